Source: an optimization exercise on an open RTL-to-GDS flow (aim: small area and a short achievable clock period). Production flows keep margins and buffers that such runs may drop. Where RTL was checked, it was by simulation tests only, not by an equivalence proof against the original. Order is by start time. A run may have started before the one above it ended, and the first run may already hold edits. Some runs may be left out. An edit can pass the tests and still lose a function that they never use. The RTL of run 19 was laid out without a check of its function. Power is estimated from default activity; no workload was simulated.

**config.mk**
```make
export PLATFORM = sky130hd
export DESIGN_NAME = dwt_haar2d
export DESIGN_NICKNAME = dwt_haar2d
export VERILOG_FILES = /design/flow/design.v
export SDC_FILE = /design/flow/constraint.sdc
export NUM_CORES = 4
export LEC_CHECK = 0
export CAP_MARGIN = 20
export CORE_MARGIN = 2
export CORE_UTILIZATION = 40
export SLEW_MARGIN = 20
```
**constraint.sdc**
```tcl
create_clock -name core_clock -period 7.0 [get_ports {HCLK}]
set_input_delay 1.4000 -clock core_clock [delete_from_list [all_inputs] [get_ports {HCLK}]]
set_output_delay 1.4000 -clock core_clock [all_outputs]
set_load 0.01 [all_outputs]
```
**design.v**
```verilog
module dwt_haar2d
#(parameter WIDTH = 128                      
)
(
    input                     HCLK,          
    input                     HRESETn,       
    input                     in_valid,      
    input       [7:0]         in_r0,         
    input       [7:0]         in_g0,
    input       [7:0]         in_b0,
    input       [7:0]         in_r1,         
    input       [7:0]         in_g1,
    input       [7:0]         in_b1,
    output reg                out_valid,
    output reg  signed [9:0]  out_r_ca,
    output reg  signed [9:0]  out_g_ca,
    output reg  signed [9:0]  out_b_ca,
    output reg  signed [9:0]  out_r_ch,
    output reg  signed [9:0]  out_g_ch,
    output reg  signed [9:0]  out_b_ch,
    output reg  signed [9:0]  out_r_cv,
    output reg  signed [9:0]  out_g_cv,
    output reg  signed [9:0]  out_b_cv,
    output reg  signed [9:0]  out_r_cd,
    output reg  signed [9:0]  out_g_cd,
    output reg  signed [9:0]  out_b_cd
);
localparam PAIRS = WIDTH/2;
reg [7:0] col;                               
reg       row_odd;                           
reg signed [8:0] org_R_L [0 : PAIRS-1];
reg signed [8:0] org_G_L [0 : PAIRS-1];
reg signed [8:0] org_B_L [0 : PAIRS-1];
reg signed [8:0] org_R_H [0 : PAIRS-1];
reg signed [8:0] org_G_H [0 : PAIRS-1];
reg signed [8:0] org_B_H [0 : PAIRS-1];
wire [9:0] sum_r  = {2'b00, in_r0} + {2'b00, in_r1};
wire [9:0] sum_g  = {2'b00, in_g0} + {2'b00, in_g1};
wire [9:0] sum_b  = {2'b00, in_b0} + {2'b00, in_b1};
wire [9:0] diff_r = {2'b00, in_r0} - {2'b00, in_r1};
wire [9:0] diff_g = {2'b00, in_g0} - {2'b00, in_g1};
wire [9:0] diff_b = {2'b00, in_b0} - {2'b00, in_b1};
wire signed [8:0] DATA_R_L = sum_r[9:1];
wire signed [8:0] DATA_G_L = sum_g[9:1];
wire signed [8:0] DATA_B_L = sum_b[9:1];
wire signed [8:0] DATA_R_H = diff_r[9:1];
wire signed [8:0] DATA_G_H = diff_g[9:1];
wire signed [8:0] DATA_B_H = diff_b[9:1];
always @(posedge HCLK, negedge HRESETn) begin
    if (!HRESETn) begin
        col     <= 0;
        row_odd <= 1'b0;
    end else if (in_valid) begin
        if (col == PAIRS-1) begin
            col     <= 0;
            row_odd <= ~row_odd;
        end else begin
            col     <= col + 1;
        end
    end
end
always @(posedge HCLK) begin
    if (in_valid && !row_odd) begin
        org_R_L[col] <= DATA_R_L;
        org_G_L[col] <= DATA_G_L;
        org_B_L[col] <= DATA_B_L;
        org_R_H[col] <= DATA_R_H;
        org_G_H[col] <= DATA_G_H;
        org_B_H[col] <= DATA_B_H;
    end
end
always @(posedge HCLK, negedge HRESETn) begin
    if (!HRESETn)
        out_valid <= 1'b0;
    else
        out_valid <= in_valid && row_odd;
end
always @(posedge HCLK) begin
    if (in_valid && row_odd) begin
        out_r_ca <= org_R_L[col] + DATA_R_L;
        out_g_ca <= org_G_L[col] + DATA_G_L;
        out_b_ca <= org_B_L[col] + DATA_B_L;
        out_r_ch <= org_R_L[col] - DATA_R_L;
        out_g_ch <= org_G_L[col] - DATA_G_L;
        out_b_ch <= org_B_L[col] - DATA_B_L;
        out_r_cv <= org_R_H[col] + DATA_R_H;
        out_g_cv <= org_G_H[col] + DATA_G_H;
        out_b_cv <= org_B_H[col] + DATA_B_H;
        out_r_cd <= org_R_H[col] - DATA_R_H;
        out_g_cd <= org_G_H[col] - DATA_G_H;
        out_b_cd <= org_B_H[col] - DATA_B_H;
    end
end
endmodule
```
**run.sh**
```bash
#!/bin/bash
# synth_recipe.tcl (not shown) runs the flow's synth.tcl, then flattens the netlist and writes it again
# the make line also repeats each setting of config.mk as NAME=value (left out here)
make -C /OpenROAD-flow-scripts/flow DESIGN_CONFIG=/design/flow/config.mk WORK_HOME=/design/flow/orfs CLKGATE_MAP_FILE= SYNTH_SCRIPT=/design/flow/synth_recipe.tcl finish
```
==> results of run 1 <==
==> sequential cells by signal (all words and copies together), names as in the netlist <==
signal and flops:
col 8, org_B_H 512, org_B_L 512, org_G_H 512, org_G_L 512, org_R_H 512
org_R_L 512, out_b_ca 9, out_b_cd 10, out_b_ch 9, out_b_cv 9, out_g_ca 8
out_g_cd 10, out_g_ch 10, out_g_cv 9, out_r_ca 8, out_r_cd 9, out_r_ch 10
out_r_cv 10, out_valid 1, row_odd 1
==> final timing paths <==
check                        start     endpoint  slack (ps)  depth (start not counted)
min in group asynchronous  HRESETn       col[5]        1120                          1
hold reg to reg             col[7]       col[7]         520                          1
hold / removal              col[7]       col[7]         520                          1
max in group asynchronous  HRESETn       col[1]        5030                          1
setup / recovery            col[2]  out_g_ch[7]         810                         16
setup reg to reg            col[2]  out_g_ch[7]         810                         16
==> cell usage after synthesis (20+ instances only) <==
library cell / number
nand3_1: 34
a21oi_1: 185
nand4_1: 40
a31oi_1: 84
buf_2: 160
inv_1: 143
nor2_1: 275
a41oi_1: 20
edfxtp_1: 3183
o21bai_1: 46
nor3_1: 63
xnor2_1: 84
o22ai_1: 440
nor4_1: 62
nor2b_1: 26
nand2_1: 93
a22oi_1: 428
o22a_1: 40
a221oi_1: 167
a222oi_1: 25
xor2_1: 33
o221ai_1: 95
nand2b_1: 24
a22o_1: 107
buf_4: 36
buf_1: 74
mux4_2: 32
mux2i_1: 137
ha_1: 140
or2_2: 20
mux2_2: 139
o21ai_0: 99
clkbuf_1: 146
==> worst reg2reg max path: stages (launching register included) <==
cell and delay (ps):
dfrtp_4 640, buf_12 290, and2_1 550, a221oi_1 510, a21oi_1 90, a221oi_1 240
o22ai_1 190, nor4_1 960, o21ai_0 730, ha_1 620, inv_1 80, a21oi_1 240
o21bai_1 110, a21oi_1 240, o21bai_1 100, a21oi_1 220, xor2_1 100
==> layer usage <==
layer  vias to the layer above  share of wire (%)  routed length (um)
li1                      29659                  -                   -
met1                     39869                 36              166000
met2                      6643                 44              202000
met3                      1242                 14               66400
met4                         0                6.3               29200
met5                         -                  0                   0
==> cell families (layout without fill, tap and decap cells) <==
family | count (synthesis) | after routing | synth area share [%]
mux | 308 | 308 | 2.99
other cells | 1 | 19 | 0.00306
xor+xnor | 117 | 117 | 0.837
fa+ha+maj | 158 | 158 | 1.72
buf+inv | 575 | 1285 | 2.12
compound gates | 1909 | 1909 | 11.3
simple gates | 700 | 700 | 2.81
flops | 3193 | 3193 | 78.3
==> area by class of cell <==
type                            count  area, sq um
Tap cell                         4100         5130
Timing Repair Buffer              562         5400
Sequential cell                  3193        95800
Antenna cell                       16         40.0
Clock inverter                    188         1750
Multi-Input combinational cell   3195        25000
Fill cell                       25751       163000
Clock buffer                      390         8570
Inverter                          145          547
==> power by group <==
group	internal, W	switching [W]
Clock	0.00984	0.00736
Combinational	0.00541	0.0123
Sequential	0.0229	0.000257
Total	0.0382	0.0199
==> per-stage QoR <==
stage               hold WS, ps  total power [W]
global placement            475           0.0406
global route                519           0.0594
finish                      517           0.0581
CTS                         506           0.0576
floorplan                   459           0.0330
detailed placement          496           0.0407
==> reports/metrics.cfg, run 1 <==
[run_status]
status=timing/DRC/antenna clean

[finish]
syn_to_final_growth_pct=16.2
layout_commonest_cell=edfxtp_1
fin_cells=11789
layout-drive-gt1-share_pct=15.7
stdcell_area_sq_um=142000
num-nets-final=7631
utilization_pct=46.6
layout_common_cells=edfxtp_1, o22ai_1, a22oi_1

[clocking]
cts_resized=0
cts_setup_buffers=0
cts_tree=done
cts_hold_buf=0
clock-sinks=3193
clkTransAtPathRegs_ps=60
ctsLongestPathBuffers=4
numCtsBuffers=325
clock_latency_ps=910
cts_root_buffer=clkbuf_16
h-tree-depth=5

[placed_design]
dpl_worst_slack_ps=1190
place_area_sq_um=132000
hpwl_um=257000
gp_congestion=0.910
portBuffers=168
place_inst=11195

[min_path]
min_path_type=flip-flop to flip-flop

[synthesis]
ys_types=91
avgSynthCellArea_sq_um=17.6
synth_cells=6961
synthArstFlopShare_pct=0.313
yosysTopAreaCellShare_pct=78.1
yosysWarnings=1
synth_ff_type=edfxtp_1
ys_seq_area_share_pct=78.3
synthesis.area_sq_um=122000
synth_area_leader_cell=edfxtp_1
synth_edf_count=3183
netlist_top_cells_area=edfxtp_1, a22oi_1, o22ai_1, ha_1, mux2_2
ys_seq_elements=3193

[global_routing]
grt_pass1_vias=71675
overflow=0
gr-usage-met3_pct=7.84
grt_start_max_net_pins=103
grtUsageMet2_pct=43.0
grt_usage_pct=29.0
grt_most_used_layer=met2
grt_pass1_wl_um=617000
met1_usage_pct=38.9
antenna_found_initial=27

[worst_setup_path]
crit_fanout=49
path_delay_family=compound AO/OA/AOI/OAI gates
criticalPathCategory=flip-flop to flip-flop
path_common_cell=a21oi_1
required_ps=7610
cp-start-kind=flip-flop
end_kind=flip-flop
worst_path_max_delay_cell=nor4_1
path_cells=buf_12 > and2_1 > a221oi_1 > a21oi_1 > a221oi_1 > o22ai_1 > nor4_1 > o21ai_0 > ha_1 > inv_1 > a21oi_1 > o21bai_1 > a21oi_1 > o21bai_1 > a21oi_1 > xor2_1
worst-path-buf-inv=2
worst_ep_arrival_time_ps=6800
critPathMaxStageDelay_ps=950

[timing]
slew_headroom_pct=15.1
fmax_ghz=0.162
worst_slew_pin_slew_ps=1260
fin_crit_ps=6190
finalMaxSlewViolations=0
fin_crit_sh_pct=88.4
setup_tns_ps=0
final_hold_viol_count=0
setup_slack_ps=811
skew_ps=58.0
setup_viol=0
rsz0062_at_grt=false

[floorplanning]
rows=203
io_pins=172
core_area_sq_um=305000
dieHeight_um=557
die_x_um=557
die_area_sq_um=311000
start_util_pct=40.1

[power]
peakVddDrop_v=0.000210
powerDensity_nw_per_um2=408
p_leak_nw=45.1

[routing]
routedWlPerCell_um=39.3
via_count=77413
drt_iter0_drc=14941
drt-pass1-iter-count=8
drc=0
ant_nets=0
via_per_inst=6.57
wirelength_um=463000

[run]
cap_violations=0

==> inputs of run 2 (changes only) <==
==> design.v (replaced) <==
module dwt_haar2d
#(parameter WIDTH = 128                      
)
(
    input                     HCLK,          
    input                     HRESETn,       
    input                     in_valid,      
    input       [7:0]         in_r0,         
    input       [7:0]         in_g0,
    input       [7:0]         in_b0,
    input       [7:0]         in_r1,         
    input       [7:0]         in_g1,
    input       [7:0]         in_b1,
    output reg                out_valid,
    output reg  signed [9:0]  out_r_ca,
    output reg  signed [9:0]  out_g_ca,
    output reg  signed [9:0]  out_b_ca,
    output reg  signed [9:0]  out_r_ch,
    output reg  signed [9:0]  out_g_ch,
    output reg  signed [9:0]  out_b_ch,
    output reg  signed [9:0]  out_r_cv,
    output reg  signed [9:0]  out_g_cv,
    output reg  signed [9:0]  out_b_cv,
    output reg  signed [9:0]  out_r_cd,
    output reg  signed [9:0]  out_g_cd,
    output reg  signed [9:0]  out_b_cd
);
localparam PAIRS = WIDTH/2;
reg        v1;                               
reg [47:0] pix;                              
always @(posedge HCLK, negedge HRESETn) begin
    if (!HRESETn)
        v1 <= 1'b0;
    else
        v1 <= in_valid;
end
always @(posedge HCLK)
    pix <= {in_r0, in_g0, in_b0, in_r1, in_g1, in_b1};
wire [7:0] r0 = pix[47:40], g0 = pix[39:32], b0 = pix[31:24];
wire [7:0] r1 = pix[23:16], g1 = pix[15:8],  b1 = pix[7:0];
reg [5:0] col;                               
reg       row_odd;                           
always @(posedge HCLK, negedge HRESETn) begin
    if (!HRESETn) begin
        col     <= 6'd0;
        row_odd <= 1'b0;
    end else if (v1) begin
        col <= col + 6'd1;
        if (col == PAIRS-1)
            row_odd <= ~row_odd;
    end
end
wire [8:0] sum_r  = {1'b0, r0} + {1'b0, r1};
wire [8:0] sum_g  = {1'b0, g0} + {1'b0, g1};
wire [8:0] sum_b  = {1'b0, b0} + {1'b0, b1};
wire [8:0] diff_r = {1'b0, r0} - {1'b0, r1};
wire [8:0] diff_g = {1'b0, g0} - {1'b0, g1};
wire [8:0] diff_b = {1'b0, b0} - {1'b0, b1};
wire [7:0] L_r = sum_r[8:1],  L_g = sum_g[8:1],  L_b = sum_b[8:1];     
wire [7:0] H_r = diff_r[8:1], H_g = diff_g[8:1], H_b = diff_b[8:1];    
wire [47:0] lh = {L_r, L_g, L_b, H_r, H_g, H_b};
reg [47:0] sr [0:PAIRS-1];
integer i;
always @(posedge HCLK) begin
    if (v1) begin
        sr[0] <= lh;
        for (i = 1; i < PAIRS; i = i + 1)
            sr[i] <= sr[i-1];
    end
end
wire [47:0] top = sr[PAIRS-1];
wire [7:0] tL_r = top[47:40], tL_g = top[39:32], tL_b = top[31:24];
wire [7:0] tH_r = top[23:16], tH_g = top[15:8],  tH_b = top[7:0];
always @(posedge HCLK, negedge HRESETn) begin
    if (!HRESETn)
        out_valid <= 1'b0;
    else
        out_valid <= v1 && row_odd;
end
always @(posedge HCLK) begin
    out_r_ca <= {2'b00, tL_r} + {2'b00, L_r};
    out_g_ca <= {2'b00, tL_g} + {2'b00, L_g};
    out_b_ca <= {2'b00, tL_b} + {2'b00, L_b};
    out_r_ch <= {2'b00, tL_r} - {2'b00, L_r};
    out_g_ch <= {2'b00, tL_g} - {2'b00, L_g};
    out_b_ch <= {2'b00, tL_b} - {2'b00, L_b};
    out_r_cv <= {{2{tH_r[7]}}, tH_r} + {{2{H_r[7]}}, H_r};
    out_g_cv <= {{2{tH_g[7]}}, tH_g} + {{2{H_g[7]}}, H_g};
    out_b_cv <= {{2{tH_b[7]}}, tH_b} + {{2{H_b[7]}}, H_b};
    out_r_cd <= {{2{tH_r[7]}}, tH_r} - {{2{H_r[7]}}, H_r};
    out_g_cd <= {{2{tH_g[7]}}, tH_g} - {{2{H_g[7]}}, H_g};
    out_b_cd <= {{2{tH_b[7]}}, tH_b} - {{2{H_b[7]}}, H_b};
end
endmodule
==> reports/metrics.cfg, run 2 <==
[synthesis]
yosysTopAreaCellShare_pct=90.5  ; was 78.1%
ys_types=70  ; was 91
ys_seq_elements=3231  ; was 3193
synth_compound_area_share_pct=1.50  ; was 11.3%
synth_ff_type=edfxtp_1  ; unchanged
synth_fa_ha_area_share_pct=2.13  ; was 1.72%
synth-simple-area-share_pct=0.823  ; was 2.81%
ys_top_cells_by_count=edfxtp_1, dfxtp_1, ha_1  ; was edfxtp_1, o22ai_1, a22oi_1
synthesis.area_sq_um=102000  ; was 122000 sq um
synthArstFlopShare_pct=0.279  ; was 0.313%
netlist_top_cells_area=edfxtp_1, dfxtp_1, ha_1, xnor2_1, inv_1  ; was edfxtp_1, a22oi_1, o22ai_1, ha_1, mux2_2
yosysWarnings=2  ; was 1
synth_area_leader_cell=edfxtp_1  ; unchanged
synth_mux_area_share_pct=0.0503  ; was 2.99%
synth_edf_count=3072  ; was 3183
synth_xor_area_share_pct=1.01  ; was 0.837%
ys_seq_area_share_pct=93.7  ; was 78.3%
synth_most_common_cell=edfxtp_1  ; unchanged
synth_top_family_by_area=adder cells  ; was compound AO/OA/AOI/OAI gates
synth_cells=4042  ; was 6961
avgSynthCellArea_sq_um=25.2  ; was 17.6 sq um

[global_routing]
antenna_found_initial=13  ; was 27
grt_start_max_net_pins=232  ; was 103
grt_pass1_wl_um=209000  ; was 617000 um
overflow=0  ; unchanged
grt_usage_pct=10.3  ; was 29.0%
grt_pass1_vias=35931  ; was 71.7k

[floorplanning]
start_util_pct=40.2  ; was 40.1%
rows=185  ; was 203
dieHeight_um=509  ; was 557 um
die_area_sq_um=259000  ; was 311000 sq um
io_pins=172  ; unchanged
core_area_sq_um=254000  ; was 305000 sq um
die_x_um=509  ; was 557 um

[routing]
wirelength_um=136000  ; was 463000 um
drt_iter0_drc=3434  ; was 14.9k
ant_nets=0  ; unchanged
routedWlPerCell_um=16.8  ; was 39.3 um
drc=0  ; unchanged
via_per_inst=4.50  ; was 6.57
via_count=36661  ; was 77.4k
drt-pass1-iter-count=5  ; was 8

[worst_setup_path]
required_ps=5600  ; was 7610 ps
critPathMaxStageDelay_ps=630  ; was 950 ps
rr_startpoint=pix[10]  ; was col[2]
crit_fanout=1  ; was 49
worst_ep_arrival_time_ps=2100  ; was 6800 ps
regToRegSetupSlack_ps=3750  ; was 810 ps
end_kind=output pin  ; was flip-flop
ff2ff_path_depth=13  ; was 16
r2r-end=out_g_cd[7]  ; was out_g_ch[7]
worst_path_max_delay_cell=clkdlybuf4s50_1  ; was nor4_1
path_cells=clkdlybuf4s50_1  ; was buf_12 > and2_1 > a221oi_1 > a21oi_1 > a221oi_1 > o22ai_1 > nor4_1 > o21ai_0 > ha_1 > inv_1 > a21oi_1 > o21bai_1 > a21oi_1 > o21bai_1 > a21oi_1 > xor2_1
worst-path-buf-inv=1  ; was 2
path_delay_family=buffers and inverters  ; was compound AO/OA/AOI/OAI gates
cp-start-kind=flip-flop  ; unchanged
criticalPathCategory=flip-flop to output pin  ; was flip-flop to flip-flop

[finish]
layout_commonest_cell=edfxtp_1  ; unchanged
utilization_pct=46.7  ; was 46.6%
stdcell_area_sq_um=119000  ; was 142000 sq um
syn_to_final_growth_pct=16.3  ; was 16.2%
layout_common_cells=edfxtp_1, clkbuf_16, clkdlybuf4s50_1  ; was edfxtp_1, o22ai_1, a22oi_1
num-nets-final=4745  ; was 7631
regMostFlops=sr
largest_register_ffs=3072
reg.largest.list=sr: 3072 flops, pix: 48 flops
layout-drive-gt1-share_pct=11.5  ; was 15.7%

[clocking]
clock_latency_ps=930  ; was 910 ps
clock-sinks=3231  ; was 3193
cts_hold_buf=0  ; unchanged
numCtsBuffers=332  ; was 325
ctsLongestPathBuffers=4  ; unchanged
cts_root_buffer=clkbuf_16  ; unchanged
cts_setup_buffers=0  ; unchanged
clkTransAtPathRegs_ps=60  ; about the same
h-tree-depth=5  ; unchanged
cts_resized=0  ; unchanged
cts_tree=done  ; unchanged

[timing]
fin_crit_ps=3500  ; was 6190 ps
fin_crit_sh_pct=50.1  ; was 88.4%
slew_headroom_pct=29.8  ; was 15.1%
finalMaxSlewViolations=0  ; unchanged
setup_tns_ps=0  ; unchanged
skew_ps=92.9  ; was 58.0 ps
fmax_ghz=0.285  ; was 0.162 GHz
worst_slew_pin_slew_ps=1050  ; was 1260 ps
rsz0062_at_grt=false  ; unchanged
setup_viol=0  ; unchanged
final_hold_viol_count=0  ; unchanged

[power]
p_switching_w=0.00863  ; was 0.0199 W
power_frac_seq_pct=54.7  ; was 39.9%
peakVddDrop_v=0.000259  ; was 0.000210 V
swShare_pct=20.3  ; was 34.3%
pwr-share-clk_pct=40.1  ; was 29.6%
powerDensity_nw_per_um2=359  ; was 408 nW/um^2
p_leak_nw=40.6  ; was 45.1 nW
power_frac_comb_pct=5.2  ; was 30.5%
intPower_w=0.0339  ; was 0.0382 W

[placed_design]
gp_congestion=0.786  ; was 0.910
portBuffers=168  ; unchanged
place_area_sq_um=108000  ; was 132000 sq um
hpwl_um=67600  ; was 257000 um

[run_status]
status=timing/DRC/antenna clean  ; unchanged

[run]
cap_violations=0  ; unchanged

[min_path]
min_to=sr[3][25]  ; was col[7]
min_path_type=flip-flop to flip-flop  ; unchanged
hold_path_depth=0  ; was 1
min-delay-start=sr[2][25]  ; was col[7]

## run 2: kinds of logic (layout without fill, tap and decap cells)
group,after synthesis,after routing
AO/OA/AOI/OAI,191,191
XOR/XNOR,117,117
adder cells (fa/ha/maj),163,163
buffers and inverters,174,904
flip-flops,3231,3231
multiplexers,5,5
other,1,4
AND/OR/NAND/NOR,160,160
## run 2: metrics by stage
step / std cells / power (W) / hold WS [ps] / worst slack [ps]
global route: 8141 / 0.0443 / 350 / 3400
global placement: 7562 / 0.0259 / 401 / 3820
detailed placement: 7562 / 0.0259 / 405 / 3760
floorplan: 4044 / 0.0253 / 400 / -15820
finish: 8141 / 0.0425 / 346 / 3500
CTS: 8139 / 0.0433 / 344 / 3400
## run 2: cell type report
cell class | instances | area (sq um)
diodes | 1 | 2.50
clock inverters | 172 | 1850
flip-flops and latches | 3231 | 95500
clock buffers | 405 | 8770
inverters | 123 | 462
repair buffers | 204 | 2120
fillers | 20580 | 135000
multi-input cells | 639 | 5630
well taps | 3366 | 4210
## run 2: worst max-delay path by stage
| stage | slack (ps) | startpoint | end | cells after the start |
|---|---|---|---|---|
| 2_1_floorplan | -15820 | v1 | col[1] | 1 |
| 3_3_place_gp | 3820 | pix[10] | out_g_cd[7] | 13 |
| 3_5_place_dp | 3760 | pix[10] | out_g_cd[7] | 13 |
| 4_1_cts | 3400 | out_g_cd[8] | out_g_cd[9] | 1 |
| 5_1_grt | 3400 | out_g_cd[8] | out_g_cd[8] | 1 |
| 6_report | 3500 | out_g_cv[7] | out_g_cv[7] | 1 |
## run 2: power by group through the flow
stage	logic [W]	clock network (W)	registers [W]
after CTS	0.00224	0.0177	0.0233
after detailed placement	0.00224	0	0.0237
after global routing	0.00242	0.0185	0.0234
after global placement	0.00220	0	0.0237
final	0.00220	0.0171	0.0233
after floorplan	0.000926	0	0.0244
## run 2: metal layers
metal | up-vias | part of all wire (%) | track usage, %
met2 | 659 | 41 | 13.5
met5 | - | 0 | 0
met3 | 317 | 4.2 | 2.40
li1 | 16810 | - | -
met4 | 0 | 3.1 | 3.98
met1 | 18875 | 52 | 16.3
==> inputs of run 3 (changes only) <==
--- a/design.v
+++ b/design.v
@@ -28,5 +28,6 @@
 localparam PAIRS = WIDTH/2;
 reg        v1;                               
-reg [47:0] pix;                              
+reg [5:0]  col;                              
+reg        row_odd;                          
 always @(posedge HCLK, negedge HRESETn) begin
     if (!HRESETn)
@@ -35,10 +36,4 @@
         v1 <= in_valid;
 end
-always @(posedge HCLK)
-    pix <= {in_r0, in_g0, in_b0, in_r1, in_g1, in_b1};
-wire [7:0] r0 = pix[47:40], g0 = pix[39:32], b0 = pix[31:24];
-wire [7:0] r1 = pix[23:16], g1 = pix[15:8],  b1 = pix[7:0];
-reg [5:0] col;                               
-reg       row_odd;                           
 always @(posedge HCLK, negedge HRESETn) begin
     if (!HRESETn) begin
@@ -51,13 +46,15 @@
     end
 end
-wire [8:0] sum_r  = {1'b0, r0} + {1'b0, r1};
-wire [8:0] sum_g  = {1'b0, g0} + {1'b0, g1};
-wire [8:0] sum_b  = {1'b0, b0} + {1'b0, b1};
-wire [8:0] diff_r = {1'b0, r0} - {1'b0, r1};
-wire [8:0] diff_g = {1'b0, g0} - {1'b0, g1};
-wire [8:0] diff_b = {1'b0, b0} - {1'b0, b1};
-wire [7:0] L_r = sum_r[8:1],  L_g = sum_g[8:1],  L_b = sum_b[8:1];     
-wire [7:0] H_r = diff_r[8:1], H_g = diff_g[8:1], H_b = diff_b[8:1];    
-wire [47:0] lh = {L_r, L_g, L_b, H_r, H_g, H_b};
+wire [8:0] sum_r  = {1'b0, in_r0} + {1'b0, in_r1};
+wire [8:0] sum_g  = {1'b0, in_g0} + {1'b0, in_g1};
+wire [8:0] sum_b  = {1'b0, in_b0} + {1'b0, in_b1};
+wire [8:0] diff_r = {1'b0, in_r0} - {1'b0, in_r1};
+wire [8:0] diff_g = {1'b0, in_g0} - {1'b0, in_g1};
+wire [8:0] diff_b = {1'b0, in_b0} - {1'b0, in_b1};
+reg [47:0] lh;                               
+always @(posedge HCLK)
+    lh <= {sum_r[8:1], sum_g[8:1], sum_b[8:1], diff_r[8:1], diff_g[8:1], diff_b[8:1]};
+wire [7:0] L_r = lh[47:40], L_g = lh[39:32], L_b = lh[31:24];     
+wire [7:0] H_r = lh[23:16], H_g = lh[15:8],  H_b = lh[7:0];       
 reg [47:0] sr [0:PAIRS-1];
 integer i;
==> reports/metrics.cfg, run 3 <==
[routing]
drc=0  ; unchanged
drt-pass1-iter-count=5  ; unchanged
via_count=36788  ; was 36.7k
via_per_inst=4.50  ; about the same
ant_nets=0  ; unchanged
dr_wl_met2_um=54300  ; was 55400 um
topRoutingLayerUsed=met4  ; unchanged
routedWlPerCell_um=16.2  ; was 16.8 um
wl_met3_um=6520  ; was 5770 um
wirelength_um=132000  ; was 136000 um
drt_iter0_drc=3511  ; was 3434
wl_met1_um=67100  ; was 70900 um

[worst_setup_path]
required_ps=5600  ; about the same
end_kind=output pin  ; unchanged
criticalPathCategory=flip-flop to output pin  ; unchanged
worst-path-buf-inv=1  ; unchanged
path_delay_family=buffers and inverters  ; unchanged
cp-start-kind=flip-flop  ; unchanged
path_cells=clkdlybuf4s50_1  ; unchanged
r2r-end=sr[11][24]  ; was out_g_cd[7]
ff2ff_path_depth=2  ; was 13
worst_path_max_delay_cell=clkdlybuf4s50_1  ; unchanged
rr_startpoint=v1  ; was pix[10]
worst_ep_arrival_time_ps=1970  ; was 2100 ps
crit_fanout=1  ; unchanged
regToRegSetupSlack_ps=4150  ; was 3750 ps
critPathMaxStageDelay_ps=600  ; was 630 ps

[synthesis]
ys_seq_elements=3231  ; unchanged
synth_most_common_cell=edfxtp_1  ; unchanged
ys_top_cells_by_count=edfxtp_1, dfxtp_1, ha_1, inv_1, xnor2_1  ; was edfxtp_1, dfxtp_1, ha_1
ys_seq_area_share_pct=94.0  ; was 93.7%
synth_fa_ha_area_share_pct=2.07  ; was 2.13%
synth_mux_area_share_pct=0.0111  ; was 0.0503%
netlist_top_cells_area=edfxtp_1, dfxtp_1, ha_1, xnor2_1, inv_1  ; unchanged
avgSynthCellArea_sq_um=25.0  ; was 25.2 sq um
synth_xor_area_share_pct=0.880  ; was 1.01%
synthArstFlopShare_pct=0.279  ; unchanged
synthesis.area_sq_um=102000  ; about the same
synth_top_family_by_area=adder cells  ; unchanged
synth_cells=4061  ; was 4042
synth-simple-area-share_pct=0.908  ; was 0.823%
yosysTopAreaCellShare_pct=90.8  ; was 90.5%
synth_compound_area_share_pct=1.32  ; was 1.50%
synth_edf_count=3072  ; unchanged
yosysWarnings=2  ; unchanged
synth_ff_type=edfxtp_1  ; unchanged
synth_area_leader_cell=edfxtp_1  ; unchanged
ys_types=59  ; was 70

[floorplanning]
dieHeight_um=508  ; was 509 um
rows=184  ; was 185
die_area_sq_um=258000  ; was 259000 sq um
core_area_sq_um=252000  ; was 254000 sq um
start_util_pct=40.3  ; was 40.2%
io_pins=172  ; unchanged
die_x_um=508  ; was 509 um

[timing]
final_hold_viol_count=0  ; unchanged
fin_crit_ps=3370  ; was 3500 ps
worst_slew_pin_slew_ps=980  ; was 1050 ps
fin_crit_sh_pct=48.1  ; was 50.1%
fin_hold_ws_ps=375  ; was 346 ps
setup_slack_ps=3630  ; was 3500 ps
skew_ps=57.4  ; was 92.9 ps
setup_viol=0  ; unchanged
slew_headroom_pct=33.8  ; was 29.8%
setup_tns_ps=0  ; unchanged
finalMaxSlewViolations=0  ; unchanged
fmax_ghz=0.297  ; was 0.285 GHz
rsz0062_at_grt=false  ; unchanged

[global_routing]
grt_start_max_net_pins=177  ; was 232
grt_pass1_vias=35992  ; was 35.9k
overflow=0  ; unchanged
antenna_found_initial=23  ; was 13
grt_usage_pct=9.93  ; was 10.3%
grt_pass1_wl_um=204000  ; was 209000 um

[power]
p_leak_nw=40.4  ; was 40.6 nW
peakVddDrop_v=0.000266  ; was 0.000259 V
powerDensity_nw_per_um2=358  ; was 359 nW/um^2

[clocking]
numCtsBuffers=338  ; was 332
clock-sinks=3231  ; unchanged
cts_root_buffer=clkbuf_16  ; unchanged
cts_resized=0  ; unchanged
clkTransAtPathRegs_ps=70  ; was 60 ps
ctsLongestPathBuffers=4  ; unchanged
cts_setup_buffers=0  ; unchanged
clock_latency_ps=930  ; about the same
cts_hold_buf=0  ; unchanged
cts_tree=done  ; unchanged
h-tree-depth=5  ; unchanged

[finish]
num-nets-final=4784  ; was 4745
layout_common_cells=edfxtp_1, clkbuf_16, clkdlybuf4s50_1  ; unchanged
stdcell_area_sq_um=118000  ; was 119000 sq um
syn_to_final_growth_pct=16.3  ; about the same
layout-drive-gt1-share_pct=10.6  ; was 11.5%
regMostFlops=sr  ; unchanged
utilization_pct=46.9  ; was 46.7%
largest_register_ffs=3072  ; unchanged
reg.largest.list=sr: 3072 flops, lh: 48 flops  ; was sr: 3072 flops, pix: 48 flops
layout_commonest_cell=edfxtp_1  ; unchanged

[placed_design]
gp_congestion=0.774  ; was 0.786
portBuffers=168  ; unchanged
hpwl_um=65100  ; was 67600 um
dpl_worst_slack_ps=3440  ; was 3760 ps
place_area_sq_um=108000  ; about the same

[min_path]
min_path_type=flip-flop to flip-flop  ; unchanged
hold_path_depth=0  ; unchanged
min-delay-start=sr[0][45]  ; was sr[2][25]
min_to=sr[1][45]  ; was sr[3][25]

[run_status]
status=timing/DRC/antenna clean  ; unchanged

[run]
cap_violations=0  ; unchanged

[run 3: how the worst max path moves through the flow]
stage / slack (ps) / endpoint / startpoint / depth (start not counted)
final: 3630 / out_b_ch[7] / out_b_ch[7] / 1
after global routing: 3510 / out_b_ch[7] / out_b_ch[7] / 1
after CTS: 3480 / out_b_ch[7] / out_b_ch[7] / 1
after detailed placement: 3440 / lh[46] / in_r1[2] / 8
after global placement: 3460 / lh[46] / in_r1[2] / 8
after floorplan: -15820 / col[1] / v1 / 1
[run 3: where the power goes]
| group | leakage, nW | switching [W] | internal (W) |
|---|---|---|---|
| clock network | 5.07 | 0.00686 | 0.00988 |
| registers | 31.4 | 0.000542 | 0.0228 |
| logic | 3.92 | 0.00124 | 0.000979 |
| total | 40.4 | 0.00865 | 0.0336 |
[run 3: cells by family after synthesis]
family / Yosys count
mux: 1
other cells: 1
buf+inv: 187
compound gates: 187
xor+xnor: 102
simple gates: 195
flops: 3231
fa+ha+maj: 157
[run 3: layer usage]
metal / track usage [%] / vias up
met1: 15.3 / 18819
met3: 2.47 / 331
li1: - / 16897
met5: 0 / -
met4: 4.31 / 0
met2: 13.3 / 741
[run 3: area by class of cell]
cell class / count / area [sq um]
Inverter: 139 / 522
Fill cell: 20310 / 134000
Multi-Input combinational cell: 645 / 5280
Clock buffer: 411 / 8880
Tap cell: 3348 / 4190
Sequential cell: 3231 / 95500
Clock inverter: 177 / 1510
Timing Repair Buffer: 221 / 2250
Antenna cell: 2 / 5.00
[run 3: stage by stage]
stage               total power, W  cells
floorplan                   0.0253   4063
global placement            0.0259   7584
detailed placement          0.0260   7584
CTS                         0.0430   8172
global route                0.0440   8173
finish                      0.0423   8174
[run 3: worst reg2reg max path, stage by stage, from the launching register on]
cell	delay, ps
dfrtp_4	980
buf_12	800
buf_12	670
==> inputs of run 4 (changes only) <==
--- a/config.mk
+++ b/config.mk
@@ -9,3 +9,6 @@
 export CORE_MARGIN = 2
 export CORE_UTILIZATION = 40
+export CTS_BUF_LIST = sky130_fd_sc_hd__clkbuf_8
+export CTS_CLUSTER_SIZE = 30
+export SETUP_SLACK_MARGIN = 5
 export SLEW_MARGIN = 20
==> reports/metrics.cfg, run 4 <==
[timing]
rsz0062_at_grt=true  ; was false
finalMaxSlewViolations=0  ; unchanged
worst_slew_pin_slew_ps=778  ; was 980 ps
skew_ps=93.8  ; was 57.4 ps
fmax_ghz=0.339  ; was 0.297 GHz
setup_tns_ps=0  ; unchanged
fin_crit_ps=2950  ; was 3370 ps
fin_crit_sh_pct=42.1  ; was 48.1%
slew_headroom_pct=48.2  ; was 33.8%
fin_hold_ws_ps=359  ; was 375 ps
final_hold_viol_count=0  ; unchanged
setup_viol=0  ; unchanged

[worst_setup_path]
worst_ep_arrival_time_ps=1550  ; was 1970 ps
worst_path_max_delay_cell=dfxtp_4  ; was clkdlybuf4s50_1
criticalPathCategory=flip-flop to output pin  ; unchanged
required_ps=5600  ; about the same
end_kind=output pin  ; unchanged
crit_fanout=1  ; unchanged
cp-start-kind=flip-flop  ; unchanged
path_cells=buf_6  ; was clkdlybuf4s50_1
critPathMaxStageDelay_ps=400  ; was 600 ps
path_delay_family=flip-flops  ; was buffers and inverters
worst-path-buf-inv=1  ; unchanged

[finish]
regMostFlops=sr  ; unchanged
utilization_pct=47.3  ; was 46.9%
reg.largest.list=sr: 3072 flops, lh: 48 flops  ; unchanged
layout-drive-gt1-share_pct=21.4  ; was 10.6%
layout_commonest_cell=edfxtp_1  ; unchanged
layout_common_cells=edfxtp_1, clkbuf_8, inv_1  ; was edfxtp_1, clkbuf_16, clkdlybuf4s50_1
syn_to_final_growth_pct=17.2  ; was 16.3%
num-nets-final=5046  ; was 4784
largest_register_ffs=3072  ; unchanged
fin_cells=8553  ; was 8174
stdcell_area_sq_um=119000  ; was 118000 sq um

[clocking]
cts_root_buffer=clkbuf_8  ; was clkbuf_16
ctsLongestPathBuffers=4  ; unchanged
clock_latency_ps=1070  ; was 930 ps
numCtsBuffers=531  ; was 338
clkTransAtPathRegs_ps=70  ; about the same
h-tree-depth=6  ; was 5
clock-sinks=3231  ; unchanged
cts_tree=done  ; unchanged

[placed_design]
place_area_sq_um=108000  ; unchanged
hpwl_um=65100  ; unchanged
portBuffers=168  ; unchanged
place_inst=7584  ; unchanged
gp_congestion=0.774  ; unchanged

[routing]
drc=0  ; unchanged
wirelength_um=141000  ; was 132000 um
ant_nets=0  ; unchanged
drt-pass1-iter-count=5  ; unchanged
drt_iter0_drc=3135  ; was 3511
via_count=38474  ; was 36.8k
routedWlPerCell_um=16.5  ; was 16.2 um
via_per_inst=4.50  ; about the same

[power]
powerDensity_nw_per_um2=340  ; was 358 nW/um^2
peakVddDrop_v=0.000244  ; was 0.000266 V
p_leak_nw=41.6  ; was 40.4 nW

[synthesis]
ys_types=59  ; unchanged
yosysTopAreaCellShare_pct=90.8  ; unchanged
synth_mux_area_share_pct=0.0111  ; unchanged
yosysWarnings=2  ; unchanged
ys_seq_elements=3231  ; unchanged
synth-simple-area-share_pct=0.908  ; unchanged
synth_ff_type=edfxtp_1  ; unchanged
synth_edf_count=3072  ; unchanged
ys_seq_area_share_pct=94.0  ; unchanged
synth_xor_area_share_pct=0.880  ; unchanged
synth_cells=4061  ; unchanged
avgSynthCellArea_sq_um=25.0  ; unchanged
netlist_top_cells_area=edfxtp_1, dfxtp_1, ha_1, xnor2_1, inv_1  ; unchanged
synth_top_family_by_area=adder cells  ; unchanged
ys_top_cells_by_count=edfxtp_1, dfxtp_1, ha_1, inv_1, xnor2_1  ; unchanged
synth_most_common_cell=edfxtp_1  ; unchanged
synth_compound_area_share_pct=1.32  ; unchanged
synth_fa_ha_area_share_pct=2.07  ; unchanged
synth_area_leader_cell=edfxtp_1  ; unchanged
synthesis.area_sq_um=102000  ; unchanged
synthArstFlopShare_pct=0.279  ; unchanged

[global_routing]
grt_pass1_vias=38488  ; was 36.0k
grt_usage_pct=10.6  ; was 9.93%
grt_pass1_wl_um=216000  ; was 204000 um
grt_start_max_net_pins=151  ; was 177
antenna_found_initial=27  ; was 23
overflow=0  ; unchanged

[floorplanning]
core_area_sq_um=252000  ; unchanged
dieHeight_um=508  ; unchanged
rows=184  ; unchanged
io_pins=172  ; unchanged
start_util_pct=40.3  ; unchanged
die_x_um=508  ; unchanged
die_area_sq_um=258000  ; unchanged

[run]
cap_violations=0  ; unchanged

[min_path]
min_path_type=flip-flop to flip-flop  ; unchanged

[run_status]
status=timing/DRC/antenna clean  ; unchanged

run 4: kinds of logic after synthesis:
family | after synthesis
buf+inv | 187
xor+xnor | 102
fa+ha+maj | 157
compound gates | 187
flops | 3231
mux | 1
simple gates | 195
other cells | 1
run 4: per-stage QoR:
stage	power [W]	setup slack, ps
4_1_cts	0.0410	3880
2_1_floorplan	0.0253	-15820
3_3_place_gp	0.0259	3460
6_report	0.0404	4050
3_5_place_dp	0.0260	3440
5_1_grt	0.0424	3930
run 4: path summary, 6_finish.rpt:
path | startpoint | to | slack, ps | depth (start not counted)
min in group asynchronous | HRESETn | row_odd | 690 | 1
max in group asynchronous | HRESETn | v1 | 5940 | 1
setup reg to reg | sr[63][8] | out_g_cv[8] | 4940 | 6
hold reg to reg | sr[43][10] | sr[44][10] | 360 | 0
setup / recovery | out_b_ch[7] | out_b_ch[7] | 4050 | 1
hold / removal | sr[43][10] | sr[44][10] | 360 | 0
run 4: report_power, final:
group	switching [W]	total (W)	internal, W
Clock	0.00698	0.0146	0.00758
Combinational	0.00136	0.00250	0.00114
Sequential	0.000591	0.0234	0.0228
Total	0.00892	0.0404	0.0315
run 4: final cells by class:
| class | count | area (sq um) |
|---|---|---|
| antenna | 4 | 10.0 |
| tap | 3348 | 4190 |
| fill | 20325 | 133000 |
| timing repair buffer | 290 | 3290 |
| sequential | 3231 | 95600 |
| clock buffer | 543 | 7470 |
| clock inverter | 353 | 1820 |
| inverter | 139 | 524 |
| multi-input combinational | 645 | 6080 |
run 4: repair_timing:
| action | 4_1_cts | 5_1_grt |
|---|---|---|
| setup endpoints to repair | 2960 | 891 |
| pin swaps | 41 | 62 |
| buffers inserted | 26 | 31 |
| hold buffers | 0 | 0 |
| resized for setup | 769 | 178 |
| cloned | 11 | 1 |
run 4: metal layers:
layer | GRT usage (%) | wire length [um]
met3 | 3.23 | 8330
met2 | 14.2 | 59500
met4 | 4.84 | 4010
met1 | 15.8 | 69400
met5 | 0 | 0
==> inputs of run 5 (changes only) <==
--- a/config.mk
+++ b/config.mk
@@ -8,7 +8,9 @@
 export CAP_MARGIN = 20
 export CORE_MARGIN = 2
-export CORE_UTILIZATION = 40
-export CTS_BUF_LIST = sky130_fd_sc_hd__clkbuf_8
+export CORE_UTILIZATION = 70
+export CTS_BUF_LIST = sky130_fd_sc_hd__clkbuf_16
+export CTS_CLUSTER_DIAMETER = 100
 export CTS_CLUSTER_SIZE = 30
+export PLACE_DENSITY = 0.75
 export SETUP_SLACK_MARGIN = 5
 export SLEW_MARGIN = 20
==> reports/metrics.cfg, run 5 <==
[run]
cap_violations=0  ; unchanged

[routing]
wl_met1_um=66400  ; was 69400 um
wl_met3_um=6670  ; was 8330 um
topRoutingLayerUsed=met5  ; was met4
dr_wl_met2_um=69000  ; was 59500 um
drc=0  ; unchanged
wirelength_um=145000  ; was 141000 um
via_per_inst=5.63  ; was 4.50
routedWlPerCell_um=22.6  ; was 16.5 um
ant_nets=0  ; unchanged
via_count=36106  ; was 38.5k
drt_iter0_drc=3467  ; was 3135
drt-pass1-iter-count=5  ; unchanged

[finish]
largest_register_ffs=3072  ; unchanged
num-nets-final=4630  ; was 5046
regMostFlops=sr  ; unchanged
fillerInstances=6954  ; was 20.3k
reg.largest.list=sr: 3072 flops, lh: 48 flops  ; unchanged
layout-drive-gt1-share_pct=14.6  ; was 21.4%
stdcell_area_sq_um=111000  ; was 119000 sq um
layout_commonest_cell=edfxtp_1  ; unchanged
layout_common_cells=edfxtp_1, inv_1, clkbuf_16  ; was edfxtp_1, clkbuf_8, inv_1
syn_to_final_growth_pct=9.55  ; was 17.2%

[worst_setup_path]
path_cells=buf_2  ; was buf_6
critPathMaxStageDelay_ps=370  ; was 400 ps
end_kind=output pin  ; unchanged
worst-path-buf-inv=1  ; unchanged
criticalPathCategory=flip-flop to output pin  ; unchanged
cp-start-kind=flip-flop  ; unchanged
worst_ep_arrival_time_ps=1250  ; was 1550 ps
crit_fanout=1  ; unchanged
path_delay_family=flip-flops  ; unchanged
worst_path_max_delay_cell=dfrtp_1  ; was dfxtp_4
required_ps=5600  ; about the same

[global_routing]
antenna_found_initial=4  ; was 27
grt_pass1_vias=34816  ; was 38.5k
grt_usage_pct=18.8  ; was 10.6%
overflow=0  ; unchanged
grt_pass1_wl_um=209000  ; was 216000 um
grt_start_max_net_pins=141  ; was 151

[placed_design]
hpwl_um=64600  ; was 65100 um
portBuffers=168  ; unchanged
dpl_worst_slack_ps=3450  ; was 3440 ps
place_area_sq_um=106000  ; was 108000 sq um
gp_congestion=0.827  ; was 0.774

[floorplanning]
start_util_pct=70.6  ; was 40.3%
dieHeight_um=385  ; was 508 um
io_pins=172  ; unchanged
core_area_sq_um=144000  ; was 252000 sq um
rows=139  ; was 184
die_x_um=385  ; was 508 um
die_area_sq_um=148000  ; was 258000 sq um

[clocking]
clkTransAtPathRegs_ps=110  ; was 70 ps
clock_latency_ps=760  ; was 1070 ps
clock-sinks=3231  ; unchanged
h-tree-depth=3  ; was 6
ctsLongestPathBuffers=3  ; was 4
cts_root_buffer=clkbuf_16  ; was clkbuf_8
numCtsBuffers=117  ; was 531
cts_hold_buf=0  ; unchanged
cts_tree=done  ; unchanged

[synthesis]
synth_most_common_cell=edfxtp_1  ; unchanged
synth_ff_type=edfxtp_1  ; unchanged
ys_top_cells_by_count=edfxtp_1, dfxtp_1, ha_1, inv_1, xnor2_1  ; unchanged
netlist_top_cells_area=edfxtp_1, dfxtp_1, ha_1, xnor2_1, inv_1  ; unchanged
ys_seq_elements=3231  ; unchanged
synth_area_leader_cell=edfxtp_1  ; unchanged
yosysWarnings=2  ; unchanged
synth_edf_count=3072  ; unchanged
synthArstFlopShare_pct=0.279  ; unchanged
ys_seq_area_share_pct=94.0  ; unchanged
ys_types=59  ; unchanged
yosysTopAreaCellShare_pct=90.8  ; unchanged
avgSynthCellArea_sq_um=25.0  ; unchanged
synth_cells=4061  ; unchanged
synthesis.area_sq_um=102000  ; unchanged

[min_path]
min_path_type=flip-flop to flip-flop  ; unchanged

[timing]
setup_tns_ps=0  ; unchanged
rsz0062_at_grt=true  ; unchanged
slew_headroom_pct=53.4  ; was 48.2%
fmax_ghz=0.377  ; was 0.339 GHz
setup_slack_ps=4350  ; was 4050 ps
finalMaxSlewViolations=0  ; unchanged
skew_ps=35.5  ; was 93.8 ps
fin_crit_ps=2650  ; was 2950 ps
worst_slew_pin_slew_ps=699  ; was 778 ps
setup_viol=0  ; unchanged
final_hold_viol_count=0  ; unchanged
fin_crit_sh_pct=37.9  ; was 42.1%

[run_status]
status=timing/DRC/antenna clean  ; unchanged

[power]
powerDensity_nw_per_um2=307  ; was 340 nW/um^2
peakVddDrop_v=0.000285  ; was 0.000244 V
p_leak_nw=38.2  ; was 41.6 nW

## run 5: cell count changes in the layout (fill, tap and decap cells not counted), sizes merged
cell,previous run,this run
buf,235,253
bufbuf,4,3
bufinv,10,1
clkbuf,547,131
clkdlybuf4s15,2,5
clkdlybuf4s50,28,10
clkinv,153,1
clkinvlp,20,0
diode,4,2
dlymetal6s2s,12,1
inv,309,227
## run 5: layout make-up
type,instances,area (sq um),area share (%)
diodes,2,5.00,0.00450
inverters,139,532,0.478
well taps,1903,2380,2.14
repair buffers,288,3110,2.80
flip-flops and latches,3231,95600,85.9
clock inverters,90,394,0.354
multi-input cells,645,6210,5.58
clock buffers,120,3000,2.70
## run 5: cell families (layout without fill, tap and decap cells)
kind of cell | count (synthesis) | after routing | share of synthesized area (%)
other | 1 | 5 | 0.00369
multiplexers | 1 | 1 | 0.0111
XOR/XNOR | 102 | 102 | 0.880
buffers and inverters | 187 | 637 | 0.791
AND/OR/NAND/NOR | 195 | 195 | 0.908
adder cells (fa/ha/maj) | 157 | 157 | 2.07
AO/OA/AOI/OAI | 187 | 187 | 1.32
flip-flops | 3231 | 3231 | 94.0
## run 5: power by group
group	internal, W	leakage (nW)	switching [W]	total [W]
Sequential	0.0228	31.4	0.000659	0.0234
Clock	0.00319	1.97	0.00518	0.00837
Combinational	0.00110	4.78	0.00130	0.00240
## run 5: final timing paths
path	end	slack (ps)	start	cells after the start
max	out_valid	4350	out_valid	1
min	sr[29][30]	400	sr[28][30]	0
max reg2reg	out_b_cd[8]	4840	sr[63][0]	10
min reg2reg	sr[29][30]	400	sr[28][30]	0
max in group asynchronous	v1	5690	HRESETn	1
min in group asynchronous	v1	950	HRESETn	1
## run 5: repair_timing
item | 4_1_cts | 5_1_grt
setup endpoints to repair | 3059 | 1177
gates cloned | 8 | 3
resized for setup | 878 | 198
pin swaps | 64 | 79
setup buffers | 49 | 26
## run 5: metal layers
| layer | up-vias | global-route usage, % |
|---|---|---|
| li1 | 16422 | - |
| met4 | 2 | 3.65 |
| met2 | 826 | 29.1 |
| met3 | 171 | 2.89 |
| met1 | 18685 | 29.8 |
| met5 | - | 0 |
## run 5: stage by stage
| step | hold WS, ps | cells | utilization (%) | power, W |
|---|---|---|---|---|
| floorplan | 400 | 4063 | - | 0.0253 |
| detailed placement | 405 | 6120 | 73.5 | 0.0258 |
| global route | 421 | 6416 | 77.3 | 0.0353 |
| finish | 405 | 6418 | 77.4 | 0.0342 |
| global placement | 401 | 6120 | 73.5 | 0.0257 |
| CTS | 411 | 6387 | 76.7 | 0.0342 |
==> inputs of run 6 (changes only) <==
--- a/config.mk
+++ b/config.mk
@@ -11,5 +11,5 @@
 export CTS_BUF_LIST = sky130_fd_sc_hd__clkbuf_16
 export CTS_CLUSTER_DIAMETER = 100
-export CTS_CLUSTER_SIZE = 30
+export CTS_CLUSTER_SIZE = 25
 export PLACE_DENSITY = 0.75
 export SETUP_SLACK_MARGIN = 5
==> reports/metrics.cfg, run 6 <==
[power]
p_leak_nw=38.4  ; was 38.2 nW
p_total_w=0.0353  ; was 0.0342 W
powerDensity_nw_per_um2=315  ; was 307 nW/um^2
peakVddDrop_v=0.000278  ; was 0.000285 V

[timing]
setup_tns_ps=0  ; unchanged
rsz0062_at_grt=true  ; unchanged
slew_headroom_pct=49.6  ; was 53.4%
fin_crit_ps=2680  ; was 2650 ps
finalMaxSlewViolations=0  ; unchanged
fin_hold_ws_ps=398  ; was 405 ps
skew_ps=35.8  ; was 35.5 ps
fin_crit_sh_pct=38.3  ; was 37.9%
final_hold_viol_count=0  ; unchanged
worst_slew_pin_slew_ps=756  ; was 699 ps
setup_viol=0  ; unchanged
fmax_ghz=0.373  ; was 0.377 GHz

[worst_setup_path]
path_cells=buf_2  ; unchanged
worst_ep_arrival_time_ps=1280  ; was 1250 ps
worst-path-buf-inv=1  ; unchanged
path_delay_family=flip-flops  ; unchanged
crit_cells=1  ; unchanged
critPathLaunch=out_valid  ; unchanged
critPathMaxStageDelay_ps=360  ; was 370 ps
crit_path_end=out_valid  ; unchanged
r2r-end=out_b_ca[7]  ; was out_b_cd[8]
regToRegSetupSlack_ps=4760  ; was 4840 ps
crit_fanout=1  ; unchanged
end_kind=output pin  ; unchanged
rr_startpoint=sr[63][24]  ; was sr[63][0]
worst_path_max_delay_cell=dfrtp_1  ; unchanged
cp-start-kind=flip-flop  ; unchanged
ff2ff_path_depth=8  ; was 10
criticalPathCategory=flip-flop to output pin  ; unchanged
required_ps=5600  ; about the same

[synthesis]
yosysTopAreaCellShare_pct=90.8  ; unchanged
yosysWarnings=2  ; unchanged
synth_cells=4061  ; unchanged
synth_most_common_cell=edfxtp_1  ; unchanged
synthArstFlopShare_pct=0.279  ; unchanged
synth_ff_type=edfxtp_1  ; unchanged
avgSynthCellArea_sq_um=25.0  ; unchanged
ys_seq_elements=3231  ; unchanged
netlist_top_cells_area=edfxtp_1, dfxtp_1, ha_1, xnor2_1, inv_1  ; unchanged
synthesis.area_sq_um=102000  ; unchanged
synth_area_leader_cell=edfxtp_1  ; unchanged
ys_top_cells_by_count=edfxtp_1, dfxtp_1, ha_1, inv_1, xnor2_1  ; unchanged
ys_types=59  ; unchanged
synth_edf_count=3072  ; unchanged
ys_seq_area_share_pct=94.0  ; unchanged

[clocking]
clock_latency_ps=800  ; was 760 ps
h-tree-depth=4  ; was 3
cts_root_buffer=clkbuf_16  ; unchanged
clkTransAtPathRegs_ps=110  ; about the same
numCtsBuffers=147  ; was 117
cts_tree=done  ; unchanged
clock-sinks=3231  ; unchanged
ctsLongestPathBuffers=3  ; unchanged

[routing]
drc=0  ; unchanged
ant_nets=0  ; unchanged
drt_iter0_drc=3728  ; was 3467
via_per_inst=5.71  ; was 5.63
drt-pass1-iter-count=5  ; unchanged
via_count=36652  ; was 36.1k
wirelength_um=150000  ; was 145000 um
routedWlPerCell_um=23.4  ; was 22.6 um

[floorplanning]
start_util_pct=70.6  ; unchanged
rows=139  ; unchanged
die_area_sq_um=148000  ; unchanged
die_x_um=385  ; unchanged
dieHeight_um=385  ; unchanged
core_area_sq_um=144000  ; unchanged
io_pins=172  ; unchanged

[global_routing]
grt_usage_pct=19.6  ; was 18.8%
grt_start_max_net_pins=147  ; was 141
antenna_found_initial=6  ; was 4
grt_pass1_wl_um=216000  ; was 209000 um
overflow=0  ; unchanged
grt_pass1_vias=35705  ; was 34.8k

[finish]
layout-drive-gt1-share_pct=15.5  ; was 14.6%
layout_commonest_cell=edfxtp_1  ; unchanged
reg.largest.list=sr: 3072 flops, lh: 48 flops  ; unchanged
layout_common_cells=edfxtp_1, inv_1, clkbuf_16  ; unchanged
diodes=0  ; was 2
largest_register_ffs=3072  ; unchanged
fillerInstances=6837  ; was 6954
num-nets-final=4658  ; was 4630
syn_to_final_growth_pct=10.3  ; was 9.55%
regMostFlops=sr  ; unchanged
fin_cells=6414  ; was 6418
utilization_pct=77.9  ; was 77.4%

[placed_design]
portBuffers=168  ; unchanged
place_inst=6120  ; unchanged
hpwl_um=64600  ; unchanged
gp_congestion=0.827  ; unchanged

[run_status]
status=timing/DRC/antenna clean  ; unchanged

[min_path]
min-delay-start=sr[7][31]  ; was sr[28][30]
min_path_type=flip-flop to flip-flop  ; unchanged

[run]
cap_violations=0  ; unchanged

==> run 6: cell counts after synthesis <==
Identical to the previous run, type by type.
==> run 6: area by class of cell <==
cell class / instances / area, sq um / area share [%]
Tap cell: 1903 / 2380 / 2.13
Clock inverter: 60 / 324 / 0.289
Timing Repair Buffer: 286 / 3090 / 2.76
Sequential cell: 3231 / 95600 / 85.4
Multi-Input combinational cell: 645 / 6290 / 5.62
Inverter: 139 / 537 / 0.479
Clock buffer: 150 / 3750 / 3.35
==> run 6: through the flow <==
step	cell area, sq um	setup WS (ps)
final	112000	4320
after global routing	112000	4240
after CTS	111000	4240
after detailed placement	106000	3450
after global placement	106000	3520
after floorplan	102000	-15820
==> run 6: where the power goes <==
part | internal, W | switching, W | total [W]
Clock | 0.00392 | 0.00547 | 0.00939
Combinational | 0.00110 | 0.00133 | 0.00243
Sequential | 0.0228 | 0.000670 | 0.0234
==> run 6: worst min-delay path by stage <==
| stage | end | slack [ps] | depth (start not counted) |
|---|---|---|---|
| 2_1_floorplan | sr[10][0] | 400 | 0 |
| 3_3_place_gp | sr[22][28] | 400 | 0 |
| 3_5_place_dp | sr[10][5] | 400 | 0 |
| 4_1_cts | sr[38][38] | 410 | 0 |
| 5_1_grt | sr[8][31] | 410 | 0 |
| 6_report | sr[8][31] | 400 | 0 |
==> run 6: per-layer routing <==
layer / vias to the layer above / global-route usage, % / wire [um] / part of all wire, %
met3: 191 / 3.23 / 7310 / 4.9
met5: - / 0 / 11 / 0.0073
met1: 19007 / 30.6 / 67500 / 45
met4: 2 / 4.58 / 2500 / 1.7
met2: 1011 / 30.2 / 73100 / 49
li1: 16441 / - / - / -
==> run 6: repair_timing <==
action,CTS,global route
buffers inserted,42,33
hold buffers,0,0
endpoints found under the setup margin,3059,1276
pin swaps,64,90
resized for setup,848,241
gates cloned,7,2
==> run 6: logic make-up (layout without fill, tap and decap cells) <==
kind of cell               Yosys count  in the layout  synth area share, %
AOI/OAI and AO/OA                  187            187                 1.32
xor gates and xnor gates           102            102                0.880
adders and majority gates          157            157                 2.07
buffers and inverters              187            635                0.791
DFF                               3231           3231                 94.0
muxes                                1              1               0.0111
other                                1              3              0.00369
and+or+nand+nor                    195            195                0.908
==> inputs of run 7 (changes only) <==
--- a/config.mk
+++ b/config.mk
@@ -8,9 +8,9 @@
 export CAP_MARGIN = 20
 export CORE_MARGIN = 2
-export CORE_UTILIZATION = 70
+export CORE_UTILIZATION = 82
 export CTS_BUF_LIST = sky130_fd_sc_hd__clkbuf_16
 export CTS_CLUSTER_DIAMETER = 100
 export CTS_CLUSTER_SIZE = 25
-export PLACE_DENSITY = 0.75
+export PLACE_DENSITY = 0.88
 export SETUP_SLACK_MARGIN = 5
 export SLEW_MARGIN = 20
==> reports/metrics.cfg, run 7 <==
[synthesis]
synth_cells=4061  ; unchanged
yosysWarnings=2  ; unchanged
ys_seq_area_share_pct=94.0  ; unchanged
synth_edf_count=3072  ; unchanged
synthesis.area_sq_um=102000  ; unchanged
netlist_top_cells_area=edfxtp_1, dfxtp_1, ha_1, xnor2_1, inv_1  ; unchanged
synth_ff_type=edfxtp_1  ; unchanged
ys_types=59  ; unchanged
ys_top_cells_by_count=edfxtp_1, dfxtp_1, ha_1, inv_1, xnor2_1  ; unchanged
synth_area_leader_cell=edfxtp_1  ; unchanged
avgSynthCellArea_sq_um=25.0  ; unchanged
synthArstFlopShare_pct=0.279  ; unchanged
ys_seq_elements=3231  ; unchanged
yosysTopAreaCellShare_pct=90.8  ; unchanged
synth_most_common_cell=edfxtp_1  ; unchanged

[run_status]
haltStage=detailed placement
error=[ERROR DPL-0033] detailed placement checks failed during check placement.
status=aborted with a tool error  ; was timing/DRC/antenna clean

[placed_design]
hpwl_um=111000  ; was 64600 um
portBuffers=168  ; unchanged
gp_congestion=0.813  ; was 0.827

[floorplanning]
dieHeight_um=356  ; was 385 um
rows=129  ; was 139
die_x_um=356  ; was 385 um
io_pins=172  ; unchanged
start_util_pct=82.4  ; was 70.6%

-- run 7: cell counts after synthesis --
Identical to the previous run, type by type.
-- run 7: cell families after synthesis --
| logic type | after synthesis | share of synthesized area (%) |
|---|---|---|
| xor gates and xnor gates | 102 | 0.880 |
| other | 1 | 0.00369 |
| DFF | 3231 | 94.0 |
| AOI/OAI and AO/OA | 187 | 1.32 |
| muxes | 1 | 0.0111 |
| adders and majority gates | 157 | 2.07 |
| buffers and inverters | 187 | 0.791 |
| and+or+nand+nor | 195 | 0.908 |
-- run 7: per-stage QoR --
step	std cells	instance area [sq um]	total power [W]
3_3_place_gp	5859	106000	0.0257
2_1_floorplan	4063	102000	0.0253
-- run 7: how the worst max path moves through the flow --
stage / depth (start not counted) / end
floorplan: 1 / col[1]
global placement: 7 / lh[47]
-- run 7: power groups by stage --
stage / logic [W] / registers, W / clock network [W]
after floorplan: 0.000850 / 0.0245 / 0
after global placement: 0.00206 / 0.0237 / 0
==> inputs of run 8 (changes only) <==
--- a/config.mk
+++ b/config.mk
@@ -6,11 +6,12 @@
 export NUM_CORES = 4
 export LEC_CHECK = 0
+export ABC_AREA = 1
 export CAP_MARGIN = 20
 export CORE_MARGIN = 2
-export CORE_UTILIZATION = 82
+export CORE_UTILIZATION = 70
 export CTS_BUF_LIST = sky130_fd_sc_hd__clkbuf_16
 export CTS_CLUSTER_DIAMETER = 100
 export CTS_CLUSTER_SIZE = 25
-export PLACE_DENSITY = 0.88
+export PLACE_DENSITY = 0.75
 export SETUP_SLACK_MARGIN = 5
 export SLEW_MARGIN = 20
==> reports/metrics.cfg, run 8 <==
[timing]
fin_crit_ps=2730
worst_slew_pin_slew_ps=966
setup_tns_ps=0
fmax_ghz=0.366
fin_crit_sh_pct=39.1
setup_viol=0
finalMaxSlewViolations=0
skew_ps=30.1
fin_hold_ws_ps=395
final_hold_viol_count=0
rsz0062_at_grt=true
slew_headroom_pct=35.6

[worst_setup_path]
crit_cells=1
worst_path_max_delay_cell=dfxtp_4
critPathMaxStageDelay_ps=410
worst_ep_arrival_time_ps=1330
crit_fanout=1
ff2ff_path_depth=9
r2r-end=out_g_ca[7]
required_ps=5600
rr_startpoint=lh[38]
path_cells=buf_6
criticalPathCategory=flip-flop to output pin
cp-start-kind=flip-flop
regToRegSetupSlack_ps=4970
worst-path-buf-inv=1
end_kind=output pin
path_delay_family=flip-flops

[global_routing]
gr-usage-met3_pct=3.10
antenna_found_initial=13
met1_usage_pct=32.4
grt_pass1_vias=37930
grtUsageMet2_pct=32.3
overflow=0
grt_most_used_layer=met1
grt_pass1_wl_um=232000
grt_usage_pct=20.8
grt_start_max_net_pins=203

[synthesis]
yosysWarnings=2  ; unchanged
synth_top_family_by_area=simple AND/OR/NAND/NOR gates  ; was adder cells
yosysTopAreaCellShare_pct=89.9  ; was 90.8%
synth-simple-area-share_pct=2.51  ; was 0.908%
synth_cells=4505  ; was 4061
ys_top_cells_by_count=edfxtp_1, nand2_1, inv_1  ; was edfxtp_1, dfxtp_1, ha_1, inv_1, xnor2_1
avgSynthCellArea_sq_um=22.8  ; was 25.0 sq um
synthArstFlopShare_pct=0.279  ; unchanged
synth_compound_area_share_pct=0.453  ; was 1.32%
synth_ff_type=edfxtp_1  ; unchanged
synth_fa_ha_area_share_pct=2.05  ; was 2.07%
netlist_top_cells_area=edfxtp_1, dfxtp_1, ha_1, nand2_1, inv_1  ; was edfxtp_1, dfxtp_1, ha_1, xnor2_1, inv_1
synth_mux_area_share_pct=0.0110  ; was 0.0111%
synth_most_common_cell=edfxtp_1  ; unchanged
ys_seq_elements=3231  ; unchanged
synth_xor_area_share_pct=0.520  ; was 0.880%
synth_edf_count=3072  ; unchanged
synth_area_leader_cell=edfxtp_1  ; unchanged
ys_seq_area_share_pct=93.1  ; was 94.0%
synthesis.area_sq_um=103000  ; was 102000 sq um
ys_types=33  ; was 59

[routing]
routedWlPerCell_um=22.8
via_count=38674
ant_nets=0
drt-pass1-iter-count=6
drc=0
drt_iter0_drc=3989
wirelength_um=157000
via_per_inst=5.62

[clocking]
numCtsBuffers=147
cts_hold_buf=0
clock_latency_ps=810
ctsLongestPathBuffers=3
cts_root_buffer=clkbuf_16
clkTransAtPathRegs_ps=120
cts_tree=done
h-tree-depth=4
clock-sinks=3231

[floorplanning]
io_pins=172  ; unchanged
rows=140  ; was 129
die_area_sq_um=150000
die_x_um=387  ; was 356 um
start_util_pct=70.5  ; was 82.4%
dieHeight_um=387  ; was 356 um
core_area_sq_um=146000

[placed_design]
place_inst=6589
gp_congestion=0.830  ; was 0.813
portBuffers=168  ; unchanged
hpwl_um=73900  ; was 111000 um

[finish]
largest_register_ffs=3072
fillerInstances=7215
num-nets-final=5073
layout_common_cells=edfxtp_1, nand2_1, inv_1
regMostFlops=sr
layout_commonest_cell=edfxtp_1
fin_cells=6879
syn_to_final_growth_pct=9.82
layout-drive-gt1-share_pct=12.5
reg.largest.list=sr: 3072 flops, lh: 48 flops

[min_path]
min-delay-start=sr[33][10]
min_to=sr[34][10]
hold_path_depth=0
min_path_type=flip-flop to flip-flop

[power]
powerDensity_nw_per_um2=314
peakVddDrop_v=0.000259
p_leak_nw=40.4

[run]
cap_violations=0

[run_status]
status=timing/DRC/antenna clean  ; was aborted with a tool error

[run 8: cell types whose count changed after synthesis, sizes merged, moves of 18 or more]
cell / previous run / this run
nor2b: 27 / 0
a21oi: 50 / 69
nand2: 30 / 456
nand3: 8 / 87
o21a: 18 / 0
xnor2: 75 / 20
inv: 139 / 295
nor3: 27 / 0
[run 8: cell families after synthesis]
group | after synthesis
AND/OR/NAND/NOR | 626
XOR/XNOR | 60
AO/OA/AOI/OAI | 83
adder cells (fa/ha/maj) | 157
multiplexers | 1
buffers and inverters | 346
flip-flops | 3231
other | 1
[run 8: worst max path at each step]
| stage | startpoint | end | slack, ps |
|---|---|---|---|
| 3_5_place_dp | in_r0[1] | lh[45] | 3860 |
| 6_report | out_r_ca[3] | out_r_ca[3] | 4270 |
| 3_3_place_gp | in_g0[6] | lh[38] | 3840 |
| 2_1_floorplan | v1 | row_odd | -15860 |
| 5_1_grt | out_r_ca[3] | out_r_ca[3] | 4210 |
| 4_1_cts | out_r_ca[3] | out_r_ca[3] | 4210 |
[run 8: metal layers]
metal / routed length (um) / part of all wire, %
met1: 71700 / 46
met2: 73500 / 47
met3: 8290 / 5.3
met4: 3300 / 2.1
met5: 13 / 0.0083
[run 8: final cells by class]
class                           count  area [sq um]  share of cell area, %
Antenna cell                        1          2.50                0.00222
Clock inverter                     93           474                  0.421
Timing Repair Buffer              257          3130                   2.78
Tap cell                         1917          2400                   2.13
Sequential cell                  3231         95700                   84.9
Inverter                          298          1120                  0.993
Multi-Input combinational cell    930          6070                   5.39
Clock buffer                      152          3800                   3.38
[run 8: timing repair]
| action | CTS | global route |
|---|---|---|
| setup endpoints to repair | 2956 | 1282 |
| gates cloned | 10 | 2 |
| pin swaps | 24 | 19 |
| setup buffers | 17 | 15 |
| resized for setup | 827 | 99 |
[run 8: where the power goes]
group	internal [W]	switching, W	total, W
clock network	0.00403	0.00554	0.00957
logic	0.000966	0.00149	0.00245
registers	0.0227	0.000658	0.0234
[run 8: metrics by stage]
step	total power (W)	instance area, sq um	util, %	worst slack [ps]
finish	0.0354	113000	77.4	4270
global route	0.0366	113000	77.4	4210
global placement	0.0258	107000	73.4	3840
CTS	0.0356	112000	77.1	4210
floorplan	0.0253	103000	-	-15860
detailed placement	0.0259	107000	73.4	3860
==> inputs of run 9 (changes only) <==
--- a/config.mk
+++ b/config.mk
@@ -6,5 +6,4 @@
 export NUM_CORES = 4
 export LEC_CHECK = 0
-export ABC_AREA = 1
 export CAP_MARGIN = 20
 export CORE_MARGIN = 2
@@ -14,4 +13,4 @@
 export CTS_CLUSTER_SIZE = 25
 export PLACE_DENSITY = 0.75
-export SETUP_SLACK_MARGIN = 5
+export SETUP_SLACK_MARGIN = 4.4
 export SLEW_MARGIN = 20
==> reports/metrics.cfg, run 9 <==
[floorplanning]
die_area_sq_um=148000  ; was 150000 sq um
core_area_sq_um=144000  ; was 146000 sq um
rows=139  ; was 140
dieHeight_um=385  ; was 387 um
die_x_um=385  ; was 387 um
io_pins=172  ; unchanged
start_util_pct=70.6  ; was 70.5%

[worst_setup_path]
critPathMaxStageDelay_ps=360  ; was 410 ps
worst_ep_arrival_time_ps=1280  ; was 1330 ps
regToRegSetupSlack_ps=4520  ; was 4970 ps
path_delay_family=flip-flops  ; unchanged
rr_startpoint=lh[28]  ; was lh[38]
r2r-end=out_b_ca[7]  ; was out_g_ca[7]
worst_path_max_delay_cell=dfrtp_1  ; was dfxtp_4
crit_fanout=1  ; unchanged
criticalPathCategory=flip-flop to output pin  ; unchanged
path_cells=buf_2  ; was buf_6
end_kind=output pin  ; unchanged
cp-start-kind=flip-flop  ; unchanged
required_ps=5600  ; about the same
worst-path-buf-inv=1  ; unchanged
ff2ff_path_depth=7  ; was 9

[timing]
setup_tns_ps=0  ; unchanged
fin_crit_sh_pct=38.3  ; was 39.1%
fin_crit_ps=2680  ; was 2730 ps
skew_ps=30.6  ; was 30.1 ps
rsz0062_at_grt=true  ; unchanged
slew_headroom_pct=24.9  ; was 35.6%
worst_slew_pin_slew_ps=1130  ; was 966 ps
finalMaxSlewViolations=0  ; unchanged
final_hold_viol_count=0  ; unchanged
fmax_ghz=0.373  ; was 0.366 GHz
setup_viol=0  ; unchanged

[clocking]
clock_latency_ps=800  ; was 810 ps
ctsLongestPathBuffers=3  ; unchanged
clock-sinks=3231  ; unchanged
h-tree-depth=4  ; unchanged
cts_tree=done  ; unchanged
cts_root_buffer=clkbuf_16  ; unchanged
clkTransAtPathRegs_ps=110  ; was 120 ps
numCtsBuffers=147  ; unchanged

[routing]
drt-pass1-iter-count=5  ; was 6
drc=0  ; unchanged
via_per_inst=5.63  ; was 5.62
ant_nets=0  ; unchanged
wirelength_um=140000  ; was 157000 um
drt_iter0_drc=3803  ; was 3989
routedWlPerCell_um=22.1  ; was 22.8 um
via_count=35703  ; was 38.7k

[placed_design]
portBuffers=168  ; unchanged
hpwl_um=64600  ; was 73900 um
place_area_sq_um=106000  ; was 107000 sq um
gp_congestion=0.827  ; was 0.830

[power]
powerDensity_nw_per_um2=316  ; was 314 nW/um^2
p_leak_nw=37.7  ; was 40.4 nW
p_total_w=0.0348  ; was 0.0354 W
p_switching_w=0.00722  ; was 0.00768 W
power_frac_seq_pct=67.2  ; was 66.1%
intPower_w=0.0276  ; was 0.0277 W
peakVddDrop_v=0.000268  ; was 0.000259 V
swShare_pct=20.7  ; was 21.7%
power_frac_comb_pct=6.0  ; was 6.9%
pwr-share-clk_pct=26.8  ; was 27.0%

[synthesis]
ys_types=59  ; was 33
synth_most_common_cell=edfxtp_1  ; unchanged
ys_seq_area_share_pct=94.0  ; was 93.1%
yosysTopAreaCellShare_pct=90.8  ; was 89.9%
synth_edf_count=3072  ; unchanged
synth_cells=4061  ; was 4505
ys_top_cells_by_count=edfxtp_1, dfxtp_1, ha_1, inv_1, xnor2_1  ; was edfxtp_1, nand2_1, inv_1
avgSynthCellArea_sq_um=25.0  ; was 22.8 sq um
synthArstFlopShare_pct=0.279  ; unchanged
synth_area_leader_cell=edfxtp_1  ; unchanged
yosysWarnings=2  ; unchanged
synthesis.area_sq_um=102000  ; was 103000 sq um
ys_seq_elements=3231  ; unchanged
synth_ff_type=edfxtp_1  ; unchanged
netlist_top_cells_area=edfxtp_1, dfxtp_1, ha_1, xnor2_1, inv_1  ; was edfxtp_1, dfxtp_1, ha_1, nand2_1, inv_1

[global_routing]
overflow=0  ; unchanged
grt_pass1_wl_um=206000  ; was 232000 um
grt_pass1_vias=34735  ; was 37.9k
grt_usage_pct=18.7  ; was 20.8%
antenna_found_initial=4  ; was 13
grt_start_max_net_pins=207  ; was 203

[finish]
largest_register_ffs=3072  ; unchanged
layout-drive-gt1-share_pct=9.27  ; was 12.5%
stdcell_area_sq_um=110000  ; was 113000 sq um
layout_commonest_cell=edfxtp_1  ; unchanged
layout_common_cells=edfxtp_1, inv_1, clkbuf_16  ; was edfxtp_1, nand2_1, inv_1
syn_to_final_growth_pct=8.47  ; was 9.82%
num-nets-final=4582  ; was 5073
fillerInstances=7112  ; was 7215
reg.largest.list=sr: 3072 flops, lh: 48 flops  ; unchanged
regMostFlops=sr  ; unchanged

[min_path]
hold_path_depth=0  ; unchanged
min_path_type=flip-flop to flip-flop  ; unchanged
min_to=sr[38][38]  ; was sr[34][10]
min-delay-start=sr[37][38]  ; was sr[33][10]

[run_status]
status=timing/DRC/antenna clean  ; unchanged

[run]
cap_violations=0  ; unchanged

## run 9: worst max-delay path by stage
stage | startpoint | end | slack [ps] | cells after the start
after global routing | out_valid | out_valid | 4240 | 1
after global placement | in_r1[2] | lh[46] | 3520 | 8
after detailed placement | in_g1[2] | lh[38] | 3450 | 8
final | out_valid | out_valid | 4320 | 1
after floorplan | v1 | col[1] | -15820 | 1
after CTS | out_valid | out_valid | 4240 | 1
## run 9: through the flow
stage                     hold slack, ps  utilization (%)  std cells  setup slack [ps]
after detailed placement             405             73.5       6120              3450
after global placement               401             73.5       6120              3520
after floorplan                      400                -       4063            -15820
after CTS                            412             76.4       6334              4240
after global routing                 413             76.6       6338              4240
final                                410             76.6       6339              4320
## run 9: repair_timing
item,CTS,global route
hold buffers,0,0
pin swaps,2,6
resized for setup,590,60
gates cloned,1,2
setup endpoints to repair,1316,1099
hold endpoints to repair,0,0
buffers inserted,3,2
## run 9: kinds of logic (layout without fill, tap and decap cells)
group / after synthesis / in the layout / synth area share, %
flops: 3231 / 3231 / 94.0
simple gates: 195 / 195 / 0.908
compound gates: 187 / 187 / 1.32
buf+inv: 187 / 559 / 0.791
fa+ha+maj: 157 / 157 / 2.07
xor+xnor: 102 / 102 / 0.880
other cells: 1 / 4 / 0.00369
mux: 1 / 1 / 0.0111
## run 9: area by class of cell
cell class / count / area (sq um) / area share, %
Multi-Input combinational cell: 645 / 5340 / 4.84
Tap cell: 1903 / 2380 / 2.16
Clock inverter: 60 / 324 / 0.294
Clock buffer: 150 / 3750 / 3.41
Inverter: 139 / 522 / 0.474
Antenna cell: 1 / 2.50 / 0.00227
Timing Repair Buffer: 210 / 2260 / 2.05
Sequential cell: 3231 / 95600 / 86.8
## run 9: per-layer routing
metal | vias to the layer above | track usage [%] | wire (um)
li1 | 16276 | - | -
met1 | 18528 | 29.5 | 65100
met2 | 745 | 28.2 | 66500
met3 | 152 | 3.23 | 6430
met4 | 2 | 4.20 | 2080
met5 | - | 0 | 11
## run 9: power groups by stage
stage	clock, W	combinational [W]	sequential [W]
floorplan	0	0.000850	0.0245
global placement	0	0.00204	0.0237
detailed placement	0	0.00209	0.0237
CTS	0.00966	0.00200	0.0234
global route	0.0102	0.00227	0.0235
finish	0.00933	0.00207	0.0234
==> inputs of run 10 (changes only) <==
--- a/config.mk
+++ b/config.mk
@@ -13,4 +13,4 @@
 export CTS_CLUSTER_SIZE = 25
 export PLACE_DENSITY = 0.75
-export SETUP_SLACK_MARGIN = 4.4
+export SETUP_SLACK_MARGIN = 3.5
 export SLEW_MARGIN = 20
==> reports/metrics.cfg, run 10 <==
[global_routing]
antenna_found_initial=4  ; unchanged
grt_pass1_wl_um=205000  ; was 206000 um
grt_pass1_vias=34620  ; was 34.7k
grt_usage_pct=18.5  ; was 18.7%
overflow=0  ; unchanged
grt_start_max_net_pins=207  ; unchanged

[synthesis]
synth_xor_area_share_pct=0.880  ; unchanged
synth_edf_count=3072  ; unchanged
synthArstFlopShare_pct=0.279  ; unchanged
synthesis.area_sq_um=102000  ; unchanged
ys_types=59  ; unchanged
ys_seq_area_share_pct=94.0  ; unchanged
synth_ff_type=edfxtp_1  ; unchanged
netlist_top_cells_area=edfxtp_1, dfxtp_1, ha_1, xnor2_1, inv_1  ; unchanged
synth_most_common_cell=edfxtp_1  ; unchanged
ys_seq_elements=3231  ; unchanged
synth_compound_area_share_pct=1.32  ; unchanged
synth_cells=4061  ; unchanged
avgSynthCellArea_sq_um=25.0  ; unchanged
synth-simple-area-share_pct=0.908  ; unchanged
synth_fa_ha_area_share_pct=2.07  ; unchanged
ys_top_cells_by_count=edfxtp_1, dfxtp_1, ha_1, inv_1, xnor2_1  ; unchanged
synth_top_family_by_area=adder cells  ; unchanged
synth_area_leader_cell=edfxtp_1  ; unchanged
yosysWarnings=2  ; unchanged
yosysTopAreaCellShare_pct=90.8  ; unchanged
synth_mux_area_share_pct=0.0111  ; unchanged

[timing]
fin_crit_ps=3100  ; was 2680 ps
fmax_ghz=0.322  ; was 0.373 GHz
fin_crit_sh_pct=44.3  ; was 38.3%
setup_viol=0  ; unchanged
finalMaxSlewViolations=0  ; unchanged
slew_headroom_pct=29.1  ; was 24.9%
final_hold_viol_count=0  ; unchanged
skew_ps=29.7  ; was 30.6 ps
worst_slew_pin_slew_ps=1060  ; was 1130 ps
rsz0062_at_grt=false  ; was true
setup_tns_ps=0  ; unchanged
setup_slack_ps=3900  ; was 4320 ps

[worst_setup_path]
path_delay_family=buffers and inverters  ; was flip-flops
crit_fanout=2  ; was 1
rr_startpoint=v1  ; was lh[28]
end_kind=output pin  ; unchanged
criticalPathCategory=flip-flop to output pin  ; unchanged
worst-path-buf-inv=1  ; unchanged
worst_path_max_delay_cell=clkdlybuf4s50_1  ; was dfrtp_1
critPathLaunch=out_b_ch[0]  ; was out_valid
worst_ep_arrival_time_ps=1700  ; was 1280 ps
required_ps=5600  ; about the same
critPathMaxStageDelay_ps=560  ; was 360 ps
cp-start-kind=flip-flop  ; unchanged
path_cells=clkdlybuf4s50_1  ; was buf_2

[placed_design]
gp_congestion=0.827  ; unchanged
hpwl_um=64600  ; unchanged
dpl_worst_slack_ps=3450  ; unchanged
portBuffers=168  ; unchanged

[floorplanning]
io_pins=172  ; unchanged
die_x_um=385  ; unchanged
dieHeight_um=385  ; unchanged
start_util_pct=70.6  ; unchanged
die_area_sq_um=148000  ; unchanged
rows=139  ; unchanged
core_area_sq_um=144000  ; unchanged

[routing]
drc=0  ; unchanged
wirelength_um=137000  ; was 140000 um
drt_iter0_drc=3576  ; was 3803
drt-pass1-iter-count=5  ; unchanged
via_per_inst=5.62  ; was 5.63
via_count=35589  ; was 35.7k
ant_nets=0  ; unchanged
routedWlPerCell_um=21.6  ; was 22.1 um

[power]
peakVddDrop_v=0.000267  ; was 0.000268 V
p_leak_nw=37.4  ; was 37.7 nW
p_total_w=0.0347  ; was 0.0348 W
powerDensity_nw_per_um2=316  ; about the same

[finish]
layout-drive-gt1-share_pct=4.70  ; was 9.27%
num-nets-final=4574  ; was 4582
regMostFlops=sr  ; unchanged
layout_commonest_cell=edfxtp_1  ; unchanged
largest_register_ffs=3072  ; unchanged
reg.largest.list=sr: 3072 flops, lh: 48 flops  ; unchanged
syn_to_final_growth_pct=8.18  ; was 8.47%
fillerInstances=7142  ; was 7112
layout_common_cells=edfxtp_1, inv_1, clkdlybuf4s50_1  ; was edfxtp_1, inv_1, clkbuf_16

[min_path]
min-delay-start=sr[42][14]  ; was sr[37][38]
min_path_type=flip-flop to flip-flop  ; unchanged

[clocking]
h-tree-depth=4  ; unchanged
clock_latency_ps=790  ; was 800 ps
cts_hold_buf=0  ; unchanged
cts_root_buffer=clkbuf_16  ; unchanged
cts_resized=0  ; was 590
ctsLongestPathBuffers=3  ; unchanged
cts_setup_buffers=0  ; was 3
cts_tree=done  ; unchanged
numCtsBuffers=147  ; unchanged
clock-sinks=3231  ; unchanged
clkTransAtPathRegs_ps=100  ; was 110 ps

[run_status]
status=timing/DRC/antenna clean  ; unchanged

[run]
cap_violations=0  ; unchanged

run 10: cell counts after synthesis:
Identical to the previous run, type by type.
run 10: cell families after synthesis:
family,after synthesis
simple gates,195
other cells,1
flops,3231
buf+inv,187
mux,1
fa+ha+maj,157
compound gates,187
xor+xnor,102
run 10: where the power goes:
group	internal (W)	switching, W
Combinational	0.000956	0.00114
Sequential	0.0227	0.000609
Clock	0.00392	0.00536
run 10: routing by layer:
layer | up-vias | routed length (um) | global-route usage [%]
met2 | 715 | 64100 | 27.8
met3 | 154 | 5930 | 3.01
met4 | 2 | 2070 | 4.21
li1 | 16262 | - | -
met1 | 18456 | 64500 | 29.4
met5 | - | 11 | 0
run 10: worst reg2reg max path, stage by stage, from the launching register on:
cell and delay (ps):
dfrtp_4 1030, buf_12 570, buf_4 860
run 10: area by class of cell:
class	count	area (sq um)	area share, %
Sequential cell	3231	95500	86.9
Multi-Input combinational cell	645	5280	4.81
Clock buffer	150	3750	3.42
Tap cell	1903	2380	2.17
Timing Repair Buffer	202	2110	1.92
Inverter	139	522	0.475
Clock inverter	60	324	0.295
Antenna cell	1	2.50	0.00228
run 10: final timing paths:
check,endpoint,slack (ps),cells past startpoint
worst max-delay path,out_b_ch[0],3900,1
worst min-delay path,sr[43][14],410,0
worst max register to register,sr[60][36],4130,2
worst min register to register,sr[43][14],410,0
max in group asynchronous,v1,5690,1
min in group asynchronous,col[0],930,1
run 10: metrics by stage:
step	instance area (sq um)	util, %	cells	hold WS (ps)
final	110000	76.4	6331	411
after global routing	110000	76.4	6330	413
after CTS	110000	76.4	6330	412
after detailed placement	106000	73.5	6120	405
after global placement	106000	73.5	6120	401
after floorplan	102000	-	4063	400
==> inputs of run 11 (changes only) <==
--- a/config.mk
+++ b/config.mk
@@ -9,8 +9,8 @@
 export CORE_MARGIN = 2
 export CORE_UTILIZATION = 70
-export CTS_BUF_LIST = sky130_fd_sc_hd__clkbuf_16
+export CTS_BUF_LIST = sky130_fd_sc_hd__clkbuf_8 sky130_fd_sc_hd__clkbuf_16
 export CTS_CLUSTER_DIAMETER = 100
-export CTS_CLUSTER_SIZE = 25
+export CTS_CLUSTER_SIZE = 22
 export PLACE_DENSITY = 0.75
-export SETUP_SLACK_MARGIN = 3.5
+export SETUP_SLACK_MARGIN = 4.6
 export SLEW_MARGIN = 20
==> reports/metrics.cfg, run 11 <==
[finish]
reg.largest.list=sr: 3072 flops, lh: 48 flops  ; unchanged
largest_register_ffs=3072  ; unchanged
layout_common_cells=edfxtp_1, inv_1, clkbuf_16  ; was edfxtp_1, inv_1, clkdlybuf4s50_1
utilization_pct=77.2  ; was 76.4%
layout_commonest_cell=edfxtp_1  ; unchanged
regMostFlops=sr  ; unchanged
layout-drive-gt1-share_pct=10.4  ; was 4.70%
fin_cells=6369  ; was 6331
syn_to_final_growth_pct=9.29  ; was 8.18%
num-nets-final=4607  ; was 4574

[floorplanning]
die_x_um=385  ; unchanged
start_util_pct=70.6  ; unchanged
dieHeight_um=385  ; unchanged
rows=139  ; unchanged
die_area_sq_um=148000  ; unchanged
core_area_sq_um=144000  ; unchanged
io_pins=172  ; unchanged

[power]
peakVddDrop_v=0.000294  ; was 0.000267 V
p_total_w=0.0355  ; was 0.0347 W
powerDensity_nw_per_um2=319  ; was 316 nW/um^2
p_leak_nw=38.2  ; was 37.4 nW

[timing]
setup_viol=0  ; unchanged
slew_headroom_pct=31.8  ; was 29.1%
fmax_ghz=0.374  ; was 0.322 GHz
worst_slew_pin_slew_ps=1020  ; was 1060 ps
fin_crit_ps=2670  ; was 3100 ps
rsz0062_at_grt=true  ; was false
finalMaxSlewViolations=0  ; unchanged
skew_ps=26.0  ; was 29.7 ps
setup_tns_ps=0  ; unchanged
setup_slack_ps=4330  ; was 3900 ps
final_hold_viol_count=0  ; unchanged
fin_crit_sh_pct=38.1  ; was 44.3%

[synthesis]
synth-simple-area-share_pct=0.908  ; unchanged
synth_fa_ha_area_share_pct=2.07  ; unchanged
ys_seq_elements=3231  ; unchanged
synth_mux_area_share_pct=0.0111  ; unchanged
ys_top_cells_by_count=edfxtp_1, dfxtp_1, ha_1, inv_1, xnor2_1  ; unchanged
synth_cells=4061  ; unchanged
synth_edf_count=3072  ; unchanged
yosysWarnings=2  ; unchanged
synth_top_family_by_area=adder cells  ; unchanged
synth_xor_area_share_pct=0.880  ; unchanged
synthesis.area_sq_um=102000  ; unchanged
ys_types=59  ; unchanged
synth_ff_type=edfxtp_1  ; unchanged
yosysTopAreaCellShare_pct=90.8  ; unchanged
avgSynthCellArea_sq_um=25.0  ; unchanged
synthArstFlopShare_pct=0.279  ; unchanged
netlist_top_cells_area=edfxtp_1, dfxtp_1, ha_1, xnor2_1, inv_1  ; unchanged
synth_most_common_cell=edfxtp_1  ; unchanged
ys_seq_area_share_pct=94.0  ; unchanged
synth_area_leader_cell=edfxtp_1  ; unchanged
synth_compound_area_share_pct=1.32  ; unchanged

[placed_design]
hpwl_um=64600  ; unchanged
dpl_worst_slack_ps=3450  ; unchanged
gp_congestion=0.827  ; unchanged
place_inst=6120  ; unchanged
portBuffers=168  ; unchanged

[global_routing]
grt_usage_pct=19.3  ; was 18.5%
grt_pass1_wl_um=211000  ; was 205000 um
grt_start_max_net_pins=207  ; unchanged
antenna_found_initial=9  ; was 4
overflow=0  ; unchanged
grt_pass1_vias=35462  ; was 34.6k

[clocking]
clock_latency_ps=800  ; was 790 ps
cts_hold_buf=0  ; unchanged
h-tree-depth=4  ; unchanged
cts_tree=done  ; unchanged
ctsLongestPathBuffers=3  ; unchanged
numCtsBuffers=164  ; was 147
clock-sinks=3231  ; unchanged
cts_root_buffer=clkbuf_16  ; unchanged
clkTransAtPathRegs_ps=110  ; was 100 ps

[routing]
routedWlPerCell_um=22.7  ; was 21.6 um
wirelength_um=145000  ; was 137000 um
via_per_inst=5.68  ; was 5.62
ant_nets=0  ; unchanged
drt-pass1-iter-count=6  ; was 5
drc=0  ; unchanged
via_count=36167  ; was 35.6k
drt_iter0_drc=3460  ; was 3576

[worst_setup_path]
crit_fanout=1  ; was 2
critPathMaxStageDelay_ps=360  ; was 560 ps
r2r-end=sr[4][4]  ; was sr[60][36]
ff2ff_path_depth=2  ; unchanged
required_ps=5600  ; about the same
cp-start-kind=flip-flop  ; unchanged
worst-path-buf-inv=1  ; unchanged
crit_cells=1  ; unchanged
regToRegSetupSlack_ps=4650  ; was 4130 ps
worst_ep_arrival_time_ps=1270  ; was 1700 ps
crit_path_end=out_valid  ; was out_b_ch[0]
rr_startpoint=v1  ; unchanged
criticalPathCategory=flip-flop to output pin  ; unchanged
path_delay_family=flip-flops  ; was buffers and inverters
critPathLaunch=out_valid  ; was out_b_ch[0]
path_cells=buf_2  ; was clkdlybuf4s50_1
end_kind=output pin  ; unchanged
worst_path_max_delay_cell=dfrtp_1  ; was clkdlybuf4s50_1

[run_status]
status=timing/DRC/antenna clean  ; unchanged

[run]
cap_violations=0  ; unchanged

[min_path]
min_path_type=flip-flop to flip-flop  ; unchanged

==> run 11: cell counts after synthesis <==
No cell type changed its count.
==> run 11: kinds of logic (layout without fill, tap and decap cells) <==
logic type / Yosys count / count (layout)
buf+inv: 187 / 587
mux: 1 / 1
compound gates: 187 / 187
xor+xnor: 102 / 102
fa+ha+maj: 157 / 157
flops: 3231 / 3231
other cells: 1 / 6
simple gates: 195 / 195
==> run 11: what timing repair did <==
action,CTS,global route
pin swaps,11,17
cloned,3,1
endpoints found under the setup margin,1643,520
buffers inserted,6,5
resized for setup,618,96
==> run 11: worst min-delay path by stage <==
stage / from / endpoint / cells after the start
2_1_floorplan: sr[9][0] / sr[10][0] / 0
3_3_place_gp: sr[21][28] / sr[22][28] / 0
3_5_place_dp: sr[9][5] / sr[10][5] / 0
4_1_cts: sr[42][3] / sr[43][3] / 0
5_1_grt: sr[0][23] / sr[1][23] / 0
6_report: sr[18][45] / sr[19][45] / 0
==> run 11: where the power goes <==
part / internal, W / switching [W]
logic: 0.000942 / 0.00119
clock network: 0.00444 / 0.00546
registers: 0.0228 / 0.000663
total: 0.0281 / 0.00732
==> run 11: stage by stage <==
step	hold slack [ps]	area, sq um
detailed placement	405	106000
finish	402	111000
global placement	401	106000
global route	415	111000
floorplan	400	102000
CTS	414	110000
==> run 11: cell type report <==
| class | instances | area, sq um |
|---|---|---|
| Multi-Input combinational cell | 645 | 5540 |
| Timing Repair Buffer | 218 | 2410 |
| Fill cell | 6974 | 32800 |
| Clock inverter | 57 | 225 |
| Clock buffer | 173 | 4330 |
| Inverter | 139 | 522 |
| Tap cell | 1903 | 2380 |
| Antenna cell | 3 | 7.51 |
| Sequential cell | 3231 | 95600 |
==> run 11: metal layers <==
metal  global-route usage [%]  part of all wire [%]  vias to the layer above
li1                         -                     -                    16341
met1                     29.9                    46                    18752
met2                     29.7                    47                      876
met3                     3.34                   5.2                      194
met4                     4.43                   1.7                        4
met5                        0                 0.017                        -
==> inputs of run 12 (changes only) <==
==> flow/run.sh (new file) <==
#!/bin/bash
# Standard layout; clock tree built with a non-default routing rule
# (wider spacing) on the clock nets to cut clock-wire capacitance.
set -e
bash standard.sh finish \
  "CTS_ARGS=-sink_clustering_enable -repair_clock_nets -sink_clustering_size 22 -sink_clustering_max_diameter 100 -buf_list sky130_fd_sc_hd__clkbuf_16 -apply_ndr full" \
  > standard.log 2>&1
==> standard.sh (new file) <==
#!/bin/bash
# synth_recipe.tcl (not shown) runs the flow's synth.tcl, then flattens the netlist and writes it again
# the make line also repeats each setting of config.mk as NAME=value (left out here)
make -C /OpenROAD-flow-scripts/flow DESIGN_CONFIG=/design/flow/config.mk WORK_HOME=/design/flow/orfs CLKGATE_MAP_FILE= SYNTH_SCRIPT=/design/flow/synth_recipe.tcl "${@:-finish}"
removed: run.sh
==> reports/metrics.cfg, run 12 <==
[finish]
num-nets-final=4607  ; unchanged
fillerInstances=6974  ; unchanged
layout_commonest_cell=edfxtp_1  ; unchanged
syn_to_final_growth_pct=9.29  ; unchanged
regMostFlops=sr  ; unchanged
reg.largest.list=sr: 3072 flops, lh: 48 flops  ; unchanged
layout_common_cells=edfxtp_1, inv_1, clkbuf_16  ; unchanged
layout-drive-gt1-share_pct=10.4  ; unchanged
largest_register_ffs=3072  ; unchanged

[worst_setup_path]
crit_cells=1  ; unchanged
worst_path_max_delay_cell=dfrtp_1  ; unchanged
crit_path_end=out_valid  ; unchanged
ff2ff_path_depth=2  ; unchanged
critPathMaxStageDelay_ps=360  ; about the same
end_kind=output pin  ; unchanged
path_cells=buf_2  ; unchanged
critPathLaunch=out_valid  ; unchanged
r2r-end=sr[4][4]  ; unchanged
path_delay_family=flip-flops  ; unchanged
worst-path-buf-inv=1  ; unchanged
criticalPathCategory=flip-flop to output pin  ; unchanged
crit_fanout=1  ; unchanged
worst_ep_arrival_time_ps=1270  ; about the same
rr_startpoint=v1  ; unchanged
regToRegSetupSlack_ps=4650  ; about the same
required_ps=5600  ; about the same
cp-start-kind=flip-flop  ; unchanged

[power]
intPower_w=0.0281  ; unchanged
swShare_pct=20.6  ; unchanged
power_frac_seq_pct=66.1  ; about the same
p_switching_w=0.00732  ; unchanged
peakVddDrop_v=0.000294  ; unchanged
power_frac_comb_pct=6.0  ; about the same
powerDensity_nw_per_um2=319  ; unchanged
pwr-share-clk_pct=27.9  ; about the same
p_leak_nw=38.2  ; unchanged

[timing]
finalMaxSlewViolations=0  ; unchanged
final_hold_viol_count=0  ; unchanged
fmax_ghz=0.374  ; unchanged
fin_hold_ws_ps=402  ; unchanged
rsz0062_at_grt=true  ; unchanged
fin_crit_ps=2670  ; unchanged
setup_tns_ps=0  ; unchanged
fin_crit_sh_pct=38.1  ; unchanged
slew_headroom_pct=31.8  ; unchanged
setup_viol=0  ; unchanged
worst_slew_pin_slew_ps=1020  ; unchanged
skew_ps=26.0  ; unchanged

[synthesis]
synthArstFlopShare_pct=0.279  ; unchanged
ys_types=59  ; unchanged
netlist_top_cells_area=edfxtp_1, dfxtp_1, ha_1, xnor2_1, inv_1  ; unchanged
synth_area_leader_cell=edfxtp_1  ; unchanged
yosysWarnings=2  ; unchanged
synth_edf_count=3072  ; unchanged
ys_top_cells_by_count=edfxtp_1, dfxtp_1, ha_1, inv_1, xnor2_1  ; unchanged
avgSynthCellArea_sq_um=25.0  ; unchanged
synth_cells=4061  ; unchanged
yosysTopAreaCellShare_pct=90.8  ; unchanged
ys_seq_area_share_pct=94.0  ; unchanged
synth_ff_type=edfxtp_1  ; unchanged
synth_most_common_cell=edfxtp_1  ; unchanged
ys_seq_elements=3231  ; unchanged
synthesis.area_sq_um=102000  ; unchanged

[routing]
drc=0  ; unchanged
drt_iter0_drc=3460  ; unchanged
routedWlPerCell_um=22.7  ; unchanged
wirelength_um=145000  ; unchanged
via_count=36167  ; unchanged
ant_nets=0  ; unchanged
drt-pass1-iter-count=6  ; unchanged
via_per_inst=5.68  ; unchanged

[clocking]
numCtsBuffers=164  ; unchanged
clock-sinks=3231  ; unchanged
cts_tree=done  ; unchanged
clock_latency_ps=800  ; about the same
h-tree-depth=4  ; unchanged
cts_hold_buf=0  ; unchanged
ctsLongestPathBuffers=3  ; unchanged
clkTransAtPathRegs_ps=110  ; about the same
cts_root_buffer=clkbuf_16  ; unchanged

[global_routing]
grt_pass1_vias=35462  ; unchanged
grt_start_max_net_pins=207  ; unchanged
grt_usage_pct=19.3  ; unchanged
antenna_found_initial=9  ; unchanged
grt_pass1_wl_um=211000  ; unchanged
overflow=0  ; unchanged

[floorplanning]
io_pins=172  ; unchanged
dieHeight_um=385  ; unchanged
core_area_sq_um=144000  ; unchanged
die_area_sq_um=148000  ; unchanged
die_x_um=385  ; unchanged
rows=139  ; unchanged
start_util_pct=70.6  ; unchanged

[min_path]
min_path_type=flip-flop to flip-flop  ; unchanged
min-delay-start=sr[18][45]  ; unchanged

[run]
cap_violations=0  ; unchanged

[run_status]
status=timing/DRC/antenna clean  ; unchanged

[placed_design]
hpwl_um=64600  ; unchanged
portBuffers=168  ; unchanged
gp_congestion=0.827  ; unchanged

-- run 12: how the worst min path moves through the flow --
stage	endpoint	cells after the start
6_report	sr[19][45]	0
2_1_floorplan	sr[10][0]	0
4_1_cts	sr[43][3]	0
3_3_place_gp	sr[22][28]	0
5_1_grt	sr[1][23]	0
3_5_place_dp	sr[10][5]	0
-- run 12: cell type report --
type,instances,area [sq um],share of cell area [%]
diodes,3,7.51,0.00676
repair buffers,218,2410,2.17
clock inverters,57,225,0.203
inverters,139,522,0.470
well taps,1903,2380,2.15
clock buffers,173,4330,3.90
multi-input cells,645,5540,5.00
flip-flops and latches,3231,95600,86.1
-- run 12: repair_timing --
item | 4_1_cts | 5_1_grt
setup endpoints to repair | 1643 | 520
setup buffers | 6 | 5
resized for setup | 618 | 96
pin swaps | 11 | 17
gates cloned | 3 | 1
-- run 12: kinds of logic (layout without fill, tap and decap cells) --
kind of cell / count (synthesis) / count (layout) / share of synthesized area (%)
mux: 1 / 1 / 0.0111
fa+ha+maj: 157 / 157 / 2.07
xor+xnor: 102 / 102 / 0.880
buf+inv: 187 / 587 / 0.791
simple gates: 195 / 195 / 0.908
other cells: 1 / 6 / 0.00369
flops: 3231 / 3231 / 94.0
compound gates: 187 / 187 / 1.32
-- run 12: metal layers --
metal / track usage (%) / wire, um
met5: 0 / 25
met3: 3.34 / 7460
met2: 29.7 / 68600
met1: 29.9 / 66000
met4: 4.43 / 2510
-- run 12: through the flow --
stage	setup slack [ps]	instances	instance area, sq um	power (W)	utilization [%]
after floorplan	-15820	4063	102000	0.0253	-
after global placement	3520	6120	106000	0.0257	73.5
after detailed placement	3450	6120	106000	0.0258	73.5
after CTS	4260	6359	110000	0.0357	76.8
after global routing	4260	6367	111000	0.0367	77.2
final	4330	6369	111000	0.0355	77.2
-- run 12: power groups by stage --
stage,Combinational (W),Clock (W),Sequential (W)
after global placement,0.00204,0,0.0237
after floorplan,0.000850,0,0.0245
after detailed placement,0.00209,0,0.0237
after global routing,0.00232,0.0108,0.0235
after CTS,0.00203,0.0102,0.0234
final,0.00214,0.00990,0.0234
==> inputs of run 13 (changes only) <==
==> run.sh (new file) <==
#!/bin/bash
# synth_recipe.tcl (not shown) runs the flow's synth.tcl, then flattens the netlist and writes it again
# the make line also repeats each setting of config.mk as NAME=value (left out here)
make -C /OpenROAD-flow-scripts/flow DESIGN_CONFIG=/design/flow/config.mk WORK_HOME=/design/flow/orfs CLKGATE_MAP_FILE= SYNTH_SCRIPT=/design/flow/synth_recipe.tcl finish
--- a/config.mk
+++ b/config.mk
@@ -9,8 +9,8 @@
 export CORE_MARGIN = 2
 export CORE_UTILIZATION = 70
-export CTS_BUF_LIST = sky130_fd_sc_hd__clkbuf_8 sky130_fd_sc_hd__clkbuf_16
+export CTS_BUF_LIST = sky130_fd_sc_hd__clkbuf_16
 export CTS_CLUSTER_DIAMETER = 100
 export CTS_CLUSTER_SIZE = 22
 export PLACE_DENSITY = 0.75
-export SETUP_SLACK_MARGIN = 4.6
+export SETUP_SLACK_MARGIN = 4.8
 export SLEW_MARGIN = 20
removed: flow/run.sh
removed: standard.sh
==> reports/metrics.cfg, run 13 <==
[run_status]
status=timing/DRC/antenna clean  ; unchanged

[timing]
finalMaxSlewViolations=0  ; unchanged
worst_slew_pin_slew_ps=1070  ; was 1020 ps
skew_ps=27.9  ; was 26.0 ps
fmax_ghz=0.374  ; about the same
setup_tns_ps=0  ; unchanged
fin_crit_ps=2670  ; about the same
slew_headroom_pct=28.4  ; was 31.8%
final_hold_viol_count=0  ; unchanged
rsz0062_at_grt=true  ; unchanged
fin_crit_sh_pct=38.2  ; was 38.1%
setup_viol=0  ; unchanged

[finish]
layout_commonest_cell=edfxtp_1  ; unchanged
fillerInstances=6937  ; was 6974
syn_to_final_growth_pct=9.54  ; was 9.29%
layout-drive-gt1-share_pct=12.1  ; was 10.4%
reg.largest.list=sr: 3072 flops, lh: 48 flops  ; unchanged
multi_input_area_sq_um=5730  ; was 5540 sq um
largest_register_ffs=3072  ; unchanged
layout_common_cells=edfxtp_1, inv_1, clkbuf_16  ; unchanged
num-nets-final=4630  ; was 4607
fin_cells=6390  ; was 6369
regMostFlops=sr  ; unchanged
seq_area_sq_um=95600  ; about the same

[clocking]
numCtsBuffers=164  ; unchanged
cts_tree=done  ; unchanged
ctsLongestPathBuffers=3  ; unchanged
clock-sinks=3231  ; unchanged
cts_root_buffer=clkbuf_16  ; unchanged
h-tree-depth=4  ; unchanged
clkTransAtPathRegs_ps=90  ; was 110 ps
cts_hold_buf=0  ; unchanged
clock_latency_ps=800  ; about the same

[power]
power_frac_comb_pct=6.2  ; was 6.0%
p_total_w=0.0355  ; about the same
peakVddDrop_v=0.000294  ; about the same
swShare_pct=20.7  ; was 20.6%
power_frac_seq_pct=65.9  ; was 66.1%
powerDensity_nw_per_um2=319  ; about the same
p_leak_nw=38.3  ; was 38.2 nW
pwr-share-clk_pct=27.9  ; about the same
intPower_w=0.0282  ; was 0.0281 W
p_switching_w=0.00737  ; was 0.00732 W

[worst_setup_path]
critPathMaxStageDelay_ps=360  ; about the same
crit_fanout=1  ; unchanged
worst_path_max_delay_cell=dfrtp_1  ; unchanged
worst_ep_arrival_time_ps=1270  ; about the same
criticalPathCategory=flip-flop to output pin  ; unchanged
path_delay_family=flip-flops  ; unchanged
cp-start-kind=flip-flop  ; unchanged
required_ps=5600  ; about the same
worst-path-buf-inv=1  ; unchanged
path_cells=buf_2  ; unchanged
end_kind=output pin  ; unchanged

[synthesis]
ys_types=59  ; unchanged
ys_seq_area_share_pct=94.0  ; unchanged
ys_seq_elements=3231  ; unchanged
synth_edf_count=3072  ; unchanged
synth_area_leader_cell=edfxtp_1  ; unchanged
avgSynthCellArea_sq_um=25.0  ; unchanged
netlist_top_cells_area=edfxtp_1, dfxtp_1, ha_1, xnor2_1, inv_1  ; unchanged
synth_ff_type=edfxtp_1  ; unchanged
synthesis.area_sq_um=102000  ; unchanged
synthArstFlopShare_pct=0.279  ; unchanged
yosysTopAreaCellShare_pct=90.8  ; unchanged
yosysWarnings=2  ; unchanged
ys_top_cells_by_count=edfxtp_1, dfxtp_1, ha_1, inv_1, xnor2_1  ; unchanged
synth_cells=4061  ; unchanged
synth_most_common_cell=edfxtp_1  ; unchanged

[floorplanning]
die_area_sq_um=148000  ; unchanged
core_area_sq_um=144000  ; unchanged
dieHeight_um=385  ; unchanged
die_x_um=385  ; unchanged
rows=139  ; unchanged
start_util_pct=70.6  ; unchanged
io_pins=172  ; unchanged

[routing]
drt-pass1-iter-count=6  ; unchanged
via_count=36191  ; about the same
ant_nets=0  ; unchanged
drt_iter0_drc=3662  ; was 3460
via_per_inst=5.66  ; was 5.68
routedWlPerCell_um=23.0  ; was 22.7 um
wirelength_um=147000  ; was 145000 um
drc=0  ; unchanged

[placed_design]
gp_congestion=0.827  ; unchanged
place_inst=6120  ; unchanged
hpwl_um=64600  ; unchanged
portBuffers=168  ; unchanged

[run]
cap_violations=0  ; unchanged

[global_routing]
antenna_found_initial=9  ; unchanged
grt_pass1_vias=35798  ; was 35.5k
overflow=0  ; unchanged
grt_start_max_net_pins=207  ; unchanged
grt_pass1_wl_um=214000  ; was 211000 um
grt_usage_pct=19.7  ; was 19.3%

[min_path]
min_path_type=flip-flop to flip-flop  ; unchanged

run 13: cell counts after synthesis:
No cell type changed its count.
run 13: power groups by stage:
stage / combinational, W / clock [W] / sequential, W
CTS: 0.00207 / 0.0102 / 0.0234
finish: 0.00219 / 0.00991 / 0.0234
global route: 0.00238 / 0.0108 / 0.0236
detailed placement: 0.00209 / 0 / 0.0237
global placement: 0.00204 / 0 / 0.0237
floorplan: 0.000850 / 0 / 0.0245
run 13: kinds of logic after synthesis:
family	Yosys count	share of synthesized area (%)
AOI/OAI and AO/OA	187	1.32
xor gates and xnor gates	102	0.880
adders and majority gates	157	2.07
buffers and inverters	187	0.791
DFF	3231	94.0
muxes	1	0.0111
other	1	0.00369
and+or+nand+nor	195	0.908
run 13: path summary, 6_finish.rpt:
path | start | end | slack (ps) | cells past startpoint
worst min-delay path | sr[26][29] | sr[27][29] | 410 | 0
max in group asynchronous | HRESETn | v1 | 5690 | 1
worst max register to register | sr[63][24] | out_b_ch[8] | 4840 | 8
worst min register to register | sr[26][29] | sr[27][29] | 410 | 0
worst max-delay path | out_valid | out_valid | 4330 | 1
min in group asynchronous | HRESETn | col[1] | 940 | 1
run 13: per-stage QoR:
step	worst slack (ps)	cell area (sq um)	hold WS, ps	util (%)
after floorplan	-15820	102000	400	-
after global placement	3520	106000	401	73.5
after detailed placement	3450	106000	405	73.5
after CTS	4260	111000	414	77.1
after global routing	4250	111000	422	77.3
final	4330	111000	410	77.3
run 13: final cells by class:
cell class	instances	area share, %
Timing Repair Buffer	241	2.22
Tap cell	1903	2.14
Clock inverter	57	0.202
Multi-Input combinational cell	645	5.15
Clock buffer	173	3.89
Inverter	139	0.469
Sequential cell	3231	85.9
Antenna cell	1	0.00225
run 13: routing by layer:
metal	track usage [%]	wire, um	share of wire [%]	vias up
li1	-	-	-	16386
met1	29.8	65900	45	18689
met2	30.8	70300	48	890
met3	3.47	7490	5.1	222
met4	4.86	2950	2.0	4
met5	0	25	0.017	-
run 13: timing repair:
item,4_1_cts,5_1_grt
endpoints found under the hold margin,0,0
endpoints found under the setup margin,2223,152
gates cloned,4,0
buffers inserted,31,4
gates resized for setup,694,116
pin swaps,35,21
==> inputs of run 14 (changes only) <==
--- a/config.mk
+++ b/config.mk
@@ -10,7 +10,7 @@
 export CORE_UTILIZATION = 70
 export CTS_BUF_LIST = sky130_fd_sc_hd__clkbuf_16
-export CTS_CLUSTER_DIAMETER = 100
+export CTS_CLUSTER_DIAMETER = 60
 export CTS_CLUSTER_SIZE = 22
 export PLACE_DENSITY = 0.75
-export SETUP_SLACK_MARGIN = 4.8
+export SETUP_SLACK_MARGIN = 4.6
 export SLEW_MARGIN = 20
==> reports/metrics.cfg, run 14 <==
[worst_setup_path]
critPathMaxStageDelay_ps=360  ; about the same
crit_fanout=1  ; unchanged
regToRegSetupSlack_ps=4710  ; was 4840 ps
path_delay_family=flip-flops  ; unchanged
end_kind=output pin  ; unchanged
worst-path-buf-inv=1  ; unchanged
criticalPathCategory=flip-flop to output pin  ; unchanged
required_ps=5600  ; about the same
worst_ep_arrival_time_ps=1290  ; was 1270 ps
path_cells=buf_2  ; unchanged
worst_path_max_delay_cell=dfrtp_1  ; unchanged
cp-start-kind=flip-flop  ; unchanged

[finish]
fillerInstances=6865  ; was 6937
reg.largest.list=sr: 3072 flops, lh: 48 flops  ; unchanged
seq_area_sq_um=95600  ; about the same
regMostFlops=sr  ; unchanged
num-nets-final=4633  ; was 4630
syn_to_final_growth_pct=10.2  ; was 9.54%
layout-drive-gt1-share_pct=12.0  ; was 12.1%
largest_register_ffs=3072  ; unchanged
multi_input_area_sq_um=5620  ; was 5730 sq um
layout_common_cells=edfxtp_1, clkbuf_16, inv_1  ; was edfxtp_1, inv_1, clkbuf_16
stdcell_area_sq_um=112000  ; was 111000 sq um
layout_commonest_cell=edfxtp_1  ; unchanged
utilization_pct=77.8  ; was 77.3%

[floorplanning]
start_util_pct=70.6  ; unchanged
rows=139  ; unchanged
dieHeight_um=385  ; unchanged
die_x_um=385  ; unchanged
core_area_sq_um=144000  ; unchanged
io_pins=172  ; unchanged
die_area_sq_um=148000  ; unchanged

[power]
power_frac_seq_pct=64.6  ; was 65.9%
peakVddDrop_v=0.000336  ; was 0.000294 V
swShare_pct=20.9  ; was 20.7%
power_frac_comb_pct=6.0  ; was 6.2%
pwr-share-clk_pct=29.5  ; was 27.9%
p_switching_w=0.00758  ; was 0.00737 W
p_leak_nw=38.6  ; was 38.3 nW
powerDensity_nw_per_um2=324  ; was 319 nW/um^2
intPower_w=0.0287  ; was 0.0282 W

[synthesis]
ys_seq_area_share_pct=94.0  ; unchanged
yosysTopAreaCellShare_pct=90.8  ; unchanged
synth_area_leader_cell=edfxtp_1  ; unchanged
yosysWarnings=2  ; unchanged
synthArstFlopShare_pct=0.279  ; unchanged
avgSynthCellArea_sq_um=25.0  ; unchanged
netlist_top_cells_area=edfxtp_1, dfxtp_1, ha_1, xnor2_1, inv_1  ; unchanged
synth_most_common_cell=edfxtp_1  ; unchanged
ys_seq_elements=3231  ; unchanged
synth_edf_count=3072  ; unchanged
synth_cells=4061  ; unchanged
synthesis.area_sq_um=102000  ; unchanged
ys_types=59  ; unchanged
ys_top_cells_by_count=edfxtp_1, dfxtp_1, ha_1, inv_1, xnor2_1  ; unchanged
synth_ff_type=edfxtp_1  ; unchanged

[timing]
slew_headroom_pct=30.2  ; was 28.4%
fmax_ghz=0.372  ; was 0.374 GHz
final_hold_viol_count=0  ; unchanged
skew_ps=20.8  ; was 27.9 ps
setup_slack_ps=4310  ; was 4330 ps
worst_slew_pin_slew_ps=1050  ; was 1070 ps
fin_crit_ps=2690  ; was 2670 ps
setup_tns_ps=0  ; unchanged
finalMaxSlewViolations=0  ; unchanged
setup_viol=0  ; unchanged
fin_crit_sh_pct=38.4  ; was 38.2%
rsz0062_at_grt=true  ; unchanged

[clocking]
clock-sinks=3231  ; unchanged
cts_root_buffer=clkbuf_16  ; unchanged
cts_hold_buf=0  ; unchanged
h-tree-depth=4  ; unchanged
clkTransAtPathRegs_ps=90  ; about the same
ctsLongestPathBuffers=3  ; unchanged
cts_tree=done  ; unchanged
numCtsBuffers=174  ; was 164
clock_latency_ps=810  ; was 800 ps

[global_routing]
grt_usage_pct=19.5  ; was 19.7%
grt_start_max_net_pins=207  ; unchanged
grt_pass1_vias=35606  ; was 35.8k
antenna_found_initial=6  ; was 9
overflow=0  ; unchanged
grt_pass1_wl_um=215000  ; was 214000 um

[placed_design]
hpwl_um=64600  ; unchanged
dpl_worst_slack_ps=3450  ; unchanged
place_area_sq_um=106000  ; unchanged
portBuffers=168  ; unchanged
gp_congestion=0.827  ; unchanged

[routing]
drt-pass1-iter-count=5  ; was 6
drc=0  ; unchanged
ant_nets=0  ; unchanged
routedWlPerCell_um=22.7  ; was 23.0 um
drt_iter0_drc=3608  ; was 3662
via_per_inst=5.68  ; was 5.66
via_count=36480  ; was 36.2k
wirelength_um=146000  ; was 147000 um

[run]
cap_violations=0  ; unchanged

[run_status]
status=timing/DRC/antenna clean  ; unchanged

[min_path]
min_path_type=flip-flop to flip-flop  ; unchanged

-- run 14: cell counts after synthesis --
No cell type changed its count.
-- run 14: kinds of logic after synthesis --
kind of cell | synth area share (%)
adder cells (fa/ha/maj) | 2.07
AO/OA/AOI/OAI | 1.32
XOR/XNOR | 0.880
AND/OR/NAND/NOR | 0.908
multiplexers | 0.0111
other | 0.00369
buffers and inverters | 0.791
flip-flops | 94.0
-- run 14: per-layer routing --
| layer | wire [um] | vias up | share of wire, % | GRT usage, % |
|---|---|---|---|---|
| met4 | 2780 | 4 | 1.9 | 5.35 |
| met2 | 69200 | 982 | 47 | 29.9 |
| met5 | 19 | - | 0.013 | 0 |
| li1 | - | 16430 | - | - |
| met1 | 66400 | 18859 | 46 | 30.3 |
| met3 | 7270 | 205 | 5.0 | 3.13 |
-- run 14: metrics by stage --
step / hold WS (ps) / cells / power [W]
floorplan: 400 / 4063 / 0.0253
global placement: 401 / 6120 / 0.0257
detailed placement: 405 / 6120 / 0.0258
CTS: 410 / 6398 / 0.0365
global route: 421 / 6419 / 0.0375
finish: 410 / 6420 / 0.0363
-- run 14: area by class of cell --
cell class | count | share of cell area [%]
well taps | 1903 | 2.13
clock buffers | 184 | 4.12
clock inverters | 83 | 0.536
diodes | 1 | 0.00224
repair buffers | 234 | 2.30
multi-input cells | 645 | 5.02
inverters | 139 | 0.466
flip-flops and latches | 3231 | 85.4
-- run 14: power groups by stage --
| stage | clock network [W] | logic, W | registers [W] |
|---|---|---|---|
| 2_1_floorplan | 0 | 0.000850 | 0.0245 |
| 3_3_place_gp | 0 | 0.00204 | 0.0237 |
| 3_5_place_dp | 0 | 0.00209 | 0.0237 |
| 4_1_cts | 0.0110 | 0.00203 | 0.0234 |
| 5_1_grt | 0.0116 | 0.00235 | 0.0235 |
| 6_report | 0.0107 | 0.00216 | 0.0234 |
-- run 14: final timing paths --
| path | depth (start not counted) | start | endpoint |
|---|---|---|---|
| worst max-delay path | 1 | out_valid | out_valid |
| max in group asynchronous | 1 | HRESETn | v1 |
| worst min register to register | 0 | sr[3][32] | sr[4][32] |
| worst max register to register | 6 | sr[63][16] | out_r_cv[8] |
| min in group asynchronous | 1 | HRESETn | v1 |
| worst min-delay path | 0 | sr[3][32] | sr[4][32] |
-- run 14: repair_timing --
item / 4_1_cts / 5_1_grt
pin swaps: 16 / 22
cloned: 4 / 0
setup endpoints to repair: 1627 / 287
setup buffers: 7 / 20
hold endpoints to repair: 0 / 0
gates resized for setup: 620 / 119
==> inputs of run 15 (changes only) <==
--- a/config.mk
+++ b/config.mk
@@ -8,9 +8,9 @@
 export CAP_MARGIN = 20
 export CORE_MARGIN = 2
-export CORE_UTILIZATION = 70
+export CORE_UTILIZATION = 65
 export CTS_BUF_LIST = sky130_fd_sc_hd__clkbuf_16
-export CTS_CLUSTER_DIAMETER = 60
+export CTS_CLUSTER_DIAMETER = 100
 export CTS_CLUSTER_SIZE = 22
-export PLACE_DENSITY = 0.75
+export PLACE_DENSITY = 0.85
 export SETUP_SLACK_MARGIN = 4.6
 export SLEW_MARGIN = 20
==> reports/metrics.cfg, run 15 <==
[timing]
worst_slew_pin_slew_ps=1140  ; was 1050 ps
final_hold_viol_count=0  ; unchanged
fin_crit_ps=2740  ; was 2690 ps
rsz0062_at_grt=true  ; unchanged
setup_viol=0  ; unchanged
fmax_ghz=0.365  ; was 0.372 GHz
fin_crit_sh_pct=39.2  ; was 38.4%
slew_headroom_pct=24.2  ; was 30.2%
setup_tns_ps=0  ; unchanged
skew_ps=34.7  ; was 20.8 ps
finalMaxSlewViolations=0  ; unchanged

[worst_setup_path]
critPathMaxStageDelay_ps=430  ; was 360 ps
criticalPathCategory=flip-flop to output pin  ; unchanged
crit_fanout=1  ; unchanged
path_cells=buf_6  ; was buf_2
ff2ff_path_depth=6  ; unchanged
path_delay_family=flip-flops  ; unchanged
end_kind=output pin  ; unchanged
worst_path_max_delay_cell=dfxtp_4  ; was dfrtp_1
worst-path-buf-inv=1  ; unchanged
worst_ep_arrival_time_ps=1340  ; was 1290 ps
crit_cells=1  ; unchanged
required_ps=5600  ; about the same
cp-start-kind=flip-flop  ; unchanged

[finish]
syn_to_final_growth_pct=10.4  ; was 10.2%
utilization_pct=72.0  ; was 77.8%
layout_common_cells=edfxtp_1, inv_1, clkbuf_16  ; was edfxtp_1, clkbuf_16, inv_1
largest_register_ffs=3072  ; unchanged
layout-drive-gt1-share_pct=12.5  ; was 12.0%
fin_cells=6598  ; was 6420
stdcell_area_sq_um=112000  ; about the same
layout_commonest_cell=edfxtp_1  ; unchanged
num-nets-final=4646  ; was 4633
regMostFlops=sr  ; unchanged
reg.largest.list=sr: 3072 flops, lh: 48 flops  ; unchanged

[clocking]
cts_hold_buf=0  ; unchanged
cts_root_buffer=clkbuf_16  ; unchanged
ctsLongestPathBuffers=3  ; unchanged
h-tree-depth=4  ; unchanged
cts_tree=done  ; unchanged
numCtsBuffers=165  ; was 174
clock_latency_ps=800  ; was 810 ps
clkTransAtPathRegs_ps=100  ; was 90 ps
clock-sinks=3231  ; unchanged

[synthesis]
synth_most_common_cell=edfxtp_1  ; unchanged
synth_mux_area_share_pct=0.0111  ; unchanged
synth_area_leader_cell=edfxtp_1  ; unchanged
synth_ff_type=edfxtp_1  ; unchanged
netlist_top_cells_area=edfxtp_1, dfxtp_1, ha_1, xnor2_1, inv_1  ; unchanged
yosysTopAreaCellShare_pct=90.8  ; unchanged
ys_top_cells_by_count=edfxtp_1, dfxtp_1, ha_1, inv_1, xnor2_1  ; unchanged
synth_cells=4061  ; unchanged
synth_fa_ha_area_share_pct=2.07  ; unchanged
synthArstFlopShare_pct=0.279  ; unchanged
synth_edf_count=3072  ; unchanged
synth_top_family_by_area=adder cells  ; unchanged
synth-simple-area-share_pct=0.908  ; unchanged
ys_types=59  ; unchanged
ys_seq_area_share_pct=94.0  ; unchanged
avgSynthCellArea_sq_um=25.0  ; unchanged
synthesis.area_sq_um=102000  ; unchanged
ys_seq_elements=3231  ; unchanged
yosysWarnings=2  ; unchanged
synth_xor_area_share_pct=0.880  ; unchanged
synth_compound_area_share_pct=1.32  ; unchanged

[floorplanning]
die_area_sq_um=159000  ; was 148000 sq um
core_area_sq_um=156000  ; was 144000 sq um
io_pins=172  ; unchanged
start_util_pct=65.2  ; was 70.6%
rows=145  ; was 139
die_x_um=399  ; was 385 um
dieHeight_um=399  ; was 385 um

[min_path]
hold_path_depth=0  ; unchanged
min_path_type=flip-flop to flip-flop  ; unchanged

[global_routing]
antenna_found_initial=14  ; was 6
grtUsageMet2_pct=31.1  ; was 29.9%
grt_usage_pct=20.0  ; was 19.5%
overflow=0  ; unchanged
grt_start_max_net_pins=201  ; was 207
grt_pass1_vias=37256  ; was 35.6k
grt_pass1_wl_um=234000  ; was 215000 um
gr-usage-met3_pct=4.36  ; was 3.13%
met1_usage_pct=29.2  ; was 30.3%
grt_most_used_layer=met2  ; was met1

[routing]
drt_iter0_drc=4421  ; was 3608
routedWlPerCell_um=25.6  ; was 22.7 um
via_count=38039  ; was 36.5k
drc=0  ; unchanged
drt-pass1-iter-count=6  ; was 5
ant_nets=0  ; unchanged
wirelength_um=169000  ; was 146000 um
via_per_inst=5.77  ; was 5.68

[run_status]
status=timing/DRC/antenna clean  ; unchanged

[run]
cap_violations=0  ; unchanged

[power]
peakVddDrop_v=0.000283  ; was 0.000336 V
powerDensity_nw_per_um2=323  ; was 324 nW/um^2
p_leak_nw=38.7  ; was 38.6 nW

[placed_design]
place_inst=6274  ; was 6120
hpwl_um=71800  ; was 64600 um
gp_congestion=0.812  ; was 0.827
portBuffers=168  ; unchanged
place_area_sq_um=106000  ; about the same

-- run 15: cell count changes in the layout (fill, tap and decap cells not counted), sizes merged, moves of 4 or more --
cell and change:
inv +43, clkbuf -11, clkinv -22, clkdlybuf4s50 -4
clkinvlp -4, bufinv -5, buf +21
-- run 15: worst paths after layout --
check                            start  slack [ps]     endpoint
setup / recovery           out_g_ch[7]        4260  out_g_ch[7]
hold / removal               sr[1][19]         400    sr[2][19]
setup reg to reg            sr[63][27]        4510  out_b_ca[7]
hold reg to reg              sr[1][19]         400    sr[2][19]
max in group asynchronous      HRESETn        5800           v1
min in group asynchronous      HRESETn         880    out_valid
-- run 15: repair_timing --
item                                   in CTS  in global routing
buffers inserted                           18                 31
setup endpoints to repair                2440               1087
endpoints found under the hold margin       0                  0
cloned                                      6                  0
gates resized for setup                   701                128
pin swaps                                  23                 44
-- run 15: final cells by class --
class,count,area [sq um]
clock buffer,171,4280
multi-input combinational,645,5820
inverter,139,528
clock inverter,95,445
antenna,3,7.51
fill,8183,43600
timing repair buffer,256,2820
tap,2058,2570
sequential,3231,95600
-- run 15: cells by family after synthesis --
family,after synthesis
AOI/OAI and AO/OA,187
xor gates and xnor gates,102
adders and majority gates,157
buffers and inverters,187
DFF,3231
muxes,1
other,1
and+or+nand+nor,195
-- run 15: layer usage --
layer	wire length (um)	vias to the layer above
met5	41	-
met3	12100	408
li1	-	16446
met1	69900	19529
met4	5310	6
met2	81300	1650
-- run 15: power by group --
| part | switching [W] | total [W] | internal (W) |
|---|---|---|---|
| sequential | 0.000745 | 0.0235 | 0.0228 |
| clock | 0.00577 | 0.0102 | 0.00446 |
| combinational | 0.00141 | 0.00244 | 0.00103 |
-- run 15: stage by stage --
step	hold WS (ps)	total power, W	setup slack, ps
floorplan	400	0.0253	-15820
global placement	400	0.0257	3170
detailed placement	405	0.0259	3100
CTS	398	0.0360	4180
global route	418	0.0372	4180
finish	400	0.0362	4260
==> inputs of run 16 (changes only) <==
--- a/config.mk
+++ b/config.mk
@@ -8,9 +8,10 @@
 export CAP_MARGIN = 20
 export CORE_MARGIN = 2
-export CORE_UTILIZATION = 65
+export CORE_UTILIZATION = 70
 export CTS_BUF_LIST = sky130_fd_sc_hd__clkbuf_16
 export CTS_CLUSTER_DIAMETER = 100
 export CTS_CLUSTER_SIZE = 22
-export PLACE_DENSITY = 0.85
+export GPL_TIMING_DRIVEN = 1
+export PLACE_DENSITY = 0.75
 export SETUP_SLACK_MARGIN = 4.6
 export SLEW_MARGIN = 20
==> reports/metrics.cfg, run 16 <==
[floorplanning]
rows=139  ; was 145
die_area_sq_um=148000  ; was 159000 sq um
core_area_sq_um=144000  ; was 156000 sq um
io_pins=172  ; unchanged
start_util_pct=70.6  ; was 65.2%
dieHeight_um=385  ; was 399 um
die_x_um=385  ; was 399 um

[worst_setup_path]
path_cells=buf_2  ; was buf_6
path_delay_family=flip-flops  ; unchanged
worst-path-buf-inv=1  ; unchanged
regToRegSetupSlack_ps=4650  ; was 4510 ps
end_kind=output pin  ; unchanged
rr_startpoint=v1  ; was sr[63][27]
worst_ep_arrival_time_ps=1270  ; was 1340 ps
ff2ff_path_depth=2  ; was 6
crit_fanout=1  ; unchanged
required_ps=5600  ; about the same
critPathMaxStageDelay_ps=360  ; was 430 ps
cp-start-kind=flip-flop  ; unchanged
r2r-end=sr[4][4]  ; was out_b_ca[7]
worst_path_max_delay_cell=dfrtp_1  ; was dfxtp_4
criticalPathCategory=flip-flop to output pin  ; unchanged

[routing]
wirelength_um=145000  ; was 169000 um
via_per_inst=5.68  ; was 5.77
via_count=36167  ; was 38.0k
ant_nets=0  ; unchanged
drt-pass1-iter-count=6  ; unchanged
routedWlPerCell_um=22.7  ; was 25.6 um
drc=0  ; unchanged
drt_iter0_drc=3460  ; was 4421

[power]
p_total_w=0.0355  ; was 0.0362 W
p_leak_nw=38.2  ; was 38.7 nW
peakVddDrop_v=0.000294  ; was 0.000283 V
swShare_pct=20.6  ; was 21.9%
powerDensity_nw_per_um2=319  ; was 323 nW/um^2
intPower_w=0.0281  ; was 0.0283 W
power_frac_seq_pct=66.1  ; was 65.0%
power_frac_comb_pct=6.0  ; was 6.7%
p_switching_w=0.00732  ; was 0.00792 W
pwr-share-clk_pct=27.9  ; was 28.3%

[synthesis]
synth_edf_count=3072  ; unchanged
netlist_top_cells_area=edfxtp_1, dfxtp_1, ha_1, xnor2_1, inv_1  ; unchanged
ys_top_cells_by_count=edfxtp_1, dfxtp_1, ha_1, inv_1, xnor2_1  ; unchanged
synth_most_common_cell=edfxtp_1  ; unchanged
yosysWarnings=2  ; unchanged
synth_cells=4061  ; unchanged
synthArstFlopShare_pct=0.279  ; unchanged
synth_ff_type=edfxtp_1  ; unchanged
synth_area_leader_cell=edfxtp_1  ; unchanged
ys_seq_elements=3231  ; unchanged
ys_seq_area_share_pct=94.0  ; unchanged
synthesis.area_sq_um=102000  ; unchanged
yosysTopAreaCellShare_pct=90.8  ; unchanged
ys_types=59  ; unchanged
avgSynthCellArea_sq_um=25.0  ; unchanged

[finish]
reg.largest.list=sr: 3072 flops, lh: 48 flops  ; unchanged
fillerInstances=6974  ; was 8183
syn_to_final_growth_pct=9.29  ; was 10.4%
num-nets-final=4607  ; was 4646
regMostFlops=sr  ; unchanged
largest_register_ffs=3072  ; unchanged
layout-drive-gt1-share_pct=10.4  ; was 12.5%
layout_commonest_cell=edfxtp_1  ; unchanged
layout_common_cells=edfxtp_1, inv_1, clkbuf_16  ; unchanged

[clocking]
cts_hold_buf=0  ; unchanged
clock-sinks=3231  ; unchanged
clock_latency_ps=800  ; about the same
clkTransAtPathRegs_ps=110  ; was 100 ps
cts_root_buffer=clkbuf_16  ; unchanged
h-tree-depth=4  ; unchanged
cts_tree=done  ; unchanged
numCtsBuffers=164  ; was 165
ctsLongestPathBuffers=3  ; unchanged

[timing]
finalMaxSlewViolations=0  ; unchanged
fin_crit_sh_pct=38.1  ; was 39.2%
worst_slew_pin_slew_ps=1020  ; was 1140 ps
skew_ps=26.0  ; was 34.7 ps
slew_headroom_pct=31.8  ; was 24.2%
setup_slack_ps=4330  ; was 4260 ps
final_hold_viol_count=0  ; unchanged
fmax_ghz=0.374  ; was 0.365 GHz
setup_viol=0  ; unchanged
setup_tns_ps=0  ; unchanged
rsz0062_at_grt=true  ; unchanged
fin_crit_ps=2670  ; was 2740 ps

[global_routing]
antenna_found_initial=9  ; was 14
grt_pass1_wl_um=211000  ; was 234000 um
overflow=0  ; unchanged
grt_pass1_vias=35462  ; was 37.3k
grt_start_max_net_pins=207  ; was 201
grt_usage_pct=19.3  ; was 20.0%

[placed_design]
hpwl_um=64600  ; was 71800 um
dpl_worst_slack_ps=3450  ; was 3100 ps
portBuffers=168  ; unchanged
gp_congestion=0.827  ; was 0.812

[min_path]
min_to=sr[19][45]  ; was sr[2][19]
min_path_type=flip-flop to flip-flop  ; unchanged
min-delay-start=sr[18][45]  ; was sr[1][19]
hold_path_depth=0  ; unchanged

[run]
cap_violations=0  ; unchanged

[run_status]
status=timing/DRC/antenna clean  ; unchanged

-- run 16: worst max path at each step --
stage	startpoint	end	slack (ps)	cells after the start
final	out_valid	out_valid	4330	1
after global routing	out_valid	out_valid	4260	1
after CTS	out_valid	out_valid	4260	1
after detailed placement	in_g1[2]	lh[38]	3450	8
after global placement	in_r1[2]	lh[46]	3520	8
after floorplan	v1	col[1]	-15820	1
-- run 16: layout make-up --
type	instances	area [sq um]	area share, %
flip-flops and latches	3231	95600	86.1
multi-input cells	645	5540	5.00
clock buffers	173	4330	3.90
repair buffers	218	2410	2.17
well taps	1903	2380	2.15
inverters	139	522	0.470
clock inverters	57	225	0.203
diodes	3	7.51	0.00676
-- run 16: power groups by stage --
stage               Combinational, W  Sequential (W)  Clock [W]
CTS                          0.00203          0.0234     0.0102
global route                 0.00232          0.0235     0.0108
floorplan                   0.000850          0.0245          0
finish                       0.00214          0.0234    0.00990
global placement             0.00204          0.0237          0
detailed placement           0.00209          0.0237          0
-- run 16: logic make-up after synthesis --
| family | Yosys count | share of synthesized area, % |
|---|---|---|
| flip-flops | 3231 | 94.0 |
| multiplexers | 1 | 0.0111 |
| AO/OA/AOI/OAI | 187 | 1.32 |
| XOR/XNOR | 102 | 0.880 |
| buffers and inverters | 187 | 0.791 |
| other | 1 | 0.00369 |
| adder cells (fa/ha/maj) | 157 | 2.07 |
| AND/OR/NAND/NOR | 195 | 0.908 |
-- run 16: repair_timing --
item,4_1_cts,5_1_grt
gates cloned,3,1
setup buffers,6,5
setup endpoints to repair,1643,520
gates resized for setup,618,96
pin swaps,11,17
-- run 16: through the flow --
| stage | instance area [sq um] | cells | hold WS [ps] | utilization (%) |
|---|---|---|---|---|
| final | 111000 | 6369 | 402 | 77.2 |
| after global placement | 106000 | 6120 | 401 | 73.5 |
| after floorplan | 102000 | 4063 | 400 | - |
| after global routing | 111000 | 6367 | 415 | 77.2 |
| after detailed placement | 106000 | 6120 | 405 | 73.5 |
| after CTS | 110000 | 6359 | 414 | 76.8 |
-- run 16: routing by layer --
| metal | vias up | track usage, % | wire length, um | part of all wire, % |
|---|---|---|---|---|
| li1 | 16341 | - | - | - |
| met1 | 18752 | 29.9 | 66000 | 46 |
| met2 | 876 | 29.7 | 68600 | 47 |
| met3 | 194 | 3.34 | 7460 | 5.2 |
| met4 | 4 | 4.43 | 2510 | 1.7 |
| met5 | - | 0 | 25 | 0.017 |
==> inputs of run 17 (changes only) <==
==> flow/run.sh (new file) <==
#!/bin/bash
# Standard layout; clock tree with two levels of sink clustering.
set -e
bash standard.sh finish \
  "CTS_ARGS=-sink_clustering_enable -repair_clock_nets -sink_clustering_size 22 -sink_clustering_max_diameter 100 -buf_list sky130_fd_sc_hd__clkbuf_16 -sink_clustering_levels 2" \
  > standard.log 2>&1
==> standard.sh (new file) <==
#!/bin/bash
# synth_recipe.tcl (not shown) runs the flow's synth.tcl, then flattens the netlist and writes it again
# the make line also repeats each setting of config.mk as NAME=value (left out here)
make -C /OpenROAD-flow-scripts/flow DESIGN_CONFIG=/design/flow/config.mk WORK_HOME=/design/flow/orfs CLKGATE_MAP_FILE= SYNTH_SCRIPT=/design/flow/synth_recipe.tcl "${@:-finish}"
--- a/config.mk
+++ b/config.mk
@@ -9,8 +9,7 @@
 export CORE_MARGIN = 2
 export CORE_UTILIZATION = 70
-export CTS_BUF_LIST = sky130_fd_sc_hd__clkbuf_16
+export CTS_BUF_LIST = sky130_fd_sc_hd__clkbuf_8 sky130_fd_sc_hd__clkbuf_16
 export CTS_CLUSTER_DIAMETER = 100
 export CTS_CLUSTER_SIZE = 22
-export GPL_TIMING_DRIVEN = 1
 export PLACE_DENSITY = 0.75
 export SETUP_SLACK_MARGIN = 4.6
removed: run.sh
==> reports/metrics.cfg, run 17 <==
[placed_design]
gp_congestion=0.827  ; unchanged
portBuffers=168  ; unchanged
hpwl_um=64600  ; unchanged
place_inst=6120  ; unchanged

[synthesis]
synth_mux_area_share_pct=0.0111  ; unchanged
synth_fa_ha_area_share_pct=2.07  ; unchanged
synth-simple-area-share_pct=0.908  ; unchanged
synth_xor_area_share_pct=0.880  ; unchanged
synth_top_family_by_area=adder cells  ; unchanged
ys_seq_elements=3231  ; unchanged
synth_area_leader_cell=edfxtp_1  ; unchanged
yosysWarnings=2  ; unchanged
synth_edf_count=3072  ; unchanged
ys_top_cells_by_count=edfxtp_1, dfxtp_1, ha_1, inv_1, xnor2_1  ; unchanged
synth_most_common_cell=edfxtp_1  ; unchanged
synth_compound_area_share_pct=1.32  ; unchanged
netlist_top_cells_area=edfxtp_1, dfxtp_1, ha_1, xnor2_1, inv_1  ; unchanged
ys_types=59  ; unchanged
ys_seq_area_share_pct=94.0  ; unchanged
yosysTopAreaCellShare_pct=90.8  ; unchanged
synth_ff_type=edfxtp_1  ; unchanged
avgSynthCellArea_sq_um=25.0  ; unchanged
synthesis.area_sq_um=102000  ; unchanged
synth_cells=4061  ; unchanged
synthArstFlopShare_pct=0.279  ; unchanged

[timing]
setup_tns_ps=0  ; unchanged
fin_hold_ws_ps=402  ; unchanged
worst_slew_pin_slew_ps=1020  ; unchanged
final_hold_viol_count=0  ; unchanged
finalMaxSlewViolations=0  ; unchanged
skew_ps=26.0  ; unchanged
fin_crit_sh_pct=38.1  ; unchanged
rsz0062_at_grt=true  ; unchanged
slew_headroom_pct=31.8  ; unchanged
setup_viol=0  ; unchanged
fmax_ghz=0.374  ; unchanged
fin_crit_ps=2670  ; unchanged

[power]
power_frac_comb_pct=6.0  ; about the same
pwr-share-clk_pct=27.9  ; about the same
p_switching_w=0.00732  ; unchanged
p_total_w=0.0355  ; unchanged
intPower_w=0.0281  ; unchanged
p_leak_nw=38.2  ; unchanged
swShare_pct=20.6  ; unchanged
peakVddDrop_v=0.000294  ; unchanged
powerDensity_nw_per_um2=319  ; unchanged
power_frac_seq_pct=66.1  ; about the same

[worst_setup_path]
path_delay_family=flip-flops  ; unchanged
critPathMaxStageDelay_ps=360  ; about the same
required_ps=5600  ; about the same
worst_ep_arrival_time_ps=1270  ; about the same
path_cells=buf_2  ; unchanged
crit_fanout=1  ; unchanged
criticalPathCategory=flip-flop to output pin  ; unchanged
worst_path_max_delay_cell=dfrtp_1  ; unchanged
worst-path-buf-inv=1  ; unchanged
end_kind=output pin  ; unchanged
cp-start-kind=flip-flop  ; unchanged

[run]
cap_violations=0  ; unchanged

[floorplanning]
start_util_pct=70.6  ; unchanged
core_area_sq_um=144000  ; unchanged
io_pins=172  ; unchanged
die_x_um=385  ; unchanged
dieHeight_um=385  ; unchanged
die_area_sq_um=148000  ; unchanged
rows=139  ; unchanged

[routing]
drt_iter0_drc=3460  ; unchanged
drc=0  ; unchanged
wirelength_um=145000  ; unchanged
routedWlPerCell_um=22.7  ; unchanged
via_count=36167  ; unchanged
ant_nets=0  ; unchanged
drt-pass1-iter-count=6  ; unchanged
via_per_inst=5.68  ; unchanged

[finish]
num-nets-final=4607  ; unchanged
utilization_pct=77.2  ; unchanged
layout_common_cells=edfxtp_1, inv_1, clkbuf_16  ; unchanged
largest_register_ffs=3072  ; unchanged
fillerInstances=6974  ; unchanged
syn_to_final_growth_pct=9.29  ; unchanged
reg.largest.list=sr: 3072 flops, lh: 48 flops  ; unchanged
fin_cells=6369  ; unchanged
layout-drive-gt1-share_pct=10.4  ; unchanged
layout_commonest_cell=edfxtp_1  ; unchanged
regMostFlops=sr  ; unchanged

[clocking]
ctsLongestPathBuffers=3  ; unchanged
cts_tree=done  ; unchanged
h-tree-depth=4  ; unchanged
numCtsBuffers=164  ; unchanged
clock-sinks=3231  ; unchanged
cts_root_buffer=clkbuf_16  ; unchanged
clkTransAtPathRegs_ps=110  ; about the same
clock_latency_ps=800  ; about the same

[min_path]
min_path_type=flip-flop to flip-flop  ; unchanged

[global_routing]
overflow=0  ; unchanged
grt_usage_pct=19.3  ; unchanged
grt_start_max_net_pins=207  ; unchanged
antenna_found_initial=9  ; unchanged
grt_pass1_wl_um=211000  ; unchanged
grt_pass1_vias=35462  ; unchanged

[run_status]
status=timing/DRC/antenna clean  ; unchanged

run 17: final cells by class:
cell class	count	area, sq um	share of cell area, %
flip-flops and latches	3231	95600	86.1
multi-input cells	645	5540	5.00
clock buffers	173	4330	3.90
repair buffers	218	2410	2.17
well taps	1903	2380	2.15
inverters	139	522	0.470
clock inverters	57	225	0.203
diodes	3	7.51	0.00676
run 17: worst paths after layout:
path | to | cells past startpoint | slack, ps | startpoint
max in group asynchronous | v1 | 1 | 5680 | HRESETn
min in group asynchronous | col[1] | 1 | 940 | HRESETn
min | sr[19][45] | 0 | 400 | sr[18][45]
max | out_valid | 1 | 4330 | out_valid
min reg2reg | sr[19][45] | 0 | 400 | sr[18][45]
max reg2reg | sr[4][4] | 2 | 4650 | v1
run 17: timing repair:
item	in CTS	in global routing
gates cloned	3	1
setup endpoints to repair	1643	520
setup buffers	6	5
resized for setup	618	96
hold buffers	0	0
pin swaps	11	17
run 17: power by group through the flow:
stage / combinational (W) / sequential (W) / clock (W)
floorplan: 0.000850 / 0.0245 / 0
global placement: 0.00204 / 0.0237 / 0
detailed placement: 0.00209 / 0.0237 / 0
CTS: 0.00203 / 0.0234 / 0.0102
global route: 0.00232 / 0.0235 / 0.0108
finish: 0.00214 / 0.0234 / 0.00990
run 17: kinds of logic after synthesis:
family | Yosys count
flops | 3231
simple gates | 195
compound gates | 187
buf+inv | 187
fa+ha+maj | 157
xor+xnor | 102
other cells | 1
mux | 1
run 17: per-layer routing:
layer / GRT usage (%) / part of all wire (%)
met1: 29.9 / 46
met2: 29.7 / 47
met3: 3.34 / 5.2
met4: 4.43 / 1.7
met5: 0 / 0.017
run 17: metrics by stage:
step | worst slack [ps] | instance area, sq um
after floorplan | -15820 | 102000
after detailed placement | 3450 | 106000
after global routing | 4260 | 111000
after CTS | 4260 | 110000
final | 4330 | 111000
after global placement | 3520 | 106000
==> inputs of run 18 (changes only) <==
==> flow/run.sh (replaced) <==
#!/bin/bash
# Standard layout; clock tree with repeaters on the long tree wires.
set -e
bash standard.sh finish \
  "CTS_ARGS=-sink_clustering_enable -repair_clock_nets -sink_clustering_size 22 -sink_clustering_max_diameter 100 -buf_list sky130_fd_sc_hd__clkbuf_16 -distance_between_buffers 80" \
  > standard.log 2>&1
==> reports/metrics.cfg, run 18 <==
[worst_setup_path]
cp-start-kind=flip-flop  ; unchanged
path_delay_family=flip-flops  ; unchanged
crit_fanout=1  ; unchanged
path_cells=buf_2  ; unchanged
end_kind=output pin  ; unchanged
regToRegSetupSlack_ps=4720  ; was 4650 ps
worst-path-buf-inv=1  ; unchanged
required_ps=5600  ; about the same
worst_path_max_delay_cell=dfrtp_1  ; unchanged
worst_ep_arrival_time_ps=1450  ; was 1270 ps
criticalPathCategory=flip-flop to output pin  ; unchanged
critPathMaxStageDelay_ps=360  ; about the same

[timing]
final_hold_viol_count=0  ; unchanged
setup_slack_ps=4150  ; was 4330 ps
fmax_ghz=0.351  ; was 0.374 GHz
fin_crit_sh_pct=40.7  ; was 38.1%
slew_headroom_pct=24.6  ; was 31.8%
fin_crit_ps=2850  ; was 2670 ps
setup_tns_ps=0  ; unchanged
skew_ps=33.2  ; was 26.0 ps
finalMaxSlewViolations=0  ; unchanged
worst_slew_pin_slew_ps=1130  ; was 1020 ps
rsz0062_at_grt=true  ; unchanged
setup_viol=0  ; unchanged

[floorplanning]
die_x_um=385  ; unchanged
dieHeight_um=385  ; unchanged
core_area_sq_um=144000  ; unchanged
die_area_sq_um=148000  ; unchanged
rows=139  ; unchanged
start_util_pct=70.6  ; unchanged
io_pins=172  ; unchanged

[finish]
layout-drive-gt1-share_pct=10.2  ; was 10.4%
regMostFlops=sr  ; unchanged
stdcell_area_sq_um=111000  ; about the same
seq_area_sq_um=95600  ; about the same
layout_commonest_cell=edfxtp_1  ; unchanged
layout_common_cells=edfxtp_1, inv_1, clkbuf_16  ; unchanged
largest_register_ffs=3072  ; unchanged
syn_to_final_growth_pct=9.40  ; was 9.29%
reg.largest.list=sr: 3072 flops, lh: 48 flops  ; unchanged
fillerInstances=6990  ; was 6974
num-nets-final=4622  ; was 4607
multi_input_area_sq_um=5420  ; was 5540 sq um

[global_routing]
grt_pass1_wl_um=212000  ; was 211000 um
grt_pass1_vias=35456  ; about the same
grt_usage_pct=19.0  ; was 19.3%
grt_start_max_net_pins=207  ; unchanged
antenna_found_initial=7  ; was 9
overflow=0  ; unchanged

[synthesis]
ys_top_cells_by_count=edfxtp_1, dfxtp_1, ha_1, inv_1, xnor2_1  ; unchanged
synth_ff_type=edfxtp_1  ; unchanged
ys_seq_area_share_pct=94.0  ; unchanged
yosysWarnings=2  ; unchanged
synth_cells=4061  ; unchanged
synth_most_common_cell=edfxtp_1  ; unchanged
netlist_top_cells_area=edfxtp_1, dfxtp_1, ha_1, xnor2_1, inv_1  ; unchanged
synthesis.area_sq_um=102000  ; unchanged
ys_seq_elements=3231  ; unchanged
ys_types=59  ; unchanged
yosysTopAreaCellShare_pct=90.8  ; unchanged
synth_edf_count=3072  ; unchanged
avgSynthCellArea_sq_um=25.0  ; unchanged
synthArstFlopShare_pct=0.279  ; unchanged
synth_area_leader_cell=edfxtp_1  ; unchanged

[placed_design]
portBuffers=168  ; unchanged
gp_congestion=0.827  ; unchanged
hpwl_um=64600  ; unchanged
place_area_sq_um=106000  ; unchanged
dpl_worst_slack_ps=3450  ; unchanged

[clocking]
numCtsBuffers=178  ; was 164
clkTransAtPathRegs_ps=80  ; was 110 ps
clock_latency_ps=960  ; was 800 ps
cts_root_buffer=clkbuf_16  ; unchanged
cts_tree=done  ; unchanged
ctsLongestPathBuffers=6  ; was 3
h-tree-depth=4  ; unchanged
cts_hold_buf=0  ; unchanged
clock-sinks=3231  ; unchanged

[power]
p_leak_nw=38.2  ; about the same
peakVddDrop_v=0.000295  ; was 0.000294 V
powerDensity_nw_per_um2=322  ; was 319 nW/um^2

[routing]
drc=0  ; unchanged
ant_nets=0  ; unchanged
drt-pass1-iter-count=5  ; was 6
drt_iter0_drc=3650  ; was 3460
wirelength_um=145000  ; about the same
via_per_inst=5.69  ; was 5.68
via_count=36295  ; was 36.2k
routedWlPerCell_um=22.7  ; about the same

[run_status]
status=timing/DRC/antenna clean  ; unchanged

[min_path]
min_path_type=flip-flop to flip-flop  ; unchanged

[run]
cap_violations=0  ; unchanged

==> run 18: area by class of cell <==
class | count | share of cell area [%]
clock inverters | 56 | 0.195
repair buffers | 219 | 2.16
multi-input cells | 645 | 4.88
flip-flops and latches | 3231 | 86.0
inverters | 139 | 0.470
diodes | 2 | 0.00450
clock buffers | 183 | 4.12
well taps | 1903 | 2.14
==> run 18: power by group <==
group	internal [W]	switching, W
combinational	0.000933	0.00119
clock	0.00471	0.00557
sequential	0.0228	0.000654
total	0.0284	0.00742
==> run 18: layer usage <==
layer	vias to the layer above	global-route usage [%]	routed length [um]
li1	16376	-	-
met1	18707	30.0	66100
met2	983	29.2	68200
met3	227	2.73	7470
met4	2	4.86	3020
met5	-	0	11
==> run 18: through the flow <==
step | util [%] | hold WS [ps] | instances | power, W
finish | 77.2 | 397 | 6378 | 0.0358
global route | 77.2 | 408 | 6377 | 0.0370
CTS | 76.9 | 393 | 6366 | 0.0361
detailed placement | 73.5 | 405 | 6120 | 0.0258
global placement | 73.5 | 401 | 6120 | 0.0257
floorplan | - | 400 | 4063 | 0.0253
==> run 18: worst paths after layout <==
kind                       cells past startpoint       from           to
max                                            1  out_valid    out_valid
max reg2reg                                    7     lh[18]  out_r_cd[8]
max in group asynchronous                      1    HRESETn           v1
min reg2reg                                    0  sr[39][3]    sr[40][3]
min in group asynchronous                      1    HRESETn       col[1]
min                                            0  sr[39][3]    sr[40][3]
==> run 18: cell families after synthesis <==
logic type	count (synthesis)	share of synthesized area, %
AO/OA/AOI/OAI	187	1.32
XOR/XNOR	102	0.880
adder cells (fa/ha/maj)	157	2.07
buffers and inverters	187	0.791
flip-flops	3231	94.0
multiplexers	1	0.0111
other	1	0.00369
AND/OR/NAND/NOR	195	0.908
==> run 18: what timing repair did <==
action	CTS	global route
gates cloned	3	1
endpoints found under the hold margin	0	0
setup buffers	4	9
setup endpoints to repair	1776	459
pin swaps	3	12
resized for setup	597	76
==> inputs of run 19 (changes only) <==
--- a/design.v
+++ b/design.v
@@ -57,14 +57,62 @@
 wire [7:0] L_r = lh[47:40], L_g = lh[39:32], L_b = lh[31:24];     
 wire [7:0] H_r = lh[23:16], H_g = lh[15:8],  H_b = lh[7:0];       
-reg [47:0] sr [0:PAIRS-1];
+function [14:0] enc15;
+    input [7:0] l;
+    input [7:0] h;
+    reg   [6:0] a;
+    begin
+        a = l[6:0] ^ {7{l[7]}};
+        enc15 = h[7] ? {l[7], ~h[6:0], a} : {l[7], a, h[6:0]};
+    end
+endfunction
+function [15:0] dec16;
+    input [14:0] n;
+    input        esc;
+    input [6:0]  e;
+    reg   [6:0]  x, y, a;
+    reg          ge;
+    begin
+        x  = n[13:7];
+        y  = n[6:0];
+        ge = (x >= y);
+        a  = ge ? x : y;
+        if (esc)
+            dec16 = {1'b0, e, 1'b1, ~e};
+        else
+            dec16 = {n[14], a ^ {7{n[14]}}, ~ge, ge ? y : ~x};
+    end
+endfunction
+wire escR = ~L_r[7] && (H_r == ~L_r);
+wire escG = ~L_g[7] && (H_g == ~L_g);
+wire escB = ~L_b[7] && (H_b == ~L_b);
+wire esc  = escR | escG | escB;
+wire [1:0] kesc = escR ? 2'd0 : escG ? 2'd1 : 2'd2;      
+wire [6:0] Ek   = escR ? L_r[6:0] : escG ? L_g[6:0] : L_b[6:0];
+wire [14:0] N_r = enc15(L_r, H_r);
+wire [14:0] N_g = enc15(L_g, H_g);
+wire [14:0] N_b = enc15(L_b, H_b);
+wire [14:0] S0  = esc ? {kesc, escG, escB, Ek, 4'b0000} : N_r;
+wire [14:0] S1  = (esc && kesc == 2'd1) ? N_r : escG ? {8'd0, L_g[6:0]} : N_g;
+wire [14:0] S2  = (esc && kesc == 2'd2) ? N_r : escB ? {8'd0, L_b[6:0]} : N_b;
+wire [45:0] pk46 = {esc, S0, S1, S2};
+reg [45:0] sr [0:PAIRS-2];
+reg [47:0] top;                              
 integer i;
+wire [45:0] p   = sr[PAIRS-2];
+wire        pF  = p[45];
+wire [14:0] pS0 = p[44:30], pS1 = p[29:15], pS2 = p[14:0];
+wire [1:0]  pk  = pS0[14:13];
+wire [6:0]  pEk = pS0[10:4];
+wire [15:0] dR  = dec16(pF ? (pk == 2'd1 ? pS1 : pS2) : pS0, pF && pk == 2'd0, pEk);
+wire [15:0] dG  = dec16(pS1, pF && pS0[12], pk == 2'd1 ? pEk : pS1[6:0]);
+wire [15:0] dB  = dec16(pS2, pF && pS0[11], pk == 2'd2 ? pEk : pS2[6:0]);
 always @(posedge HCLK) begin
     if (v1) begin
-        sr[0] <= lh;
-        for (i = 1; i < PAIRS; i = i + 1)
+        sr[0] <= pk46;
+        for (i = 1; i < PAIRS-1; i = i + 1)
             sr[i] <= sr[i-1];
+        top <= {dR[15:8], dG[15:8], dB[15:8], dR[7:0], dG[7:0], dB[7:0]};
     end
 end
-wire [47:0] top = sr[PAIRS-1];
 wire [7:0] tL_r = top[47:40], tL_g = top[39:32], tL_b = top[31:24];
 wire [7:0] tH_r = top[23:16], tH_g = top[15:8],  tH_b = top[7:0];
==> run.sh (new file) <==
#!/bin/bash
# synth_recipe.tcl (not shown) runs the flow's synth.tcl, then flattens the netlist and writes it again
# the make line also repeats each setting of config.mk as NAME=value (left out here)
make -C /OpenROAD-flow-scripts/flow DESIGN_CONFIG=/design/flow/config.mk WORK_HOME=/design/flow/orfs CLKGATE_MAP_FILE= SYNTH_SCRIPT=/design/flow/synth_recipe.tcl finish
removed: flow/run.sh
removed: standard.sh
==> reports/metrics.cfg, run 19 <==
[power]
power_frac_comb_pct=9.5  ; was 5.9%
pwr-share-clk_pct=27.2  ; was 28.7%
intPower_w=0.0276  ; was 0.0284 W
power_frac_seq_pct=63.3  ; was 65.4%
swShare_pct=23.4  ; was 20.7%
p_leak_nw=39.5  ; was 38.2 nW
p_total_w=0.0360  ; was 0.0358 W
powerDensity_nw_per_um2=321  ; was 322 nW/um^2
peakVddDrop_v=0.000277  ; was 0.000295 V
p_switching_w=0.00843  ; was 0.00742 W

[finish]
largest_register_ffs=2898  ; was 3072
layout_commonest_cell=edfxtp_1  ; unchanged
layout_common_cells=edfxtp_1, inv_1, clkbuf_16  ; unchanged
syn_to_final_growth_pct=11.3  ; was 9.40%
num-nets-final=5098  ; was 4622
regMostFlops=sr  ; unchanged
layout-drive-gt1-share_pct=15.0  ; was 10.2%
reg.largest.list=sr: 2898 flops, lh: 48 flops, top: 48 flops  ; was sr: 3072 flops, lh: 48 flops
fillerInstances=7007  ; was 6990

[synthesis]
ys_seq_elements=3105  ; was 3231
yosysWarnings=2  ; unchanged
ys_top_cells_by_count=edfxtp_1, inv_1, ha_1  ; was edfxtp_1, dfxtp_1, ha_1, inv_1, xnor2_1
synth_edf_count=2946  ; was 3072
synth_ff_type=edfxtp_1  ; unchanged
netlist_top_cells_area=edfxtp_1, dfxtp_1, ha_1, xnor2_1, inv_1  ; unchanged
yosysTopAreaCellShare_pct=87.7  ; was 90.8%
synthesis.area_sq_um=101000  ; was 102000 sq um
avgSynthCellArea_sq_um=22.7  ; was 25.0 sq um
ys_types=53  ; was 59
synth_cells=4438  ; was 4061
synth_most_common_cell=edfxtp_1  ; unchanged
synthArstFlopShare_pct=0.290  ; was 0.279%
synth_area_leader_cell=edfxtp_1  ; unchanged
ys_seq_area_share_pct=90.9  ; was 94.0%

[global_routing]
antenna_found_initial=18  ; was 7
grt_pass1_wl_um=251000  ; was 212000 um
grt_usage_pct=23.7  ; was 19.0%
overflow=0  ; unchanged
grt_pass1_vias=39108  ; was 35.5k
grt_start_max_net_pins=204  ; was 207

[timing]
fin_crit_sh_pct=43.7  ; was 40.7%
skew_ps=41.1  ; was 33.2 ps
rsz0062_at_grt=true  ; unchanged
finalMaxSlewViolations=0  ; unchanged
fmax_ghz=0.327  ; was 0.351 GHz
fin_hold_ws_ps=394  ; was 397 ps
final_hold_viol_count=0  ; unchanged
slew_headroom_pct=28.6  ; was 24.6%
worst_slew_pin_slew_ps=1070  ; was 1130 ps
setup_tns_ps=0  ; unchanged
fin_crit_ps=3060  ; was 2850 ps
setup_viol=0  ; unchanged

[worst_setup_path]
criticalPathCategory=flip-flop to flip-flop  ; was flip-flop to output pin
critPathMaxStageDelay_ps=460  ; was 360 ps
required_ps=7510  ; was 5600 ps
worst_ep_arrival_time_ps=3570  ; was 1450 ps
path_cells=and2b_4 > nand2_2 > a31oi_4 > ha_1 > nand2b_4 > maj3_2 > o211ai_1 > buf_4 > o211ai_4 > mux2i_2 > xor2_1 > o21ai_0  ; was buf_2
end_kind=flip-flop  ; was output pin
worst_path_max_delay_cell=edfxtp_1  ; was dfrtp_1
crit_fanout=6  ; was 1
cp-start-kind=flip-flop  ; unchanged

[routing]
drt-pass1-iter-count=5  ; unchanged
drc=0  ; unchanged
ant_nets=0  ; unchanged
routedWlPerCell_um=26.0  ; was 22.7 um
via_count=39969  ; was 36.3k
wirelength_um=179000  ; was 145000 um
via_per_inst=5.82  ; was 5.69
drt_iter0_drc=4320  ; was 3650

[clocking]
cts_tree=done  ; unchanged
cts_hold_buf=0  ; unchanged
numCtsBuffers=159  ; was 178
cts_root_buffer=clkbuf_16  ; unchanged
clkTransAtPathRegs_ps=90  ; was 80 ps
h-tree-depth=4  ; unchanged
clock-sinks=3105  ; was 3231
clock_latency_ps=830  ; was 960 ps
ctsLongestPathBuffers=3  ; was 6

[placed_design]
portBuffers=168  ; unchanged
hpwl_um=87900  ; was 64600 um
gp_congestion=0.860  ; was 0.827

[floorplanning]
die_x_um=384  ; was 385 um
start_util_pct=70.4  ; was 70.6%
core_area_sq_um=143000  ; was 144000 sq um
rows=139  ; unchanged
dieHeight_um=384  ; was 385 um
die_area_sq_um=147000  ; was 148000 sq um
io_pins=172  ; unchanged

[run_status]
status=timing/DRC/antenna clean  ; unchanged

[run]
cap_violations=0  ; unchanged

[min_path]
min_path_type=flip-flop to flip-flop  ; unchanged

run 19: changes by cell type after synthesis, moves of 17 or more:
cell	previous run	this run
edfxtp_1	3072	2946
o21ai_0	20	106
a21oi_1	50	124
nand2_1	30	92
mux2i_1	0	59
inv_1	139	196
xor2_1	27	83
nor2_1	74	105
o21bai_1	21	50
clkbuf_1	9	30
a21o_1	5	25
nor3_1	27	7
ha_1	139	156
run 19: critical path, delay by kind of cell (launching register included):
kind                       cells  cell delay, ps
buffers and inverters          1             180
adders and majority gates      2             560
and+or+nand+nor                3             550
AOI/OAI and AO/OA              4             600
DFF                            1             460
xor gates and xnor gates       1             170
muxes                          1             250
run 19: power groups by stage:
stage / clock, W / combinational, W / sequential (W)
final: 0.00980 / 0.00344 / 0.0228
after global routing: 0.0106 / 0.00368 / 0.0229
after CTS: 0.00995 / 0.00316 / 0.0228
after detailed placement: 0 / 0.00296 / 0.0230
after global placement: 0 / 0.00290 / 0.0230
after floorplan: 0 / 0.00121 / 0.0237
run 19: path summary, 6_finish.rpt:
| kind | startpoint | endpoint | slack [ps] | cells after the start |
|---|---|---|---|---|
| setup / recovery | sr[62][44] | top[46] | 3940 | 12 |
| setup reg to reg | sr[62][44] | top[46] | 3940 | 12 |
| max in group asynchronous | HRESETn | v1 | 5790 | 1 |
| hold / removal | sr[51][7] | sr[52][7] | 390 | 0 |
| min in group asynchronous | HRESETn | col[2] | 880 | 1 |
| hold reg to reg | sr[51][7] | sr[52][7] | 390 | 0 |
run 19: per-layer routing:
layer	GRT usage (%)	wire, um	up-vias
met2	35.8	84300	1655
li1	-	-	17719
met3	5.28	14400	279
met5	0	19	-
met1	35.8	75400	20312
met4	6.56	4470	4
run 19: cell type report:
class                   instances  area (sq um)  share of cell area (%)
diodes                          1          2.50                 0.00223
clock inverters                85           444                   0.396
multi-input cells            1080          9090                    8.10
repair buffers                331          3590                    3.20
clock buffers                 162          4050                    3.61
well taps                    1903          2380                    2.12
flip-flops and latches       3105         91900                    81.9
inverters                     196           757                   0.675
run 19: repair_timing:
action,4_1_cts,5_1_grt
buffers inserted,56,48
cloned,15,4
endpoints found under the setup margin,2488,1233
gates resized for setup,820,180
pin swaps,60,71
run 19: kinds of logic after synthesis:
logic type	Yosys count	synth area share [%]
and+or+nand+nor	296	1.36
adders and majority gates	175	2.30
AOI/OAI and AO/OA	359	2.13
other	1	0.00372
muxes	73	0.742
buffers and inverters	261	1.07
xor gates and xnor gates	168	1.46
DFF	3105	90.9
run 19: stage by stage:
step	instances	utilization [%]	setup WS, ps	cell area, sq um
global route	6862	78.3	3840	112000
floorplan	4440	-	-14910	101000
finish	6863	78.3	3940	112000
detailed placement	6491	73.4	2980	105000
global placement	6491	73.4	3030	105000
CTS	6809	77.5	3990	111000
==> inputs of run 20 (changes only) <==
--- a/design.v
+++ b/design.v
@@ -57,62 +57,14 @@
 wire [7:0] L_r = lh[47:40], L_g = lh[39:32], L_b = lh[31:24];     
 wire [7:0] H_r = lh[23:16], H_g = lh[15:8],  H_b = lh[7:0];       
-function [14:0] enc15;
-    input [7:0] l;
-    input [7:0] h;
-    reg   [6:0] a;
-    begin
-        a = l[6:0] ^ {7{l[7]}};
-        enc15 = h[7] ? {l[7], ~h[6:0], a} : {l[7], a, h[6:0]};
-    end
-endfunction
-function [15:0] dec16;
-    input [14:0] n;
-    input        esc;
-    input [6:0]  e;
-    reg   [6:0]  x, y, a;
-    reg          ge;
-    begin
-        x  = n[13:7];
-        y  = n[6:0];
-        ge = (x >= y);
-        a  = ge ? x : y;
-        if (esc)
-            dec16 = {1'b0, e, 1'b1, ~e};
-        else
-            dec16 = {n[14], a ^ {7{n[14]}}, ~ge, ge ? y : ~x};
-    end
-endfunction
-wire escR = ~L_r[7] && (H_r == ~L_r);
-wire escG = ~L_g[7] && (H_g == ~L_g);
-wire escB = ~L_b[7] && (H_b == ~L_b);
-wire esc  = escR | escG | escB;
-wire [1:0] kesc = escR ? 2'd0 : escG ? 2'd1 : 2'd2;      
-wire [6:0] Ek   = escR ? L_r[6:0] : escG ? L_g[6:0] : L_b[6:0];
-wire [14:0] N_r = enc15(L_r, H_r);
-wire [14:0] N_g = enc15(L_g, H_g);
-wire [14:0] N_b = enc15(L_b, H_b);
-wire [14:0] S0  = esc ? {kesc, escG, escB, Ek, 4'b0000} : N_r;
-wire [14:0] S1  = (esc && kesc == 2'd1) ? N_r : escG ? {8'd0, L_g[6:0]} : N_g;
-wire [14:0] S2  = (esc && kesc == 2'd2) ? N_r : escB ? {8'd0, L_b[6:0]} : N_b;
-wire [45:0] pk46 = {esc, S0, S1, S2};
-reg [45:0] sr [0:PAIRS-2];
-reg [47:0] top;                              
+reg [47:0] sr [0:PAIRS-1];
 integer i;
-wire [45:0] p   = sr[PAIRS-2];
-wire        pF  = p[45];
-wire [14:0] pS0 = p[44:30], pS1 = p[29:15], pS2 = p[14:0];
-wire [1:0]  pk  = pS0[14:13];
-wire [6:0]  pEk = pS0[10:4];
-wire [15:0] dR  = dec16(pF ? (pk == 2'd1 ? pS1 : pS2) : pS0, pF && pk == 2'd0, pEk);
-wire [15:0] dG  = dec16(pS1, pF && pS0[12], pk == 2'd1 ? pEk : pS1[6:0]);
-wire [15:0] dB  = dec16(pS2, pF && pS0[11], pk == 2'd2 ? pEk : pS2[6:0]);
 always @(posedge HCLK) begin
     if (v1) begin
-        sr[0] <= pk46;
-        for (i = 1; i < PAIRS-1; i = i + 1)
+        sr[0] <= lh;
+        for (i = 1; i < PAIRS; i = i + 1)
             sr[i] <= sr[i-1];
-        top <= {dR[15:8], dG[15:8], dB[15:8], dR[7:0], dG[7:0], dB[7:0]};
     end
 end
+wire [47:0] top = sr[PAIRS-1];
 wire [7:0] tL_r = top[47:40], tL_g = top[39:32], tL_b = top[31:24];
 wire [7:0] tH_r = top[23:16], tH_g = top[15:8],  tH_b = top[7:0];
--- a/config.mk
+++ b/config.mk
@@ -6,5 +6,5 @@
 export NUM_CORES = 4
 export LEC_CHECK = 0
-export CAP_MARGIN = 20
+export CAP_MARGIN = 10
 export CORE_MARGIN = 2
 export CORE_UTILIZATION = 70
@@ -14,3 +14,3 @@
 export PLACE_DENSITY = 0.75
 export SETUP_SLACK_MARGIN = 4.6
-export SLEW_MARGIN = 20
+export SLEW_MARGIN = 10
==> reports/metrics.cfg, run 20 <==
[run_status]
status=timing/DRC/antenna clean  ; unchanged

[synthesis]
yosysTopAreaCellShare_pct=90.8  ; was 87.7%
ys_seq_elements=3231  ; was 3105
synth_cells=4061  ; was 4438
ys_top_cells_by_count=edfxtp_1, dfxtp_1, ha_1, inv_1, xnor2_1  ; was edfxtp_1, inv_1, ha_1
synth_area_leader_cell=edfxtp_1  ; unchanged
synthArstFlopShare_pct=0.279  ; was 0.290%
synthesis.area_sq_um=102000  ; was 101000 sq um
synth_most_common_cell=edfxtp_1  ; unchanged
synth_ff_type=edfxtp_1  ; unchanged
ys_seq_area_share_pct=94.0  ; was 90.9%
yosysWarnings=2  ; unchanged
synth_edf_count=3072  ; was 2946
netlist_top_cells_area=edfxtp_1, dfxtp_1, ha_1, xnor2_1, inv_1  ; unchanged
avgSynthCellArea_sq_um=25.0  ; was 22.7 sq um
ys_types=59  ; was 53

[floorplanning]
rows=139  ; unchanged
core_area_sq_um=144000  ; was 143000 sq um
start_util_pct=70.6  ; was 70.4%
die_area_sq_um=148000  ; was 147000 sq um
io_pins=172  ; unchanged
dieHeight_um=385  ; was 384 um
die_x_um=385  ; was 384 um

[placed_design]
hpwl_um=64600  ; was 87900 um
gp_congestion=0.827  ; was 0.860
dpl_worst_slack_ps=3450  ; was 2980 ps
place_area_sq_um=106000  ; was 105000 sq um
portBuffers=168  ; unchanged

[worst_setup_path]
path_cells=buf_2  ; was and2b_4 > nand2_2 > a31oi_4 > ha_1 > nand2b_4 > maj3_2 > o211ai_1 > buf_4 > o211ai_4 > mux2i_2 > xor2_1 > o21ai_0
worst_ep_arrival_time_ps=1270  ; was 3570 ps
path_delay_family=flip-flops  ; was compound AO/OA/AOI/OAI gates
end_kind=output pin  ; was flip-flop
criticalPathCategory=flip-flop to output pin  ; was flip-flop to flip-flop
worst-path-buf-inv=1  ; unchanged
crit_fanout=1  ; was 6
worst_path_max_delay_cell=dfrtp_1  ; was edfxtp_1
cp-start-kind=flip-flop  ; unchanged
critPathMaxStageDelay_ps=360  ; was 460 ps
required_ps=5600  ; was 7510 ps

[timing]
setup_viol=0  ; unchanged
setup_slack_ps=4330  ; was 3940 ps
fmax_ghz=0.374  ; was 0.327 GHz
worst_slew_pin_slew_ps=1110  ; was 1070 ps
fin_hold_ws_ps=410  ; was 394 ps
skew_ps=27.5  ; was 41.1 ps
slew_headroom_pct=25.8  ; was 28.6%
setup_tns_ps=0  ; unchanged
finalMaxSlewViolations=0  ; unchanged
final_hold_viol_count=0  ; unchanged
rsz0062_at_grt=true  ; unchanged
fin_crit_ps=2670  ; was 3060 ps
fin_crit_sh_pct=38.2  ; was 43.7%

[power]
power_frac_seq_pct=66.1  ; was 63.3%
p_leak_nw=38.2  ; was 39.5 nW
swShare_pct=20.6  ; was 23.4%
power_frac_comb_pct=6.0  ; was 9.5%
p_switching_w=0.00730  ; was 0.00843 W
pwr-share-clk_pct=27.9  ; was 27.2%
powerDensity_nw_per_um2=319  ; was 321 nW/um^2
intPower_w=0.0281  ; was 0.0276 W
peakVddDrop_v=0.000297  ; was 0.000277 V

[finish]
largest_register_ffs=3072  ; was 2898
layout_commonest_cell=edfxtp_1  ; unchanged
layout-drive-gt1-share_pct=10.4  ; was 15.0%
syn_to_final_growth_pct=9.26  ; was 11.3%
utilization_pct=77.1  ; was 78.3%
num-nets-final=4606  ; was 5098
multi_input_area_sq_um=5540  ; was 9090 sq um
reg.largest.list=sr: 3072 flops, lh: 48 flops  ; was sr: 2898 flops, lh: 48 flops, top: 48 flops
regMostFlops=sr  ; unchanged
fillerInstances=6975  ; was 7007
layout_common_cells=edfxtp_1, inv_1, clkbuf_16  ; unchanged
seq_area_sq_um=95600  ; was 91900 sq um
stdcell_area_sq_um=111000  ; was 112000 sq um

[clocking]
clock_latency_ps=800  ; was 830 ps
cts_tree=done  ; unchanged
numCtsBuffers=164  ; was 159
clock-sinks=3231  ; was 3105
h-tree-depth=4  ; unchanged
cts_root_buffer=clkbuf_16  ; unchanged
cts_hold_buf=0  ; unchanged
ctsLongestPathBuffers=3  ; unchanged
clkTransAtPathRegs_ps=110  ; was 90 ps

[routing]
routedWlPerCell_um=22.6  ; was 26.0 um
ant_nets=0  ; unchanged
drt-pass1-iter-count=5  ; unchanged
via_count=36149  ; was 40.0k
drc=0  ; unchanged
wirelength_um=144000  ; was 179000 um
drt_iter0_drc=3436  ; was 4320
via_per_inst=5.68  ; was 5.82

[global_routing]
antenna_found_initial=9  ; was 18
overflow=0  ; unchanged
grt_start_max_net_pins=207  ; was 204
grt_pass1_vias=35462  ; was 39.1k
grt_pass1_wl_um=211000  ; was 251000 um
grt_usage_pct=19.3  ; was 23.7%

[min_path]
min_path_type=flip-flop to flip-flop  ; unchanged

[run]
cap_violations=0  ; unchanged

[run 20: power by group through the flow]
stage	registers [W]	clock network, W	logic [W]
floorplan	0.0245	0	0.000850
global placement	0.0237	0	0.00204
detailed placement	0.0237	0	0.00209
CTS	0.0234	0.0102	0.00203
global route	0.0235	0.0108	0.00232
finish	0.0234	0.00988	0.00213
[run 20: logic make-up after synthesis]
kind of cell / after synthesis / share of synthesized area [%]
flip-flops: 3231 / 94.0
XOR/XNOR: 102 / 0.880
AO/OA/AOI/OAI: 187 / 1.32
adder cells (fa/ha/maj): 157 / 2.07
AND/OR/NAND/NOR: 195 / 0.908
other: 1 / 0.00369
multiplexers: 1 / 0.0111
buffers and inverters: 187 / 0.791
[run 20: final timing paths]
check                           startpoint          to  slack, ps  cells past startpoint
worst max register to register          v1   sr[19][5]       4660                      2
worst min-delay path            sr[16][21]  sr[17][21]        410                      0
min in group asynchronous          HRESETn      col[1]        940                      1
max in group asynchronous          HRESETn          v1       5680                      1
worst min register to register  sr[16][21]  sr[17][21]        410                      0
worst max-delay path             out_valid   out_valid       4330                      1
[run 20: area by class of cell]
cell class	instances	area share, %
Antenna cell	2	0.00451
Clock buffer	173	3.90
Clock inverter	57	0.203
Inverter	139	0.470
Multi-Input combinational cell	645	5.00
Sequential cell	3231	86.1
Tap cell	1903	2.15
Timing Repair Buffer	217	2.14
[run 20: stage by stage]
step,cells,total power (W)
floorplan,4063,0.0253
global placement,6120,0.0257
detailed placement,6120,0.0258
CTS,6359,0.0357
global route,6366,0.0367
finish,6367,0.0354
[run 20: repair_timing]
item                                    CTS  global route
endpoints found under the hold margin     0             0
buffers inserted                          6             5
cloned                                    3             1
setup endpoints to repair              1643           520
pin swaps                                11            17
resized for setup                       618            96
[run 20: metal layers]
layer	wire (um)	global-route usage, %	up-vias
li1	-	-	16334
met1	65300	29.9	18733
met2	68100	29.7	877
met3	7710	3.34	201
met4	2510	4.43	4
met5	25	0	-
==> inputs of run 21 (changes only) <==
--- a/config.mk
+++ b/config.mk
@@ -6,5 +6,5 @@
 export NUM_CORES = 4
 export LEC_CHECK = 0
-export CAP_MARGIN = 10
+export CAP_MARGIN = 0
 export CORE_MARGIN = 2
 export CORE_UTILIZATION = 70
@@ -14,3 +14,3 @@
 export PLACE_DENSITY = 0.75
 export SETUP_SLACK_MARGIN = 4.6
-export SLEW_MARGIN = 10
+export SLEW_MARGIN = 0
==> reports/metrics.cfg, run 21 <==
[finish]
reg.largest.list=sr: 3072 flops, lh: 48 flops  ; unchanged
num-nets-final=4606  ; unchanged
regMostFlops=sr  ; unchanged
largest_register_ffs=3072  ; unchanged
utilization_pct=77.1  ; unchanged
syn_to_final_growth_pct=9.26  ; unchanged
layout-drive-gt1-share_pct=10.4  ; unchanged
layout_commonest_cell=edfxtp_1  ; unchanged
fin_cells=6367  ; unchanged
layout_common_cells=edfxtp_1, inv_1, clkbuf_16  ; unchanged

[worst_setup_path]
path_delay_family=flip-flops  ; unchanged
required_ps=5600  ; about the same
cp-start-kind=flip-flop  ; unchanged
criticalPathCategory=flip-flop to output pin  ; unchanged
critPathMaxStageDelay_ps=360  ; about the same
crit_fanout=1  ; unchanged
end_kind=output pin  ; unchanged
worst_path_max_delay_cell=dfrtp_1  ; unchanged
path_cells=buf_2  ; unchanged
worst-path-buf-inv=1  ; unchanged
worst_ep_arrival_time_ps=1270  ; about the same

[clocking]
clock_latency_ps=800  ; about the same
ctsLongestPathBuffers=3  ; unchanged
h-tree-depth=4  ; unchanged
cts_tree=done  ; unchanged
numCtsBuffers=164  ; unchanged
cts_root_buffer=clkbuf_16  ; unchanged
clock-sinks=3231  ; unchanged
clkTransAtPathRegs_ps=110  ; about the same

[global_routing]
overflow=0  ; unchanged
grt_usage_pct=19.3  ; unchanged
grt_pass1_vias=35462  ; unchanged
antenna_found_initial=9  ; unchanged
grt_start_max_net_pins=207  ; unchanged
grt_pass1_wl_um=211000  ; unchanged

[routing]
drc=0  ; unchanged
drt_iter0_drc=3436  ; unchanged
topRoutingLayerUsed=met5  ; unchanged
via_count=36149  ; unchanged
wirelength_um=144000  ; unchanged
drt-pass1-iter-count=5  ; unchanged
via_per_inst=5.68  ; unchanged
routedWlPerCell_um=22.6  ; unchanged
dr_wl_met2_um=68100  ; unchanged
ant_nets=0  ; unchanged
wl_met1_um=65300  ; unchanged
wl_met3_um=7710  ; unchanged

[run]
cap_violations=0  ; unchanged

[synthesis]
synthArstFlopShare_pct=0.279  ; unchanged
synth_compound_area_share_pct=1.32  ; unchanged
synth-simple-area-share_pct=0.908  ; unchanged
ys_seq_area_share_pct=94.0  ; unchanged
synth_top_family_by_area=adder cells  ; unchanged
ys_top_cells_by_count=edfxtp_1, dfxtp_1, ha_1, inv_1, xnor2_1  ; unchanged
netlist_top_cells_area=edfxtp_1, dfxtp_1, ha_1, xnor2_1, inv_1  ; unchanged
synth_mux_area_share_pct=0.0111  ; unchanged
ys_types=59  ; unchanged
synth_xor_area_share_pct=0.880  ; unchanged
synth_ff_type=edfxtp_1  ; unchanged
yosysWarnings=2  ; unchanged
avgSynthCellArea_sq_um=25.0  ; unchanged
synth_edf_count=3072  ; unchanged
synth_area_leader_cell=edfxtp_1  ; unchanged
synth_cells=4061  ; unchanged
synthesis.area_sq_um=102000  ; unchanged
ys_seq_elements=3231  ; unchanged
yosysTopAreaCellShare_pct=90.8  ; unchanged
synth_most_common_cell=edfxtp_1  ; unchanged
synth_fa_ha_area_share_pct=2.07  ; unchanged

[timing]
setup_tns_ps=0  ; unchanged
fin_crit_sh_pct=38.2  ; unchanged
fmax_ghz=0.374  ; unchanged
setup_viol=0  ; unchanged
rsz0062_at_grt=true  ; unchanged
worst_slew_pin_slew_ps=1110  ; unchanged
skew_ps=27.5  ; unchanged
setup_slack_ps=4330  ; unchanged
fin_crit_ps=2670  ; unchanged
slew_headroom_pct=25.8  ; unchanged
final_hold_viol_count=0  ; unchanged
finalMaxSlewViolations=0  ; unchanged

[run_status]
status=timing/DRC/antenna clean  ; unchanged

[placed_design]
dpl_worst_slack_ps=3450  ; unchanged
place_inst=6120  ; unchanged
hpwl_um=64600  ; unchanged
gp_congestion=0.827  ; unchanged
portBuffers=168  ; unchanged

[power]
powerDensity_nw_per_um2=319  ; unchanged
p_leak_nw=38.2  ; unchanged
peakVddDrop_v=0.000297  ; unchanged

[floorplanning]
die_x_um=385  ; unchanged
core_area_sq_um=144000  ; unchanged
io_pins=172  ; unchanged
dieHeight_um=385  ; unchanged
die_area_sq_um=148000  ; unchanged
start_util_pct=70.6  ; unchanged
rows=139  ; unchanged

[min_path]
min_path_type=flip-flop to flip-flop  ; unchanged

run 21: cell counts after synthesis:
No cell type changed its count.
run 21: logic make-up (layout without fill, tap and decap cells):
| group | after synthesis | count (layout) |
|---|---|---|
| xor+xnor | 102 | 102 |
| other cells | 1 | 5 |
| fa+ha+maj | 157 | 157 |
| buf+inv | 187 | 586 |
| mux | 1 | 1 |
| flops | 3231 | 3231 |
| compound gates | 187 | 187 |
| simple gates | 195 | 195 |
run 21: cell type report:
cell class                      instances  area (sq um)
Clock inverter                         57           225
Antenna cell                            2          5.00
Sequential cell                      3231         95600
Fill cell                            6975         32900
Timing Repair Buffer                  217          2380
Multi-Input combinational cell        645          5540
Inverter                              139           522
Clock buffer                          173          4330
Tap cell                             1903          2380
run 21: final timing paths:
kind | start | to | slack [ps] | cells past startpoint
max | out_valid | out_valid | 4330 | 1
max in group asynchronous | HRESETn | v1 | 5680 | 1
min in group asynchronous | HRESETn | col[1] | 940 | 1
min reg2reg | sr[16][21] | sr[17][21] | 410 | 0
min | sr[16][21] | sr[17][21] | 410 | 0
max reg2reg | v1 | sr[19][5] | 4660 | 2
run 21: where the power goes:
part | total, W | switching, W | internal (W)
clock network | 0.00988 | 0.00544 | 0.00444
registers | 0.0234 | 0.000661 | 0.0228
logic | 0.00213 | 0.00119 | 0.000940
total | 0.0354 | 0.00730 | 0.0281
run 21: what timing repair did:
item,in CTS,in global routing
gates cloned,3,1
gates resized for setup,618,96
setup buffers,6,5
endpoints found under the hold margin,0,0
endpoints found under the setup margin,1643,520
hold buffers,0,0
pin swaps,11,17
run 21: metrics by stage:
stage	area [sq um]	power [W]	hold slack, ps
4_1_cts	110000	0.0357	414
3_5_place_dp	106000	0.0258	405
2_1_floorplan	102000	0.0253	400
6_report	111000	0.0354	410
3_3_place_gp	106000	0.0257	401
5_1_grt	111000	0.0367	415
run 21: per-layer routing:
layer / vias to the layer above / global-route usage, %
met5: - / 0
met4: 4 / 4.43
met3: 201 / 3.34
met2: 877 / 29.7
met1: 18733 / 29.9
li1: 16334 / -

[port drivers added, routing unchanged]
Ports are ideal in the flow. The routed layouts listed here were re-timed in OpenROAD.
Step 1 (the two cells are an assumption about what drives the block):
set clk [get_ports {HCLK}]
set_driving_cell -lib_cell sky130_fd_sc_hd__clkbuf_16 $clk
set_driving_cell -lib_cell sky130_fd_sc_hd__buf_2 [delete_from_list [all_inputs] $clk]
Step 2 adds t to the input delays and takes it off the output delays; t is the mean of the earliest and latest rising clock arrival at the registers after step 1. Input paths then give back, and output paths get back, about the clock's delay inside the block.
Slacks: ideal / step 1 / step 2; pairs: ideal / step 1.
run | t (ns) | setup slack, ns | hold slack, ns | worst setup path at the end | slew at the worst register clock pin (ns)
run 1 | 0.984 | 0.811 / 0.811 / 0.811 | 0.517 / 0.517 / 0.517 | register to register | 0.07 / 0.07
run 2 | 0.962 | 3.495 / 3.410 / 3.751 | 0.346 / 0.346 / 0.346 | register to register | 0.07 / 0.07
run 3 | 0.981 | 3.630 / 3.550 / 3.485 | 0.375 / 0.375 / 0.375 | input to register | 0.07 / 0.07
run 4 | 1.089 | 4.052 / 3.973 / 3.842 | 0.359 / 0.359 / 0.359 | input to register | 0.07 / 0.07
run 5 | 0.828 | 4.349 / 4.268 / 4.043 | 0.405 / 0.405 / 0.405 | input to register | 0.13 / 0.13
run 6 | 0.863 | 4.316 / 4.237 / 3.930 | 0.398 / 0.398 / 0.398 | input to register | 0.11 / 0.11
run 8 | 0.878 | 4.266 / 4.186 / 4.187 | 0.395 / 0.395 / 0.395 | input to register | 0.12 / 0.12
run 9 | 0.859 | 4.316 / 4.239 / 3.398 | 0.410 / 0.410 / 0.410 | input to register | 0.12 / 0.12
run 10 | 0.855 | 3.896 / 3.820 / 3.399 | 0.411 / 0.411 / 0.411 | input to register | 0.11 / 0.11
run 11 | 0.856 | 4.330 / 4.253 / 3.510 | 0.402 / 0.402 / 0.402 | input to register | 0.11 / 0.11
run 12 | 0.856 | 4.330 / 4.253 / 3.510 | 0.402 / 0.402 / 0.402 | input to register | 0.11 / 0.11
run 13 | 0.857 | 4.329 / 4.253 / 3.856 | 0.410 / 0.410 / 0.410 | input to register | 0.10 / 0.10
run 14 | 0.877 | 4.314 / 4.233 / 3.546 | 0.410 / 0.410 / 0.410 | input to register | 0.10 / 0.10
run 15 | 0.848 | 4.258 / 4.190 / 3.489 | 0.400 / 0.400 / 0.400 | input to register | 0.10 / 0.10
run 16 | 0.856 | 4.330 / 4.253 / 3.510 | 0.402 / 0.402 / 0.402 | input to register | 0.11 / 0.11
run 17 | 0.856 | 4.330 / 4.253 / 3.510 | 0.402 / 0.402 / 0.402 | input to register | 0.11 / 0.11
run 18 | 1.028 | 4.149 / 4.070 / 3.473 | 0.397 / 0.397 / 0.397 | input to register | 0.10 / 0.10
run 19 | 0.885 | 3.939 / 3.939 / 3.850 | 0.394 / 0.394 / 0.394 | input to register | 0.11 / 0.11
run 20 | 0.858 | 4.329 / 4.252 / 3.521 | 0.410 / 0.410 / 0.410 | input to register | 0.11 / 0.11
run 21 | 0.858 | 4.329 / 4.252 / 3.521 | 0.410 / 0.410 / 0.410 | input to register | 0.11 / 0.11
After both steps every run listed still meets setup and hold. The setup slack of run 9, which loses most, moves by -0.077 ns with the drivers and by -0.918 ns with both steps.
